This is an optimization exercise on Yosys and OpenROAD, whose aim is small area, not a production implementation. RTL that was checked went through simulation tests only; none was proved equivalent to the original. Runs are listed by start time; runs that overlapped did not see each other's results, and the first one shown may already differ from the original design. Some runs may be left out. An edit can pass the tests and still lose a function that they never use. The RTL of runs 3, 4, 6, 11 and 12 was laid out without a check of its function.

==> design/flow/design.v <==
module My_Distance_Count
(
	CLK, RTSn, test_count, Hundred, Ten, One, D_Ten, D_Hundred,LED_Out
);
	input CLK;
	input RTSn;
	input test_count;
	output reg [3:0]Hundred;
	output reg [3:0]Ten;
	output reg [3:0]One;
	output reg [3:0]D_Ten;
	output reg [3:0]D_Hundred;
	output reg [7:0]LED_Out; 
	reg [23:0] led_case;
	reg [23:0]pulse;
	reg [23:0]count1;
	reg [23:0]count2;
	reg [23:0]count3;
	reg [23:0]count4;
	reg [23:0]count5;
	reg [23:0]count6;
	reg [23:0]count_f;
	reg [23:0]count_l;
	reg t1,t2;
	parameter eee = 24'd10294;
	parameter led_30 = 24'd88235;
	parameter H = 24'd294118;
	parameter T = 24'd29412;
	parameter O = 24'd2941;
	parameter DT = 24'd294;
	parameter DH = 24'd29;
	reg [23:0]Count_5HZ;
	reg CLK_5HZ;
	parameter T5HZ = 24'd4_999_999;
	wire tick = (Count_5HZ == T5HZ) && !CLK_5HZ;
	always @ ( posedge CLK )
		begin 
			if(!RTSn)
				begin
					Count_5HZ <= 0;
					CLK_5HZ <= 0;
				end
			else if( Count_5HZ == T5HZ )
				begin
					Count_5HZ <= 0;
					CLK_5HZ <= ~CLK_5HZ;
				end
			else
				Count_5HZ <= Count_5HZ + 1;
		end
	always @ (posedge CLK)begin
		if(!RTSn)
		begin
			t1 <= 0;
			t2 <= 0;
		end
		else 
		begin
			t1 <= test_count;
			t2 <= t1;
		end
	end
	always @ (posedge CLK)begin
		if(!RTSn)
		begin
			pulse <= 0;
			count1 <= 0;
			count2 <= 0;
			count3 <= 0;
			count4 <= 0;
			count5 <= 0;
			count6 <= 0;
		end
		else if(test_count== 1)begin
			if(pulse >= 24'd750000)
				begin					
					pulse <= 0;
				end
			else
				begin
					pulse <= pulse + 1;
				end
		end
		else if({t1,t2}==2'b01)begin			
			count1 <= pulse;
			count2 <= count1;
			count3 <= count2;
			count4 <= count3;
			count5 <= count4;
			count6 <= count5;
			pulse <= 0;
		end
	end
	always @ (posedge CLK)begin
		if(!RTSn)
		begin
			count_f <= 0;
			Hundred <= 0;
			Ten <= 0;
			One <= 0;
			D_Ten <= 0;
			D_Hundred <= 0;
		end
		else if(tick) begin
			count_f <= (count1+count2+count3+count4+count5+count6)/6;
			if(count_f <= eee)
				begin
					Hundred <= 0;
					Ten <= 0;
					One <= 0;
					D_Ten <= 0;
					D_Hundred <= 0;
				end
			else
				begin
					Hundred <= (count_f - eee)/H;
					Ten <= ((count_f - eee)%H)/T;
					One <= (((count_f - eee)%H)%T)/O;
					D_Ten <= ((((count_f - eee)%H)%T)%O)/DT;
					D_Hundred <= (((((count_f - eee)%H)%T)%O)%DT)/DH;
				end
		end
	end
	always @ (posedge CLK)begin
		if(!RTSn)
		begin
			count_l <= 0;
			led_case <= 0;
			LED_Out <= 8'b0;
		end
		else if(tick) begin
			count_l <= (count1+count2+count3+count4+count5+count6)/6;
			if(count_l <= eee)
				begin
					LED_Out <= 8'b0;
				end
			else
				begin
					led_case <= (count_l - eee)/led_30;
					case(led_case)
						24'd0:	LED_Out <= 8'b00000001;
						24'd1:	LED_Out <= 8'b00000011;
						24'd2:	LED_Out <= 8'b00000111;
						24'd3:	LED_Out <= 8'b00001111;
						24'd4:	LED_Out <= 8'b00011111;
						24'd5:	LED_Out <= 8'b00111111;
						24'd6:	LED_Out <= 8'b01111111;
						24'd7:	LED_Out <= 8'b11111111;				
						default:	LED_Out <= 8'b11111111;
					endcase
				end	
		end
	end
endmodule
module My_Dig
(
	CLK, RSTn, Hundred, Ten, One, D_Ten, D_Hundred, Digitron_Out, DigitronCS_Out
);
	 input CLK;
	 input RSTn;
	 input [3:0] Hundred;
	 input [3:0] Ten;
	 input [3:0] One;
	 input [3:0] D_Ten;
	 input [3:0] D_Hundred;
	 output [7:0]Digitron_Out; 
	 output [5:0]DigitronCS_Out;
    parameter T250K = 24'd200000;
	 reg [23:0]Count;
	 reg [3:0]SingleNum;
	 reg [7:0]W_Digitron_Out;
	 reg [5:0]W_DigitronCS_Out;
	 parameter _0 = 8'b0011_1111, _1 = 8'b0000_0110, _2 = 8'b0101_1011,
			 	  _3 = 8'b0100_1111, _4 = 8'b0110_0110, _5 = 8'b0110_1101,
			 	  _6 = 8'b0111_1101, _7 = 8'b0000_0111, _8 = 8'b0111_1111,
				  _9 = 8'b0110_1111;
	always @ ( posedge CLK )
		begin	
			 if(!RSTn)
				begin
					Count <= 24'd0;
					SingleNum = 4'd0;
					W_Digitron_Out = 8'd0;
					W_DigitronCS_Out = 6'd0;
				end
			 else if( Count == T250K )
				begin
					Count <= 16'd0;
					W_DigitronCS_Out = {1'b1,W_DigitronCS_Out[0],W_DigitronCS_Out[4:1]};
					case(W_DigitronCS_Out)
						6'b11_1110: SingleNum = D_Hundred;		
						6'b11_1101: SingleNum = D_Ten;		
						6'b11_1011: SingleNum = One;	
						6'b11_0111: SingleNum = Ten;		
						6'b10_1111: SingleNum = Hundred;		
						default:	W_DigitronCS_Out = 6'b11_1110;
					endcase
					case(SingleNum)
						0:  W_Digitron_Out = _0;
						1:  W_Digitron_Out = _1;
						2:  W_Digitron_Out = _2;
						3:  W_Digitron_Out = _3;
						4:  W_Digitron_Out = _4;
						5:  W_Digitron_Out = _5;
						6:  W_Digitron_Out = _6;
						7:  W_Digitron_Out = _7;
						8:  W_Digitron_Out = _8;
						9:  W_Digitron_Out = _9;
					endcase
				end
			else
				Count <= Count + 1'b1;
	end
	 assign Digitron_Out = (W_DigitronCS_Out == 6'b11_1011) ? {1'b1,W_Digitron_Out[6:0]} : W_Digitron_Out;
	 assign DigitronCS_Out = W_DigitronCS_Out;
endmodule
module dis_sound(
 CLK, RSTn, pulse_r, pulse_t, test_count, Digitron_Out, DigitronCS_Out,LED_Out
);
	input CLK;
	input RSTn; 
	input pulse_r;
	input pulse_t;
	output reg test_count;
	output [7:0]Digitron_Out;
	output [5:0]DigitronCS_Out;
	output [7:0]LED_Out;
	parameter headshoulders=12'd100;
	reg [11:0] count_hs;
	reg R1,R2;
	reg T1,T2;
	wire [3:0]Hundred;
	wire [3:0]Ten;
	wire [3:0]One;
	wire [3:0]D_Ten;
	wire [3:0]D_Hundred;
	always @ (posedge CLK) begin
		if(!RSTn)
			begin
				R1 <= 0;
				R2 <= 0;
				T1 <= 0;
				T2 <= 0;				
			end
		else
			begin
				R1 <= pulse_r;
				R2 <= R1;
				T1 <= pulse_t;
				T2 <= T1;	
			end
	end
	always @ (posedge CLK) begin
		if(!RSTn)
			begin
				test_count <= 0;
				count_hs <= 0;
			end
		else if({T1,T2}==2'b10) begin		 
				test_count <= 1;
			end
		else if(count_hs >= 12'd100) 		 
			begin				
				if({R1,R2}==2'b10)			 
					test_count <= 0;
				else if({R1,R2}==2'b01)     
					count_hs <= 0;	
			end
		else 
			count_hs <= count_hs + 1;
	end
	My_Distance_Count #(.T5HZ(24'd4095)) U1
(
	.CLK(CLK) ,	 
	.RTSn(RSTn) ,	 
	.test_count(test_count) ,	 
	.Hundred(Hundred) ,	 
	.Ten(Ten) ,	 
	.One(One) ,	 
	.D_Ten(D_Ten) ,	 
	.D_Hundred(D_Hundred) ,	 
	.LED_Out(LED_Out) 	 
);
	My_Dig #(.T250K(24'd15)) U2
(
	.CLK(CLK) ,	 
	.RSTn(RSTn) ,	 
	.Hundred(Hundred) ,	 
	.Ten(Ten) ,	 
	.One(One) ,	 
	.D_Ten(D_Ten) ,	 
	.D_Hundred(D_Hundred) ,	 
	.Digitron_Out(Digitron_Out) ,	 
	.DigitronCS_Out(DigitronCS_Out) 	 
);
endmodule
==> design/flow/run.sh <==
#!/bin/bash
# synth_recipe.tcl (not shown) runs the flow's synth.tcl, then flattens the netlist and writes it again
# the make line also repeats each setting of config.mk as NAME=value (left out here)
make -C /OpenROAD-flow-scripts/flow DESIGN_CONFIG=/design/flow/config.mk WORK_HOME=/design/flow/orfs CLKGATE_MAP_FILE= SYNTH_SCRIPT=/design/flow/synth_recipe.tcl finish
==> design/flow/config.mk <==
export PLATFORM = sky130hd
export DESIGN_NAME = dis_sound
export DESIGN_NICKNAME = dis_sound
export VERILOG_FILES = /design/flow/design.v
export SDC_FILE = /design/flow/constraint.sdc
export NUM_CORES = 4
export LEC_CHECK = 0
export CAP_MARGIN = 20
export CORE_MARGIN = 2
export CORE_UTILIZATION = 40
export SLEW_MARGIN = 20
==> design/flow/constraint.sdc <==
create_clock -name core_clock -period 25.0 [get_ports {CLK}]
set_input_delay 5.0000 -clock core_clock [delete_from_list [all_inputs] [get_ports {CLK}]]
set_output_delay 5.0000 -clock core_clock [all_outputs]
set_load 0.01 [all_outputs]
==> results of run 1 <==
## final timing paths
check	startpoint	endpoint	depth (start not counted)
max	U1.count_l[7]$_SDFFE_PN0P_	U1.D_Hundred[0]$_SDFFE_PN0P_	88
min reg2reg	T1$_SDFF_PN0_	T2$_SDFF_PN0_	1
min	T1$_SDFF_PN0_	T2$_SDFF_PN0_	1
max reg2reg	U1.count_l[7]$_SDFFE_PN0P_	U1.D_Hundred[0]$_SDFFE_PN0P_	88
## per-layer routing
layer | GRT usage, % | up-vias
met2 | 33.6 | 841
li1 | - | 16500
met5 | 0 | -
met3 | 2.14 | 113
met1 | 31.6 | 15700
met4 | 3.92 | 0
## worst register-to-register path, delay by kind of cell (launching register included)
kind                     cells  cell delay [ns]
multiplexers                 3             1.32
AND/OR/NAND/NOR             26             6.76
buffers and inverters        6             1.11
XOR/XNOR                     4             0.81
flip-flops                   1             0.40
adder cells (fa/ha/maj)      2             0.48
AO/OA/AOI/OAI               47            12.97
## sequential cells by signal (all words and copies together), names as in the netlist, 6 cells and up, named ones only
signal,cells
U1.count4,24
U1.led_case,8
U2.W_Digitron_Out,7
U1.Count_5HZ,24
U1.count_l,24
count_hs,12
U1.count5,24
U2.Count,24
U2.W_DigitronCS_Out,6
U1.count3,24
U1.count2,24
U1.count1,24
U1.pulse,24
U1.count6,24
U1.LED_Out,8
## layout make-up
cell class / count / area [um^2] / area share (%)
antenna: 1 / 2.50 / 0.00664
tap: 1134 / 1420 / 3.76
clock buffer: 46 / 1020 / 2.70
inverter: 235 / 890 / 2.36
sequential: 320 / 6410 / 17.0
clock inverter: 15 / 119 / 0.315
timing repair buffer: 209 / 1650 / 4.37
multi-input combinational: 3792 / 26200 / 69.5
## layout by cell type, fill, tap and decap left out, types with 73 or more instances in the layout
master	instances
fa_1	73
dfxtp_1	318
a21oi_1	457
nand3_1	138
nand2_1	627
xor2_1	94
xnor2_1	227
nor3_1	103
buf_4	182
o21ai_0	178
nor2_1	405
inv_1	229
## through the flow
stage                     util [%]  std cells  setup slack (ns)  area (um^2)
after floorplan                  -       4538              2.27        34000
after global placement        42.6       5651             0.519        35700
after detailed placement      42.6       5651             0.217        35700
after CTS                     43.9       5712            0.0769        36900
after global routing          44.9       5751            -0.137        37700
final                         44.9       5752              1.01        37700
## cell families after synthesis
logic type      count (synthesis)  share of synthesized area (%)
xor+xnor                      343                           9.39
fa+ha+maj                     165                           7.51
buf+inv                       430                           5.89
simple gates                 1802                           26.1
compound gates               1410                           30.0
mux                            68                           2.26
flops                         320                           18.8
## timing repair
item	in CTS	in global routing
hold buffers	0	0
setup buffers	0	35
gates resized for setup	0	99
setup endpoints to repair	0	4
==> results.json, run 1 <==
{
  "ctsLongestPathBuffers": 3,
  "wl_per_cell_um": 16.9,
  "die_w_um": 296,
  "finalMaxSlewViolations": 0,
  "max_freq_mhz": 41.7,
  "grt_pass1_vias": 30200,
  "cts.sinks": 320,
  "synth.most_common_cell": "nand2_1",
  "first_iter_violations": 2798,
  "end_kind": "flip-flop",
  "yosysWarnings": 3,
  "ys_top_cells_by_count": "nand2_1, a21oi_1, nor2_1, dfxtp_1, xnor2_1",
  "crit_slowest_cell": "or4_4",
  "nFillCells": 8522,
  "hold_viol_final": 0,
  "num-nets-final": 4739,
  "max_stage_delay_ns": 0.61,
  "grt.overflow.total": 0,
  "grtUsageTotal_pct": 21.3,
  "hpwlAfterDp_um": 73000,
  "firstDrtPassIters": 5,
  "cts_made_buffers": 35,
  "core_area_um2": 84000,
  "routed-via-count": 33200,
  "io_pins": 27,
  "crit_type": "flip-flop to flip-flop",
  "finalCritPeriodShare_pct": 96.0,
  "synthFlopType": "dfxtp_1",
  "place.gp.congestion": 0.951,
  "antenna_found_initial": 1,
  "outcome": "timing/DRC/antenna clean",
  "cp_top_family": "compound AO/OA/AOI/OAI gates",
  "drc": 0,
  "initial_core_util_pct": 40.5,
  "fin_crit_ns": 23.99,
  "cts_tree": "done",
  "r2r_setup_slack_ns": 1.01,
  "cp_common_cell": "buf_4",
  "cp.arrival_ns": 24.38,
  "wl_met3_um": 4660,
  "worst_pin_slew_ns": 1.02,
  "antenna_left": 0,
  "layout-drive-gt1-share_pct": 14.6,
  "slew-limit-headroom_pct": 30.4,
  "synth_top_area_cell": "dfxtp_1",
  "routed-wl-met2_um": 42700,
  "required_ns": 25.38,
  "synth_fp_nets": 4684,
  "yosysSeqAreaShare_pct": 18.8,
  "async_flop_share_pct": 0,
  "yosysUniqueCellTypes": 186,
  "synth.cell_area_um2": 34000,
  "synth_seq_cells": 320,
  "synth_area_leaders": "dfxtp_1, nand2_1, a21oi_1",
  "drt-met1-wl_um": 48100,
  "via_per_inst": 5.76,
  "clk_latency_ns": 0.52,
  "numPortBuffers": 26,
  "path_clk_slew_ns": 0.06,
  "rows": 106,
  "wl_um": 97000,
  "dieArea_um2": 87400,
  "synthCells": 4538,
  "grt_start_max_net_pins": 101,
  "worstPathMaxFanout": 13,
  "die_y_um": 296,
  "timing.hold.ws_ns": 0.448,
  "grt_pass1_wl_um": 158000,
  "path_buf_inv": 6,
  "synth_top_cell_area_share_pct": 18.8,
  "htreeDepth": 2,
  "synthToLayoutAreaGrowth_pct": 10.8,
  "drv_cap": 0,
  "skew_ns": 0.0144,
  "top_layer": "met4",
  "syn_avg_cell_area_um2": 7.49,
  "synth_edf_count": 0,
  "root_buffer": "clkbuf_16",
  "tns_ns": 0,
  "setup_viol": 0,
  "min_path_type": "flip-flop to flip-flop",
  "critPathLaunchType": "flip-flop"
}
Power of run 1 is not shown: the default activity estimate is doubtful for this run.
==> run 2, diff against run 1 <==
==> design/flow/design.v (replaced) <==
module My_Distance_Count(CLK, RTSn, test_count, tick, digits, on, LED_Out);
	input CLK;
	input RTSn;
	input test_count;
	input tick;
	output [17:0] digits;
	output reg on;
	output [7:0] LED_Out;
	reg t1, t2;
	reg [19:0] pulse;
	reg [19:0] c1, c2, c3, c4, c5, c6;
	reg [2:0] vc;                  
	wire shift = ~test_count & ~t1 & t2;
	wire wrap = pulse[19] & pulse[17] & pulse[16] & pulse[14] & pulse[13] &
	            pulse[12] & pulse[8] & pulse[7] & pulse[5] & pulse[4];
	always @ (posedge CLK) begin
		if(!RTSn) begin
			t1 <= 0; t2 <= 0;
		end else begin
			t1 <= test_count; t2 <= t1;
		end
	end
	always @ (posedge CLK) begin
		if(!RTSn)
			pulse <= 0;
		else if(test_count)
			pulse <= wrap ? 20'd0 : pulse + 1'b1;
		else if(shift)
			pulse <= 0;
	end
	always @ (posedge CLK) begin
		if(RTSn & shift) begin
			c1 <= pulse; c2 <= c1; c3 <= c2; c4 <= c3; c5 <= c4; c6 <= c5;
		end
	end
	always @ (posedge CLK) begin
		if(!RTSn)
			vc <= 0;
		else if(shift && vc != 3'd6)
			vc <= vc + 1'b1;
	end
	localparam S_IDLE = 5'd0, S_SUB0 = 5'd6, S_ADD6 = 5'd7,
	           S_LED1 = 5'd9, S_LED7 = 5'd15, S_DH = 5'd16, S_DDH = 5'd20;
	reg [4:0] st;
	reg [2:0] pos;                 
	reg [22:0] W;
	reg [17:0] N;                  
	reg [2:0] q;                   
	reg cond;                      
	reg [17:0] D;                  
	reg [2:0] led_case, led_show;
	wire cap = (st == S_IDLE && tick) || (st >= 5'd1 && st <= 5'd5);
	wire [5:0] sel;
	assign sel[0] = cap && pos == 3'd1 && vc >= 3'd1;
	assign sel[1] = cap && pos == 3'd2 && vc >= 3'd2;
	assign sel[2] = cap && pos == 3'd3 && vc >= 3'd3;
	assign sel[3] = cap && pos == 3'd4 && vc >= 3'd4;
	assign sel[4] = cap && pos == 3'd5 && vc >= 3'd5;
	assign sel[5] = cap && pos == 3'd6 && vc >= 3'd6;
	wire [19:0] entry = ({20{sel[0]}} & c1) | ({20{sel[1]}} & c2) | ({20{sel[2]}} & c3) |
	                    ({20{sel[3]}} & c4) | ({20{sel[4]}} & c5) | ({20{sel[5]}} & c6);
	reg [22:0] kc;                 
	reg cin;
	always @* begin
		cin = 1'b1;
		case(st)
			S_SUB0:  kc = ~23'd61770;
			S_ADD6:  begin kc = 23'd6; cin = 1'b0; end
			5'd9:    kc = ~23'd529410;
			5'd10:   kc = ~23'd1058820;
			5'd11:   kc = ~23'd1588230;
			5'd12:   kc = ~23'd2117640;
			5'd13:   kc = ~23'd2647050;
			5'd14:   kc = ~23'd3176460;
			5'd15:   kc = ~23'd3705870;
			5'd16:   kc = ~23'd1764708;
			5'd17:   kc = ~23'd176472;
			5'd18:   kc = ~23'd17646;
			5'd19:   kc = ~23'd1764;
			5'd20:   kc = ~23'd174;
			default: begin kc = 23'd0; cin = 1'b0; end
		endcase
	end
	wire [22:0] A = (st == S_IDLE) ? 23'd0 : W;
	wire [23:0] sum = {1'b0, A} + {1'b0, kc | {3'b000, entry}} + cin;
	wire ok = sum[23];             
	wire is_dig = (st >= S_DH && st <= S_DDH);
	wire is_led = (st >= S_LED1 && st <= S_LED7);
	wire upd = cap || st == S_ADD6 || ((st == S_SUB0 || is_dig) && ok);
	always @ (posedge CLK) begin
		if(upd) W <= sum[22:0];
	end
	always @ (posedge CLK) begin
		if(!RTSn) begin
			st <= S_IDLE;
			pos <= 3'd6;
		end else begin
			if(cap)
				pos <= (st == 5'd5) ? 3'd6 : pos - 1'b1 + shift;
			case(st)
				S_IDLE:  if(tick) st <= 5'd1;
				S_ADD6:  st <= S_LED1;
				S_DDH:   if(!ok) st <= S_IDLE;
				default: if(!(is_dig && ok)) st <= st + 1'b1;
			endcase
		end
	end
	always @ (posedge CLK) begin
		if(!RTSn)
			cond <= 0;
		else if(st == S_SUB0)
			cond <= ok;
	end
	always @ (posedge CLK) begin
		if(st == S_ADD6)
			q <= 0;
		else if(is_led && ok)
			q <= st[2:0];
	end
	always @ (posedge CLK) begin
		if(st == S_ADD6)
			N <= {N[13:0], 4'd0};
		else if(is_dig) begin
			if(ok)
				N[3:0] <= N[3:0] + 1'b1;
			else if(st != S_DDH)
				N <= {N[13:0], 4'd0};
		end
	end
	always @ (posedge CLK) begin
		if(tick) begin
			D <= N;
			led_show <= led_case;
		end
	end
	always @ (posedge CLK) begin
		if(!RTSn) begin
			on <= 0;
			led_case <= 0;
		end else if(tick) begin
			on <= cond;
			if(cond) led_case <= q;
		end
	end
	assign digits = D;
	assign LED_Out = {8{on}} & {led_show == 3'd7, led_show >= 3'd6, led_show >= 3'd5,
	                  led_show >= 3'd4, led_show >= 3'd3, led_show >= 3'd2,
	                  led_show >= 3'd1, 1'b1};
endmodule
module My_Dig(CLK, RSTn, step, digits, on, Digitron_Out, DigitronCS_Out);
	input CLK;
	input RSTn;
	input step;
	input [17:0] digits;
	input on;
	output [7:0] Digitron_Out;
	output [5:0] DigitronCS_Out;
	reg [2:0] st;
	reg [3:0] shown;        
	reg [3:0] sel;
	always @* begin
		case(st)
			3'd1: sel = {2'b00, digits[17:16]};
			3'd2: sel = digits[15:12];
			3'd3: sel = digits[11:8];
			3'd4: sel = digits[7:4];
			default: sel = digits[3:0];
		endcase
	end
	wire [3:0] val = (on && st != 3'd0) ? sel : 4'd0;
	always @ (posedge CLK) begin
		if(!RSTn) begin
			st <= 0;
			shown <= 4'd15;
		end else if(step) begin
			st <= (st == 3'd5 || st == 3'd0) ? 3'd1 : st + 1'b1;
			if(!(val[3] & val[1]))
				shown <= val;
		end
	end
	reg [6:0] seg;
	always @* begin
		case(shown)
			4'd0: seg = 7'b011_1111;
			4'd1: seg = 7'b000_0110;
			4'd2: seg = 7'b101_1011;
			4'd3: seg = 7'b100_1111;
			4'd4: seg = 7'b110_0110;
			4'd5: seg = 7'b110_1101;
			4'd6: seg = 7'b111_1101;
			4'd7: seg = 7'b000_0111;
			4'd8: seg = 7'b111_1111;
			4'd9: seg = 7'b110_1111;
			default: seg = 7'b000_0000;
		endcase
	end
	assign Digitron_Out = {st == 3'd4, seg};
	assign DigitronCS_Out = (st == 3'd0) ? 6'b000000 :
	                        (st == 3'd1) ? 6'b111110 :
	                        (st == 3'd2) ? 6'b101111 :
	                        (st == 3'd3) ? 6'b110111 :
	                        (st == 3'd4) ? 6'b111011 : 6'b111101;
endmodule
module dis_sound(
 CLK, RSTn, pulse_r, pulse_t, test_count, Digitron_Out, DigitronCS_Out,LED_Out
);
	input CLK;
	input RSTn;
	input pulse_r;
	input pulse_t;
	output reg test_count;
	output [7:0]Digitron_Out;
	output [5:0]DigitronCS_Out;
	output [7:0]LED_Out;
	reg R1,R2;
	reg T1,T2;
	reg [6:0] count_hs;           
	reg [12:0] cnt;               
	wire hs_done = count_hs[6] & count_hs[5] & count_hs[2];    
	always @ (posedge CLK) begin
		if(!RSTn) begin
			R1 <= 0; R2 <= 0; T1 <= 0; T2 <= 0;
		end else begin
			R1 <= pulse_r; R2 <= R1; T1 <= pulse_t; T2 <= T1;
		end
	end
	always @ (posedge CLK) begin
		if(!RSTn) begin
			test_count <= 0;
			count_hs <= 0;
		end else if(T1 & ~T2)
			test_count <= 1;
		else if(hs_done) begin
			if(R1 & ~R2)
				test_count <= 0;
			else if(~R1 & R2)
				count_hs <= 0;
		end else
			count_hs <= count_hs + 1'b1;
	end
	always @ (posedge CLK)
		if(!RSTn) cnt <= 0;
		else cnt <= cnt + 1'b1;
	wire step = &cnt[3:0];                  
	wire tick = (cnt == 13'h0FFF);          
	wire [17:0] digits;
	wire on;
	My_Distance_Count U1 (
		.CLK(CLK), .RTSn(RSTn), .test_count(test_count), .tick(tick),
		.digits(digits), .on(on), .LED_Out(LED_Out));
	My_Dig U2 (
		.CLK(CLK), .RSTn(RSTn), .step(step), .digits(digits), .on(on),
		.Digitron_Out(Digitron_Out), .DigitronCS_Out(DigitronCS_Out));
endmodule
==> results.json, run 2 <==
{
  "outcome": "timing/DRC/antenna clean",
  "htreeDepth": 1,
  "synthFlopType": "edfxtp_1",
  "routed-via-count": 8475,
  "cp_common_cell": "buf_4",
  "clk_latency_ns": 0.55,
  "fin_ws_ns": 17.27,
  "rsz0062_at_grt": "no",
  "layout-drive-gt1-share_pct": 8.21,
  "cts_made_buffers": 30,
  "cp-startpoint": "RSTn",
  "cts.sinks": 281,
  "cts_tree": "done",
  "synth.most_common_cell": "edfxtp_1",
  "path_buf_inv": 6,
  "n_antenna_cell": 0,
  "core_area_um2": 30800,
  "crit_chain": "clkdlybuf4s50_1 > buf_4 > inv_2 > buf_4 > nor2_4 > buf_4 > buf_4",
  "path_clk_slew_ns": 0.06,
  "grtUsageTotal_pct": 16.1,
  "io_pins": 27,
  "async_flop_share_pct": 0,
  "numPortBuffers": 26,
  "synth_area_leaders": "edfxtp_1, dfxtp_1, ha_1",
  "initial_core_util_pct": 40.8,
  "worstPathMaxFanout": 76,
  "ys_top_cells_by_count": "edfxtp_1, dfxtp_1, nor2_1, a21oi_1, nand2_1",
  "max_freq_mhz": 129,
  "synth_top_area_cell": "edfxtp_1",
  "yosysWarnings": 3,
  "r2r-end": "U1.kc[17]$_DFF_P_",
  "hpwlAfterDp_um": 17700,
  "endpoint": "U1.c5[6]$_DFFE_PP_",
  "end_kind": "flip-flop",
  "drc": 0,
  "layoutNonFillerInstCount": 1541,
  "firstDrtPassIters": 8,
  "antenna_found_initial": 0,
  "largest_reg_flops": 23,
  "first_iter_violations": 796,
  "holdBufCountCts": 0,
  "synth_fp_nets": 1156,
  "grt_pass1_vias": 8145,
  "yosysSeqAreaShare_pct": 58.8,
  "dp_slack_ns": 16.70,
  "finalCritPeriodShare_pct": 30.9,
  "top_register": "U1.W",
  "reg2reg_depth": 22,
  "final_common_cell": "edfxtp_1",
  "num-nets-final": 1183,
  "skew_ns": 0.0189,
  "dp_cells": 1485,
  "nFillCells": 2757,
  "worst_pin_slew_ns": 1.02,
  "r2r-start": "cnt[0]$_SDFF_PN0_",
  "postCtsSetupBuffers": 0,
  "antenna_left": 0,
  "critPathLaunchType": "input pin",
  "hold_path_startpoint": "U1.N[17]$_DFFE_PP_",
  "cp_top_family": "buffers and inverters",
  "yosysUniqueCellTypes": 74,
  "via_per_inst": 5.50,
  "root_buffer": "clkbuf_16",
  "fin_crit_ns": 7.73,
  "dieArea_um2": 32900,
  "drv_cap": 0,
  "grt.overflow.total": 0,
  "grt_start_max_net_pins": 77,
  "synth.cell_area_um2": 12600,
  "synth_top_cell_area_share_pct": 42.5,
  "wl_um": 26500,
  "required_ns": 25.16,
  "r2r_setup_slack_ns": 17.51,
  "die_w_um": 181,
  "crit_type": "input pin to flip-flop",
  "synth_edf_count": 178,
  "max_stage_delay_ns": 0.80,
  "finalMaxSlewViolations": 0,
  "hold_viol_final": 0,
  "syn_avg_cell_area_um2": 11.5,
  "wl_per_cell_um": 17.2,
  "crit_slowest_cell": "buf_4",
  "mostFrequentLayoutCells": "edfxtp_1, dfxtp_1, nor2_1, a21oi_1, nand2_1",
  "min_path_type": "flip-flop to flip-flop",
  "ctsResizeCount": 0,
  "place.gp.congestion": 0.828,
  "cp_num_cells": 7,
  "cp.arrival_ns": 7.90,
  "die_y_um": 181,
  "slew-limit-headroom_pct": 32.0,
  "rows": 64,
  "synthToLayoutAreaGrowth_pct": 14.1,
  "tns_ns": 0,
  "ctsLongestPathBuffers": 3,
  "setup_viol": 0,
  "timing.hold.ws_ns": 0.419,
  "grt_pass1_wl_um": 43100,
  "synth_seq_cells": 281,
  "synthCells": 1094
}
run 2: cells by family after synthesis:
group                      share of synthesized area [%]
adders and majority gates                           5.88
AOI/OAI and AO/OA                                   15.3
DFF                                                 58.8
xor gates and xnor gates                            2.50
buffers and inverters                               2.75
muxes                                               1.35
and+or+nand+nor                                     13.4
run 2: final cells by class:
class / count / area, um^2 / share of cell area (%)
clock buffers: 34 / 787 / 5.48
clock inverters: 22 / 272 / 1.89
inverters: 40 / 150 / 1.04
multi-input cells: 730 / 4910 / 34.2
flip-flops and latches: 281 / 7410 / 51.5
well taps: 396 / 495 / 3.45
repair buffers: 38 / 350 / 2.44
run 2: worst min path at each step:
stage	endpoint	slack [ns]	depth (start not counted)
3_5_place_dp	U1.D[14]$_DFFE_PN_	0.40	0
5_1_grt	U1.D[17]$_DFFE_PN_	0.44	0
4_1_cts	U1.D[14]$_DFFE_PN_	0.42	0
2_1_floorplan	U1.D[14]$_DFFE_PN_	0.40	0
6_report	U1.D[17]$_DFFE_PN_	0.42	0
3_3_place_gp	U1.D[17]$_DFFE_PN_	0.40	0
run 2: through the flow:
step / cell area, um^2 / util, %
finish: 14400 / 46.6
global route: 14400 / 46.6
CTS: 14400 / 46.6
detailed placement: 13300 / 43.2
global placement: 13300 / 43.2
floorplan: 12600 / -
run 2: worst register-to-register path, cell delays in order, from the launching register on:
cell and delay [ns]:
dfxtp_1 0.35, ha_1 0.21, nand3_1 0.22, or4_4 0.65, inv_2 0.44, a21bo_2 0.32
nand3_1 0.23, nor3_4 0.83, a222oi_1 0.28, nand3_1 0.24, ha_1 0.29, a211oi_1 0.32
o211ai_1 0.20, nand4_1 0.26, o31ai_2 0.19, a211oi_4 0.35, mux2i_1 0.65, inv_1 0.28
ha_1 0.34, o211ai_1 0.20, a32oi_1 0.11, a31oi_1 0.26, o31ai_1 0.11
run 2: layer usage:
| layer | global-route usage, % | routed length [um] | up-vias |
|---|---|---|---|
| met4 | 5.59 | 833 | 0 |
| met2 | 24.8 | 11700 | 204 |
| met5 | 0 | 0 | - |
| li1 | - | - | 4177 |
| met3 | 2.77 | 1350 | 47 |
| met1 | 22.8 | 12600 | 4047 |
Power of run 2 is not shown: the default activity estimate is doubtful for this run.
==> run 3, diff against run 2 <==
--- a/design/flow/design.v
+++ b/design/flow/design.v
@@ -7,4 +7,31 @@
 	output reg on;
 	output [7:0] LED_Out;
+	function [23:0] radd;
+		input [22:0] x;
+		input [22:0] y;
+		input ci;
+		integer i;
+		reg cc;
+		begin
+			cc = ci;
+			for (i = 0; i < 23; i = i + 1) begin
+				radd[i] = x[i] ^ y[i] ^ cc;
+				cc = (x[i] & y[i]) | (x[i] & cc) | (y[i] & cc);
+			end
+			radd[23] = cc;
+		end
+	endfunction
+	function [19:0] rinc20;
+		input [19:0] x;
+		integer i;
+		reg cc;
+		begin
+			cc = 1'b1;
+			for (i = 0; i < 20; i = i + 1) begin
+				rinc20[i] = x[i] ^ cc;
+				cc = x[i] & cc;
+			end
+		end
+	endfunction
 	reg t1, t2;
 	reg [19:0] pulse;
@@ -25,5 +52,5 @@
 			pulse <= 0;
 		else if(test_count)
-			pulse <= wrap ? 20'd0 : pulse + 1'b1;
+			pulse <= wrap ? 20'd0 : rinc20(pulse);
 		else if(shift)
 			pulse <= 0;
@@ -60,28 +87,18 @@
 	wire [19:0] entry = ({20{sel[0]}} & c1) | ({20{sel[1]}} & c2) | ({20{sel[2]}} & c3) |
 	                    ({20{sel[3]}} & c4) | ({20{sel[4]}} & c5) | ({20{sel[5]}} & c6);
-	reg [22:0] kc;                 
-	reg cin;
-	always @* begin
-		cin = 1'b1;
-		case(st)
-			S_SUB0:  kc = ~23'd61770;
-			S_ADD6:  begin kc = 23'd6; cin = 1'b0; end
-			5'd9:    kc = ~23'd529410;
-			5'd10:   kc = ~23'd1058820;
-			5'd11:   kc = ~23'd1588230;
-			5'd12:   kc = ~23'd2117640;
-			5'd13:   kc = ~23'd2647050;
-			5'd14:   kc = ~23'd3176460;
-			5'd15:   kc = ~23'd3705870;
-			5'd16:   kc = ~23'd1764708;
-			5'd17:   kc = ~23'd176472;
-			5'd18:   kc = ~23'd17646;
-			5'd19:   kc = ~23'd1764;
-			5'd20:   kc = ~23'd174;
-			default: begin kc = 23'd0; cin = 1'b0; end
-		endcase
-	end
-	wire [22:0] A = (st == S_IDLE) ? 23'd0 : W;
-	wire [23:0] sum = {1'b0, A} + {1'b0, kc | {3'b000, entry}} + cin;
+	function [22:0] k;
+		input [4:0] s;
+		input [4:0] v;
+		input [22:0] c;
+		k = (s == v) ? c : 23'd0;
+	endfunction
+	wire [22:0] kc = k(st, S_SUB0, ~23'd61770) | k(st, S_ADD6, 23'd6) |
+		k(st, 5'd9, ~23'd529410) | k(st, 5'd10, ~23'd1058820) | k(st, 5'd11, ~23'd1588230) |
+		k(st, 5'd12, ~23'd2117640) | k(st, 5'd13, ~23'd2647050) | k(st, 5'd14, ~23'd3176460) |
+		k(st, 5'd15, ~23'd3705870) | k(st, 5'd16, ~23'd1764708) | k(st, 5'd17, ~23'd176472) |
+		k(st, 5'd18, ~23'd17646) | k(st, 5'd19, ~23'd1764) | k(st, 5'd20, ~23'd174);
+	wire cin = st >= S_SUB0 && st != S_ADD6;
+	wire [22:0] A = {W[22:8], (st == S_IDLE) ? 8'd0 : W[7:0]};
+	wire [23:0] sum = radd(A, kc | {3'b000, entry}, cin);
 	wire ok = sum[23];             
 	wire is_dig = (st >= S_DH && st <= S_DDH);
@@ -93,5 +110,5 @@
 	always @ (posedge CLK) begin
 		if(!RTSn) begin
-			st <= S_IDLE;
+			st <= S_DH;
 			pos <= 3'd6;
 		end else begin
@@ -179,20 +196,14 @@
 		end
 	end
-	reg [6:0] seg;
-	always @* begin
-		case(shown)
-			4'd0: seg = 7'b011_1111;
-			4'd1: seg = 7'b000_0110;
-			4'd2: seg = 7'b101_1011;
-			4'd3: seg = 7'b100_1111;
-			4'd4: seg = 7'b110_0110;
-			4'd5: seg = 7'b110_1101;
-			4'd6: seg = 7'b111_1101;
-			4'd7: seg = 7'b000_0111;
-			4'd8: seg = 7'b111_1111;
-			4'd9: seg = 7'b110_1111;
-			default: seg = 7'b000_0000;
-		endcase
-	end
+	function [6:0] p;
+		input [3:0] v;
+		input [3:0] d;
+		input [6:0] c;
+		p = (v == d) ? c : 7'd0;
+	endfunction
+	wire [6:0] seg = p(shown, 0, 7'b011_1111) | p(shown, 1, 7'b000_0110) | p(shown, 2, 7'b101_1011) |
+		p(shown, 3, 7'b100_1111) | p(shown, 4, 7'b110_0110) | p(shown, 5, 7'b110_1101) |
+		p(shown, 6, 7'b111_1101) | p(shown, 7, 7'b000_0111) | p(shown, 8, 7'b111_1111) |
+		p(shown, 9, 7'b110_1111);
 	assign Digitron_Out = {st == 3'd4, seg};
 	assign DigitronCS_Out = (st == 3'd0) ? 6'b000000 :
@@ -239,7 +250,19 @@
 			count_hs <= count_hs + 1'b1;
 	end
+	function [12:0] rinc13;
+		input [12:0] x;
+		integer i;
+		reg cc;
+		begin
+			cc = 1'b1;
+			for (i = 0; i < 13; i = i + 1) begin
+				rinc13[i] = x[i] ^ cc;
+				cc = x[i] & cc;
+			end
+		end
+	endfunction
 	always @ (posedge CLK)
 		if(!RSTn) cnt <= 0;
-		else cnt <= cnt + 1'b1;
+		else cnt <= rinc13(cnt);
 	wire step = &cnt[3:0];                  
 	wire tick = (cnt == 13'h0FFF);          
--- a/design/flow/config.mk
+++ b/design/flow/config.mk
@@ -9,3 +9,5 @@
 export CORE_MARGIN = 2
 export CORE_UTILIZATION = 40
+export CTS_CLUSTER_DIAMETER = 80
+export CTS_CLUSTER_SIZE = 30
 export SLEW_MARGIN = 20
==> results.json, run 3 <==
{
  "cp.arrival_ns": 13.15,
  "top_register": "U1.W",
  "synth_seq_cells": 255,
  "via_per_inst": 5.30,
  "layoutNonFillerInstCount": 1271,
  "hold_viol_final": 0,
  "rsz0062_at_grt": "no",
  "drc": 0,
  "r2r_setup_slack_ns": 11.95,
  "postCtsSetupBuffers": 0,
  "max_stage_delay_ns": 0.73,
  "final_area_um2": 12400,
  "slew-limit-headroom_pct": 29.6,
  "die_y_um": 172,
  "setup_viol": 0,
  "ctsLongestPathBuffers": 3,
  "cp_common_cell": "fa_1",
  "initial_core_util_pct": 40.6,
  "max_freq_mhz": 76.6,
  "antenna_left": 0,
  "io_pins": 27,
  "cts_made_buffers": 14,
  "ctsResizeCount": 0,
  "drv_cap": 0,
  "fin_crit_ns": 13.05,
  "final_common_cell": "edfxtp_1",
  "numPortBuffers": 26,
  "min_path_type": "flip-flop to flip-flop",
  "routed-via-count": 6738,
  "critPathLaunchType": "flip-flop",
  "synth_area_leaders": "edfxtp_1, dfxtp_1, ha_1",
  "cts_tree": "done",
  "synth.cell_area_um2": 11300,
  "async_flop_share_pct": 0,
  "holdBufCountCts": 0,
  "r2r-end": "U1.W[15]$_DFFE_PP_",
  "nFillCells": 2582,
  "path_buf_inv": 3,
  "synth_fp_nets": 953,
  "r2r-start": "U1.st[0]$_SDFFE_PN0P_",
  "worstPathMaxFanout": 28,
  "synth_top_area_cell": "edfxtp_1",
  "grt_start_max_net_pins": 86,
  "yosysUniqueCellTypes": 76,
  "grt_pass1_wl_um": 35500,
  "num-nets-final": 960,
  "place.gp.congestion": 0.888,
  "hold_path_startpoint": "U1.N[16]$_DFFE_PP_",
  "register_area_um2": 6890,
  "crit_slowest_cell": "or3_1",
  "finalMaxSlewViolations": 0,
  "multiInputGateArea_um2": 3990,
  "grt_pass1_vias": 6534,
  "htreeDepth": 1,
  "fin_util_pct": 44.5,
  "mostFrequentLayoutCells": "edfxtp_1, dfxtp_1, nand2_1, inv_1, ha_1",
  "n_antenna_cell": 0,
  "worst_pin_slew_ns": 1.06,
  "synth_edf_count": 178,
  "wl_per_cell_um": 17.0,
  "min_path_cells": 0,
  "finalCritPeriodShare_pct": 52.2,
  "grt.overflow.total": 0,
  "firstDrtPassIters": 5,
  "cp_top_family": "adder cells",
  "yosysSeqAreaShare_pct": 61.0,
  "reg2reg_depth": 33,
  "tns_ns": 0,
  "synthFlopType": "edfxtp_1",
  "core_area_um2": 27800,
  "dp_cells": 1247,
  "hpwlAfterDp_um": 14900,
  "path_clk_slew_ns": 0.10,
  "min_to": "U1.D[16]$_DFFE_PN_",
  "yosysWarnings": 3,
  "cts.sinks": 255,
  "grtUsageTotal_pct": 15.1,
  "skew_ns": 0.0357,
  "first_iter_violations": 657,
  "synth.most_common_cell": "edfxtp_1",
  "place_area_um2": 11900,
  "outcome": "timing/DRC/antenna clean",
  "wl_um": 21600,
  "synth_top_cell_area_share_pct": 47.4,
  "antenna_found_initial": 0,
  "clk_latency_ns": 0.51,
  "largest_reg_flops": 23,
  "synthToLayoutAreaGrowth_pct": 9.62,
  "layout-drive-gt1-share_pct": 6.16,
  "required_ns": 25.11,
  "synthCells": 878,
  "crit_type": "flip-flop to flip-flop",
  "end_kind": "flip-flop",
  "die_w_um": 172,
  "rows": 61,
  "ys_top_cells_by_count": "edfxtp_1, dfxtp_1, nand2_1, inv_1",
  "syn_avg_cell_area_um2": 12.8,
  "root_buffer": "clkbuf_16",
  "dieArea_um2": 29600
}
==> run 3: cell types whose count changed in the layout (fill, tap and decap cells not counted), moves of 20 or more <==
cell,before,now
a22o_1,2,38
o21ai_0,45,24
a222oi_1,20,0
fa_1,2,23
nor2_1,93,47
nand3_1,50,16
a21oi_1,82,35
dfxtp_1,103,77
==> run 3: cells by family (layout without fill, tap and decap cells) <==
group | Yosys count | count (layout) | share of synthesized area [%]
buffers and inverters | 104 | 119 | 3.81
adders and majority gates | 71 | 71 | 9.40
DFF | 255 | 255 | 61.0
xor gates and xnor gates | 6 | 6 | 0.466
AOI/OAI and AO/OA | 218 | 218 | 14.6
muxes | 7 | 7 | 0.643
and+or+nand+nor | 217 | 217 | 10.0
==> run 3: worst max-delay path by stage <==
stage	slack (ns)	cells after the start	from	to
after floorplan	13.06	35	U1.st[1]$_SDFFE_PN0P_	U1.W[0]$_DFFE_PP_
after global placement	12.24	33	U1.st[0]$_SDFFE_PN0P_	U1.W[13]$_DFFE_PP_
after detailed placement	11.94	33	U1.st[0]$_SDFFE_PN0P_	U1.W[12]$_DFFE_PP_
after CTS	11.91	33	U1.st[0]$_SDFFE_PN0P_	U1.W[15]$_DFFE_PP_
after global routing	11.25	33	U1.st[0]$_SDFFE_PN0P_	U1.W[15]$_DFFE_PP_
final	11.95	33	U1.st[0]$_SDFFE_PN0P_	U1.W[15]$_DFFE_PP_
==> run 3: final cells by class <==
type | instances | area share [%]
multi-input cells | 519 | 32.3
flip-flops and latches | 255 | 55.7
clock buffers | 17 | 3.10
well taps | 378 | 3.82
inverters | 58 | 1.77
clock inverters | 7 | 0.577
repair buffers | 37 | 2.77
==> run 3: metrics by stage <==
stage / setup slack [ns] / hold slack [ns]
3_5_place_dp: 11.94 / 0.419
3_3_place_gp: 12.24 / 0.402
6_report: 11.95 / 0.425
5_1_grt: 11.25 / 0.439
2_1_floorplan: 13.06 / 0.400
4_1_cts: 11.91 / 0.437
==> run 3: per-layer routing <==
metal | track usage (%) | vias to the layer above | wire length, um
li1 | - | 3279 | -
met1 | 23.2 | 3281 | 10700
met2 | 22.4 | 138 | 9440
met3 | 2.11 | 40 | 907
met4 | 3.95 | 0 | 542
met5 | 0 | - | 0
Power of run 3 is not shown: the default activity estimate is doubtful for this run.
==> run 4, diff against run 3 <==
--- a/design/flow/config.mk
+++ b/design/flow/config.mk
@@ -9,5 +9,5 @@
 export CORE_MARGIN = 2
 export CORE_UTILIZATION = 40
-export CTS_CLUSTER_DIAMETER = 80
-export CTS_CLUSTER_SIZE = 30
+export CTS_CLUSTER_DIAMETER = 60
+export CTS_CLUSTER_SIZE = 22
 export SLEW_MARGIN = 20
==> results.json, run 4 <==
{
  "grt_pass1_vias": 6618,
  "layout-drive-gt1-share_pct": 7.40,
  "place.gp.congestion": 0.888,
  "met2_usage_pct": 22.4,
  "synth_top_area_cell": "edfxtp_1",
  "tns_ns": 0,
  "firstDrtPassIters": 6,
  "grtUsageMet3_pct": 2.31,
  "antenna_left": 0,
  "final_common_cell": "edfxtp_1",
  "mostFrequentLayoutCells": "edfxtp_1, dfxtp_1, nand2_1, inv_1, ha_1",
  "max_freq_mhz": 76.6,
  "holdBufCountCts": 0,
  "path_buf_inv": 3,
  "r2r_setup_slack_ns": 11.94,
  "drv_cap": 0,
  "ctsLongestPathBuffers": 3,
  "core_area_um2": 27800,
  "yosysSeqAreaShare_pct": 61.0,
  "synth_simple_gate_area_share_pct": 10.0,
  "synth_compound_area_share_pct": 14.6,
  "grt.overflow.total": 0,
  "postCtsSetupBuffers": 0,
  "dieArea_um2": 29600,
  "end_kind": "flip-flop",
  "yosysUniqueCellTypes": 76,
  "outcome": "timing/DRC/antenna clean",
  "path_clk_slew_ns": 0.07,
  "met1_usage_pct": 23.0,
  "cts.sinks": 255,
  "initial_core_util_pct": 40.6,
  "drc": 0,
  "rsz0062_at_grt": "no",
  "synthMuxAreaShare_pct": 0.643,
  "grt_pass1_wl_um": 35600,
  "ys_top_cells_by_count": "edfxtp_1, dfxtp_1, nand2_1, inv_1",
  "cp.arrival_ns": 13.19,
  "setup_viol": 0,
  "r2r-start": "U1.st[0]$_SDFFE_PN0P_",
  "hold_path_startpoint": "U1.N[14]$_DFFE_PP_",
  "cts_made_buffers": 20,
  "htreeDepth": 1,
  "synthXorXnorAreaFrac_pct": 0.466,
  "synth_adder_area_share_pct": 9.40,
  "antenna_found_initial": 0,
  "n_antenna_cell": 0,
  "rows": 61,
  "yosysWarnings": 3,
  "hold_viol_final": 0,
  "num-nets-final": 966,
  "hpwlAfterDp_um": 14900,
  "busiest_layer": "met1",
  "clk_latency_ns": 0.51,
  "wl_per_cell_um": 16.9,
  "routed-via-count": 6740,
  "cts_tree": "done",
  "ctsResizeCount": 0,
  "largest_reg_flops": 23,
  "synth_area_leaders": "edfxtp_1, dfxtp_1, ha_1",
  "synth_top_cell_area_share_pct": 47.4,
  "min_path_type": "flip-flop to flip-flop",
  "worstPathMaxFanout": 28,
  "finalMaxSlewViolations": 0,
  "synth.most_common_cell": "edfxtp_1",
  "wl_um": 21700,
  "async_flop_share_pct": 0,
  "die_w_um": 172,
  "synth.cell_area_um2": 11300,
  "first_iter_violations": 722,
  "syn_avg_cell_area_um2": 12.8,
  "skew_ns": 0.0148,
  "grt_start_max_net_pins": 86,
  "die_y_um": 172,
  "fin_crit_ns": 13.06,
  "crit_type": "flip-flop to flip-flop",
  "required_ns": 25.13,
  "slew-limit-headroom_pct": 29.7,
  "synth_seq_cells": 255,
  "synthToLayoutAreaGrowth_pct": 11.3,
  "top_register": "U1.W",
  "crit_slowest_cell": "or3_1",
  "root_buffer": "clkbuf_16",
  "numPortBuffers": 26,
  "critPathLaunchType": "flip-flop",
  "grtUsageTotal_pct": 15.1,
  "synth_fp_nets": 953,
  "worst_pin_slew_ns": 1.05,
  "io_pins": 27,
  "max_stage_delay_ns": 0.74,
  "cp-startpoint": "U1.st[0]$_SDFFE_PN0P_",
  "cp_top_family": "adder cells",
  "via_per_inst": 5.25,
  "synthCells": 878,
  "synthFlopType": "edfxtp_1",
  "finalCritPeriodShare_pct": 52.2,
  "synth_edf_count": 178,
  "cp_common_cell": "fa_1",
  "synth_top_family_by_area": "compound AO/OA/AOI/OAI gates"
}
==> run 4: final timing paths <==
| check | endpoint | cells past startpoint |
|---|---|---|
| worst min register to register | U1.D[14]$_DFFE_PN_ | 0 |
| worst max-delay path | U1.W[12]$_DFFE_PP_ | 33 |
| worst min-delay path | U1.D[14]$_DFFE_PN_ | 0 |
| worst max register to register | U1.W[12]$_DFFE_PP_ | 33 |
==> run 4: area by class of cell <==
cell class              count  area [um^2]
clock buffers              24          547
repair buffers             37          343
inverters                  58          219
flip-flops and latches    255         6890
multi-input cells         519         3990
clock inverters            12          103
well taps                 378          473
fillers                  2564        15200
==> run 4: through the flow <==
stage	instance area, um^2	worst slack, ns	instances	hold slack, ns	util [%]
2_1_floorplan	11300	13.06	878	0.400	-
3_3_place_gp	11900	12.24	1247	0.402	42.9
3_5_place_dp	11900	11.94	1247	0.419	42.9
4_1_cts	12600	11.89	1283	0.435	45.2
5_1_grt	12600	11.24	1283	0.437	45.2
6_report	12600	11.94	1283	0.426	45.2
==> run 4: cells by family (layout without fill, tap and decap cells) <==
kind of cell             Yosys count  in the layout
AO/OA/AOI/OAI                    218            218
multiplexers                       7              7
adder cells (fa/ha/maj)           71             71
AND/OR/NAND/NOR                  217            217
flip-flops                       255            255
buffers and inverters            104            131
XOR/XNOR                           6              6
==> run 4: per-layer routing <==
metal,vias up,wire length (um)
met4,0,556
met5,-,0
li1,3299,-
met1,3258,10700
met3,40,995
met2,143,9410
Power of run 4 is not shown: the default activity estimate is doubtful for this run.
==> run 5, diff against run 4 <==
==> design/flow/design.v (replaced) <==
module fadd(a, b, c, s, co);
	input a, b, c;
	output s, co;
	assign s = a ^ b ^ c;
	assign co = (a & b) | (a & c) | (b & c);
endmodule
module My_Dig(num, seg);
	input [3:0] num;
	output [6:0] seg;
	function [6:0] p;
		input [3:0] v;
		input [3:0] d;
		input [6:0] c;
		p = (v == d) ? c : 7'd0;
	endfunction
	assign seg = p(num, 0, 7'b011_1111) | p(num, 1, 7'b000_0110) | p(num, 2, 7'b101_1011) |
		p(num, 3, 7'b100_1111) | p(num, 4, 7'b110_0110) | p(num, 5, 7'b110_1101) |
		p(num, 6, 7'b111_1101) | p(num, 7, 7'b000_0111) | p(num, 8, 7'b111_1111) |
		p(num, 9, 7'b110_1111);
endmodule
module dis_sound(
 CLK, RSTn, pulse_r, pulse_t, test_count, Digitron_Out, DigitronCS_Out,LED_Out
);
	input CLK;
	input RSTn;
	input pulse_r;
	input pulse_t;
	output reg test_count;
	output [7:0]Digitron_Out;
	output [5:0]DigitronCS_Out;
	output [7:0]LED_Out;
	function [19:0] inc20;
		input [19:0] x;
		input ci;
		integer i;
		reg cc;
		begin
			cc = ci;
			for (i = 0; i < 20; i = i + 1) begin
				inc20[i] = x[i] ^ cc;
				cc = x[i] & cc;
			end
		end
	endfunction
	reg R1, R2, T1, T2;
	reg [6:0] count_hs;           
	wire hs_done = count_hs[6] & count_hs[5] & count_hs[2];    
	always @ (posedge CLK) begin
		if(!RSTn) begin
			R1 <= 0; R2 <= 0; T1 <= 0; T2 <= 0;
		end else begin
			R1 <= pulse_r; R2 <= R1; T1 <= pulse_t; T2 <= T1;
		end
	end
	always @ (posedge CLK) begin
		if(!RSTn) begin
			test_count <= 0;
			count_hs <= 0;
		end else if(T1 & ~T2)
			test_count <= 1;
		else if(hs_done) begin
			if(R1 & ~R2)
				test_count <= 0;
			else if(~R1 & R2)
				count_hs <= 0;
		end else
			count_hs <= count_hs + 1'b1;
	end
	reg [12:0] cnt;
	always @ (posedge CLK)
		if(!RSTn) cnt <= 0;
		else cnt <= inc20({7'd0, cnt}, 1'b1);
	wire step = &cnt[3:0];
	wire tick = (cnt == 13'h0FFF);
	reg t1, t2;
	reg [19:0] pulse;
	reg [19:0] c1, c2, c3, c4, c5, c6;
	reg [2:0] vc;                  
	wire shift = ~test_count & ~t1 & t2;
	wire wrap = pulse[19] & pulse[17] & pulse[16] & pulse[14] & pulse[13] &
	            pulse[12] & pulse[8] & pulse[7] & pulse[5] & pulse[4];
	wire pclr = ~RSTn | (test_count ? wrap : shift);
	always @ (posedge CLK) begin
		if(!RSTn) begin
			t1 <= 0; t2 <= 0;
		end else begin
			t1 <= test_count; t2 <= t1;
		end
	end
	always @ (posedge CLK)
		pulse <= inc20(pulse, test_count) & ~{20{pclr}};
	always @ (posedge CLK)
		if(RSTn & shift) begin
			c1 <= pulse; c2 <= c1; c3 <= c2; c4 <= c3; c5 <= c4; c6 <= c5;
		end
	always @ (posedge CLK)
		if(!RSTn)
			vc <= 0;
		else if(shift && vc != 3'd6)
			vc <= vc + 1'b1;
	localparam S_IDLE = 5'd0, S_SUB0 = 5'd6, S_ADD6 = 5'd7,
	           S_LED1 = 5'd9, S_LED7 = 5'd15, S_H = 5'd16, S_DH = 5'd20;
	reg [4:0] st;
	reg [2:0] pos;                 
	reg [22:0] W;
	reg [17:0] N;                  
	reg [2:0] q;                   
	reg cond;                      
	wire cap = (st == S_IDLE && tick) || (st >= 5'd1 && st <= 5'd5);
	wire [5:0] sel;
	assign sel[0] = cap && pos == 3'd1 && vc >= 3'd1;
	assign sel[1] = cap && pos == 3'd2 && vc >= 3'd2;
	assign sel[2] = cap && pos == 3'd3 && vc >= 3'd3;
	assign sel[3] = cap && pos == 3'd4 && vc >= 3'd4;
	assign sel[4] = cap && pos == 3'd5 && vc >= 3'd5;
	assign sel[5] = cap && pos == 3'd6 && vc >= 3'd6;
	wire [19:0] entry = ({20{sel[0]}} & c1) | ({20{sel[1]}} & c2) | ({20{sel[2]}} & c3) |
	                    ({20{sel[3]}} & c4) | ({20{sel[4]}} & c5) | ({20{sel[5]}} & c6);
	function [22:0] k;
		input [4:0] s;
		input [4:0] v;
		input [22:0] c;
		k = (s == v) ? c : 23'd0;
	endfunction
	wire [22:0] kc = k(st, S_SUB0, ~23'd61770) | k(st, S_ADD6, 23'd6) |
		k(st, 5'd9, ~23'd529410) | k(st, 5'd10, ~23'd1058820) | k(st, 5'd11, ~23'd1588230) |
		k(st, 5'd12, ~23'd2117640) | k(st, 5'd13, ~23'd2647050) | k(st, 5'd14, ~23'd3176460) |
		k(st, 5'd15, ~23'd3705870) | k(st, 5'd16, ~23'd1764708) | k(st, 5'd17, ~23'd176472) |
		k(st, 5'd18, ~23'd17646) | k(st, 5'd19, ~23'd1764) | k(st, 5'd20, ~23'd174);
	wire cin = st >= S_SUB0 && st != S_ADD6;
	wire [22:0] A = {W[22:8], (st == S_IDLE) ? 8'd0 : W[7:0]};
	wire [22:0] B = kc | {3'b000, entry};
	wire [23:0] cy;
	wire [22:0] sum;
	assign cy[0] = cin;
	genvar gi;
	generate for (gi = 0; gi < 23; gi = gi + 1) begin : g_add
		fadd fa (.a(A[gi]), .b(B[gi]), .c(cy[gi]), .s(sum[gi]), .co(cy[gi+1]));
	end endgenerate
	wire ok = cy[23];              
	wire is_dig = (st >= S_H && st <= S_DH);
	wire is_led = (st >= S_LED1 && st <= S_LED7);
	wire upd = cap || st == S_ADD6 || ((st == S_SUB0 || is_dig) && ok);
	always @ (posedge CLK)
		if(upd) W <= sum;
	always @ (posedge CLK) begin
		if(!RSTn) begin
			st <= S_H;             
			pos <= 3'd6;
		end else begin
			if(cap)
				pos <= (st == 5'd5) ? 3'd6 : pos - 1'b1 + shift;
			case(st)
				S_IDLE:  if(tick) st <= 5'd1;
				S_ADD6:  st <= S_LED1;
				S_DH:    if(!ok) st <= S_IDLE;
				default: if(!(is_dig && ok)) st <= st + 1'b1;
			endcase
		end
	end
	always @ (posedge CLK)
		if(!RSTn)
			cond <= 0;
		else if(st == S_SUB0)
			cond <= ok;
	always @ (posedge CLK)
		if(st == S_ADD6)
			q <= 0;
		else if(is_led && ok)
			q <= st[2:0];
	always @ (posedge CLK)
		if(st == S_ADD6)
			N <= {N[13:0], 4'd0};
		else if(is_dig) begin
			if(ok)
				N[3:0] <= N[3:0] + 1'b1;
			else if(st != S_DH)
				N <= {N[13:0], 4'd0};
		end
	reg [17:0] D;                  
	reg [2:0] led_case, led_show;
	reg on;                        
	always @ (posedge CLK)
		if(tick) begin
			D <= N;
			led_show <= led_case;
		end
	always @ (posedge CLK)
		if(!RSTn) begin
			on <= 0;
			led_case <= 0;
		end else if(tick) begin
			on <= cond;
			if(cond) led_case <= q;
		end
	assign LED_Out = {8{on}} & {led_show == 3'd7, led_show >= 3'd6, led_show >= 3'd5,
	                  led_show >= 3'd4, led_show >= 3'd3, led_show >= 3'd2,
	                  led_show >= 3'd1, 1'b1};
	reg [2:0] ds;
	reg [3:0] shown;               
	reg [3:0] dsel;
	always @* begin
		case(ds)
			3'd1: dsel = {2'b00, D[17:16]};
			3'd2: dsel = D[15:12];
			3'd3: dsel = D[11:8];
			3'd4: dsel = D[7:4];
			default: dsel = D[3:0];
		endcase
	end
	wire [3:0] val = (on && ds != 3'd0) ? dsel : 4'd0;
	always @ (posedge CLK)
		if(!RSTn) begin
			ds <= 0;
			shown <= 4'd15;
		end else if(step) begin
			ds <= (ds == 3'd5 || ds == 3'd0) ? 3'd1 : ds + 1'b1;
			if(!(val[3] & val[1]))         
				shown <= val;
		end
	wire [6:0] seg;
	My_Dig U2 (.num(shown), .seg(seg));
	assign Digitron_Out = {ds == 3'd4, seg};
	assign DigitronCS_Out = (ds == 3'd0) ? 6'b000000 :
	                        (ds == 3'd1) ? 6'b111110 :
	                        (ds == 3'd2) ? 6'b101111 :
	                        (ds == 3'd3) ? 6'b110111 :
	                        (ds == 3'd4) ? 6'b111011 : 6'b111101;
endmodule
--- a/design/flow/config.mk
+++ b/design/flow/config.mk
@@ -9,5 +9,5 @@
 export CORE_MARGIN = 2
 export CORE_UTILIZATION = 40
-export CTS_CLUSTER_DIAMETER = 60
-export CTS_CLUSTER_SIZE = 22
+export CTS_CLUSTER_DIAMETER = 80
+export CTS_CLUSTER_SIZE = 30
 export SLEW_MARGIN = 20
==> results.json, run 5 <==
{
  "fin_util_pct": 44.5,
  "ctsResizeCount": 0,
  "first_iter_violations": 698,
  "grt_pass1_wl_um": 36900,
  "synthFlopType": "edfxtp_1",
  "cp_top_family": "adder cells",
  "finalMaxSlewViolations": 0,
  "yosysWarnings": 2,
  "worst_pin_slew_ns": 1.02,
  "yosysUniqueCellTypes": 82,
  "crit_slowest_cell": "dfxtp_1",
  "mostFrequentLayoutCells": "edfxtp_1, dfxtp_1, nand2_1, inv_1, and2_1",
  "synthToLayoutAreaGrowth_pct": 8.82,
  "cts.sinks": 255,
  "grtUsageTotal_pct": 15.2,
  "cts_tree": "done",
  "grt.overflow.total": 0,
  "end_kind": "flip-flop",
  "ctsLongestPathBuffers": 3,
  "hold_path_startpoint": "N[15]$_DFFE_PP_",
  "synth_area_leaders": "edfxtp_1, dfxtp_1, ha_1",
  "cp-startpoint": "vc[1]$_SDFFE_PN0P_",
  "numPortBuffers": 26,
  "nFillCells": 2614,
  "syn_avg_cell_area_um2": 12.6,
  "synth_top_area_cell": "edfxtp_1",
  "num-nets-final": 987,
  "io_pins": 27,
  "r2r-start": "vc[1]$_SDFFE_PN0P_",
  "synth_edf_count": 178,
  "synthCells": 906,
  "grt_start_max_net_pins": 74,
  "die_y_um": 173,
  "core_area_um2": 27900,
  "synth.cell_area_um2": 11400,
  "place.gp.congestion": 0.832,
  "root_buffer": "clkbuf_16",
  "antenna_found_initial": 0,
  "rsz0062_at_grt": "no",
  "hold_viol_final": 0,
  "path_buf_inv": 2,
  "timing.hold.ws_ns": 0.430,
  "grt_pass1_vias": 6627,
  "ys_top_cells_by_count": "edfxtp_1, dfxtp_1, nand2_1, inv_1, and2_1",
  "top_register": "W",
  "outcome": "timing/DRC/antenna clean",
  "rows": 61,
  "max_stage_delay_ns": 0.66,
  "slew-limit-headroom_pct": 31.2,
  "firstDrtPassIters": 5,
  "worstPathMaxFanout": 23,
  "max_freq_mhz": 78.7,
  "min_path_type": "flip-flop to flip-flop",
  "setup_viol": 0,
  "tns_ns": 0,
  "routed-via-count": 6976,
  "largest_reg_flops": 23,
  "crit_type": "flip-flop to flip-flop",
  "synth_fp_nets": 980,
  "via_per_inst": 5.38,
  "dieArea_um2": 30000,
  "hpwlAfterDp_um": 15600,
  "finalCritPeriodShare_pct": 50.9,
  "layout-drive-gt1-share_pct": 6.31,
  "fin_crit_ns": 12.71,
  "async_flop_share_pct": 0,
  "cts_made_buffers": 13,
  "htreeDepth": 1,
  "die_w_um": 173,
  "holdBufCountCts": 0,
  "wl_um": 22800,
  "clk_latency_ns": 0.50,
  "synth.most_common_cell": "edfxtp_1",
  "synth_seq_cells": 255,
  "cp.arrival_ns": 12.88,
  "path_clk_slew_ns": 0.11,
  "antenna_left": 0,
  "skew_ns": 0.0206,
  "drc": 0,
  "initial_core_util_pct": 40.9,
  "yosysSeqAreaShare_pct": 60.2,
  "wl_per_cell_um": 17.6,
  "drv_cap": 0,
  "required_ns": 25.17,
  "synth_top_cell_area_share_pct": 46.7,
  "final_common_cell": "edfxtp_1",
  "critPathLaunchType": "flip-flop",
  "cp_common_cell": "fa_1",
  "postCtsSetupBuffers": 0,
  "n_antenna_cell": 0
}
run 5: changes by cell type in the layout (fill, tap and decap cells not counted), moves of 12 or more:
cell and change:
and2_1 +23, a22o_1 -36, nand2_1 +12, o221ai_1 +12, a221oi_1 -14, a222oi_1 +12, a22oi_1 -33
run 5: layout make-up:
| cell class | instances | area (um^2) | area share (%) |
|---|---|---|---|
| sequential | 255 | 6890 | 55.3 |
| multi-input combinational | 554 | 4140 | 33.3 |
| tap | 378 | 473 | 3.80 |
| clock buffer | 17 | 362 | 2.91 |
| timing repair buffer | 36 | 335 | 2.69 |
| inverter | 53 | 199 | 1.60 |
| clock inverter | 4 | 48.8 | 0.392 |
run 5: path summary, 6_finish.rpt:
| path | end | slack (ns) | depth (start not counted) |
|---|---|---|---|
| worst min-delay path | D[15]$_DFFE_PN_ | 0.43 | 0 |
| worst min register to register | D[15]$_DFFE_PN_ | 0.43 | 0 |
| worst max-delay path | W[12]$_DFFE_PP_ | 12.29 | 34 |
| worst max register to register | W[12]$_DFFE_PP_ | 12.29 | 34 |
run 5: kinds of logic (layout without fill, tap and decap cells):
kind of cell | Yosys count | in the layout | synth area share [%]
xor gates and xnor gates | 4 | 4 | 0.306
DFF | 255 | 255 | 60.2
adders and majority gates | 70 | 70 | 9.17
muxes | 8 | 8 | 0.722
buffers and inverters | 97 | 110 | 3.71
AOI/OAI and AO/OA | 207 | 207 | 13.5
and+or+nand+nor | 265 | 265 | 12.4
run 5: per-stage QoR:
step                area [um^2]  setup slack [ns]  instances
floorplan                 11400             12.71        906
global placement          12000             12.63       1276
detailed placement        12000             12.47       1276
CTS                       12400             12.42       1297
global route              12400             11.78       1297
finish                    12400             12.29       1297
run 5: routing by layer:
layer | GRT usage [%] | vias up | part of all wire (%)
li1 | - | 3376 | -
met1 | 22.6 | 3415 | 49
met2 | 23.1 | 154 | 45
met3 | 2.29 | 31 | 4.2
met4 | 3.99 | 0 | 2.3
met5 | 0 | - | 0
Power of run 5 is not shown: the default activity estimate is doubtful for this run.
==> run 6, diff against run 5 <==
==> design/flow/design.v: back to that of run 3 <==
--- a/design/flow/config.mk
+++ b/design/flow/config.mk
@@ -9,5 +9,6 @@
 export CORE_MARGIN = 2
 export CORE_UTILIZATION = 40
-export CTS_CLUSTER_DIAMETER = 80
-export CTS_CLUSTER_SIZE = 30
+export CTS_BUF_LIST = sky130_fd_sc_hd__clkbuf_8
+export CTS_CLUSTER_DIAMETER = 50
+export CTS_CLUSTER_SIZE = 16
 export SLEW_MARGIN = 20
==> results.json, run 6 <==
{
  "outcome": "timing/DRC/antenna clean",
  "die_w_um": 172,
  "max_freq_mhz": 76.3,
  "top_register": "U1.W",
  "worst_pin_slew_ns": 1.06,
  "hpwlAfterDp_um": 14900,
  "grtUsageTotal_pct": 15.2,
  "grt_start_max_net_pins": 86,
  "num-nets-final": 973,
  "wl_per_cell_um": 16.9,
  "finalMaxSlewViolations": 0,
  "final_common_cell": "edfxtp_1",
  "async_flop_share_pct": 0,
  "endpoint": "U1.W[13]$_DFFE_PP_",
  "syn_avg_cell_area_um2": 12.8,
  "core_area_um2": 27800,
  "numPortBuffers": 26,
  "cts_tree": "done",
  "synth_top_cell_area_share_pct": 47.4,
  "initial_core_util_pct": 40.6,
  "routed-via-count": 6812,
  "synth_edf_count": 178,
  "layout-drive-gt1-share_pct": 8.27,
  "synth.cell_area_um2": 11300,
  "place_area_um2": 11900,
  "largest_reg_flops": 23,
  "ctsLongestPathBuffers": 3,
  "final_area_um2": 12500,
  "r2r_setup_slack_ns": 11.89,
  "synthToLayoutAreaGrowth_pct": 10.5,
  "path_clk_slew_ns": 0.09,
  "synth_fp_nets": 953,
  "via_per_inst": 5.25,
  "hold_viol_final": 0,
  "synth_area_leaders": "edfxtp_1, dfxtp_1, ha_1",
  "end_kind": "flip-flop",
  "n_antenna_cell": 0,
  "cts.sinks": 255,
  "antenna_left": 0,
  "fin_crit_ns": 13.11,
  "synth_top_area_cell": "edfxtp_1",
  "rows": 61,
  "cp-startpoint": "U1.st[0]$_SDFFE_PN0P_",
  "min_path_cells": 0,
  "r2r-end": "U1.W[13]$_DFFE_PP_",
  "firstDrtPassIters": 4,
  "cp.arrival_ns": 13.29,
  "cts_made_buffers": 27,
  "crit_slowest_cell": "or3_1",
  "slew-limit-headroom_pct": 29.6,
  "dieArea_um2": 29600,
  "worstPathMaxFanout": 28,
  "drv_cap": 0,
  "yosysWarnings": 3,
  "holdBufCountCts": 0,
  "max_stage_delay_ns": 0.74,
  "ctsResizeCount": 0,
  "ys_top_cells_by_count": "edfxtp_1, dfxtp_1, nand2_1, inv_1",
  "grt_pass1_wl_um": 35900,
  "antenna_found_initial": 0,
  "die_y_um": 172,
  "grt_pass1_vias": 6665,
  "reg2reg_depth": 33,
  "tns_ns": 0,
  "wl_um": 21900,
  "required_ns": 25.18,
  "drc": 0,
  "finalCritPeriodShare_pct": 52.4,
  "root_buffer": "clkbuf_8",
  "yosysUniqueCellTypes": 76,
  "htreeDepth": 1,
  "synth.most_common_cell": "edfxtp_1",
  "crit_type": "flip-flop to flip-flop",
  "nFillCells": 2602,
  "skew_ns": 0.0401,
  "synthCells": 878,
  "cp_common_cell": "fa_1",
  "rsz0062_at_grt": "no",
  "r2r-start": "U1.st[0]$_SDFFE_PN0P_",
  "setup_viol": 0,
  "min_path_type": "flip-flop to flip-flop",
  "first_iter_violations": 637,
  "io_pins": 27,
  "grt.overflow.total": 0,
  "place.gp.congestion": 0.888,
  "clk_latency_ns": 0.59,
  "mostFrequentLayoutCells": "edfxtp_1, dfxtp_1, inv_1, nand2_1, ha_1",
  "synthFlopType": "edfxtp_1",
  "postCtsSetupBuffers": 0,
  "synth_seq_cells": 255,
  "critPathLaunchType": "flip-flop",
  "yosysSeqAreaShare_pct": 61.0
}
-- run 6: cell types whose count changed in the layout (fill, tap and decap cells not counted), sizes merged, moves of 13 or more --
cell	before	now
inv	53	73
and2	51	26
a22oi	12	44
a22o	3	38
o221ai	14	1
-- run 6: per-stage QoR --
step           hold WS, ns  setup slack (ns)  util [%]  cells
5_1_grt              0.440             11.23      44.9   1297
2_1_floorplan        0.400             13.06         -    878
3_3_place_gp         0.402             12.24      42.9   1247
4_1_cts              0.440             11.89      44.9   1297
3_5_place_dp         0.419             11.94      42.9   1247
6_report             0.433             11.89      44.9   1297
-- run 6: layout make-up --
class / instances / area [um^2] / share of cell area, %
Clock buffer: 27 / 372 / 2.98
Clock inverter: 23 / 188 / 1.50
Inverter: 58 / 219 / 1.76
Multi-Input combinational cell: 519 / 3990 / 32.0
Sequential cell: 255 / 6890 / 55.2
Tap cell: 378 / 473 / 3.79
Timing Repair Buffer: 37 / 343 / 2.75
-- run 6: worst min path at each step --
stage | from | endpoint | slack [ns]
6_report | U1.N[14]$_DFFE_PP_ | U1.D[14]$_DFFE_PN_ | 0.43
5_1_grt | U1.N[14]$_DFFE_PP_ | U1.D[14]$_DFFE_PN_ | 0.44
4_1_cts | U1.N[17]$_DFFE_PP_ | U1.D[17]$_DFFE_PN_ | 0.44
3_5_place_dp | U1.led_case[1]$_SDFFE_PN0P_ | U1.led_show[1]$_DFFE_PN_ | 0.42
3_3_place_gp | U1.N[17]$_DFFE_PP_ | U1.D[17]$_DFFE_PN_ | 0.40
2_1_floorplan | U1.N[14]$_DFFE_PP_ | U1.D[14]$_DFFE_PN_ | 0.40
-- run 6: kinds of logic after synthesis --
logic type	Yosys count	synth area share, %
muxes	7	0.643
and+or+nand+nor	217	10.0
xor gates and xnor gates	6	0.466
DFF	255	61.0
buffers and inverters	104	3.81
AOI/OAI and AO/OA	218	14.6
adders and majority gates	71	9.40
-- run 6: critical path, delay by kind of cell, from the launching register on --
kind	cells	cell delay, ns
AOI/OAI and AO/OA	3	0.48
buffers and inverters	3	0.64
DFF	1	0.42
adders and majority gates	24	9.39
and+or+nand+nor	3	1.74
-- run 6: per-layer routing --
layer	part of all wire, %	global-route usage [%]	vias to the layer above
met2	43	22.3	145
met3	4.8	2.47	39
met1	50	23.2	3312
met5	0	0	-
li1	-	-	3316
met4	2.3	4.42	0
Power of run 6 is not shown: the default activity estimate is doubtful for this run.
==> run 7, diff against run 6 <==
==> design/flow/design.v: back to that of run 5 <==
--- a/design/flow/config.mk
+++ b/design/flow/config.mk
@@ -8,7 +8,7 @@
 export CAP_MARGIN = 20
 export CORE_MARGIN = 2
-export CORE_UTILIZATION = 40
-export CTS_BUF_LIST = sky130_fd_sc_hd__clkbuf_8
-export CTS_CLUSTER_DIAMETER = 50
-export CTS_CLUSTER_SIZE = 16
+export CORE_UTILIZATION = 70
+export CTS_CLUSTER_DIAMETER = 80
+export CTS_CLUSTER_SIZE = 30
+export PLACE_DENSITY = 0.8
 export SLEW_MARGIN = 20
==> results.json, run 7 <==
{
  "hpwlAfterDp_um": 16800,
  "synthFlopType": "edfxtp_1",
  "worst_pin_slew_ns": 0.864,
  "initial_core_util_pct": 71.7,
  "synthCells": 906,
  "synth_edf_count": 178,
  "synth_fp_nets": 980,
  "required_ns": 25.19,
  "top_register": "W",
  "root_buffer": "clkbuf_16",
  "drc": 0,
  "max_freq_mhz": 76.4,
  "drv_cap": 0,
  "die_w_um": 132,
  "firstDrtPassIters": 8,
  "setup_viol": 0,
  "cp_common_cell": "fa_1",
  "layout-drive-gt1-share_pct": 6.43,
  "num-nets-final": 986,
  "worstPathMaxFanout": 17,
  "skew_ns": 0.0343,
  "largest_reg_flops": 23,
  "crit_type": "flip-flop to flip-flop",
  "tns_ns": 0,
  "min_path_type": "flip-flop to flip-flop",
  "dieArea_um2": 17400,
  "antenna_left": 0,
  "slew-limit-headroom_pct": 41.6,
  "routed-via-count": 7336,
  "place.gp.congestion": 0.908,
  "yosysSeqAreaShare_pct": 60.2,
  "ctsLongestPathBuffers": 3,
  "finalMaxSlewViolations": 0,
  "mostFrequentLayoutCells": "edfxtp_1, dfxtp_1, nand2_1, inv_1, and2_1",
  "end_kind": "flip-flop",
  "core_area_um2": 15900,
  "first_iter_violations": 915,
  "htreeDepth": 1,
  "synth_top_area_cell": "edfxtp_1",
  "via_per_inst": 6.47,
  "grtUsageTotal_pct": 27.6,
  "ys_top_cells_by_count": "edfxtp_1, dfxtp_1, nand2_1, inv_1, and2_1",
  "grt_pass1_wl_um": 37900,
  "syn_avg_cell_area_um2": 12.6,
  "io_pins": 27,
  "grt_start_max_net_pins": 92,
  "finalCritPeriodShare_pct": 52.4,
  "critPathLaunchType": "flip-flop",
  "postCtsSetupBuffers": 0,
  "grt.overflow.total": 0,
  "cp.arrival_ns": 13.29,
  "wl_um": 23900,
  "cts_tree": "done",
  "rows": 46,
  "wl_per_cell_um": 21.0,
  "rsz0062_at_grt": "no",
  "ctsResizeCount": 0,
  "path_clk_slew_ns": 0.11,
  "n_antenna_cell": 0,
  "clk_latency_ns": 0.49,
  "synth.cell_area_um2": 11400,
  "hold_viol_final": 0,
  "synth_area_leaders": "edfxtp_1, dfxtp_1, ha_1",
  "fin_crit_ns": 13.09,
  "cts.sinks": 255,
  "antenna_found_initial": 0,
  "grt_pass1_vias": 7067,
  "crit_slowest_cell": "dfxtp_1",
  "yosysUniqueCellTypes": 82,
  "outcome": "timing/DRC/antenna clean",
  "numPortBuffers": 26,
  "synth_top_cell_area_share_pct": 46.7,
  "max_stage_delay_ns": 0.65,
  "synth.most_common_cell": "edfxtp_1",
  "final_common_cell": "edfxtp_1",
  "yosysWarnings": 2,
  "die_y_um": 132,
  "holdBufCountCts": 0,
  "synth_seq_cells": 255,
  "cts_made_buffers": 12,
  "async_flop_share_pct": 0,
  "synthToLayoutAreaGrowth_pct": 7.08
}
run 7: cell count changes in the layout (fill, tap and decap cells not counted), sizes merged, moves of 13 or more:
cell    previous run  this run
o221ai             1        14
inv               73        52
and2              26        51
a22oi             44        12
a22o              38         3
run 7: per-stage QoR:
stage	setup WS (ns)	hold WS, ns	cells	instance area [um^2]	util (%)
after CTS	12.07	0.430	1133	12200	76.6
final	11.91	0.430	1134	12200	76.8
after global placement	12.44	0.413	1112	11800	74.1
after detailed placement	12.24	0.405	1113	11800	74.1
after floorplan	12.71	0.398	906	11400	-
after global routing	11.56	0.447	1134	12200	76.8
run 7: path summary, 6_finish.rpt:
check	from	endpoint	slack, ns	cells past startpoint
worst max-delay path	vc[1]$_SDFFE_PN0P_	W[11]$_DFFE_PP_	11.91	34
worst min-delay path	N[16]$_DFFE_PP_	D[16]$_DFFE_PN_	0.43	0
worst max register to register	vc[1]$_SDFFE_PN0P_	W[11]$_DFFE_PP_	11.91	34
worst min register to register	N[16]$_DFFE_PP_	D[16]$_DFFE_PN_	0.43	0
run 7: critical path: cells and delay by family, from the launching register on:
family                   cells  cell delay, ns
buffers and inverters        2            0.33
adder cells (fa/ha/maj)     25            9.54
AO/OA/AOI/OAI                4            0.91
flip-flops                   1            0.65
AND/OR/NAND/NOR              3            1.34
run 7: logic make-up (layout without fill, tap and decap cells):
group	count (synthesis)	in the layout	synth area share, %
adders and majority gates	70	70	9.17
AOI/OAI and AO/OA	207	207	13.5
xor gates and xnor gates	4	4	0.306
DFF	255	255	60.2
buffers and inverters	97	109	3.71
and+or+nand+nor	265	265	12.4
muxes	8	8	0.722
run 7: cell type report:
cell class / count / area (um^2)
Tap cell: 216 / 270
Fill cell: 984 / 3700
Multi-Input combinational cell: 554 / 4140
Sequential cell: 255 / 6890
Timing Repair Buffer: 36 / 359
Clock buffer: 18 / 379
Clock inverter: 2 / 11.3
Inverter: 53 / 199
run 7: metal layers:
layer	GRT usage, %	share of wire, %	wire [um]	vias up
li1	-	-	-	3374
met1	40.4	43	10200	3588
met2	45.2	49	11600	335
met3	3.04	6.7	1600	39
met4	6.52	2.0	489	0
met5	0	0	0	-
Power of run 7 is not shown: the default activity estimate is doubtful for this run.
==> run 8, diff against run 7 <==
==> design/flow/flow/run.sh (new file) <==
#!/bin/bash
# Layout flow: the standard ORFS flow (standard.sh, unchanged synthesis,
# floorplan, power grid and routing) with two changes to how buffers are
# chosen: ports get the smallest buffer cell, and clock tree synthesis uses
# larger sink clusters without dummy loads. The full output of the run goes
# to flow_run.log here, and the ORFS logs are copied to orfs_logs/.
set -euo pipefail
export BUFFER_PORTS_ARGS="-buffer_cell sky130_fd_sc_hd__buf_1"
export CTS_ARGS="-sink_clustering_enable -repair_clock_nets -sink_clustering_size 30 -sink_clustering_max_diameter 80 -dont_use_dummy_load"
status=0
bash standard.sh > flow_run.log 2>&1 || status=$?
mkdir -p orfs_logs
cp -r orfs/logs/. orfs_logs/ 2>/dev/null || true
exit $status
==> design/flow/standard.sh (new file) <==
#!/bin/bash
# synth_recipe.tcl (not shown) runs the flow's synth.tcl, then flattens the netlist and writes it again
# the make line also repeats each setting of config.mk as NAME=value (left out here)
make -C /OpenROAD-flow-scripts/flow DESIGN_CONFIG=/design/flow/config.mk WORK_HOME=/design/flow/orfs CLKGATE_MAP_FILE= SYNTH_SCRIPT=/design/flow/synth_recipe.tcl "${@:-finish}"
--- a/design/flow/config.mk
+++ b/design/flow/config.mk
@@ -8,7 +8,6 @@
 export CAP_MARGIN = 20
 export CORE_MARGIN = 2
-export CORE_UTILIZATION = 70
+export CORE_UTILIZATION = 40
 export CTS_CLUSTER_DIAMETER = 80
 export CTS_CLUSTER_SIZE = 30
-export PLACE_DENSITY = 0.8
 export SLEW_MARGIN = 20
removed: design/flow/run.sh
==> results.json, run 8 <==
{
  "fin_crit_ns": 12.59,
  "required_ns": 25.13,
  "via_per_inst": 5.34,
  "synth_edf_count": 178,
  "synthToLayoutAreaGrowth_pct": 6.87,
  "dp_cells": 1277,
  "die_w_um": 173,
  "drc": 0,
  "cts_made_buffers": 14,
  "layoutNonFillerInstCount": 1291,
  "yosysSeqAreaShare_pct": 60.2,
  "cp.arrival_ns": 12.73,
  "synth.cell_area_um2": 11400,
  "ctsLongestPathBuffers": 3,
  "holdBufCountCts": 0,
  "ys_top_cells_by_count": "edfxtp_1, dfxtp_1, nand2_1, inv_1, and2_1",
  "cp_common_cell": "fa_1",
  "finalMaxSlewViolations": 0,
  "async_flop_share_pct": 0,
  "grt_pass1_wl_um": 36400,
  "crit_slowest_cell": "dfxtp_1",
  "first_iter_violations": 688,
  "max_stage_delay_ns": 0.65,
  "min_path_type": "flip-flop to flip-flop",
  "routed-via-count": 6890,
  "synth_area_leaders": "edfxtp_1, dfxtp_1, ha_1",
  "firstDrtPassIters": 5,
  "layout-drive-gt1-share_pct": 6.02,
  "synth_seq_cells": 255,
  "die_y_um": 173,
  "critPathLaunchType": "flip-flop",
  "grtUsageTotal_pct": 15.0,
  "clk_latency_ns": 0.51,
  "reg2reg_depth": 34,
  "initial_core_util_pct": 40.9,
  "synth_top_cell_area_share_pct": 46.7,
  "root_buffer": "clkbuf_16",
  "synth.most_common_cell": "edfxtp_1",
  "num-nets-final": 989,
  "place.gp.congestion": 0.842,
  "core_area_um2": 27900,
  "min_path_cells": 0,
  "grt.overflow.total": 0,
  "finalCritPeriodShare_pct": 50.4,
  "largest_reg_flops": 23,
  "wl_per_cell_um": 17.6,
  "slew-limit-headroom_pct": 34.0,
  "top_register": "W",
  "outcome": "timing/DRC/antenna clean",
  "max_freq_mhz": 79.4,
  "ctsResizeCount": 0,
  "antenna_left": 0,
  "io_pins": 27,
  "synth_fp_nets": 980,
  "wl_um": 22800,
  "drv_cap": 0,
  "worstPathMaxFanout": 23,
  "skew_ns": 0.0524,
  "synthFlopType": "edfxtp_1",
  "yosysWarnings": 2,
  "rsz0062_at_grt": "no",
  "mostFrequentLayoutCells": "edfxtp_1, dfxtp_1, nand2_1, inv_1, and2_1",
  "setup_viol": 0,
  "synthCells": 906,
  "crit_type": "flip-flop to flip-flop",
  "synth_top_area_cell": "edfxtp_1",
  "n_antenna_cell": 0,
  "tns_ns": 0,
  "hpwlAfterDp_um": 15700,
  "hold_path_startpoint": "N[15]$_DFFE_PP_",
  "grt_pass1_vias": 6619,
  "dieArea_um2": 30000,
  "hold_viol_final": 0,
  "rows": 61,
  "postCtsSetupBuffers": 0,
  "cts.sinks": 255,
  "final_common_cell": "edfxtp_1",
  "grt_start_max_net_pins": 63,
  "numPortBuffers": 26,
  "path_clk_slew_ns": 0.11,
  "cp-startpoint": "vc[1]$_SDFFE_PN0P_",
  "end_kind": "flip-flop",
  "worst_pin_slew_ns": 0.976,
  "htreeDepth": 1,
  "cts_tree": "done",
  "yosysUniqueCellTypes": 82,
  "antenna_found_initial": 0,
  "syn_avg_cell_area_um2": 12.6,
  "r2r-start": "vc[1]$_SDFFE_PN0P_"
}
## run 8: cell counts after synthesis
Identical to the previous run, type by type.
## run 8: cells by family (layout without fill, tap and decap cells)
group	count (synthesis)	after routing	share of synthesized area [%]
AO/OA/AOI/OAI	207	207	13.5
adder cells (fa/ha/maj)	70	70	9.17
buffers and inverters	97	104	3.71
multiplexers	8	8	0.722
AND/OR/NAND/NOR	265	265	12.4
XOR/XNOR	4	4	0.306
flip-flops	255	255	60.2
## run 8: area by class of cell
| cell class | instances | area [um^2] |
|---|---|---|
| sequential | 255 | 6890 |
| fill | 2671 | 15700 |
| inverter | 53 | 199 |
| timing repair buffer | 37 | 180 |
| clock buffer | 14 | 350 |
| multi-input combinational | 554 | 4130 |
| tap | 378 | 473 |
## run 8: worst paths after layout
| check | slack [ns] | to |
|---|---|---|
| max reg2reg | 12.41 | W[10]$_DFFE_PP_ |
| min reg2reg | 0.41 | D[15]$_DFFE_PN_ |
| max | 12.41 | W[10]$_DFFE_PP_ |
| min | 0.41 | D[15]$_DFFE_PN_ |
## run 8: metal layers
metal  share of wire, %  up-vias  track usage, %  routed length, um
met2                 45      148            23.3              10300
met1                 48     3331            22.2              11000
met3                4.2       26            1.98                951
met5                  0        -               0                  0
li1                   -     3385               -                  -
met4                2.3        0            4.03                512
## run 8: through the flow
step	util, %	setup slack [ns]	cell area [um^2]	hold slack, ns
after floorplan	-	12.71	11400	0.398
after global placement	42.5	12.66	11900	0.401
after detailed placement	42.5	12.59	11900	0.405
after CTS	43.7	12.46	12200	0.412
after global routing	43.7	11.79	12200	0.420
final	43.7	12.41	12200	0.413
## run 8: critical path, delay by kind of cell, from the launching register on
family / cells / cell delay (ns)
DFF: 1 / 0.65
adders and majority gates: 25 / 9.38
AOI/OAI and AO/OA: 4 / 0.79
and+or+nand+nor: 3 / 1.00
buffers and inverters: 2 / 0.38
Power of run 8 is not shown: the default activity estimate is doubtful for this run.
==> run 9, diff against run 8 <==
--- a/design/flow/config.mk
+++ b/design/flow/config.mk
@@ -11,3 +11,4 @@
 export CTS_CLUSTER_DIAMETER = 80
 export CTS_CLUSTER_SIZE = 30
+export GPL_TIMING_DRIVEN = 0
 export SLEW_MARGIN = 20
==> results.json, run 9 <==
{
  "outcome": "timing/DRC/antenna clean",
  "final_common_cell": "edfxtp_1",
  "yosysWarnings": 2,
  "num-nets-final": 1032,
  "timing.hold.ws_ns": 0.431,
  "synthCells": 906,
  "min_path_type": "flip-flop to flip-flop",
  "drc": 0,
  "finalCritPeriodShare_pct": 52.3,
  "setup_viol": 0,
  "slew-limit-headroom_pct": 46.7,
  "path_clk_slew_ns": 0.12,
  "end_kind": "flip-flop",
  "required_ns": 25.14,
  "syn_avg_cell_area_um2": 12.6,
  "grtUsageTotal_pct": 15.7,
  "largest_reg_flops": 23,
  "die_w_um": 173,
  "hold_viol_final": 0,
  "via_per_inst": 5.38,
  "crit_type": "flip-flop to flip-flop",
  "synth_top_area_cell": "edfxtp_1",
  "routed-wl-met2_um": 11100,
  "synth.most_common_cell": "edfxtp_1",
  "first_iter_violations": 679,
  "hold_path_startpoint": "c2[14]$_DFFE_PP_",
  "grt.overflow.total": 0,
  "synth_seq_cells": 255,
  "synth.cell_area_um2": 11400,
  "layout-drive-gt1-share_pct": 7.32,
  "wl_um": 23500,
  "critPathLaunchType": "flip-flop",
  "r2r-start": "pos[1]$_SDFFE_PN1N_",
  "rows": 61,
  "place.gp.congestion": 0.815,
  "routed-via-count": 7179,
  "numPortBuffers": 26,
  "rsz0062_at_grt": "no",
  "register_area_um2": 6890,
  "grt_pass1_vias": 6974,
  "n_antenna_cell": 0,
  "htreeDepth": 1,
  "yosysSeqAreaShare_pct": 60.2,
  "nFillCells": 2589,
  "drv_cap": 0,
  "root_buffer": "clkbuf_16",
  "top_register": "W",
  "cp_common_cell": "fa_1",
  "postCtsSetupBuffers": 0,
  "ctsResizeCount": 0,
  "max_freq_mhz": 76.5,
  "io_pins": 27,
  "dieArea_um2": 30000,
  "cp.arrival_ns": 13.22,
  "multiInputGateArea_um2": 4140,
  "hpwlAfterDp_um": 16800,
  "antenna_found_initial": 0,
  "grt_pass1_wl_um": 38100,
  "fin_crit_ns": 13.08,
  "yosysUniqueCellTypes": 82,
  "holdBufCountCts": 0,
  "crit_slowest_cell": "a21boi_1",
  "async_flop_share_pct": 0,
  "wl_per_cell_um": 17.6,
  "cp-startpoint": "pos[1]$_SDFFE_PN1N_",
  "fin_util_pct": 44.9,
  "wl_met3_um": 996,
  "top_layer": "met4",
  "die_y_um": 173,
  "drt-met1-wl_um": 11000,
  "synthToLayoutAreaGrowth_pct": 9.63,
  "synth_area_leaders": "edfxtp_1, dfxtp_1, ha_1",
  "skew_ns": 0.0808,
  "worstPathMaxFanout": 12,
  "synthFlopType": "edfxtp_1",
  "synth_edf_count": 178,
  "cts_made_buffers": 14,
  "initial_core_util_pct": 40.9,
  "clk_latency_ns": 0.51,
  "synth_fp_nets": 980,
  "grt_start_max_net_pins": 31,
  "mostFrequentLayoutCells": "edfxtp_1, dfxtp_1, nand2_1, inv_1, and2_1",
  "worst_pin_slew_ns": 0.797,
  "core_area_um2": 27900,
  "ctsLongestPathBuffers": 3,
  "finalMaxSlewViolations": 0,
  "antenna_left": 0,
  "tns_ns": 0,
  "cts_tree": "done",
  "max_stage_delay_ns": 0.61,
  "cts.sinks": 255,
  "synth_top_cell_area_share_pct": 46.7,
  "ys_top_cells_by_count": "edfxtp_1, dfxtp_1, nand2_1, inv_1, and2_1",
  "firstDrtPassIters": 5
}
==> run 9: cell count changes in the layout (fill, tap and decap cells not counted), moves of 2 or more <==
cell / before / now
buf_12: 0 / 2
clkbuf_1: 0 / 28
buf_6: 0 / 12
buf_4: 11 / 2
buf_2: 0 / 6
buf_16: 0 / 2
buf_1: 26 / 28
==> run 9: layer usage <==
layer | global-route usage [%] | up-vias
li1 | - | 3461
met1 | 22.5 | 3520
met2 | 25.9 | 169
met3 | 1.74 | 29
met4 | 3.11 | 0
met5 | 0 | -
==> run 9: logic make-up after synthesis <==
family | count (synthesis) | synth area share (%)
buf+inv | 97 | 3.71
simple gates | 265 | 12.4
xor+xnor | 4 | 0.306
mux | 8 | 0.722
fa+ha+maj | 70 | 9.17
compound gates | 207 | 13.5
flops | 255 | 60.2
==> run 9: worst max-delay path, delay by kind of cell, from the launching register on <==
family / cells / cell delay [ns]
AOI/OAI and AO/OA: 4 / 1.27
adders and majority gates: 23 / 9.26
and+or+nand+nor: 3 / 0.78
DFF: 1 / 0.41
buffers and inverters: 4 / 0.97
==> run 9: path summary, 6_finish.rpt <==
path                      endpoint  slack, ns  cells after the start
hold reg to reg   c3[14]$_DFFE_PP_       0.43                      0
hold / removal    c3[14]$_DFFE_PP_       0.43                      0
setup / recovery   W[12]$_DFFE_PP_      11.92                     34
setup reg to reg   W[12]$_DFFE_PP_      11.92                     34
==> run 9: cell type report <==
cell class,count,area share [%]
sequential,255,54.9
multi-input combinational,554,33.0
clock buffer,14,2.79
timing repair buffer,36,2.08
tap,378,3.77
buffer,44,1.80
inverter,53,1.59
==> run 9: through the flow <==
stage	area (um^2)	setup WS (ns)	instances
detailed placement	12200	12.07	1320
finish	12500	11.92	1334
CTS	12500	11.90	1334
global placement	12000	11.02	1310
floorplan	11400	12.71	906
global route	12500	11.44	1334
Power of run 9 is not shown: the default activity estimate is doubtful for this run.
==> run 10, diff against run 9 <==
==> design/flow/flow/run.sh (replaced) <==
#!/bin/bash
# Layout flow: the standard ORFS flow (standard.sh: the same synthesis
# script, floorplan, power grid, placement and routing) with three changes:
#  - the final technology mapping in synthesis uses an area-oriented ABC script
#    (flow/abc_own.script) in place of ORFS's abc_speed.script; registers are
#    mapped exactly as in the standard synthesis, ABC only remaps the gates;
#  - ports are buffered with the smallest buffer cell;
#  - clock tree synthesis uses larger sink clusters and no dummy loads.
# The full output of the run goes to flow_run.log here; the ORFS logs are
# copied to orfs_logs/.
set -euo pipefail
WORK=$PWD
rm -rf "$WORK/own_scripts"
cp -r "$FLOW_HOME/scripts" "$WORK/own_scripts"
cp "$WORK/flow/abc_own.script" "$WORK/own_scripts/abc_speed.script"
export BUFFER_PORTS_ARGS="-buffer_cell sky130_fd_sc_hd__buf_1"
export CTS_ARGS="-sink_clustering_enable -repair_clock_nets -sink_clustering_size 30 -sink_clustering_max_diameter 80 -dont_use_dummy_load"
status=0
bash standard.sh "SCRIPTS_DIR=$WORK/own_scripts" finish > flow_run.log 2>&1 || status=$?
mkdir -p orfs_logs
cp -r orfs/logs/. orfs_logs/ 2>/dev/null || true
exit $status
==> design/flow/flow/abc_own.script (new file) <==
&get -n
&st
&dch
&nf
&st
&syn2
&if -g -K 6
&synch2
&nf
&st
&syn2
&if -g -K 6
&synch2
&nf
&st
&syn2
&if -g -K 6
&synch2
&nf
&st
&syn2
&if -g -K 6
&synch2
&nf
&st
&syn2
&if -g -K 6
&synch2
&nf
&st
&dch
&st
&deepsyn -T 60
&dch
&nf -R 1000
&put
topo
dnsize -c
--- a/design/flow/config.mk
+++ b/design/flow/config.mk
@@ -11,4 +11,3 @@
 export CTS_CLUSTER_DIAMETER = 80
 export CTS_CLUSTER_SIZE = 30
-export GPL_TIMING_DRIVEN = 0
 export SLEW_MARGIN = 20
==> results.json, run 10 <==
{
  "outcome": "timing/DRC/antenna clean",
  "drc": 0,
  "synth_seq_cells": 255,
  "yosysWarnings": 2,
  "cp.arrival_ns": 12.57,
  "min_path_type": "flip-flop to flip-flop",
  "synthFlopType": "edfxtp_1",
  "finalMaxSlewViolations": 0,
  "die_y_um": 165,
  "synthToLayoutAreaGrowth_pct": 9.37,
  "mostFrequentLayoutCells": "edfxtp_1, dfxtp_1, nand2_1, clkinv_1, ha_1",
  "hpwlAfterDp_um": 12900,
  "worst_pin_slew_ns": 0.944,
  "synth_top_area_cell": "edfxtp_1",
  "first_iter_violations": 736,
  "synth_fp_nets": 841,
  "rsz0062_at_grt": "no",
  "grt_pass1_wl_um": 30500,
  "worstPathMaxFanout": 26,
  "grtUsageTotal_pct": 14.1,
  "ctsLongestPathBuffers": 3,
  "drv_cap": 0,
  "root_buffer": "clkbuf_16",
  "grt.overflow.total": 0,
  "setup_viol": 0,
  "path_buf_inv": 4,
  "num-nets-final": 892,
  "htreeDepth": 1,
  "critPathLaunchType": "flip-flop",
  "routed-via-count": 6136,
  "wl_um": 19100,
  "via_per_inst": 5.33,
  "path_clk_slew_ns": 0.11,
  "syn_avg_cell_area_um2": 13.6,
  "dieArea_um2": 27300,
  "ctsResizeCount": 0,
  "cts_tree": "done",
  "top_register": "W",
  "crit_type": "flip-flop to flip-flop",
  "ys_top_cells_by_count": "edfxtp_1, dfxtp_1, nand2_1, clkinv_1, ha_1",
  "finalCritPeriodShare_pct": 49.9,
  "synth.cell_area_um2": 10400,
  "clk_latency_ns": 0.49,
  "core_area_um2": 25800,
  "cp_common_cell": "fa_1",
  "firstDrtPassIters": 7,
  "synth.most_common_cell": "edfxtp_1",
  "synthCells": 767,
  "cts.sinks": 255,
  "fin_crit_ns": 12.47,
  "postCtsSetupBuffers": 0,
  "die_w_um": 165,
  "crit_slowest_cell": "nand3_2",
  "slew-limit-headroom_pct": 37.0,
  "rows": 59,
  "synth_edf_count": 178,
  "async_flop_share_pct": 0,
  "holdBufCountCts": 0,
  "yosysSeqAreaShare_pct": 66.2,
  "end_kind": "flip-flop",
  "place.gp.congestion": 0.843,
  "tns_ns": 0,
  "hold_viol_final": 0,
  "synth_top_cell_area_share_pct": 51.3,
  "skew_ns": 0.0337,
  "cts_made_buffers": 13,
  "max_freq_mhz": 80.2,
  "wl_per_cell_um": 16.6,
  "max_stage_delay_ns": 0.48,
  "initial_core_util_pct": 40.3,
  "yosysUniqueCellTypes": 45,
  "largest_reg_flops": 23,
  "required_ns": 25.10,
  "antenna_found_initial": 0,
  "n_antenna_cell": 0,
  "grt_start_max_net_pins": 78,
  "antenna_left": 0,
  "layout-drive-gt1-share_pct": 4.29,
  "final_common_cell": "edfxtp_1",
  "cp_top_family": "adder cells",
  "synth_area_leaders": "edfxtp_1, dfxtp_1, ha_1",
  "numPortBuffers": 26,
  "io_pins": 27,
  "grt_pass1_vias": 5709
}
run 10: cell count changes in the layout (fill, tap and decap cells not counted), sizes merged, moves of 10 or more:
cell / previous run / this run
a222oi: 12 / 24
clkinv: 2 / 59
nand3: 27 / 17
a21o: 11 / 1
buf: 52 / 37
a21oi: 46 / 26
o221ai: 14 / 2
a32oi: 10 / 0
clkbuf: 42 / 13
inv: 51 / 1
a31oi: 4 / 21
a22oi: 12 / 23
o21ai: 32 / 18
run 10: logic make-up (layout without fill, tap and decap cells):
logic type | after synthesis | count (layout) | synth area share (%)
and+or+nand+nor | 229 | 229 | 11.0
xor gates and xnor gates | 4 | 4 | 0.337
adders and majority gates | 70 | 70 | 10.1
DFF | 255 | 255 | 66.2
buffers and inverters | 61 | 110 | 2.24
AOI/OAI and AO/OA | 147 | 147 | 10.1
muxes | 1 | 1 | 0.0962
run 10: layout make-up:
class	instances	area [um^2]
Multi-Input combinational cell	451	3350
Inverter	60	228
Fill cell	2384	14500
Sequential cell	255	6890
Clock buffer	13	325
Timing Repair Buffer	37	180
Tap cell	335	419
run 10: final timing paths:
kind,slack [ns],endpoint,cells past startpoint,start
worst max-delay path,12.53,W[8]$_DFFE_PP_,38,cnt[0]$_SDFF_PN0_
worst min-delay path,0.43,c6[8]$_DFFE_PP_,0,c5[8]$_DFFE_PP_
worst max register to register,12.53,W[8]$_DFFE_PP_,38,cnt[0]$_SDFF_PN0_
worst min register to register,0.43,c6[8]$_DFFE_PP_,0,c5[8]$_DFFE_PP_
run 10: routing by layer:
layer / vias to the layer above / global-route usage, % / share of wire, %
met5: - / 0 / 0
met4: 0 / 3.33 / 1.7
met3: 25 / 2.45 / 6.5
met2: 190 / 21.5 / 44
met1: 2949 / 21.1 / 48
li1: 2972 / - / -
run 10: stage by stage:
stage | util [%] | hold slack, ns | worst slack (ns) | cell area (um^2) | instances
2_1_floorplan | - | 0.400 | 11.75 | 10400 | 767
6_report | 44.1 | 0.429 | 12.53 | 11400 | 1151
3_5_place_dp | 42.8 | 0.405 | 12.15 | 11100 | 1138
5_1_grt | 44.1 | 0.450 | 11.94 | 11400 | 1151
4_1_cts | 44.0 | 0.432 | 12.10 | 11400 | 1151
3_3_place_gp | 42.8 | 0.400 | 12.47 | 11000 | 1138
Power of run 10 is not shown: the default activity estimate is doubtful for this run.
==> run 11, diff against run 10 <==
--- a/design/flow/design.v
+++ b/design/flow/design.v
@@ -103,5 +103,6 @@
 	reg [4:0] st;
 	reg [2:0] pos;                 
-	reg [22:0] W;
+	reg [22:0] Wn;                 
+	wire [22:0] W = ~Wn;
 	reg [17:0] N;                  
 	reg [2:0] q;                   
@@ -143,5 +144,5 @@
 	wire upd = cap || st == S_ADD6 || ((st == S_SUB0 || is_dig) && ok);
 	always @ (posedge CLK)
-		if(upd) W <= sum;
+		if(upd) Wn <= ~sum;
 	always @ (posedge CLK) begin
 		if(!RSTn) begin
--- a/design/flow/flow/abc_own.script
+++ b/design/flow/flow/abc_own.script
@@ -33,5 +33,5 @@
 &deepsyn -T 60
 &dch
-&nf -R 1000
+&nf -a -R 1000
 &put
 topo
==> results.json, run 11 <==
{
  "cts_tree": "done",
  "final_area_um2": 11300,
  "r2r_setup_slack_ns": 13.35,
  "synth_area_leaders": "edfxtp_1, dfxtp_1, ha_1",
  "ctsResizeCount": 0,
  "cp_common_cell": "fa_1",
  "synthCells": 746,
  "slew-limit-headroom_pct": 28.9,
  "postCtsSetupBuffers": 0,
  "tns_ns": 0,
  "critPathLaunchType": "flip-flop",
  "grt_pass1_wl_um": 32700,
  "antenna_left": 0,
  "largest_reg_flops": 23,
  "hpwlAfterDp_um": 14300,
  "finalMaxSlewViolations": 0,
  "worst_pin_slew_ns": 1.04,
  "max_stage_delay_ns": 0.71,
  "grt_pass1_vias": 6031,
  "required_ns": 25.16,
  "crit_slowest_cell": "nor2b_1",
  "drc": 0,
  "end_kind": "flip-flop",
  "n_antenna_cell": 0,
  "yosysWarnings": 2,
  "min_path_cells": 0,
  "firstDrtPassIters": 6,
  "r2r-start": "cnt[0]$_SDFF_PN0_",
  "initial_core_util_pct": 40.9,
  "synth_top_area_cell": "edfxtp_1",
  "dieArea_um2": 27100,
  "drv_cap": 0,
  "wl_um": 20200,
  "clk_latency_ns": 0.48,
  "hold_viol_final": 0,
  "yosysUniqueCellTypes": 42,
  "path_buf_inv": 4,
  "synth.cell_area_um2": 10300,
  "yosysSeqAreaShare_pct": 66.6,
  "rsz0062_at_grt": "no",
  "die_w_um": 165,
  "synth_fp_nets": 820,
  "routed-via-count": 6097,
  "cts_made_buffers": 13,
  "top_register": "Wn",
  "rows": 58,
  "synthFlopType": "edfxtp_1",
  "worstPathMaxFanout": 26,
  "ctsLongestPathBuffers": 3,
  "crit_type": "flip-flop to flip-flop",
  "hold_path_startpoint": "N[17]$_DFFE_PP_",
  "synth_edf_count": 178,
  "root_buffer": "clkbuf_16",
  "fin_crit_ns": 11.65,
  "skew_ns": 0.0329,
  "place.gp.congestion": 0.889,
  "num-nets-final": 874,
  "numPortBuffers": 26,
  "synth_seq_cells": 255,
  "setup_viol": 0,
  "max_freq_mhz": 85.9,
  "core_area_um2": 25300,
  "grt.overflow.total": 0,
  "synth.most_common_cell": "edfxtp_1",
  "via_per_inst": 5.41,
  "path_clk_slew_ns": 0.10,
  "io_pins": 27,
  "async_flop_share_pct": 0,
  "htreeDepth": 1,
  "finalCritPeriodShare_pct": 46.6,
  "cp_top_family": "adder cells",
  "final_common_cell": "edfxtp_1",
  "die_y_um": 165,
  "synth_top_cell_area_share_pct": 51.7,
  "wl_per_cell_um": 17.9,
  "fin_util_pct": 44.7,
  "cts.sinks": 255,
  "min_to": "D[17]$_DFFE_PN_",
  "grtUsageTotal_pct": 15.3,
  "min_path_type": "flip-flop to flip-flop",
  "ys_top_cells_by_count": "edfxtp_1, dfxtp_1, nor2_1, ha_1, nand2_1",
  "synthToLayoutAreaGrowth_pct": 9.21,
  "cp.arrival_ns": 11.81,
  "r2r-end": "Wn[13]$_DFFE_PP_",
  "layout-drive-gt1-share_pct": 3.76,
  "outcome": "timing/DRC/antenna clean",
  "reg2reg_depth": 36,
  "first_iter_violations": 715,
  "holdBufCountCts": 0,
  "antenna_found_initial": 1,
  "mostFrequentLayoutCells": "edfxtp_1, dfxtp_1, nor2_1, nand2_1, ha_1",
  "grt_start_max_net_pins": 73,
  "syn_avg_cell_area_um2": 13.9,
  "place_area_um2": 11000
}
[run 11: final cells by class]
type | count | area [um^2]
well taps | 330 | 413
fillers | 2304 | 14000
flip-flops and latches | 255 | 6890
inverters | 36 | 138
clock buffers | 13 | 325
multi-input cells | 454 | 3320
repair buffers | 40 | 206
[run 11: kinds of logic after synthesis]
| logic type | count (synthesis) | share of synthesized area (%) |
|---|---|---|
| buffers and inverters | 37 | 1.38 |
| adders and majority gates | 70 | 10.1 |
| xor gates and xnor gates | 5 | 0.424 |
| and+or+nand+nor | 227 | 11.0 |
| AOI/OAI and AO/OA | 152 | 10.4 |
| DFF | 255 | 66.6 |
[run 11: routing by layer]
metal  track usage (%)  routed length, um
met5                 0                  0
met2              24.9               9480
met4              4.15                410
met1              21.9               9390
met3              1.88                900
[run 11: worst max path at each step]
stage | startpoint | endpoint | slack [ns] | depth (start not counted)
after floorplan | cnt[0]$_SDFF_PN0_ | Wn[0]$_DFFE_PP_ | 12.27 | 34
after global placement | cnt[0]$_SDFF_PN0_ | Wn[6]$_DFFE_PP_ | 13.51 | 35
after detailed placement | cnt[0]$_SDFF_PN0_ | Wn[13]$_DFFE_PP_ | 13.42 | 36
after CTS | cnt[0]$_SDFF_PN0_ | Wn[13]$_DFFE_PP_ | 13.37 | 36
after global routing | cnt[1]$_SDFF_PN0_ | Wn[13]$_DFFE_PP_ | 12.64 | 36
final | cnt[0]$_SDFF_PN0_ | Wn[13]$_DFFE_PP_ | 13.35 | 36
[run 11: through the flow]
stage	setup slack, ns	hold slack (ns)	cells
finish	13.35	0.431	1128
global route	12.64	0.439	1128
CTS	13.37	0.433	1128
detailed placement	13.42	0.407	1115
global placement	13.51	0.402	1114
floorplan	12.27	0.400	746
Power of run 11 is not shown: the default activity estimate is doubtful for this run.
==> run 12, diff against run 11 <==
--- a/design/flow/flow/run.sh
+++ b/design/flow/flow/run.sh
@@ -15,5 +15,5 @@
 cp "$WORK/flow/abc_own.script" "$WORK/own_scripts/abc_speed.script"
 export BUFFER_PORTS_ARGS="-buffer_cell sky130_fd_sc_hd__buf_1"
-export CTS_ARGS="-sink_clustering_enable -repair_clock_nets -sink_clustering_size 30 -sink_clustering_max_diameter 80 -dont_use_dummy_load"
+export CTS_ARGS="-sink_clustering_enable -repair_clock_nets -sink_clustering_size 10 -sink_clustering_max_diameter 40 -dont_use_dummy_load -buf_list {sky130_fd_sc_hd__clkbuf_4 sky130_fd_sc_hd__clkbuf_8 sky130_fd_sc_hd__clkbuf_16}"
 status=0
 bash standard.sh "SCRIPTS_DIR=$WORK/own_scripts" finish > flow_run.log 2>&1 || status=$?
==> results.json, run 12 <==
{
  "finalCritPeriodShare_pct": 46.6,
  "cp_common_cell": "fa_1",
  "rows": 58,
  "crit_type": "flip-flop to flip-flop",
  "synth.cell_area_um2": 10300,
  "outcome": "timing/DRC/antenna clean",
  "layout-drive-gt1-share_pct": 6.68,
  "antenna_found_initial": 1,
  "yosysSeqAreaShare_pct": 66.6,
  "num-nets-final": 899,
  "routed-wl-met2_um": 9560,
  "wl_um": 20800,
  "holdBufCountCts": 0,
  "die_w_um": 165,
  "end_kind": "flip-flop",
  "ctsResizeCount": 0,
  "clk_latency_ns": 0.51,
  "max_stage_delay_ns": 0.70,
  "timing.hold.ws_ns": 0.418,
  "synthFlopType": "edfxtp_1",
  "first_iter_violations": 744,
  "finalMaxSlewViolations": 0,
  "min_path_type": "flip-flop to flip-flop",
  "synth.most_common_cell": "edfxtp_1",
  "hold_viol_final": 0,
  "fin_crit_ns": 11.66,
  "synthToLayoutAreaGrowth_pct": 15.3,
  "top_layer": "met4",
  "synth_edf_count": 178,
  "worst_pin_slew_ns": 0.941,
  "cp_top_family": "adder cells",
  "crit_slowest_cell": "nor2b_1",
  "synth_top_area_cell": "edfxtp_1",
  "largest_reg_flops": 23,
  "routed-via-count": 6247,
  "critPathLaunchType": "flip-flop",
  "tns_ns": 0,
  "wl_met3_um": 1100,
  "dieArea_um2": 27100,
  "drt-met1-wl_um": 9610,
  "io_pins": 27,
  "yosysWarnings": 2,
  "mostFrequentLayoutCells": "edfxtp_1, dfxtp_1, nor2_1, nand2_1, ha_1",
  "ctsLongestPathBuffers": 3,
  "via_per_inst": 5.42,
  "drc": 0,
  "fin_ws_ns": 13.34,
  "cts_made_buffers": 38,
  "cp.arrival_ns": 11.82,
  "firstDrtPassIters": 8,
  "synth_fp_nets": 820,
  "cts.sinks": 255,
  "cts_tree": "done",
  "place.gp.congestion": 0.889,
  "synth_area_leaders": "edfxtp_1, dfxtp_1, ha_1",
  "grt_start_max_net_pins": 73,
  "root_buffer": "clkbuf_16",
  "top_register": "Wn",
  "final_common_cell": "edfxtp_1",
  "worstPathMaxFanout": 26,
  "setup_viol": 0,
  "syn_avg_cell_area_um2": 13.9,
  "path_buf_inv": 4,
  "required_ns": 25.17,
  "die_y_um": 165,
  "rsz0062_at_grt": "no",
  "antenna_left": 0,
  "synth_top_cell_area_share_pct": 51.7,
  "grt.overflow.total": 0,
  "postCtsSetupBuffers": 0,
  "numPortBuffers": 26,
  "n_antenna_cell": 0,
  "skew_ns": 0.0507,
  "path_clk_slew_ns": 0.05,
  "grtUsageTotal_pct": 16.0,
  "core_area_um2": 25300,
  "initial_core_util_pct": 40.9,
  "dp_slack_ns": 13.42,
  "hpwlAfterDp_um": 14300,
  "slew-limit-headroom_pct": 35.6,
  "async_flop_share_pct": 0,
  "grt_pass1_wl_um": 33500,
  "grt_pass1_vias": 6225,
  "ys_top_cells_by_count": "edfxtp_1, dfxtp_1, nor2_1, ha_1, nand2_1",
  "drv_cap": 0,
  "max_freq_mhz": 85.8,
  "yosysUniqueCellTypes": 42,
  "synth_seq_cells": 255,
  "wl_per_cell_um": 18.0,
  "nFillCells": 2237,
  "htreeDepth": 2,
  "synthCells": 746
}
[run 12: final cells by class]
type                       instances  area [um^2]  share of cell area, %
tap                              330          413                   3.47
timing repair buffer              40          206                   1.73
inverter                          36          138                   1.16
multi-input combinational        454         3320                   27.9
sequential                       255         6890                   57.8
clock buffer                      38          951                   7.98
[run 12: metal layers]
metal  up-vias  track usage (%)
met5         -                0
met3        45             3.62
met1      3023             22.2
met2       183             25.1
li1       2996                -
met4         0             4.94
[run 12: cells by family after synthesis]
group                      after synthesis  synth area share (%)
AOI/OAI and AO/OA                      152                  10.4
xor gates and xnor gates                 5                 0.424
adders and majority gates               70                  10.1
buffers and inverters                   37                  1.38
DFF                                    255                  66.6
and+or+nand+nor                        227                  11.0
[run 12: worst paths after layout]
kind	end	startpoint	depth (start not counted)	slack, ns
worst max-delay path	Wn[11]$_DFFE_PP_	cnt[0]$_SDFF_PN0_	36	13.34
worst min-delay path	D[17]$_DFFE_PN_	N[17]$_DFFE_PP_	0	0.42
worst max register to register	Wn[11]$_DFFE_PP_	cnt[0]$_SDFF_PN0_	36	13.34
worst min register to register	D[17]$_DFFE_PN_	N[17]$_DFFE_PP_	0	0.42
[run 12: through the flow]
stage	instances	utilization, %	area [um^2]
after floorplan	746	-	10300
after global placement	1114	43.4	11000
after detailed placement	1115	43.4	11000
after CTS	1153	47.2	11900
after global routing	1153	47.2	11900
final	1153	47.2	11900
Power of run 12 is not shown: the default activity estimate is doubtful for this run.
==> run 13, diff against run 12 <==
--- a/design/flow/design.v
+++ b/design/flow/design.v
@@ -130,5 +130,5 @@
 		k(st, 5'd18, ~23'd17646) | k(st, 5'd19, ~23'd1764) | k(st, 5'd20, ~23'd174);
 	wire cin = st >= S_SUB0 && st != S_ADD6;
-	wire [22:0] A = {W[22:8], (st == S_IDLE) ? 8'd0 : W[7:0]};
+	wire [22:0] A = (st == S_IDLE) ? 23'd0 : W;      
 	wire [22:0] B = kc | {3'b000, entry};
 	wire [23:0] cy;
@@ -147,5 +147,5 @@
 	always @ (posedge CLK) begin
 		if(!RSTn) begin
-			st <= S_H;             
+			st <= S_IDLE;
 			pos <= 3'd6;
 		end else begin
@@ -198,23 +198,17 @@
 	                  led_show >= 3'd4, led_show >= 3'd3, led_show >= 3'd2,
 	                  led_show >= 3'd1, 1'b1};
-	reg [2:0] ds;
+	reg [5:0] CS;
 	reg [3:0] shown;               
-	reg [3:0] dsel;
-	always @* begin
-		case(ds)
-			3'd1: dsel = {2'b00, D[17:16]};
-			3'd2: dsel = D[15:12];
-			3'd3: dsel = D[11:8];
-			3'd4: dsel = D[7:4];
-			default: dsel = D[3:0];
-		endcase
-	end
-	wire [3:0] val = (on && ds != 3'd0) ? dsel : 4'd0;
-	always @ (posedge CLK)
-		if(!RSTn) begin
-			ds <= 0;
+	wire [5:0] cs_next = CS[5] ? {1'b1, CS[0], CS[4:1]} : 6'b111110;
+	wire [3:0] dsel = ({4{~cs_next[4]}} & {2'b00, D[17:16]}) | ({4{~cs_next[3]}} & D[15:12]) |
+	                  ({4{~cs_next[2]}} & D[11:8]) | ({4{~cs_next[1]}} & D[7:4]) |
+	                  ({4{~cs_next[0]}} & D[3:0]);
+	wire [3:0] val = (on && CS[5]) ? dsel : 4'd0;
+	always @ (posedge CLK)
+		if(!RSTn) begin
+			CS <= 0;
 			shown <= 4'd15;
 		end else if(step) begin
-			ds <= (ds == 3'd5 || ds == 3'd0) ? 3'd1 : ds + 1'b1;
+			CS <= cs_next;
 			if(!(val[3] & val[1]))         
 				shown <= val;
@@ -222,9 +216,5 @@
 	wire [6:0] seg;
 	My_Dig U2 (.num(shown), .seg(seg));
-	assign Digitron_Out = {ds == 3'd4, seg};
-	assign DigitronCS_Out = (ds == 3'd0) ? 6'b000000 :
-	                        (ds == 3'd1) ? 6'b111110 :
-	                        (ds == 3'd2) ? 6'b101111 :
-	                        (ds == 3'd3) ? 6'b110111 :
-	                        (ds == 3'd4) ? 6'b111011 : 6'b111101;
+	assign Digitron_Out = {CS[5] & ~CS[2], seg};
+	assign DigitronCS_Out = CS;
 endmodule
--- a/design/flow/flow/run.sh
+++ b/design/flow/flow/run.sh
@@ -15,5 +15,5 @@
 cp "$WORK/flow/abc_own.script" "$WORK/own_scripts/abc_speed.script"
 export BUFFER_PORTS_ARGS="-buffer_cell sky130_fd_sc_hd__buf_1"
-export CTS_ARGS="-sink_clustering_enable -repair_clock_nets -sink_clustering_size 10 -sink_clustering_max_diameter 40 -dont_use_dummy_load -buf_list {sky130_fd_sc_hd__clkbuf_4 sky130_fd_sc_hd__clkbuf_8 sky130_fd_sc_hd__clkbuf_16}"
+export CTS_ARGS="-sink_clustering_enable -repair_clock_nets -sink_clustering_size 30 -sink_clustering_max_diameter 80 -dont_use_dummy_load"
 status=0
 bash standard.sh "SCRIPTS_DIR=$WORK/own_scripts" finish > flow_run.log 2>&1 || status=$?
--- a/design/flow/config.mk
+++ b/design/flow/config.mk
@@ -6,8 +6,8 @@
 export NUM_CORES = 4
 export LEC_CHECK = 0
-export CAP_MARGIN = 20
+export CAP_MARGIN = 5
 export CORE_MARGIN = 2
 export CORE_UTILIZATION = 40
 export CTS_CLUSTER_DIAMETER = 80
 export CTS_CLUSTER_SIZE = 30
-export SLEW_MARGIN = 20
+export SLEW_MARGIN = 5
==> results.json, run 13 <==
{
  "drv_cap": 0,
  "place.gp.congestion": 0.875,
  "wl_um": 19100,
  "clk_latency_ns": 0.50,
  "antenna_left": 0,
  "grtUsageMet3_pct": 2.02,
  "htreeDepth": 1,
  "initial_core_util_pct": 41.0,
  "synthToLayoutAreaGrowth_pct": 9.34,
  "grt_pass1_vias": 5762,
  "cts.sinks": 258,
  "routed-via-count": 6126,
  "cp.arrival_ns": 12.89,
  "grtUsageTotal_pct": 14.6,
  "synth.cell_area_um2": 10400,
  "fin_util_pct": 44.8,
  "synthFlopType": "edfxtp_1",
  "crit_type": "flip-flop to flip-flop",
  "synth.most_common_cell": "edfxtp_1",
  "synthCells": 754,
  "synth_top_cell_area_share_pct": 51.5,
  "finalMaxSlewViolations": 0,
  "setup_viol": 0,
  "drc": 0,
  "cts_tree": "done",
  "io_pins": 27,
  "grt.overflow.total": 0,
  "synth_fp_nets": 823,
  "cp_common_cell": "fa_1",
  "layout-drive-gt1-share_pct": 3.85,
  "die_y_um": 165,
  "rsz0062_at_grt": "no",
  "fin_crit_ns": 12.86,
  "ctsResizeCount": 0,
  "numPortBuffers": 26,
  "grt_start_max_net_pins": 83,
  "fin_ws_ns": 12.14,
  "firstDrtPassIters": 6,
  "slew-limit-headroom_pct": 31.4,
  "dieArea_um2": 27300,
  "met2_usage_pct": 21.9,
  "skew_ns": 0.0676,
  "met1_usage_pct": 22.6,
  "synth_seq_cells": 258,
  "hpwlAfterDp_um": 12800,
  "crit_slowest_cell": "or4_1",
  "worst_pin_slew_ns": 1.03,
  "async_flop_share_pct": 0,
  "rows": 58,
  "timing.hold.ws_ns": 0.417,
  "root_buffer": "clkbuf_16",
  "top_register": "Wn",
  "finalCritPeriodShare_pct": 51.5,
  "final_common_cell": "edfxtp_1",
  "path_buf_inv": 3,
  "first_iter_violations": 625,
  "synth_area_leaders": "edfxtp_1, dfxtp_1, ha_1",
  "syn_avg_cell_area_um2": 13.8,
  "holdBufCountCts": 0,
  "cts_made_buffers": 14,
  "yosysUniqueCellTypes": 47,
  "core_area_um2": 25300,
  "hold_viol_final": 0,
  "max_freq_mhz": 77.7,
  "synth_top_area_cell": "edfxtp_1",
  "min_path_type": "flip-flop to flip-flop",
  "antenna_found_initial": 0,
  "end_kind": "flip-flop",
  "largest_reg_flops": 23,
  "grt_pass1_wl_um": 31400,
  "outcome": "timing/DRC/antenna clean",
  "mostFrequentLayoutCells": "edfxtp_1, dfxtp_1, nor2_1, nand2_1, clkinv_1",
  "busiest_layer": "met1",
  "via_per_inst": 5.40,
  "yosysWarnings": 2,
  "ys_top_cells_by_count": "edfxtp_1, dfxtp_1, nor2_1, nand2_1, clkinv_1",
  "path_clk_slew_ns": 0.11,
  "critPathLaunchType": "flip-flop",
  "dp_slack_ns": 12.19,
  "n_antenna_cell": 0,
  "max_stage_delay_ns": 0.86,
  "wl_per_cell_um": 16.8,
  "required_ns": 25.02,
  "num-nets-final": 876,
  "worstPathMaxFanout": 23,
  "synth_edf_count": 178,
  "cp_top_family": "adder cells",
  "yosysSeqAreaShare_pct": 66.9,
  "ctsLongestPathBuffers": 3,
  "nFillCells": 2285,
  "tns_ns": 0,
  "postCtsSetupBuffers": 0,
  "die_w_um": 165
}
run 13: cell types whose count changed in the layout (fill, tap and decap cells not counted), sizes merged, moves of 5 or more:
cell,delta
a22oi,-5
clkbuf,-24
clkinv,+10
ha,-5
a21oi,-5
a211oi,-6
run 13: per-layer routing:
layer  routed length, um  vias up  part of all wire [%]
met2                8090      187                    42
met3                1110       31                   5.8
li1                    -     2959                     -
met5                   0        -                     0
met1                9440     2949                    49
met4                 444        0                   2.3
run 13: cell families (layout without fill, tap and decap cells):
family | after synthesis | in the layout | share of synthesized area, %
AO/OA/AOI/OAI | 153 | 153 | 10.5
XOR/XNOR | 6 | 6 | 0.506
adder cells (fa/ha/maj) | 65 | 65 | 9.50
buffers and inverters | 47 | 98 | 1.74
flip-flops | 258 | 258 | 66.9
AND/OR/NAND/NOR | 225 | 225 | 10.8
run 13: cell type report:
class                   instances  area [um^2]  share of cell area [%]
multi-input cells             449         3280                    28.9
inverters                      46          175                    1.54
flip-flops and latches        258         6950                    61.2
repair buffers                 38          188                    1.65
clock buffers                  14          350                    3.09
well taps                     330          413                    3.64
run 13: per-stage QoR:
step	instances	cell area (um^2)
2_1_floorplan	754	10400
3_3_place_gp	1121	11000
3_5_place_dp	1121	11000
4_1_cts	1135	11300
5_1_grt	1135	11300
6_report	1135	11300
run 13: final timing paths:
path	from	to	slack [ns]	depth (start not counted)
max	st[0]$_SDFFE_PN0P_	Wn[11]$_DFFE_PP_	12.14	36
min	N[7]$_DFFE_PP_	D[7]$_DFFE_PN_	0.42	0
max reg2reg	st[0]$_SDFFE_PN0P_	Wn[11]$_DFFE_PP_	12.14	36
min reg2reg	N[7]$_DFFE_PP_	D[7]$_DFFE_PN_	0.42	0
Power of run 13 is not shown: the default activity estimate is doubtful for this run.
==> run 14, diff against run 13 <==
--- a/design/flow/config.mk
+++ b/design/flow/config.mk
@@ -6,8 +6,8 @@
 export NUM_CORES = 4
 export LEC_CHECK = 0
-export CAP_MARGIN = 5
+export CAP_MARGIN = 20
 export CORE_MARGIN = 2
 export CORE_UTILIZATION = 40
 export CTS_CLUSTER_DIAMETER = 80
 export CTS_CLUSTER_SIZE = 30
-export SLEW_MARGIN = 5
+export SLEW_MARGIN = 20
==> results.json, run 14 <==
{
  "r2r-start": "st[0]$_SDFFE_PN0P_",
  "endpoint": "Wn[11]$_DFFE_PP_",
  "reg2reg_depth": 36,
  "largest_reg_flops": 23,
  "hold_viol_final": 0,
  "fin_ws_ns": 12.14,
  "grt_pass1_wl_um": 31400,
  "firstDrtPassIters": 6,
  "synthFlopType": "edfxtp_1",
  "drv_cap": 0,
  "synth_edf_count": 178,
  "synth_fp_nets": 823,
  "mostFrequentLayoutCells": "edfxtp_1, dfxtp_1, nor2_1, nand2_1, clkinv_1",
  "syn_avg_cell_area_um2": 13.8,
  "crit_type": "flip-flop to flip-flop",
  "antenna_left": 0,
  "skew_ns": 0.0676,
  "rows": 58,
  "hpwlAfterDp_um": 12800,
  "dieArea_um2": 27300,
  "core_area_um2": 25300,
  "dp_slack_ns": 12.19,
  "grt.overflow.total": 0,
  "ctsResizeCount": 0,
  "cts_made_buffers": 14,
  "n_antenna_cell": 0,
  "yosysSeqAreaShare_pct": 66.9,
  "drc": 0,
  "end_kind": "flip-flop",
  "finalMaxSlewViolations": 0,
  "htreeDepth": 1,
  "layout-drive-gt1-share_pct": 3.85,
  "num-nets-final": 876,
  "r2r-end": "Wn[11]$_DFFE_PP_",
  "io_pins": 27,
  "postCtsSetupBuffers": 0,
  "die_y_um": 165,
  "synthToLayoutAreaGrowth_pct": 9.34,
  "grt_pass1_vias": 5762,
  "setup_viol": 0,
  "antenna_found_initial": 0,
  "cp_common_cell": "fa_1",
  "synth.cell_area_um2": 10400,
  "root_buffer": "clkbuf_16",
  "synth_top_cell_area_share_pct": 51.5,
  "hold_path_startpoint": "N[7]$_DFFE_PP_",
  "min_path_type": "flip-flop to flip-flop",
  "synthCells": 754,
  "initial_core_util_pct": 41.0,
  "r2r_setup_slack_ns": 12.14,
  "synth_top_area_cell": "edfxtp_1",
  "required_ns": 25.02,
  "ctsLongestPathBuffers": 3,
  "rsz0062_at_grt": "no",
  "cts.sinks": 258,
  "max_freq_mhz": 77.7,
  "cp.arrival_ns": 12.89,
  "synth_area_leaders": "edfxtp_1, dfxtp_1, ha_1",
  "tns_ns": 0,
  "slew-limit-headroom_pct": 31.4,
  "fin_crit_ns": 12.86,
  "final_common_cell": "edfxtp_1",
  "grtUsageTotal_pct": 14.6,
  "grt_start_max_net_pins": 83,
  "max_stage_delay_ns": 0.86,
  "crit_slowest_cell": "or4_1",
  "wl_per_cell_um": 16.8,
  "wl_um": 19100,
  "worstPathMaxFanout": 23,
  "path_clk_slew_ns": 0.11,
  "via_per_inst": 5.40,
  "yosysWarnings": 2,
  "finalCritPeriodShare_pct": 51.5,
  "place.gp.congestion": 0.875,
  "yosysUniqueCellTypes": 47,
  "critPathLaunchType": "flip-flop",
  "clk_latency_ns": 0.50,
  "outcome": "timing/DRC/antenna clean",
  "cp-startpoint": "st[0]$_SDFFE_PN0P_",
  "synth.most_common_cell": "edfxtp_1",
  "ys_top_cells_by_count": "edfxtp_1, dfxtp_1, nor2_1, nand2_1, clkinv_1",
  "die_w_um": 165,
  "async_flop_share_pct": 0,
  "holdBufCountCts": 0,
  "routed-via-count": 6126,
  "first_iter_violations": 625,
  "top_register": "Wn",
  "numPortBuffers": 26,
  "synth_seq_cells": 258,
  "worst_pin_slew_ns": 1.03,
  "cts_tree": "done"
}
run 14: cell counts after synthesis:
No cell type changed its count.
run 14: worst max-delay path: cells and delay by family (launching register included):
kind                       cells  cell delay (ns)
AOI/OAI and AO/OA              2             0.63
adders and majority gates     24             9.08
buffers and inverters          3             0.36
DFF                            1             0.49
and+or+nand+nor                7             1.86
run 14: worst min path at each step:
| stage | to | cells past startpoint | slack (ns) |
|---|---|---|---|
| after floorplan | D[14]$_DFFE_PN_ | 0 | 0.40 |
| after global placement | D[14]$_DFFE_PN_ | 0 | 0.40 |
| after detailed placement | D[15]$_DFFE_PN_ | 0 | 0.41 |
| after CTS | D[7]$_DFFE_PN_ | 0 | 0.42 |
| after global routing | N[11]$_DFFE_PP_ | 0 | 0.44 |
| final | D[7]$_DFFE_PN_ | 0 | 0.42 |
run 14: final cells by class:
type | instances | area, um^2
Tap cell | 330 | 413
Multi-Input combinational cell | 449 | 3280
Timing Repair Buffer | 38 | 188
Inverter | 46 | 175
Clock buffer | 14 | 350
Sequential cell | 258 | 6950
Fill cell | 2285 | 14000
run 14: cell families (layout without fill, tap and decap cells):
group,count (synthesis),after routing,synth area share [%]
AO/OA/AOI/OAI,153,153,10.5
XOR/XNOR,6,6,0.506
AND/OR/NAND/NOR,225,225,10.8
adder cells (fa/ha/maj),65,65,9.50
buffers and inverters,47,98,1.74
flip-flops,258,258,66.9
run 14: routing by layer:
layer	part of all wire, %	vias to the layer above	GRT usage [%]
met2	42	187	21.9
met1	49	2949	22.6
met3	5.8	31	2.02
met4	2.3	0	3.44
li1	-	2959	-
met5	0	-	0
run 14: through the flow:
| stage | area (um^2) | cells | hold WS [ns] | util [%] |
|---|---|---|---|---|
| after floorplan | 10400 | 754 | 0.400 | - |
| after global placement | 11000 | 1121 | 0.402 | 43.4 |
| after detailed placement | 11000 | 1121 | 0.407 | 43.4 |
| after CTS | 11300 | 1135 | 0.423 | 44.8 |
| after global routing | 11300 | 1135 | 0.436 | 44.8 |
| final | 11300 | 1135 | 0.417 | 44.8 |
Power of run 14 is not shown: the default activity estimate is doubtful for this run.
==> run 15, diff against run 14 <==
--- a/design/flow/flow/run.sh
+++ b/design/flow/flow/run.sh
@@ -15,5 +15,5 @@
 cp "$WORK/flow/abc_own.script" "$WORK/own_scripts/abc_speed.script"
 export BUFFER_PORTS_ARGS="-buffer_cell sky130_fd_sc_hd__buf_1"
-export CTS_ARGS="-sink_clustering_enable -repair_clock_nets -sink_clustering_size 30 -sink_clustering_max_diameter 80 -dont_use_dummy_load"
+export CTS_ARGS="-sink_clustering_enable -repair_clock_nets -sink_clustering_size 26 -sink_clustering_max_diameter 160 -dont_use_dummy_load"
 status=0
 bash standard.sh "SCRIPTS_DIR=$WORK/own_scripts" finish > flow_run.log 2>&1 || status=$?
==> results.json, run 15 <==
{
  "outcome": "timing/DRC/antenna clean",
  "finalCritPeriodShare_pct": 51.6,
  "mostFrequentLayoutCells": "edfxtp_1, dfxtp_1, nor2_1, nand2_1, clkinv_1",
  "antenna_found_initial": 0,
  "cts_tree": "done",
  "fin_crit_ns": 12.90,
  "io_pins": 27,
  "top_register": "Wn",
  "max_stage_delay_ns": 0.87,
  "tns_ns": 0,
  "synth_top_area_cell": "edfxtp_1",
  "hpwlAfterDp_um": 12800,
  "synth_seq_cells": 258,
  "cp_common_cell": "fa_1",
  "synth_fp_nets": 823,
  "synth_top_cell_area_share_pct": 51.5,
  "dp_slack_ns": 12.19,
  "grt_pass1_wl_um": 31400,
  "layout-drive-gt1-share_pct": 3.73,
  "min_path_type": "flip-flop to flip-flop",
  "rows": 58,
  "n_antenna_cell": 0,
  "cts_made_buffers": 13,
  "drv_cap": 0,
  "wl_per_cell_um": 16.7,
  "firstDrtPassIters": 5,
  "required_ns": 25.05,
  "path_clk_slew_ns": 0.10,
  "crit_type": "flip-flop to flip-flop",
  "setup_viol": 0,
  "ys_top_cells_by_count": "edfxtp_1, dfxtp_1, nor2_1, nand2_1, clkinv_1",
  "cts.sinks": 258,
  "core_area_um2": 25300,
  "grt_start_max_net_pins": 83,
  "clk_latency_ns": 0.48,
  "timing.hold.ws_ns": 0.428,
  "skew_ns": 0.0395,
  "ctsResizeCount": 0,
  "place.gp.congestion": 0.875,
  "worstPathMaxFanout": 23,
  "final_common_cell": "edfxtp_1",
  "die_w_um": 165,
  "synthToLayoutAreaGrowth_pct": 9.10,
  "async_flop_share_pct": 0,
  "synth.most_common_cell": "edfxtp_1",
  "largest_reg_flops": 23,
  "yosysUniqueCellTypes": 47,
  "critPathLaunchType": "flip-flop",
  "initial_core_util_pct": 41.0,
  "rsz0062_at_grt": "no",
  "postCtsSetupBuffers": 0,
  "holdBufCountCts": 0,
  "nFillCells": 2296,
  "numPortBuffers": 26,
  "worst_pin_slew_ns": 1.01,
  "syn_avg_cell_area_um2": 13.8,
  "num-nets-final": 875,
  "synthCells": 754,
  "hold_viol_final": 0,
  "die_y_um": 165,
  "min_path_cells": 0,
  "slew-limit-headroom_pct": 32.9,
  "root_buffer": "clkbuf_16",
  "synth.cell_area_um2": 10400,
  "cp.arrival_ns": 12.95,
  "yosysSeqAreaShare_pct": 66.9,
  "htreeDepth": 1,
  "yosysWarnings": 2,
  "grt.overflow.total": 0,
  "reg2reg_depth": 36,
  "antenna_left": 0,
  "ctsLongestPathBuffers": 3,
  "max_freq_mhz": 77.5,
  "end_kind": "flip-flop",
  "via_per_inst": 5.37,
  "routed-via-count": 6084,
  "fin_ws_ns": 12.10,
  "wl_um": 19000,
  "drc": 0,
  "crit_slowest_cell": "or4_1",
  "synth_area_leaders": "edfxtp_1, dfxtp_1, ha_1",
  "grtUsageTotal_pct": 14.6,
  "synth_edf_count": 178,
  "synthFlopType": "edfxtp_1",
  "finalMaxSlewViolations": 0,
  "dieArea_um2": 27300,
  "grt_pass1_vias": 5784,
  "first_iter_violations": 642
}
## run 15: cell counts after synthesis
Identical to the previous run, type by type.
## run 15: logic make-up (layout without fill, tap and decap cells)
| logic type | Yosys count | count (layout) | synth area share (%) |
|---|---|---|---|
| and+or+nand+nor | 225 | 225 | 10.8 |
| xor gates and xnor gates | 6 | 6 | 0.506 |
| adders and majority gates | 65 | 65 | 9.50 |
| DFF | 258 | 258 | 66.9 |
| AOI/OAI and AO/OA | 153 | 153 | 10.5 |
| buffers and inverters | 47 | 97 | 1.74 |
## run 15: cell type report
type | count | area, um^2 | area share, %
flip-flops and latches | 258 | 6950 | 61.3
multi-input cells | 449 | 3280 | 28.9
well taps | 330 | 413 | 3.65
clock buffers | 13 | 325 | 2.87
repair buffers | 38 | 188 | 1.66
inverters | 46 | 175 | 1.55
## run 15: metrics by stage
stage                     cells  cell area (um^2)  util (%)
after floorplan             754             10400         -
final                      1134             11300      44.7
after global routing       1134             11300      44.7
after global placement     1121             11000      43.4
after CTS                  1134             11300      44.7
after detailed placement   1121             11000      43.4
## run 15: layer usage
metal	global-route usage (%)	vias to the layer above	wire length [um]
met5	0	-	0
met2	22.3	161	8300
met3	1.77	24	881
li1	-	2957	-
met4	3.16	0	363
met1	22.5	2942	9430
## run 15: final timing paths
kind | startpoint | endpoint | slack [ns]
setup reg to reg | st[0]$_SDFFE_PN0P_ | Wn[11]$_DFFE_PP_ | 12.10
setup / recovery | st[0]$_SDFFE_PN0P_ | Wn[11]$_DFFE_PP_ | 12.10
hold / removal | N[15]$_DFFE_PP_ | D[15]$_DFFE_PN_ | 0.43
hold reg to reg | N[15]$_DFFE_PP_ | D[15]$_DFFE_PN_ | 0.43
## run 15: worst max-delay path: cells and delay by family (launching register included)
family	cells	cell delay, ns
flops	1	0.50
compound gates	2	0.62
fa+ha+maj	24	9.10
simple gates	7	1.88
buf+inv	3	0.35
Power of run 15 is not shown: the default activity estimate is doubtful for this run.
==> run 16, diff against run 15 <==
--- a/design/flow/flow/run.sh
+++ b/design/flow/flow/run.sh
@@ -15,5 +15,5 @@
 cp "$WORK/flow/abc_own.script" "$WORK/own_scripts/abc_speed.script"
 export BUFFER_PORTS_ARGS="-buffer_cell sky130_fd_sc_hd__buf_1"
-export CTS_ARGS="-sink_clustering_enable -repair_clock_nets -sink_clustering_size 26 -sink_clustering_max_diameter 160 -dont_use_dummy_load"
+export CTS_ARGS="-sink_clustering_enable -repair_clock_nets -sink_clustering_size 30 -sink_clustering_max_diameter 120 -dont_use_dummy_load"
 status=0
 bash standard.sh "SCRIPTS_DIR=$WORK/own_scripts" finish > flow_run.log 2>&1 || status=$?
==> results.json, run 16 <==
{
  "outcome": "timing/DRC/antenna clean",
  "cp-startpoint": "st[0]$_SDFFE_PN0P_",
  "critPathLaunchType": "flip-flop",
  "wl_per_cell_um": 16.8,
  "reg2reg_depth": 36,
  "clk_latency_ns": 0.49,
  "crit_slowest_cell": "or4_1",
  "max_freq_mhz": 77.8,
  "root_buffer": "clkbuf_16",
  "final_common_cell": "edfxtp_1",
  "synthToLayoutAreaGrowth_pct": 8.86,
  "r2r-end": "Wn[21]$_DFFE_PP_",
  "synth.cell_area_um2": 10400,
  "synth_area_leaders": "edfxtp_1, dfxtp_1, ha_1",
  "io_pins": 27,
  "largest_reg_flops": 23,
  "synthCells": 754,
  "postCtsSetupBuffers": 0,
  "grt_pass1_vias": 5720,
  "yosysWarnings": 2,
  "cp_top_family": "adder cells",
  "cp_common_cell": "fa_1",
  "drc": 0,
  "hpwlAfterDp_um": 12800,
  "top_register": "Wn",
  "path_buf_inv": 3,
  "cts_made_buffers": 12,
  "die_w_um": 165,
  "place.gp.congestion": 0.875,
  "cp_num_cells": 36,
  "numPortBuffers": 26,
  "cts_tree": "done",
  "finalCritPeriodShare_pct": 51.4,
  "fin_crit_ns": 12.86,
  "grtUsageTotal_pct": 14.6,
  "synth_top_area_cell": "edfxtp_1",
  "rsz0062_at_grt": "no",
  "crit_type": "flip-flop to flip-flop",
  "path_clk_slew_ns": 0.12,
  "core_area_um2": 25300,
  "required_ns": 25.06,
  "antenna_left": 0,
  "r2r-start": "st[0]$_SDFFE_PN0P_",
  "grt_pass1_wl_um": 31300,
  "drv_cap": 0,
  "min_path_type": "flip-flop to flip-flop",
  "syn_avg_cell_area_um2": 13.8,
  "hold_viol_final": 0,
  "num-nets-final": 874,
  "cp.arrival_ns": 12.92,
  "yosysSeqAreaShare_pct": 66.9,
  "synthFlopType": "edfxtp_1",
  "endpoint": "Wn[21]$_DFFE_PP_",
  "cts.sinks": 258,
  "yosysUniqueCellTypes": 47,
  "first_iter_violations": 571,
  "skew_ns": 0.0386,
  "mostFrequentLayoutCells": "edfxtp_1, dfxtp_1, nor2_1, nand2_1, clkinv_1",
  "htreeDepth": 1,
  "end_kind": "flip-flop",
  "initial_core_util_pct": 41.0,
  "wl_um": 19100,
  "tns_ns": 0,
  "synth_top_cell_area_share_pct": 51.5,
  "synth_fp_nets": 823,
  "die_y_um": 165,
  "routed-via-count": 6096,
  "finalMaxSlewViolations": 0,
  "worstPathMaxFanout": 23,
  "grt_start_max_net_pins": 83,
  "layout-drive-gt1-share_pct": 3.61,
  "via_per_inst": 5.38,
  "ys_top_cells_by_count": "edfxtp_1, dfxtp_1, nor2_1, nand2_1, clkinv_1",
  "grt.overflow.total": 0,
  "dieArea_um2": 27300,
  "async_flop_share_pct": 0,
  "synth.most_common_cell": "edfxtp_1",
  "max_stage_delay_ns": 0.87,
  "antenna_found_initial": 0,
  "ctsResizeCount": 0,
  "ctsLongestPathBuffers": 3,
  "n_antenna_cell": 0,
  "r2r_setup_slack_ns": 12.14,
  "holdBufCountCts": 0,
  "worst_pin_slew_ns": 1.01,
  "slew-limit-headroom_pct": 32.6,
  "rows": 58,
  "firstDrtPassIters": 6,
  "synth_edf_count": 178,
  "synth_seq_cells": 258,
  "setup_viol": 0
}
==> run 16: changes by cell type in the layout (fill, tap and decap cells not counted) <==
cell       delta
clkbuf_16     -1
==> run 16: kinds of logic (layout without fill, tap and decap cells) <==
group           after synthesis  in the layout  synth area share, %
flops                       258            258                 66.9
simple gates                225            225                 10.8
compound gates              153            153                 10.5
fa+ha+maj                    65             65                 9.50
buf+inv                      47             96                 1.74
xor+xnor                      6              6                0.506
==> run 16: worst reg2reg max path, delay by kind of cell, from the launching register on <==
family,cells,cell delay [ns]
buffers and inverters,3,0.36
flip-flops,1,0.51
adder cells (fa/ha/maj),24,9.08
AO/OA/AOI/OAI,2,0.62
AND/OR/NAND/NOR,7,1.89
==> run 16: metrics by stage <==
| stage | cells | setup slack, ns | hold WS [ns] | util (%) | area, um^2 |
|---|---|---|---|---|---|
| finish | 1133 | 12.14 | 0.424 | 44.6 | 11300 |
| global route | 1133 | 11.37 | 0.442 | 44.6 | 11300 |
| CTS | 1133 | 12.15 | 0.428 | 44.6 | 11300 |
| detailed placement | 1121 | 12.19 | 0.407 | 43.4 | 11000 |
| global placement | 1121 | 12.43 | 0.402 | 43.4 | 11000 |
| floorplan | 754 | 12.02 | 0.400 | - | 10400 |
==> run 16: cell type report <==
| type | instances | area [um^2] |
|---|---|---|
| Sequential cell | 258 | 6950 |
| Tap cell | 330 | 413 |
| Multi-Input combinational cell | 449 | 3280 |
| Timing Repair Buffer | 38 | 188 |
| Clock buffer | 12 | 300 |
| Inverter | 46 | 175 |
| Fill cell | 2294 | 14000 |
==> run 16: worst min-delay path by stage <==
| stage | start | endpoint | slack [ns] | cells past startpoint |
|---|---|---|---|---|
| floorplan | N[14]$_DFFE_PP_ | D[14]$_DFFE_PN_ | 0.40 | 0 |
| global placement | N[14]$_DFFE_PP_ | D[14]$_DFFE_PN_ | 0.40 | 0 |
| detailed placement | N[15]$_DFFE_PP_ | D[15]$_DFFE_PN_ | 0.41 | 0 |
| CTS | c3[5]$_DFFE_PP_ | c4[5]$_DFFE_PP_ | 0.43 | 0 |
| global route | N[15]$_DFFE_PP_ | D[15]$_DFFE_PN_ | 0.44 | 0 |
| finish | c3[5]$_DFFE_PP_ | c4[5]$_DFFE_PP_ | 0.42 | 0 |
==> run 16: metal layers <==
| layer | part of all wire, % | track usage (%) |
|---|---|---|
| met5 | 0 | 0 |
| met4 | 1.9 | 3.04 |
| met3 | 5.8 | 2.17 |
| met2 | 43 | 22.0 |
| met1 | 49 | 22.4 |
Power of run 16 is not shown: the default activity estimate is doubtful for this run.
==> run 17, diff against run 16 <==
--- a/design/flow/config.mk
+++ b/design/flow/config.mk
@@ -9,5 +9,5 @@
 export CORE_MARGIN = 2
 export CORE_UTILIZATION = 40
-export CTS_CLUSTER_DIAMETER = 80
+export CTS_CLUSTER_DIAMETER = 120
 export CTS_CLUSTER_SIZE = 30
 export SLEW_MARGIN = 20
==> results.json, run 17 <==
{
  "synthCells": 754,
  "via_per_inst": 5.38,
  "clk_latency_ns": 0.49,
  "synth.cell_area_um2": 10400,
  "worst_pin_slew_ns": 1.01,
  "antenna_left": 0,
  "wl_um": 19100,
  "cp.arrival_ns": 12.92,
  "drv_cap": 0,
  "async_flop_share_pct": 0,
  "required_ns": 25.06,
  "rows": 58,
  "critPathLaunchType": "flip-flop",
  "crit_slowest_cell": "or4_1",
  "grtUsageMet3_pct": 2.17,
  "crit_type": "flip-flop to flip-flop",
  "core_area_um2": 25300,
  "fin_crit_ns": 12.86,
  "synth_edf_count": 178,
  "yosysUniqueCellTypes": 47,
  "finalCritPeriodShare_pct": 51.4,
  "max_stage_delay_ns": 0.87,
  "numPortBuffers": 26,
  "synth_fp_nets": 823,
  "ctsLongestPathBuffers": 3,
  "cp_common_cell": "fa_1",
  "hold_viol_final": 0,
  "grt.overflow.total": 0,
  "grt_start_max_net_pins": 83,
  "firstDrtPassIters": 6,
  "busiest_layer": "met1",
  "ys_top_cells_by_count": "edfxtp_1, dfxtp_1, nor2_1, nand2_1, clkinv_1",
  "top_register": "Wn",
  "worstPathMaxFanout": 23,
  "antenna_found_initial": 0,
  "synthFlopType": "edfxtp_1",
  "yosysSeqAreaShare_pct": 66.9,
  "place.gp.congestion": 0.875,
  "routed-via-count": 6096,
  "dieArea_um2": 27300,
  "wl_per_cell_um": 16.8,
  "register_area_um2": 6950,
  "holdBufCountCts": 0,
  "n_antenna_cell": 0,
  "syn_avg_cell_area_um2": 13.8,
  "synth.most_common_cell": "edfxtp_1",
  "finalMaxSlewViolations": 0,
  "multiInputGateArea_um2": 3280,
  "hpwlAfterDp_um": 12800,
  "met2_usage_pct": 22.0,
  "synth_top_area_cell": "edfxtp_1",
  "htreeDepth": 1,
  "min_path_type": "flip-flop to flip-flop",
  "num-nets-final": 874,
  "die_y_um": 165,
  "end_kind": "flip-flop",
  "grt_pass1_wl_um": 31300,
  "synth_seq_cells": 258,
  "grtUsageTotal_pct": 14.6,
  "cts_made_buffers": 12,
  "yosysWarnings": 2,
  "first_iter_violations": 571,
  "nFillCells": 2294,
  "path_clk_slew_ns": 0.12,
  "grt_pass1_vias": 5720,
  "synthToLayoutAreaGrowth_pct": 8.86,
  "cts.sinks": 258,
  "slew-limit-headroom_pct": 32.6,
  "dp_slack_ns": 12.19,
  "die_w_um": 165,
  "setup_viol": 0,
  "io_pins": 27,
  "final_common_cell": "edfxtp_1",
  "postCtsSetupBuffers": 0,
  "fin_ws_ns": 12.14,
  "largest_reg_flops": 23,
  "tns_ns": 0,
  "ctsResizeCount": 0,
  "root_buffer": "clkbuf_16",
  "place_area_um2": 11000,
  "mostFrequentLayoutCells": "edfxtp_1, dfxtp_1, nor2_1, nand2_1, clkinv_1",
  "final_area_um2": 11300,
  "initial_core_util_pct": 41.0,
  "synth_top_cell_area_share_pct": 51.5,
  "cts_tree": "done",
  "drc": 0,
  "layout-drive-gt1-share_pct": 3.61,
  "max_freq_mhz": 77.8,
  "outcome": "timing/DRC/antenna clean",
  "skew_ns": 0.0386,
  "synth_area_leaders": "edfxtp_1, dfxtp_1, ha_1",
  "rsz0062_at_grt": "no",
  "met1_usage_pct": 22.4
}
==> run 17: worst paths after layout <==
path                            depth (start not counted)  slack, ns                to                from
worst max-delay path                                   36      12.14  Wn[21]$_DFFE_PP_  st[0]$_SDFFE_PN0P_
worst max register to register                         36      12.14  Wn[21]$_DFFE_PP_  st[0]$_SDFFE_PN0P_
worst min-delay path                                    0       0.42   c4[5]$_DFFE_PP_     c3[5]$_DFFE_PP_
worst min register to register                          0       0.42   c4[5]$_DFFE_PP_     c3[5]$_DFFE_PP_
==> run 17: metrics by stage <==
| step | utilization, % | hold slack (ns) | cells |
|---|---|---|---|
| final | 44.6 | 0.424 | 1133 |
| after global placement | 43.4 | 0.402 | 1121 |
| after detailed placement | 43.4 | 0.407 | 1121 |
| after global routing | 44.6 | 0.442 | 1133 |
| after floorplan | - | 0.400 | 754 |
| after CTS | 44.6 | 0.428 | 1133 |
==> run 17: final cells by class <==
type	count	share of cell area [%]
timing repair buffer	38	1.66
inverter	46	1.55
clock buffer	12	2.66
multi-input combinational	449	29.0
sequential	258	61.5
tap	330	3.65
==> run 17: kinds of logic after synthesis <==
logic type	synth area share (%)
AND/OR/NAND/NOR	10.8
adder cells (fa/ha/maj)	9.50
XOR/XNOR	0.506
flip-flops	66.9
AO/OA/AOI/OAI	10.5
buffers and inverters	1.74
==> run 17: metal layers <==
layer	share of wire [%]	vias up
met5	0	-
met4	1.9	0
met1	49	2938
li1	-	2953
met3	5.8	27
met2	43	178
==> run 17: worst max-delay path: cells and delay by family (launching register included) <==
family / cells / cell delay (ns)
buffers and inverters: 3 / 0.36
adders and majority gates: 24 / 9.08
DFF: 1 / 0.51
and+or+nand+nor: 7 / 1.88
AOI/OAI and AO/OA: 2 / 0.62
Power of run 17 is not shown: the default activity estimate is doubtful for this run.
==> run 18, diff against run 17 <==
--- a/design/flow/flow/run.sh
+++ b/design/flow/flow/run.sh
@@ -15,5 +15,5 @@
 cp "$WORK/flow/abc_own.script" "$WORK/own_scripts/abc_speed.script"
 export BUFFER_PORTS_ARGS="-buffer_cell sky130_fd_sc_hd__buf_1"
-export CTS_ARGS="-sink_clustering_enable -repair_clock_nets -sink_clustering_size 30 -sink_clustering_max_diameter 120 -dont_use_dummy_load"
+export CTS_ARGS="-sink_clustering_enable -repair_clock_nets -sink_clustering_size 30 -sink_clustering_max_diameter 120 -dont_use_dummy_load -root_buf sky130_fd_sc_hd__clkbuf_8 -tree_buf sky130_fd_sc_hd__clkbuf_8 -buf_list {sky130_fd_sc_hd__clkbuf_8 sky130_fd_sc_hd__clkbuf_16}"
 status=0
 bash standard.sh "SCRIPTS_DIR=$WORK/own_scripts" finish > flow_run.log 2>&1 || status=$?
==> results.json, run 18 <==
{
  "antenna_found_initial": 0,
  "synth.most_common_cell": "edfxtp_1",
  "crit_slowest_cell": "or4_1",
  "grt.overflow.total": 0,
  "drc": 0,
  "synth_compound_area_share_pct": 10.5,
  "routed-via-count": 6116,
  "ctsResizeCount": 0,
  "synth_area_leaders": "edfxtp_1, dfxtp_1, ha_1",
  "via_per_inst": 5.40,
  "synthXorXnorAreaFrac_pct": 0.506,
  "critPathLaunchType": "flip-flop",
  "hold_path_startpoint": "c3[5]$_DFFE_PP_",
  "fin_crit_ns": 12.85,
  "synthCells": 754,
  "synth_simple_gate_area_share_pct": 10.8,
  "finalCritPeriodShare_pct": 51.4,
  "grt_start_max_net_pins": 83,
  "layout-drive-gt1-share_pct": 3.61,
  "synth_top_family_by_area": "simple AND/OR/NAND/NOR gates",
  "rows": 58,
  "r2r-start": "st[0]$_SDFFE_PN0P_",
  "synth_top_area_cell": "edfxtp_1",
  "holdBufCountCts": 0,
  "cp.arrival_ns": 12.95,
  "yosysUniqueCellTypes": 47,
  "path_clk_slew_ns": 0.12,
  "io_pins": 27,
  "synth.cell_area_um2": 10400,
  "synth_edf_count": 178,
  "core_area_um2": 25300,
  "place.gp.congestion": 0.875,
  "skew_ns": 0.0405,
  "yosysWarnings": 2,
  "mostFrequentLayoutCells": "edfxtp_1, dfxtp_1, nor2_1, nand2_1, clkinv_1",
  "slew-limit-headroom_pct": 32.3,
  "worstPathMaxFanout": 23,
  "wl_um": 19100,
  "grt_pass1_wl_um": 31300,
  "end_kind": "flip-flop",
  "finalMaxSlewViolations": 0,
  "synth_adder_area_share_pct": 9.50,
  "antenna_left": 0,
  "tns_ns": 0,
  "grt_pass1_vias": 5728,
  "top_register": "Wn",
  "postCtsSetupBuffers": 0,
  "synthMuxAreaShare_pct": 0,
  "cp_common_cell": "fa_1",
  "wl_per_cell_um": 16.9,
  "firstDrtPassIters": 5,
  "max_freq_mhz": 77.8,
  "root_buffer": "clkbuf_8",
  "yosysSeqAreaShare_pct": 66.9,
  "synth_fp_nets": 823,
  "dieArea_um2": 27300,
  "cp-startpoint": "st[0]$_SDFFE_PN0P_",
  "synthToLayoutAreaGrowth_pct": 8.53,
  "clk_latency_ns": 0.54,
  "n_antenna_cell": 0,
  "die_w_um": 165,
  "ctsLongestPathBuffers": 3,
  "die_y_um": 165,
  "drv_cap": 0,
  "required_ns": 25.10,
  "hold_viol_final": 0,
  "syn_avg_cell_area_um2": 13.8,
  "max_stage_delay_ns": 0.87,
  "synth_seq_cells": 258,
  "largest_reg_flops": 23,
  "initial_core_util_pct": 41.0,
  "htreeDepth": 1,
  "grtUsageTotal_pct": 14.6,
  "num-nets-final": 874,
  "synth_top_cell_area_share_pct": 51.5,
  "hpwlAfterDp_um": 12800,
  "final_common_cell": "edfxtp_1",
  "setup_viol": 0,
  "cts_made_buffers": 12,
  "synthFlopType": "edfxtp_1",
  "numPortBuffers": 26,
  "worst_pin_slew_ns": 1.02,
  "rsz0062_at_grt": "no",
  "min_path_type": "flip-flop to flip-flop",
  "outcome": "timing/DRC/antenna clean",
  "first_iter_violations": 562,
  "crit_type": "flip-flop to flip-flop",
  "cts_tree": "done",
  "cts.sinks": 258,
  "ys_top_cells_by_count": "edfxtp_1, dfxtp_1, nor2_1, nand2_1, clkinv_1",
  "async_flop_share_pct": 0
}
run 18: path summary, 6_finish.rpt:
check / cells past startpoint / slack [ns] / endpoint
hold reg to reg: 0 / 0.42 / c4[5]$_DFFE_PP_
setup reg to reg: 36 / 12.15 / Wn[21]$_DFFE_PP_
hold / removal: 0 / 0.42 / c4[5]$_DFFE_PP_
setup / recovery: 36 / 12.15 / Wn[21]$_DFFE_PP_
run 18: kinds of logic (layout without fill, tap and decap cells):
family / Yosys count / after routing
compound gates: 153 / 153
xor+xnor: 6 / 6
fa+ha+maj: 65 / 65
buf+inv: 47 / 96
flops: 258 / 258
simple gates: 225 / 225
run 18: worst max-delay path: cells and delay by family, from the launching register on:
kind	cells	cell delay, ns
buffers and inverters	3	0.35
DFF	1	0.50
and+or+nand+nor	7	1.87
AOI/OAI and AO/OA	2	0.62
adders and majority gates	24	9.08
run 18: layout make-up:
type,count,area (um^2)
Sequential cell,258,6950
Fill cell,2300,14100
Multi-Input combinational cell,449,3280
Tap cell,330,413
Clock buffer,12,267
Timing Repair Buffer,38,188
Inverter,46,175
run 18: per-layer routing:
layer / global-route usage [%] / vias to the layer above / routed length (um)
li1: - / 2951 / -
met1: 22.5 / 2977 / 9560
met2: 22.1 / 164 / 8200
met3: 2.00 / 24 / 1020
met4: 3.08 / 0 / 344
met5: 0 / - / 0
run 18: stage by stage:
| step | util [%] | hold WS, ns | setup WS, ns | area [um^2] | std cells |
|---|---|---|---|---|---|
| after floorplan | - | 0.400 | 12.02 | 10400 | 754 |
| after detailed placement | 43.4 | 0.407 | 12.19 | 11000 | 1121 |
| final | 44.5 | 0.423 | 12.15 | 11300 | 1133 |
| after global routing | 44.5 | 0.442 | 11.36 | 11300 | 1133 |
| after global placement | 43.4 | 0.402 | 12.43 | 11000 | 1121 |
| after CTS | 44.5 | 0.429 | 12.14 | 11300 | 1133 |
Power of run 18 is not shown: the default activity estimate is doubtful for this run.
==> run 19, diff against run 18 <==
--- a/design/flow/flow/run.sh
+++ b/design/flow/flow/run.sh
@@ -15,5 +15,5 @@
 cp "$WORK/flow/abc_own.script" "$WORK/own_scripts/abc_speed.script"
 export BUFFER_PORTS_ARGS="-buffer_cell sky130_fd_sc_hd__buf_1"
-export CTS_ARGS="-sink_clustering_enable -repair_clock_nets -sink_clustering_size 30 -sink_clustering_max_diameter 120 -dont_use_dummy_load -root_buf sky130_fd_sc_hd__clkbuf_8 -tree_buf sky130_fd_sc_hd__clkbuf_8 -buf_list {sky130_fd_sc_hd__clkbuf_8 sky130_fd_sc_hd__clkbuf_16}"
+export CTS_ARGS="-sink_clustering_enable -repair_clock_nets -sink_clustering_size 30 -sink_clustering_max_diameter 120 -dont_use_dummy_load -root_buf sky130_fd_sc_hd__clkbuf_4 -tree_buf sky130_fd_sc_hd__clkbuf_4 -buf_list {sky130_fd_sc_hd__clkbuf_4 sky130_fd_sc_hd__clkbuf_16}"
 status=0
 bash standard.sh "SCRIPTS_DIR=$WORK/own_scripts" finish > flow_run.log 2>&1 || status=$?
==> results.json, run 19 <==
{
  "synth_area_leaders": "edfxtp_1, dfxtp_1, ha_1",
  "path_clk_slew_ns": 0.11,
  "cts_made_buffers": 12,
  "tns_ns": 0,
  "finalCritPeriodShare_pct": 51.4,
  "hold_path_startpoint": "c3[13]$_DFFE_PP_",
  "first_iter_violations": 581,
  "end_kind": "flip-flop",
  "setup_viol": 0,
  "core_area_um2": 25300,
  "ys_top_cells_by_count": "edfxtp_1, dfxtp_1, nor2_1, nand2_1, clkinv_1",
  "clk_latency_ns": 0.66,
  "synth.most_common_cell": "edfxtp_1",
  "syn_avg_cell_area_um2": 13.8,
  "max_freq_mhz": 77.8,
  "fin_crit_ns": 12.86,
  "synth_seq_cells": 258,
  "cp.arrival_ns": 13.05,
  "cp_common_cell": "fa_1",
  "synth.cell_area_um2": 10400,
  "min_path_type": "flip-flop to flip-flop",
  "final_area_um2": 11300,
  "synthToLayoutAreaGrowth_pct": 8.45,
  "grt_start_max_net_pins": 83,
  "firstDrtPassIters": 5,
  "die_y_um": 165,
  "crit_type": "flip-flop to flip-flop",
  "via_per_inst": 5.39,
  "top_register": "Wn",
  "dieArea_um2": 27300,
  "io_pins": 27,
  "postCtsSetupBuffers": 0,
  "cp-startpoint": "st[0]$_SDFFE_PN0P_",
  "outcome": "timing/DRC/antenna clean",
  "cts_tree": "done",
  "layout-drive-gt1-share_pct": 3.61,
  "slew-limit-headroom_pct": 31.0,
  "final_common_cell": "edfxtp_1",
  "routed-wl-met2_um": 8230,
  "finalMaxSlewViolations": 0,
  "numPortBuffers": 26,
  "async_flop_share_pct": 0,
  "routed-via-count": 6128,
  "hold_viol_final": 0,
  "grt.overflow.total": 0,
  "yosysUniqueCellTypes": 47,
  "place_area_um2": 11000,
  "required_ns": 25.20,
  "drv_cap": 0,
  "antenna_left": 0,
  "drt-met1-wl_um": 9570,
  "grt_pass1_wl_um": 31300,
  "largest_reg_flops": 23,
  "place.gp.congestion": 0.875,
  "synth_top_area_cell": "edfxtp_1",
  "holdBufCountCts": 0,
  "wl_um": 19200,
  "grtUsageTotal_pct": 14.6,
  "ctsLongestPathBuffers": 3,
  "htreeDepth": 1,
  "worstPathMaxFanout": 23,
  "grt_pass1_vias": 5725,
  "max_stage_delay_ns": 0.87,
  "cts.sinks": 258,
  "hpwlAfterDp_um": 12800,
  "yosysWarnings": 2,
  "critPathLaunchType": "flip-flop",
  "synthCells": 754,
  "synthFlopType": "edfxtp_1",
  "skew_ns": 0.0637,
  "antenna_found_initial": 1,
  "r2r-start": "st[0]$_SDFFE_PN0P_",
  "root_buffer": "clkbuf_4",
  "wl_met3_um": 987,
  "initial_core_util_pct": 41.0,
  "yosysSeqAreaShare_pct": 66.9,
  "mostFrequentLayoutCells": "edfxtp_1, dfxtp_1, nor2_1, nand2_1, clkinv_1",
  "die_w_um": 165,
  "rsz0062_at_grt": "no",
  "worst_pin_slew_ns": 1.03,
  "synth_edf_count": 178,
  "num-nets-final": 874,
  "drc": 0,
  "top_layer": "met4",
  "synth_top_cell_area_share_pct": 51.5,
  "crit_slowest_cell": "or4_1",
  "ctsResizeCount": 0,
  "rows": 58,
  "synth_fp_nets": 823,
  "wl_per_cell_um": 16.8
}
==> run 19: cell counts after synthesis <==
No cell type changed its count.
==> run 19: per-layer routing <==
| layer | up-vias | track usage [%] |
|---|---|---|
| met1 | 2977 | 22.4 |
| met3 | 23 | 2.22 |
| li1 | 2951 | - |
| met4 | 0 | 3.44 |
| met2 | 177 | 22.0 |
| met5 | - | 0 |
==> run 19: path summary, 6_finish.rpt <==
check,slack [ns],cells after the start,end
worst min-delay path,0.41,0,c4[13]$_DFFE_PP_
worst max-delay path,12.14,36,Wn[21]$_DFFE_PP_
worst max register to register,12.14,36,Wn[21]$_DFFE_PP_
worst min register to register,0.41,0,c4[13]$_DFFE_PP_
==> run 19: critical path, delay by kind of cell, from the launching register on <==
family / cells / cell delay [ns]
compound gates: 2 / 0.62
flops: 1 / 0.51
fa+ha+maj: 24 / 9.08
buf+inv: 3 / 0.36
simple gates: 7 / 1.87
==> run 19: kinds of logic after synthesis <==
| family | synth area share [%] |
|---|---|
| DFF | 66.9 |
| and+or+nand+nor | 10.8 |
| AOI/OAI and AO/OA | 10.5 |
| xor gates and xnor gates | 0.506 |
| adders and majority gates | 9.50 |
| buffers and inverters | 1.74 |
==> run 19: layout make-up <==
type                    instances  area, um^2
well taps                     330         413
fillers                      2300       14100
multi-input cells             449        3280
inverters                      46         175
clock buffers                  12         248
flip-flops and latches        258        6950
repair buffers                 38         188
diodes                          4        10.0
==> run 19: metrics by stage <==
step | utilization, % | hold WS (ns) | cells | setup slack [ns]
2_1_floorplan | - | 0.400 | 754 | 12.02
3_3_place_gp | 43.4 | 0.402 | 1121 | 12.43
3_5_place_dp | 43.4 | 0.407 | 1121 | 12.19
4_1_cts | 44.4 | 0.428 | 1133 | 12.14
5_1_grt | 44.4 | 0.442 | 1137 | 11.36
6_report | 44.4 | 0.412 | 1137 | 12.14
Power of run 19 is not shown: the default activity estimate is doubtful for this run.
==> run 20, diff against run 19 <==
--- a/design/flow/flow/run.sh
+++ b/design/flow/flow/run.sh
@@ -6,5 +6,6 @@
 #    mapped exactly as in the standard synthesis, ABC only remaps the gates;
 #  - ports are buffered with the smallest buffer cell;
-#  - clock tree synthesis uses larger sink clusters and no dummy loads.
+#  - clock tree synthesis uses larger sink clusters, no dummy loads, and
+#    clkbuf_4 for the root and branching buffers (clkbuf_16 at the leaves).
 # The full output of the run goes to flow_run.log here; the ORFS logs are
 # copied to orfs_logs/.
==> results.json, run 20 <==
{
  "outcome": "timing/DRC/antenna clean",
  "root_buffer": "clkbuf_4",
  "setup_viol": 0,
  "crit_slowest_cell": "or4_1",
  "slew-limit-headroom_pct": 31.0,
  "drc": 0,
  "synth_edf_count": 178,
  "wl_per_cell_um": 16.8,
  "worstPathMaxFanout": 23,
  "end_kind": "flip-flop",
  "die_w_um": 165,
  "mostFrequentLayoutCells": "edfxtp_1, dfxtp_1, nor2_1, nand2_1, clkinv_1",
  "dp_slack_ns": 12.19,
  "via_per_inst": 5.39,
  "fin_util_pct": 44.4,
  "hpwlAfterDp_um": 12800,
  "min_path_type": "flip-flop to flip-flop",
  "clk_latency_ns": 0.66,
  "hold_viol_final": 0,
  "yosysUniqueCellTypes": 47,
  "synthToLayoutAreaGrowth_pct": 8.45,
  "cp_common_cell": "fa_1",
  "ys_top_cells_by_count": "edfxtp_1, dfxtp_1, nor2_1, nand2_1, clkinv_1",
  "fin_ws_ns": 12.14,
  "r2r-start": "st[0]$_SDFFE_PN0P_",
  "timing.hold.ws_ns": 0.412,
  "wl_um": 19200,
  "synth_area_leaders": "edfxtp_1, dfxtp_1, ha_1",
  "nFillCells": 2300,
  "finalCritPeriodShare_pct": 51.4,
  "largest_reg_flops": 23,
  "numPortBuffers": 26,
  "required_ns": 25.20,
  "routed-via-count": 6128,
  "synthCells": 754,
  "grt_pass1_wl_um": 31300,
  "synth.most_common_cell": "edfxtp_1",
  "finalMaxSlewViolations": 0,
  "critPathLaunchType": "flip-flop",
  "firstDrtPassIters": 5,
  "die_y_um": 165,
  "synth_top_cell_area_share_pct": 51.5,
  "rows": 58,
  "drv_cap": 0,
  "num-nets-final": 874,
  "cp-startpoint": "st[0]$_SDFFE_PN0P_",
  "htreeDepth": 1,
  "skew_ns": 0.0637,
  "synth_fp_nets": 823,
  "holdBufCountCts": 0,
  "rsz0062_at_grt": "no",
  "hold_path_startpoint": "c3[13]$_DFFE_PP_",
  "synth.cell_area_um2": 10400,
  "yosysWarnings": 2,
  "grt_pass1_vias": 5725,
  "synth_seq_cells": 258,
  "antenna_found_initial": 1,
  "initial_core_util_pct": 41.0,
  "first_iter_violations": 581,
  "ctsLongestPathBuffers": 3,
  "grt.overflow.total": 0,
  "async_flop_share_pct": 0,
  "place.gp.congestion": 0.875,
  "tns_ns": 0,
  "grtUsageTotal_pct": 14.6,
  "fin_crit_ns": 12.86,
  "ctsResizeCount": 0,
  "synthFlopType": "edfxtp_1",
  "layout-drive-gt1-share_pct": 3.61,
  "grt_start_max_net_pins": 83,
  "cts_made_buffers": 12,
  "syn_avg_cell_area_um2": 13.8,
  "top_register": "Wn",
  "worst_pin_slew_ns": 1.03,
  "path_clk_slew_ns": 0.11,
  "max_freq_mhz": 77.8,
  "crit_type": "flip-flop to flip-flop",
  "cp.arrival_ns": 13.05,
  "max_stage_delay_ns": 0.87,
  "core_area_um2": 25300,
  "cts_tree": "done",
  "yosysSeqAreaShare_pct": 66.9,
  "synth_top_area_cell": "edfxtp_1",
  "io_pins": 27,
  "dieArea_um2": 27300,
  "cts.sinks": 258,
  "antenna_left": 0,
  "postCtsSetupBuffers": 0,
  "final_common_cell": "edfxtp_1"
}
## run 20: cell counts in the layout (fill, tap and decap cells not counted)
Identical to the previous run, type by type.
## run 20: cell families after synthesis
kind of cell	share of synthesized area, %
xor gates and xnor gates	0.506
DFF	66.9
AOI/OAI and AO/OA	10.5
and+or+nand+nor	10.8
buffers and inverters	1.74
adders and majority gates	9.50
## run 20: cell type report
cell class / count / area (um^2) / area share (%)
antenna: 4 / 10.0 / 0.0889
sequential: 258 / 6950 / 61.7
multi-input combinational: 449 / 3280 / 29.1
clock buffer: 12 / 248 / 2.20
inverter: 46 / 175 / 1.56
timing repair buffer: 38 / 188 / 1.67
tap: 330 / 413 / 3.67
## run 20: metal layers
metal	vias up	routed length, um	GRT usage (%)
li1	2951	-	-
met1	2977	9570	22.4
met2	177	8230	22.0
met3	23	987	2.22
met4	0	362	3.44
met5	-	0	0
## run 20: worst max-delay path, delay by kind of cell (launching register included)
| kind | cells | cell delay (ns) |
|---|---|---|
| AOI/OAI and AO/OA | 2 | 0.62 |
| adders and majority gates | 24 | 9.08 |
| buffers and inverters | 3 | 0.36 |
| DFF | 1 | 0.51 |
| and+or+nand+nor | 7 | 1.87 |
## run 20: stage by stage
stage               instances  area, um^2
floorplan                 754       10400
global placement         1121       11000
detailed placement       1121       11000
CTS                      1133       11200
global route             1137       11300
finish                   1137       11300
## run 20: path summary, 6_finish.rpt
path	endpoint	cells after the start	slack, ns
max	Wn[21]$_DFFE_PP_	36	12.14
min	c4[13]$_DFFE_PP_	0	0.41
max reg2reg	Wn[21]$_DFFE_PP_	36	12.14
min reg2reg	c4[13]$_DFFE_PP_	0	0.41
Power of run 20 is not shown: the default activity estimate is doubtful for this run.

## afterwards: timing with drivers on the ports
In the flow no input, the clock included, has a driving cell. The finished layouts below were timed again as built, in two steps.
Step 1: set_driving_cell puts a clkbuf_16 on CLK and a buf_2 on each other input, an assumption about the parent block.
Step 2 adds t to the input delays and takes it off the output delays; t is the mean of the earliest and latest rising clock arrival at the registers after step 1. Input paths then give back, and output paths get back, about the clock's delay inside the block.
Three values: ideal, step 1, step 2; two values: the first two.
| run | t (ns) | slack for setup (ns) | worst data-port slew with drivers (ns) |
|---|---|---|---|
| run 1 | 0.575 | 1.006 / 1.006 / 1.006 | 0.03 |
| run 2 | 0.588 | 17.265 / 17.285 / 16.697 | 0.03 |
| run 3 | 0.538 | 11.951 / 11.951 / 11.951 | 0.03 |
| run 4 | 0.550 | 11.940 / 11.940 / 11.940 | 0.03 |
| run 5 | 0.538 | 12.287 / 12.287 / 12.287 | 0.04 |
| run 6 | 0.608 | 11.892 / 11.892 / 11.892 | 0.03 |
| run 7 | 0.519 | 11.907 / 11.907 / 11.907 | 0.03 |
| run 8 | 0.531 | 12.406 / 12.406 / 12.406 | 0.03 |
| run 9 | 0.520 | 11.922 / 11.922 / 11.922 | 0.03 |
| run 10 | 0.516 | 12.532 / 12.532 / 12.532 | 0.03 |
| run 11 | 0.506 | 13.354 / 13.354 / 13.354 | 0.03 |
| run 12 | 0.532 | 13.343 / 13.343 / 13.343 | 0.03 |
| run 13 | 0.507 | 12.136 / 12.136 / 12.136 | 0.03 |
| run 14 | 0.507 | 12.136 / 12.136 / 12.136 | 0.03 |
| run 15 | 0.511 | 12.095 / 12.095 / 12.095 | 0.03 |
| run 16 | 0.514 | 12.142 / 12.142 / 12.142 | 0.03 |
| run 17 | 0.514 | 12.142 / 12.142 / 12.142 | 0.03 |
| run 18 | 0.557 | 12.149 / 12.149 / 12.149 | 0.03 |
| run 19 | 0.668 | 12.142 / 12.142 / 12.142 | 0.03 |
| run 20 | 0.668 | 12.142 / 12.142 / 12.142 | 0.03 |
After both steps setup and hold are still met in every run listed. For run 2, which loses most, drivers alone change the setup slack by +0.020 ns; drivers and shift together by -0.568 ns.
